Context: an optimization exercise on an open-source flow, tuned for small area. The choices shown serve that exercise and are no tape-out recipe. Where RTL was checked, it was by simulation tests only, not by an equivalence proof against the original. Runs are listed by start time; runs that overlapped did not see each other's results, and the first one shown may already differ from the original design. The series may have gaps, and a smaller design here may also do less where the tests do not look. No functional check of the RTL was part of runs 1, 3, 17, 19, 20 and 26. In runs 12 to 28 the design's own scripts or RTL, not TritonCTS, make the clock network. The flow treats the clock pin as an ideal source. Dropping or thinning the clock tree relies on that and would not hold on a real chip. Power figures rest on the tool's default switching activity, not on a simulated workload.

**flow/config.mk**
```make
export PLATFORM = sky130hd
export DESIGN_NAME = DisplayModule
export DESIGN_NICKNAME = DisplayModule
export VERILOG_FILES = /design/flow/design.v
export SDC_FILE = /design/flow/constraint.sdc
export NUM_CORES = 4
export LEC_CHECK = 0
export CAP_MARGIN = 20
export CORE_MARGIN = 2
export CORE_UTILIZATION = 40
export SLEW_MARGIN = 20
```
**flow/constraint.sdc**
```tcl
create_clock -name core_clock -period 10.0 [get_ports {clk}]
set_input_delay 2.0000 -clock core_clock [delete_from_list [all_inputs] [get_ports {clk}]]
set_output_delay 2.0000 -clock core_clock [all_outputs]
set_load 0.01 [all_outputs]
```
**flow/design.v**
```verilog
`timescale 1ns / 1ps
module hexto7segment(
    input [3:0] x,
    output reg [6:0] r
    );
    always@(*)
        case (x)
            4'b0000 : r = 7'b0000001;
            4'b0001 : r = 7'b1001111;
            4'b0010 : r = 7'b0010010;
            4'b0011 : r = 7'b0000110;
            4'b0100 : r = 7'b1001100;
            4'b0101 : r = 7'b0100100;
            4'b0110 : r = 7'b0100000;
            4'b0111 : r = 7'b0001111;
            4'b1000 : r = 7'b0000000;
            4'b1001 : r = 7'b0001100;
            4'b1010 : r = 7'b0001000;
            4'b1011 : r = 7'b1100000;
            4'b1100 : r = 7'b0110001;
            4'b1101 : r = 7'b1000010;
            4'b1110 : r = 7'b0110000;
            4'b1111 : r = 7'b0111000;
        endcase
endmodule
`timescale 1ns / 1ps
module FourDigitOut(
    input [3:0] dig0,
    input [3:0] dig1,
    input [3:0] dig2,
    input [3:0] dig3,
    input [1:0] decimal,
    input clk,
    input en,
    input rst,
    output reg [6:0] sev_seg,
    output reg [3:0] an,
    output reg dp
    );
    wire [6:0] a,b,c,d;
    hexto7segment h0(.x(dig0), .r(a));
    hexto7segment h1(.x(dig1), .r(b));
    hexto7segment h2(.x(dig2), .r(c));
    hexto7segment h3(.x(dig3), .r(d));
    always@(posedge clk)
        if(rst) begin
            an <= 4'b0000;
            sev_seg <= 7'b0000000;
            dp <= 1'b0;
        end else if(en)
        case(an)
        4'b1110: begin 
                    an <= 4'b1101;
                    sev_seg <= b;
                    dp <= (decimal == 2'b01) ? 1'b0 : 1'b1;
                 end
        4'b1101: begin
                    an <= 4'b1011;
                    sev_seg <= c;
                    dp <= (decimal == 2'b10) ? 1'b0 : 1'b1;
                 end
        4'b1011: begin
                    an <= 4'b0111;
                    sev_seg <= d;
                    dp <= (decimal == 2'b11) ? 1'b0 : 1'b1;
                 end
        4'b0111: begin
                    an <= 4'b1110;
                    sev_seg <= a;
                    dp <= 1'b1;
                 end
        default: begin
                    an <= 4'b1110;
                    sev_seg <= a;
                    dp <= 1'b1;
                 end
        endcase
endmodule
module BCD_Adder_4 (
input [3:0] X,
input [3:0] Y,
input [3:0] Cin,
output [3:0]Z,
output[3:0] Cout);
wire [4:0] S;
assign S = X[3:0] + Y[3:0] + Cin[3:0];
assign Z = (S > 9) ? S[3:0] + 6 : S[3:0];
assign Cout = (S > 9) ? 4'b0001 : 4'b0000;
endmodule
module BCD_Adder_16(
input [15:0]X,
input [15:0]Y,
output [15:0]out,
output [3:0]Cout);
wire [3:0] C1,C2,C3;
wire [15:0] Z;
BCD_Adder_4 B1 ( X[3:0],Y[3:0],4'b0000,Z[3:0],C1);
BCD_Adder_4 B2 ( X[7:4],Y[7:4],C1,Z[7:4],C2);
BCD_Adder_4 B3 ( X[11:8],Y[11:8],C2,Z[11:8],C3);
BCD_Adder_4 B4 ( X[15:12],Y[15:12],C3,Z[15:12],Cout);
assign out = (Cout==0) ?  Z : 16'b1001100110011001;
endmodule
module Control4Adder(
input loadBCD,
input reset1,
input reset2,
input buttonU,
input buttonL,
input buttonR,
input buttonD,
input [15:0]Y,
output [15:0]adder_out,
output [3:0]Cout
);
wire [15:0]X;
wire [15:0]Z;
wire [15:0]Y2;
wire [3:0] button;
wire [1:0] reset;
reg [15:0] X1;
reg [15:0] Z1;
reg [15:0] Y1;
assign button = {buttonU,buttonL,buttonR,buttonD};
assign reset = {reset1,reset2};
always @(*)
begin
    if(loadBCD)
    Y1=Y;
    else
    Y1=0; 
end
assign Y2 = Y1;
always @(*)
begin 
		case(button)
		4'b1000: X1=16'b0000000000010000;
		4'b0100: X1=16'b0000000110000000;
		4'b0010: X1=16'b0000001000000000;
		4'b0001: X1=16'b0000010101010000;
		default: X1=0;
		endcase
end
assign X = X1;
assign adder_out = (~reset1 && ~reset2) ?  Z : Z1;
BCD_Adder_16 B5 (X, Y2, Z, Cout);
always @(*)
begin 
	case(reset)
        2'b10: Z1=16'b0000000000010000;
	    2'b01: Z1=16'b0000001000000101;
	default:Z1=0;
	endcase
end 
endmodule
`timescale 1ns / 1ps
module BCDCounter #(parameter div_bits = 26, parameter div_factor = 100000000) (
    input clk,
    input Enable,
    input Load,
    input Up,
    input Clr,
    input [3:0] D,
    output reg [3:0] Q,
    output C0
    );
    reg [div_bits:0] divider;
    wire div0 = (divider == 0) ? 1'b1 : 1'b0;
    always @ (posedge clk) begin
        if(Clr)
            divider <= 0;
        else if(divider < div_factor - 1)
            divider <= divider + 1;
        else
            divider <= 0;
    end
    always @ (posedge clk) 
    begin    
        if (Clr == 1'b1)
            Q <= 0;
        else begin
            if(Load)
                Q <= D;
            else if(!Load && Enable && Up && div0)
                Q <= (Q == 4'b1001) ? 4'b0000 : (Q + 1);
            else if(!Load && Enable && !Up && div0)
                Q <= (Q == 4'b0000) ? 4'b1001 : (Q - 1); 
            else
                Q <= Q;            
        end
    end
    assign C0 = ((Enable && Up && Q == 4'b1001) || (Enable && !Up && Q == 4'b0000)) ? 1'b1 : 1'b0;
endmodule
`timescale 1ns / 1ps
module FourDigBCD #(parameter div_bits = 26, parameter div_factor = 100000000) (
    input Clr,
    input clk,
    input Enable,
    input Load,
    input Up,
    input  [15:0] D,
    output [15:0] Q,
    output CO
    );
    wire C01, C02, C03, C04;
    BCDCounter #(div_bits, div_factor) b1(clk, Enable, Load, Up, Clr, D[3:0], Q[3:0], C01);
    BCDCounter #(div_bits, div_factor) b2(clk, C01, Load, Up, Clr, D[7:4], Q[7:4], C02);
    BCDCounter #(div_bits, div_factor) b3(clk, C02, Load, Up, Clr, D[11:8], Q[11:8], C03);
    BCDCounter #(div_bits, div_factor) b4(clk, C03, Load, Up, Clr, D[15:12], Q[15:12], C04);
    assign CO = (Enable && Up && Q == 16'h9999) || (Enable && !Up && Q == 16'h0000) ? 1'b1 : 1'b0;
endmodule
`timescale 1ns / 1ps
module SynchSinglePulse(
    input buttonIn,
    input button_en,
    input clk,
    input rst,
    output stableButton
    );
    reg synch0, synch1, synch2;
    reg synch00, synch01, synch10;
    wire debouncedButton;
    always@(posedge clk) begin
        if(rst) begin
            synch0 <= 1'b0;
            synch1 <= 1'b0;
            synch2 <= 1'b0;
        end else if(button_en) begin
            synch0 <= buttonIn;
            synch1 <= synch0;
            synch2 <= synch1;
        end
    end
    assign debouncedButton = !synch2 & synch1;
    always@(posedge clk) begin
        if(rst) begin
            synch00 <= 1'b0;
            synch01 <= 1'b0;
            synch10 <= 1'b0;
        end else begin
            synch00 <= debouncedButton;
            synch01 <= synch00;
            synch10 <= synch01;
        end
    end
    assign stableButton = !synch10 & synch01;
endmodule
`timescale 1ns / 1ps
module ClkDivider #(parameter num_bits = 31, parameter div_factor = 100000000) (
    input inclk,
    input rst,
    output reg outclk,
    output rise
    );
    wire reset;
    reg [num_bits:0] divider;
    assign reset = (divider == (div_factor >> 1)) ? 1'b1 : 1'b0;
    assign rise = reset & ~outclk;
    always@(posedge inclk) begin
        if(rst) begin
            outclk <= 1'b0;
            divider <= 0;
        end else if(reset) begin
            outclk <= outclk ^ reset;
            divider <= 0;
        end else begin
            divider <= (divider + 1);
        end
    end
endmodule
`timescale 1ns / 1ps
module DisplayModule(
    input clk,
    input rst,
    input buttonU,
    input buttonL,
    input buttonR,
    input buttonD,
    input sw0,
    input sw1,
    output [3:0] an,
    output [6:0] sev_seg,
    output dp
    );
    localparam CLK_HZ = 32768;
    reg [1:0] Sw0Reg, Sw1Reg;
    reg BCDEnable;
    reg [6:0] sevSeg2Hz, sevSeg1Hz;
    wire clk30Hz, clk2Hz, clk240Hz;
    wire en30Hz, en2Hz, en240Hz;
    wire stableButtonU, stableButtonL, stableButtonR, stableButtonD;
    wire loadBCD, CO;
    wire [6:0] sevSegOut;
    wire [15:0] newBCD, parkingTime;
    wire [3:0] Cout;
    ClkDivider #(9, CLK_HZ / 30) c0 (clk, rst, clk30Hz, en30Hz);
    ClkDivider #(13, CLK_HZ / 2) c1 (clk, rst, clk2Hz, en2Hz);
    ClkDivider #(6, CLK_HZ / 240) c2 (clk, rst, clk240Hz, en240Hz);
    SynchSinglePulse ssp0(buttonU, en30Hz, clk, rst, stableButtonU);
    SynchSinglePulse ssp1(buttonL, en30Hz, clk, rst, stableButtonL);
    SynchSinglePulse ssp2(buttonR, en30Hz, clk, rst, stableButtonR);
    SynchSinglePulse ssp3(buttonD, en30Hz, clk, rst, stableButtonD);
    always@(posedge clk) begin
        if(rst) begin
            Sw0Reg <= 2'b00;
            Sw1Reg <= 2'b00;
        end else begin
            Sw0Reg[0] <= sw0;
            Sw0Reg[1] <= Sw0Reg[0];     
            Sw1Reg[0] <= sw1;
            Sw1Reg[1] <= Sw1Reg[0];
        end
    end
    assign loadBCD = stableButtonU | stableButtonL | stableButtonR |stableButtonD | Sw1Reg[1] | Sw0Reg[1];
    FourDigBCD #(14, CLK_HZ) M1 (rst, clk, BCDEnable, loadBCD, 1'b0, newBCD, parkingTime, CO);
    Control4Adder M2 (loadBCD, sw0, sw1, stableButtonU, stableButtonL, stableButtonR, stableButtonD, parkingTime, newBCD, Cout);
    FourDigitOut M3 (parkingTime[3:0], parkingTime[7:4], parkingTime[11:8], parkingTime[15:12], 2'b00, clk, en240Hz, rst, sevSegOut, an, dp);
    always@(*) begin
        if(parkingTime > 0 && loadBCD == 0)
            BCDEnable = 1'b1;
        else
            BCDEnable = 1'b0;
    end
    always@(*) begin
        if(parkingTime <= 16'h0200 && loadBCD == 0 && parkingTime > 0)
            sevSeg2Hz = (parkingTime[0]) ? 7'h7F : 0;
        else
            sevSeg2Hz = 0;
    end
    always@(posedge clk) begin
        if(rst)
            sevSeg1Hz <= 0;
        else if(en2Hz) begin
            if(parkingTime == 0)
                sevSeg1Hz <= (sevSeg1Hz == 7'h7F) ? 0 : 7'h7F;
            else
                sevSeg1Hz <= 0;
        end
    end
    assign sev_seg = sevSeg2Hz | sevSeg1Hz | sevSegOut;
endmodule
```
**flow/run.sh**
```bash
#!/bin/bash
# synth_recipe.tcl (not shown) runs the flow's synth.tcl, then flattens the netlist and writes it again
# the make line also repeats each setting of config.mk as NAME=value (left out here)
make -C /OpenROAD-flow-scripts/flow DESIGN_CONFIG=/design/flow/config.mk WORK_HOME=/design/flow/orfs CLKGATE_MAP_FILE= SYNTH_SCRIPT=/design/flow/synth_recipe.tcl finish
```
==> flow_summary.json, run 1 <==
{
  "status": "no timing/DRC/antenna violations",
  "drc": 0,
  "synthArstFlopShare": 0,
  "grt_pass1_wl_um": 32000,
  "postRouteAntennaNets": 0,
  "max_cap_violations": 0,
  "tightest_slew_ns": 1.01,
  "final.min_clock_period_ns": 8.57,
  "crit_buf_inv": 3,
  "slew_viol_final": 0,
  "grt_use_total": 0.161,
  "synth_area_um2": 9320,
  "via_count": 7148,
  "areaGrowthSynthToFinish_pct": 10.8,
  "p_total_uw": 1870,
  "grt-ovfl-total": 0,
  "worst_slack_ns": 1.43,
  "crit_required_ns": 10.32,
  "insertion_delay_ns": 0.44,
  "floorplan.initialDensity": 0.409,
  "hold_path_class": "reg -> reg",
  "path_clk_slew_ns": 0.07,
  "viasPerCell": 5.03,
  "startpoint_type": "register",
  "max_stage_delay_ns": 0.55,
  "drt_iter0_markers": 369,
  "end_kind": "register",
  "dp_slack_ns": 1.58,
  "grt_max_degree": 59,
  "drt_first_pass_iters": 5,
  "leakage_uw": 0.00408,
  "cts_resized": 0,
  "detailed_place_hpwl_um": 13200,
  "clk_path_buf_depth": 2,
  "syn-mean-instance-area_um2": 8.51,
  "synth_cell_type_count": 80,
  "max_freq_mhz": 117,
  "grt_pass1_vias": 6521,
  "irDropWorstVdd_uv": 98.0,
  "fin_util": 0.453,
  "synth_flop_cell": "dfxtp_1",
  "io_pins": 20,
  "yosys_warnings": 9,
  "routabilityCongestion": 0.914,
  "clk_root_buffer_cell": "clkbuf_16",
  "ys_ff_latch": 179,
  "fin_crit_sh": 0.857,
  "wirelength_um": 18800,
  "rsz0062_at_grt": "no",
  "drive_gt1_frac": 0.0623,
  "fin_nets": 1159,
  "cts_tree": "done",
  "netlist_instances": 1095,
  "clock-sinks": 179,
  "whs_ns": 0.420,
  "synth_edf_count": 0,
  "numCtsBuffers": 17,
  "h-tree-depth": 4,
  "cts_setup_buffers": 0,
  "clock_skew_ns": 0.00955,
  "wl_per_cell_um": 13.2,
  "portBuffers": 19,
  "power_density_nw_per_um2": 181,
  "tns_ns": 0,
  "worstPathMaxFanout": 20,
  "finalHoldViolations": 0,
  "design.core.area_um2": 22800,
  "setup_violations": 0,
  "synth-seq-area-share": 0.385,
  "die-area_um2": 24500,
  "antenna_found_initial": 0,
  "die_w_um": 157,
  "crit_arrival_ns": 8.89,
  "worst-setup-path-type": "reg -> reg",
  "cp_slowest_cell": "o21ai_0",
  "fp-row-count": 55,
  "ctsHoldBuffers": 0,
  "diodes": 0,
  "die_y_um": 157,
  "critical-path-top-delay-family": "adder cells",
  "syn_nets": 1159,
  "slew-limit-headroom": 0.324
}
## layout by cell type (no fill, tap or decap), types with 6 or more instances in the layout
cell	instances
nor2_1	189
dfxtp_1	179
nand2_1	73
inv_1	61
nand3_1	54
ha_1	53
xor2_1	49
xnor2_1	39
a21oi_1	36
mux2i_1	25
and3_1	23
o21ai_0	23
nor2b_1	21
nor3_1	18
clkdlybuf4s50_1	18
clkbuf_16	17
nor4_1	16
nand2b_1	14
nand4_1	11
and2_1	11
a22oi_1	11
nor3b_1	9
o211ai_1	9
or3_1	8
nand3b_1	7
a211oi_1	7
or2_2	6
mux2_2	6
## routing by layer
layer | track usage | up-vias | share of wire
li1 | - | 3746 | -
met1 | 0.223 | 3277 | 0.50
met2 | 0.252 | 111 | 0.45
met3 | 0.0335 | 14 | 0.034
met4 | 0.0489 | 0 | 0.012
met5 | 0 | - | 0
## synth_stat cells, drive strengths merged (6+ instances only)
master	count	area, um2
nor4	17	121
nor3b	9	67.6
or3	8	50.1
nand2	73	274
a22oi	11	82.6
and3	23	144
and2	13	82.6
mux2	6	67.6
clkbuf	28	125
nand4	11	68.8
nor2b	21	131
xor2	49	429
nand3b	7	52.6
nor3	19	100
mux2i	25	250
a21oi	39	214
buf	15	93.8
ha	53	663
nor2	189	709
nand2b	15	101
o221ai	6	58.8
nand3	54	270
inv	62	240
or2	7	46.3
o211ai	9	67.6
dfxtp	179	3580
xnor2	39	342
o21ai	26	134
a211oi	10	90.1
## final cells by class
cell class	instances	area, um2
multi-input cells	811	5270
well taps	313	392
clock buffers	18	439
fillers	2206	12500
flip-flops and latches	179	3580
repair buffers	24	223
inverters	62	240
clock inverters	14	168
## flip-flops by register name (all words and copies together), names as in the netlist, 7 cells and up
name,cells
M1.b1.divider,15
M1.b2.divider,15
M1.b3.divider,15
M1.b4.divider,15
c1.divider,14
c0.divider,10
M3.a,7
M3.b,7
M3.c,7
M3.d,7
M3.sev_seg,7
c2.divider,7
## worst paths after layout
check / startpoint / end / slack [ns] / depth (start not counted)
min reg2reg: ssp3.synch2 / ssp3.synch00 / 0.42 / 1
max: ssp0.synch10 / M3.b[3] / 1.43 / 34
min: ssp3.synch2 / ssp3.synch00 / 0.42 / 1
max reg2reg: ssp0.synch10 / M3.b[3] / 1.43 / 34
## through the flow
step	std cells	instance area (um2)
after floorplan	1095	9320
after global placement	1388	9710
after detailed placement	1388	9710
after CTS	1420	10300
after global routing	1421	10300
final	1421	10300
## cell families (layout without fill, tap and decap cells)
group | count (synthesis) | in the layout | share of synthesized area
flip-flops | 179 | 179 | 0.385
AND/OR/NAND/NOR | 485 | 485 | 0.257
multiplexers | 31 | 31 | 0.0341
buffers and inverters | 105 | 118 | 0.0493
adder cells (fa/ha/maj) | 56 | 56 | 0.0776
XOR/XNOR | 88 | 88 | 0.0827
AO/OA/AOI/OAI | 151 | 151 | 0.115
## power breakdown
| group | total (uW) | switching [uW] | internal [uW] |
|---|---|---|---|
| sequential | 806 | 44.3 | 761 |
| clock | 676 | 312 | 364 |
| combinational | 386 | 229 | 158 |
==> inputs of run 2 (changes only) <==
==> flow/design.v (replaced) <==
`timescale 1ns / 1ps
module DisplayModule(
    input clk,
    input rst,
    input buttonU,
    input buttonL,
    input buttonR,
    input buttonD,
    input sw0,
    input sw1,
    output [3:0] an,
    output [6:0] sev_seg,
    output dp
    );
    reg p2, m3a, m3b;
    always @(posedge clk) begin
        p2  <= ~(rst | p2);
        m3a <= ~(rst | m3a | m3b);
        m3b <= ~rst & m3a;
    end
    reg [4:0] m23;
    wire m23_ph22 = ((m23 & 5'h16) == 5'h14);
    always @(posedge clk)
        if (rst | m23_ph22) m23 <= 5'h0;
        else m23 <= {~m23[3:0], m23[4] ^ m23[1]};
    reg [9:0] m547;
    wire m547_ph546 = ((m547 & 10'h37a) == 10'h368);
    wire m547_ph2 = ((m547 & 10'h26d) == 10'h228);
    always @(posedge clk)
        if (rst | m547_ph546) m547 <= 10'h2ee;
        else m547 <= {~m547[8:0], ~m547[9] ^ m547[6]};
    reg [11:0] m2731;
    wire m2731_ph2730 = ((m2731 & 12'hd9b) == 12'h513);
    always @(posedge clk)
        if (rst | m2731_ph2730) m2731 <= 12'h4b;
        else m2731 <= {~m2731[10:0], m2731[11] ^ m2731[10]};
    reg [14:0] sec;
    wire sec_low = (sec[13:0] == 14'h1555);
    wire sec_zero = sec_low & sec[14];
    always @(posedge clk)
        if (rst) sec <= 15'h5555;
        else sec <= {~sec[13:0], sec[14] ^ sec[13] ^ sec_low};
    wire k2mod6 = m3b & ~p2;
    wire e240 = k2mod6 & m23_ph22;
    wire e30  = ~p2 & m547_ph546;
    wire p30  = p2 & m547_ph2;
    wire e2   = k2mod6 & m2731_ph2730;
    wire div0 = sec_zero;
    wire [3:0] b = {buttonU, buttonL, buttonR, buttonD};
    reg [3:0] s0, s1, ed;
    always @(posedge clk) begin
        if (rst) begin
            s0 <= 4'b0; s1 <= 4'b0; ed <= 4'b0;
        end else if (e30) begin
            s0 <= b; s1 <= s0; ed <= s0 & ~s1;
        end
    end
    wire [3:0] pulse = p30 ? ed : 4'b0;
    reg [1:0] swd;
    always @(posedge clk) begin
        if (rst) swd <= 2'b0;
        else swd <= {swd[0], sw0 | sw1};
    end
    wire load = (|pulse) | swd[1];
    reg [15:0] Q;
    reg [7:0] X;    
    always @(*) begin
        case (pulse)
            4'b1000: X = 8'h01;
            4'b0100: X = 8'h18;
            4'b0010: X = 8'h20;
            4'b0001: X = 8'h55;
            default: X = 8'h00;
        endcase
    end
    wire [4:0] a1 = Q[7:4] + X[3:0];
    wire c1 = (a1 > 5'd9);
    wire [3:0] z1 = c1 ? a1[3:0] + 4'd6 : a1[3:0];
    wire [4:0] a2 = Q[11:8] + X[7:4] + c1;
    wire c2 = (a2 > 5'd9);
    wire [3:0] z2 = c2 ? a2[3:0] + 4'd6 : a2[3:0];
    wire c3 = c2 & (Q[15:12] == 4'd9);
    wire [3:0] z3 = Q[15:12] + c2;
    wire [15:0] sum = c3 ? 16'h9999 : {z3, z2, z1, Q[3:0]};
    wire [15:0] ldv = (sw0 | sw1) ? ((sw0 & sw1) ? 16'h0000 : sw0 ? 16'h0010 : 16'h0205) : sum;
    wire q0z = (Q[3:0] == 4'd0), q1z = (Q[7:4] == 4'd0), q2z = (Q[11:8] == 4'd0), q3z = (Q[15:12] == 4'd0);
    wire qz = q0z & q1z & q2z & q3z;
    wire dec = div0 & ~qz & ~load;
    wire [3:0] d0 = q0z ? 4'd9 : Q[3:0] - 1'b1;
    wire [3:0] d1 = q0z ? (q1z ? 4'd9 : Q[7:4] - 1'b1) : Q[7:4];
    wire [3:0] d2 = (q0z & q1z) ? (q2z ? 4'd9 : Q[11:8] - 1'b1) : Q[11:8];
    wire [3:0] d3 = (q0z & q1z & q2z) ? Q[15:12] - 1'b1 : Q[15:12];
    always @(posedge clk) begin
        if (rst) Q <= 16'h0000;
        else if (load) Q <= ldv;
        else if (dec) Q <= {d3, d2, d1, d0};
    end
    reg started;
    reg [1:0] g;
    reg [3:0] dig;
    reg [3:0] ndig;
    always @(*) begin
        case (g)
            2'b10: ndig = Q[3:0];
            2'b00: ndig = Q[7:4];
            2'b01: ndig = Q[11:8];
            default: ndig = Q[15:12];
        endcase
    end
    always @(posedge clk) begin
        if (rst) begin
            started <= 1'b0; g <= 2'b10; dig <= 4'd8;
        end else if (e240) begin
            started <= 1'b1; g <= {g[0], ~g[1]}; dig <= ndig;
        end
    end
    assign dp = started;
    assign an[0] = started & (g[1] | g[0]);
    assign an[1] = started & (g[1] | ~g[0]);
    assign an[2] = started & ~(g[1] & g[0]);
    assign an[3] = started & ~(g[1] & ~g[0]);
    wire [3:0] d = dig;
    wire [6:0] hx;
    assign hx[6] = (d[0] & ~d[1] & ~d[2] & ~d[3]) | (d[2] & ~d[1] & ~d[0]);
    assign hx[5] = d[2] & (d[0] ^ d[1]);
    assign hx[4] = d[1] & ~d[0] & ~d[2];
    assign hx[3] = (d[0] & ~d[1] & ~d[2]) | (d[2] & ~d[1] & ~d[0]) | (d[0] & d[1] & d[2]);
    assign hx[2] = d[0] | (d[2] & ~d[1]);
    assign hx[1] = (d[1] & ~d[2]) | (d[0] & d[1]) | (d[0] & ~d[2] & ~d[3]);
    assign hx[0] = (~d[3] & ~d[2] & ~d[1]) | (d[0] & d[1] & d[2]);
    reg blink;
    always @(posedge clk) begin
        if (rst) blink <= 1'b0;
        else if (e2) blink <= qz & ~blink;
    end
    wire flash = Q[0] & ~|Q[15:9] & ~load;
    assign sev_seg = hx | {7{flash | blink}};
endmodule
==> flow_summary.json, run 2 <==
{
  "numCtsBuffers": 9,
  "syn-mean-instance-area_um2": 8.61,
  "detailed_place_hpwl_um": 6060,
  "path_clk_slew_ns": 0.09,
  "fin_nets": 510,
  "wirelength_um": 8650,
  "yosys_warnings": 1,
  "synth_area_um2": 4050,
  "whs_ns": 0.374,
  "placed_cell_area_um2": 4330,
  "crit_required_ns": 8.00,
  "areaGrowthSynthToFinish_pct": 13.1,
  "clk_path_buf_depth": 2,
  "final_area_um2": 4570,
  "setup_violations": 0,
  "routabilityCongestion": 0.840,
  "worstPathMaxFanout": 15,
  "power_density_nw_per_um2": 202,
  "grt_pass1_vias": 3073,
  "hold_path_class": "reg -> reg",
  "design.core.area_um2": 9770,
  "tns_ns": 0,
  "drt_iter0_markers": 123,
  "top_register": "Q",
  "worst-setup-path-type": "reg -> out",
  "synth_common_cells": "dfxtp_1, nand2_1, nor2_1",
  "multi_input_area_um2": 2230,
  "ys_ff_latch": 83,
  "synth_top_area_frac": 0.411,
  "diodes": 0,
  "syn_nets": 499,
  "final_common_cell": "dfxtp_1",
  "fin_crit_sh": 0.538,
  "cts_tree": "done",
  "startpoint_type": "register",
  "crit_arrival_ns": 3.38,
  "insertion_delay_ns": 0.36,
  "die-area_um2": 10900,
  "synthArstFlopShare": 0,
  "fin_util": 0.468,
  "cpMostUsedCell": "or4_4",
  "max_freq_mhz": 186,
  "clock_skew_ns": 0.0130,
  "synth_cell_type_count": 61,
  "antenna_found_initial": 0,
  "fill_cells": 963,
  "reg.largest.list": "Q: 16 flops, sec: 15 flops, m2731: 12 flops",
  "p_total_uw": 924,
  "synth_edf_count": 0,
  "drive_gt1_frac": 0.0844,
  "synthTopCellsByArea": "dfxtp_1, ha_1, nand2_1, nor2_1, a21oi_1",
  "slew_viol_final": 0,
  "yosysMostFrequentCell": "dfxtp_1",
  "largest_reg_flops": 16,
  "final_cell_mix": "dfxtp_1, nand2_1, nor2_1, a21oi_1, inv_1",
  "leakage_uw": 0.00176,
  "portBuffers": 19,
  "grt_pass1_wl_um": 14600,
  "end_kind": "output port",
  "ctsHoldBuffers": 0,
  "synth_flop_cell": "dfxtp_1",
  "cp_slowest_cell": "clkdlybuf4s50_1",
  "die_w_um": 105,
  "slew-limit-headroom": 0.444,
  "synth-seq-area-share": 0.411,
  "rsz0062_at_grt": "no",
  "h-tree-depth": 3,
  "finalHoldViolations": 0,
  "die_y_um": 105,
  "via_count": 3347,
  "max_stage_delay_ns": 0.58,
  "cts_setup_buffers": 0,
  "fp-row-count": 36,
  "tightest_slew_ns": 0.833,
  "rrSetupSlack_ns": 4.65,
  "final.min_clock_period_ns": 5.38,
  "wl_per_cell_um": 14.0,
  "drc": 0,
  "status": "no timing/DRC/antenna violations",
  "netlist_instances": 470,
  "io_pins": 20,
  "synth_area_leader_cell": "dfxtp_1",
  "drt_first_pass_iters": 6,
  "viasPerCell": 5.41,
  "regArea_um2": 1660,
  "crit_chain": "or4_4 > a41o_1 > or4_4 > nor2_1 > a41oi_2 > o311ai_1 > clkdlybuf4s50_1",
  "max_cap_violations": 0,
  "clock-sinks": 83,
  "grt-ovfl-total": 0,
  "postRouteAntennaNets": 0,
  "irDropWorstVdd_uv": 89.6,
  "grt_max_degree": 54,
  "floorplan.initialDensity": 0.414,
  "grt_use_total": 0.163,
  "clk_root_buffer_cell": "clkbuf_8",
  "cts_resized": 0
}
[run 2: area by class of cell]
type / instances / area share
Inverter: 20 / 0.0164
Multi-Input combinational cell: 346 / 0.488
Sequential cell: 83 / 0.363
Tap cell: 133 / 0.0364
Clock inverter: 6 / 0.0224
Timing Repair Buffer: 21 / 0.0438
Clock buffer: 10 / 0.0301
[run 2: logic make-up (layout without fill, tap and decap cells)]
logic type	count (synthesis)	after routing	share of synthesized area
AND/OR/NAND/NOR	204	204	0.256
AO/OA/AOI/OAI	97	97	0.156
flip-flops	83	83	0.411
buffers and inverters	41	57	0.0399
adder cells (fa/ha/maj)	21	21	0.0687
multiplexers	14	14	0.0473
XOR/XNOR	10	10	0.0217
[run 2: worst paths after layout]
check,from,end,cells after the start
max,ed[0],sev_seg[0],7
min,m547[1],m547[2],1
min reg2reg,m547[1],m547[2],1
max reg2reg,m547[6],Q[14],22
[run 2: worst max-delay path, delay by kind of cell (launching register included)]
kind	cells	cell delay, ns
flops	1	0.39
compound gates	3	0.86
simple gates	3	1.19
buf+inv	1	0.58
[run 2: per-stage QoR]
stage	instances	setup slack (ns)
after floorplan	470	5.19
after global placement	603	4.97
after detailed placement	603	4.71
after CTS	619	4.60
after global routing	619	4.18
final	619	4.62
[run 2: where the power goes]
part           switching [uW]  internal [uW]  leakage (uW)  total, uW
registers                42.7            357      0.000681        400
clock network             133            154      0.000123        287
logic                     127            111      0.000957        237
[run 2: layer usage]
metal | vias to the layer above | GRT usage | wire (um)
met5 | - | 0 | 0
met1 | 1583 | 0.218 | 4200
met4 | 0 | 0.0598 | 139
met3 | 11 | 0.0318 | 312
met2 | 64 | 0.261 | 4000
li1 | 1689 | - | -
==> inputs of run 3 (changes only) <==
--- a/flow/design.v
+++ b/flow/design.v
@@ -64,34 +64,43 @@
     wire load = (|pulse) | swd[1];
-    reg [15:0] Q;
-    reg [7:0] X;    
-    always @(*) begin
-        case (pulse)
-            4'b1000: X = 8'h01;
-            4'b0100: X = 8'h18;
-            4'b0010: X = 8'h20;
-            4'b0001: X = 8'h55;
-            default: X = 8'h00;
-        endcase
-    end
-    wire [4:0] a1 = Q[7:4] + X[3:0];
-    wire c1 = (a1 > 5'd9);
-    wire [3:0] z1 = c1 ? a1[3:0] + 4'd6 : a1[3:0];
-    wire [4:0] a2 = Q[11:8] + X[7:4] + c1;
-    wire c2 = (a2 > 5'd9);
-    wire [3:0] z2 = c2 ? a2[3:0] + 4'd6 : a2[3:0];
-    wire c3 = c2 & (Q[15:12] == 4'd9);
-    wire [3:0] z3 = Q[15:12] + c2;
-    wire [15:0] sum = c3 ? 16'h9999 : {z3, z2, z1, Q[3:0]};
-    wire [15:0] ldv = (sw0 | sw1) ? ((sw0 & sw1) ? 16'h0000 : sw0 ? 16'h0010 : 16'h0205) : sum;
-    wire q0z = (Q[3:0] == 4'd0), q1z = (Q[7:4] == 4'd0), q2z = (Q[11:8] == 4'd0), q3z = (Q[15:12] == 4'd0);
-    wire qz = q0z & q1z & q2z & q3z;
-    wire dec = div0 & ~qz & ~load;
-    wire [3:0] d0 = q0z ? 4'd9 : Q[3:0] - 1'b1;
-    wire [3:0] d1 = q0z ? (q1z ? 4'd9 : Q[7:4] - 1'b1) : Q[7:4];
-    wire [3:0] d2 = (q0z & q1z) ? (q2z ? 4'd9 : Q[11:8] - 1'b1) : Q[11:8];
-    wire [3:0] d3 = (q0z & q1z & q2z) ? Q[15:12] - 1'b1 : Q[15:12];
+    function [4:0] fwd(input [4:0] j); fwd = {j[3:0], ~j[4]}; endfunction
+    function [4:0] bwd(input [4:0] j); bwd = {~j[0], j[4:1]}; endfunction
+    reg [4:0] j0, j1, j2, j3;    
+    wire z0 = ~j0[4] & ~j0[0], z1 = ~j1[4] & ~j1[0], z2 = ~j2[4] & ~j2[0], z3 = ~j3[4] & ~j3[0];
+    wire qz = z0 & z1 & z2 & z3;
+    wire any = |pulse;
+    wire swr = sw0 | sw1;
+    wire K = rst | (load & swr);
+    wire A = load & ~swr;
+    wire sU = pulse[3] & ~pulse[2] & ~pulse[1] & ~pulse[0];
+    wire sL = ~pulse[3] & pulse[2] & ~pulse[1] & ~pulse[0];
+    wire sR = ~pulse[3] & ~pulse[2] & pulse[1] & ~pulse[0];
+    wire sD = ~pulse[3] & ~pulse[2] & ~pulse[1] & pulse[0];
+    wire t9 = j1[4] & ~j1[3], t_ge2 = j1[1] | j1[4], t_ge5 = j1[4];
+    wire c1 = (sU & t9) | (sL & t_ge2) | (sD & t_ge5);
+    wire h9 = j2[4] & ~j2[3], h8 = j2[3] & ~j2[2], h_ge8 = j2[4] & ~j2[2], h_ge5 = j2[4], h4 = j2[3] & ~j2[4];
+    wire c2 = (sU & c1 & h9) | (sL & (h9 | (h8 & c1))) | (sR & h_ge8) | (sD & (h_ge5 | (h4 & c1)));
+    wire sat = c2 & j3[4] & ~j3[3];
+    wire As = A & ~sat;
+    wire N = A & sat;
+    wire M0 = div0 & ~qz & ~load;
+    wire M1 = M0 & z0, M2 = M1 & z1, M3 = M2 & z2;
+    wire U1 = As & sU, L1 = As & sL, D1 = As & sD;
+    wire H1 = As & ((sU & c1) | (sL & ~c1)), H2 = As & ((sL & c1) | sR);
+    wire H5 = As & sD & ~c1, H6 = As & sD & c1;
+    wire T1 = As & c2;
+    wire K5 = load & sw1 & ~sw0, K1 = load & sw0 & ~sw1;
     always @(posedge clk) begin
-        if (rst) Q <= 16'h0000;
-        else if (load) Q <= ldv;
-        else if (dec) Q <= {d3, d2, d1, d0};
+        if (rst) begin
+            j0 <= 5'b0; j1 <= 5'b0; j2 <= 5'b0; j3 <= 5'b0;
+        end else if (K) begin
+            j0 <= {5{K5}};
+            j1 <= {4'b0, K1};
+            j2 <= {3'b0, K5, K5};
+            j3 <= 5'b0;
+        end else begin
+            j0 <= N ? 5'b10000 : M0 ? bwd(j0) : j0;
+            j1 <= N ? 5'b10000 : M1 ? bwd(j1) : U1 ? fwd(j1) : L1 ? bwd(bwd(j1)) : D1 ? ~j1 : j1;
+            j2 <= N ? 5'b10000 : M2 ? bwd(j2) : H1 ? fwd(j2) : H2 ? fwd(fwd(j2)) : H5 ? ~j2 : H6 ? fwd(~j2) : j2;
+            j3 <= M3 ? bwd(j3) : T1 ? fwd(j3) : j3;
+        end
     end
@@ -99,10 +108,10 @@
     reg [1:0] g;
-    reg [3:0] dig;
-    reg [3:0] ndig;
+    reg [4:0] dig;
+    reg [4:0] ndig;
     always @(*) begin
         case (g)
-            2'b10: ndig = Q[3:0];
-            2'b00: ndig = Q[7:4];
-            2'b01: ndig = Q[11:8];
-            default: ndig = Q[15:12];
+            2'b10: ndig = j0;
+            2'b00: ndig = j1;
+            2'b01: ndig = j2;
+            default: ndig = j3;
         endcase
@@ -111,3 +120,3 @@
         if (rst) begin
-            started <= 1'b0; g <= 2'b10; dig <= 4'd8;
+            started <= 1'b0; g <= 2'b10; dig <= 5'b11000;
         end else if (e240) begin
@@ -121,11 +130,11 @@
     assign an[3] = started & ~(g[1] & ~g[0]);
-    wire [3:0] d = dig;
+    wire [4:0] j = dig;
     wire [6:0] hx;
-    assign hx[6] = (d[0] & ~d[1] & ~d[2] & ~d[3]) | (d[2] & ~d[1] & ~d[0]);
-    assign hx[5] = d[2] & (d[0] ^ d[1]);
-    assign hx[4] = d[1] & ~d[0] & ~d[2];
-    assign hx[3] = (d[0] & ~d[1] & ~d[2]) | (d[2] & ~d[1] & ~d[0]) | (d[0] & d[1] & d[2]);
-    assign hx[2] = d[0] | (d[2] & ~d[1]);
-    assign hx[1] = (d[1] & ~d[2]) | (d[0] & d[1]) | (d[0] & ~d[2] & ~d[3]);
-    assign hx[0] = (~d[3] & ~d[2] & ~d[1]) | (d[0] & d[1] & d[2]);
+    assign hx[0] = (~j[1] & j[2]) | (~j[1] & ~j[4]);
+    assign hx[1] = (~j[1] & j[2]) | (j[0] & ~j[3]);
+    assign hx[2] = (~j[3] & j[4]) | (j[0] & ~j[1]) | (~j[1] & j[2]) | (j[0] & j[2]);
+    assign hx[3] = (~j[3] & j[4]) | (j[0] & ~j[1]) | (~j[1] & j[2]) | (j[3] & ~j[4]);
+    assign hx[4] = j[1] & ~j[2];
+    assign hx[5] = j[1] & j[4];
+    assign hx[6] = (j[0] & ~j[1]) | (j[3] & ~j[4]);
     reg blink;
@@ -135,3 +144,4 @@
     end
-    wire flash = Q[0] & ~|Q[15:9] & ~load;
+    wire odd0 = (~j0[3] & j0[4]) | (j0[0] & ~j0[1]) | (~j0[1] & j0[2]) | (j0[0] & j0[4]) | (j0[2] & ~j0[3]);
+    wire flash = odd0 & ~j2[1] & ~j2[4] & z3 & ~load;
     assign sev_seg = hx | {7{flash | blink}};
--- a/flow/config.mk
+++ b/flow/config.mk
@@ -10,2 +10,4 @@
 export CORE_UTILIZATION = 40
+export CTS_CLUSTER_DIAMETER = 100
+export CTS_CLUSTER_SIZE = 40
 export SLEW_MARGIN = 20
==> flow_summary.json, run 3 <==
{
  "crit_buf_inv": 2,
  "clk_root_buffer_cell": "clkbuf_8",
  "synthArstFlopShare": 0,
  "via_count": 3302,
  "final_common_cell": "dfxtp_1",
  "hold_path_class": "reg -> reg",
  "clock_skew_ns": 0.0120,
  "critical-path-top-delay-family": "compound AO/OA/AOI/OAI gates",
  "numCtsBuffers": 9,
  "clock-sinks": 88,
  "die_w_um": 104,
  "placed_cell_area_um2": 4250,
  "die-area_um2": 10700,
  "synth_area_leader_cell": "dfxtp_1",
  "startpoint_type": "register",
  "final_cell_mix": "dfxtp_1, nor2_1, nand2_1, a21oi_1, o21ai_0",
  "p_int_uw": 598,
  "power_switching_uw": 276,
  "antenna_found_initial": 0,
  "floorplan.initialDensity": 0.409,
  "diodes": 0,
  "max_stage_delay_ns": 0.50,
  "final.min_clock_period_ns": 4.77,
  "setup_violations": 0,
  "crit_required_ns": 8.00,
  "postRouteAntennaNets": 0,
  "drt_iter0_markers": 175,
  "grt_pass1_wl_um": 14800,
  "tns_ns": 0,
  "areaGrowthSynthToFinish_pct": 12.8,
  "drive_gt1_frac": 0.0748,
  "seqPwrFrac": 0.485,
  "synth_top_area_frac": 0.444,
  "worstPathMaxFanout": 8,
  "design.core.area_um2": 9680,
  "finalHoldViolations": 0,
  "max_freq_mhz": 210,
  "detailed_place_hpwl_um": 6320,
  "yosys_warnings": 1,
  "startpoint": "m547[6]",
  "synth_edf_count": 0,
  "r2r-end": "j3[4]",
  "cp_slowest_cell": "clkdlybuf4s50_1",
  "comb_power_share": 0.222,
  "tightest_slew_ns": 0.844,
  "status": "no timing/DRC/antenna violations",
  "io_pins": 20,
  "cts_resized": 0,
  "p_sw_frac": 0.316,
  "grt_pass1_vias": 3050,
  "synthTopCellsByArea": "dfxtp_1, nor2_1, nand2_1, a21oi_1, mux2i_1",
  "synth_cell_type_count": 62,
  "ys_ff_latch": 88,
  "fill_cells": 948,
  "cp-endpoint": "sev_seg[1]",
  "yosysMostFrequentCell": "dfxtp_1",
  "rsz0062_at_grt": "no",
  "power_density_nw_per_um2": 196,
  "final_area_um2": 4470,
  "wirelength_um": 8800,
  "grt_use_total": 0.166,
  "irDropWorstVdd_uv": 115,
  "netlist_instances": 465,
  "grt_max_degree": 51,
  "cts_setup_buffers": 0,
  "drc": 0,
  "slew_viol_final": 0,
  "max_cap_violations": 0,
  "crit_chain": "inv_1 > ha_1 > nand4bb_1 > nor2_2 > a21oi_2 > a21oi_1 > nor2b_1 > o21ai_0 > clkdlybuf4s50_1",
  "syn_nets": 475,
  "p_clk_frac": 0.293,
  "synth_common_cells": "dfxtp_1, nor2_1, nand2_1",
  "synth-seq-area-share": 0.444,
  "portBuffers": 19,
  "wl_per_cell_um": 14.3,
  "reg.largest.list": "sec: 15 flops, m2731: 12 flops, m547: 10 flops",
  "r2r_cells": 11,
  "synth_area_um2": 3960,
  "drt_first_pass_iters": 4,
  "crit-reg2reg-launch": "m547[6]",
  "h-tree-depth": 3,
  "routabilityCongestion": 0.857,
  "synth_flop_cell": "dfxtp_1",
  "crit_cells": 9,
  "clk_path_buf_depth": 2,
  "fin_crit_sh": 0.477,
  "slew-limit-headroom": 0.436,
  "grt-ovfl-total": 0,
  "syn-mean-instance-area_um2": 8.52,
  "crit_arrival_ns": 2.77,
  "fp-row-count": 36,
  "path_clk_slew_ns": 0.08,
  "fin_nets": 486,
  "worst-setup-path-type": "reg -> out",
  "leakage_uw": 0.00166,
  "top_register": "sec",
  "end_kind": "output port",
  "die_y_um": 104,
  "cts_tree": "done",
  "ctsHoldBuffers": 0,
  "viasPerCell": 5.38,
  "rrSetupSlack_ns": 7.18,
  "largest_reg_flops": 15,
  "insertion_delay_ns": 0.35
}
run 3: changes by cell type in the layout (fill, tap and decap cells not counted), sizes merged, moves of 7 or more:
cell    previous run  this run
nand2b             4        11
nor2              57        74
inv               24        13
ha                19         2
nor3              18        11
run 3: worst min path at each step:
stage,end,from,cells after the start,slack (ns)
final,m2731[3],m2731[2],1,0.37
after global placement,m2731[3],m2731[2],1,0.35
after floorplan,m2731[3],m2731[2],1,0.34
after detailed placement,m2731[6],m2731[5],1,0.36
after global routing,m2731[3],m2731[2],1,0.39
after CTS,m2731[6],m2731[5],1,0.38
run 3: area by class of cell:
| type | instances | area (um2) | share of cell area |
|---|---|---|---|
| flip-flops and latches | 88 | 1760 | 0.394 |
| repair buffers | 20 | 193 | 0.0431 |
| clock buffers | 11 | 151 | 0.0339 |
| clock inverters | 5 | 61.3 | 0.0137 |
| multi-input cells | 346 | 2090 | 0.469 |
| well taps | 133 | 166 | 0.0372 |
| inverters | 11 | 41.3 | 0.00924 |
run 3: metal layers:
layer | GRT usage | up-vias | share of wire
met5 | 0 | - | 0
met4 | 0.0560 | 0 | 0.014
met3 | 0.0302 | 13 | 0.035
met2 | 0.263 | 59 | 0.46
met1 | 0.229 | 1567 | 0.49
li1 | - | 1663 | -
run 3: through the flow:
step	std cells	hold slack, ns	util	setup WS, ns	total power [uW]
after floorplan	465	0.343	-	6.34	557
after global placement	598	0.353	0.439	5.69	620
after detailed placement	598	0.359	0.439	5.59	622
after CTS	614	0.376	0.461	5.19	880
after global routing	614	0.390	0.461	5.01	924
final	614	0.374	0.461	5.23	875
run 3: kinds of logic (layout without fill, tap and decap cells):
group,count (synthesis),after routing,share of synthesized area
AND/OR/NAND/NOR,219,219,0.272
AO/OA/AOI/OAI,103,103,0.174
flip-flops,88,88,0.444
buffers and inverters,31,47,0.0309
multiplexers,20,20,0.0679
adder cells (fa/ha/maj),2,2,0.00631
XOR/XNOR,2,2,0.00442
run 3: power groups by stage:
stage,clock network (uW),logic (uW),registers [uW]
after floorplan,0,152,406
after global placement,0,190,431
after detailed placement,0,192,430
after CTS,265,193,422
after global routing,278,219,428
final,257,194,424
==> inputs of run 4 (changes only) <==
--- a/flow/design.v
+++ b/flow/design.v
@@ -51,6 +51,8 @@
     always @(posedge clk) begin
-        if (rst) begin
-            s0 <= 4'b0; s1 <= 4'b0; ed <= 4'b0;
-        end else if (e30) begin
-            s0 <= b; s1 <= s0; ed <= s0 & ~s1;
+        if (rst) s0 <= 4'b0;
+        else if (e30) s0 <= b;
+    end
+    always @(posedge clk) begin
+        if (e30) begin
+            s1 <= s0; ed <= s0 & ~s1;
         end
@@ -69,6 +71,5 @@
     wire qz = z0 & z1 & z2 & z3;
-    wire any = |pulse;
     wire swr = sw0 | sw1;
-    wire K = rst | (load & swr);
-    wire A = load & ~swr;
+    wire K = rst | (load & swr);               
+    wire A = load & ~swr & ~rst;               
     wire sU = pulse[3] & ~pulse[2] & ~pulse[1] & ~pulse[0];
@@ -83,4 +84,4 @@
     wire As = A & ~sat;
-    wire N = A & sat;
-    wire M0 = div0 & ~qz & ~load;
+    wire N = A & sat;                          
+    wire M0 = div0 & ~qz & ~load & ~rst;       
     wire M1 = M0 & z0, M2 = M1 & z1, M3 = M2 & z2;
@@ -90,17 +91,15 @@
     wire T1 = As & c2;
-    wire K5 = load & sw1 & ~sw0, K1 = load & sw0 & ~sw1;
+    wire K5 = load & sw1 & ~sw0 & ~rst, K1 = load & sw0 & ~sw1 & ~rst;
+    wire k0 = ~(K | N | M0);
+    wire k1 = ~(K | N | M1 | U1 | L1 | D1);
+    wire k2 = ~(K | N | M2 | H1 | H2 | H5 | H6);
+    wire k3 = ~(K | M3 | T1);
+    wire [4:0] nine = 5'b10000;
     always @(posedge clk) begin
-        if (rst) begin
-            j0 <= 5'b0; j1 <= 5'b0; j2 <= 5'b0; j3 <= 5'b0;
-        end else if (K) begin
-            j0 <= {5{K5}};
-            j1 <= {4'b0, K1};
-            j2 <= {3'b0, K5, K5};
-            j3 <= 5'b0;
-        end else begin
-            j0 <= N ? 5'b10000 : M0 ? bwd(j0) : j0;
-            j1 <= N ? 5'b10000 : M1 ? bwd(j1) : U1 ? fwd(j1) : L1 ? bwd(bwd(j1)) : D1 ? ~j1 : j1;
-            j2 <= N ? 5'b10000 : M2 ? bwd(j2) : H1 ? fwd(j2) : H2 ? fwd(fwd(j2)) : H5 ? ~j2 : H6 ? fwd(~j2) : j2;
-            j3 <= M3 ? bwd(j3) : T1 ? fwd(j3) : j3;
-        end
+        j0 <= ({5{k0}} & j0) | ({5{N}} & nine) | ({5{M0}} & bwd(j0)) | {5{K5}};
+        j1 <= ({5{k1}} & j1) | ({5{N}} & nine) | ({5{M1}} & bwd(j1)) | ({5{U1}} & fwd(j1))
+            | ({5{L1}} & bwd(bwd(j1))) | ({5{D1}} & ~j1) | {4'b0, K1};
+        j2 <= ({5{k2}} & j2) | ({5{N}} & nine) | ({5{M2}} & bwd(j2)) | ({5{H1}} & fwd(j2))
+            | ({5{H2}} & fwd(fwd(j2))) | ({5{H5}} & ~j2) | ({5{H6}} & fwd(~j2)) | {3'b0, K5, K5};
+        j3 <= ({5{k3}} & j3) | ({5{M3}} & bwd(j3)) | ({5{T1}} & fwd(j3));
     end
@@ -109,17 +108,13 @@
     reg [4:0] dig;
-    reg [4:0] ndig;
-    always @(*) begin
-        case (g)
-            2'b10: ndig = j0;
-            2'b00: ndig = j1;
-            2'b01: ndig = j2;
-            default: ndig = j3;
-        endcase
-    end
+    wire sel0 = e240 & g[1] & ~g[0], sel1 = e240 & ~g[1] & ~g[0];
+    wire sel2 = e240 & ~g[1] & g[0],  sel3 = e240 & g[1] & g[0];
+    wire keep = ~e240 & ~rst;
     always @(posedge clk) begin
         if (rst) begin
-            started <= 1'b0; g <= 2'b10; dig <= 5'b11000;
+            started <= 1'b0; g <= 2'b10;
         end else if (e240) begin
-            started <= 1'b1; g <= {g[0], ~g[1]}; dig <= ndig;
+            started <= 1'b1; g <= {g[0], ~g[1]};
         end
+        dig <= ({5{sel0 & ~rst}} & j0) | ({5{sel1 & ~rst}} & j1) | ({5{sel2 & ~rst}} & j2)
+             | ({5{sel3 & ~rst}} & j3) | ({5{keep}} & dig) | {rst, rst, 3'b0};
     end
==> flow_summary.json, run 4 <==
{
  "path_clk_slew_ns": 0.10,
  "crit_arrival_ns": 2.94,
  "slew-limit-headroom": 0.349,
  "syn_nets": 410,
  "fin_nets": 432,
  "synth_common_cells": "dfxtp_1, nor2_1, nand2_1",
  "die-area_um2": 10400,
  "grt_pass1_wl_um": 14200,
  "antenna_found_initial": 0,
  "netlist_instances": 400,
  "setup_violations": 0,
  "yosys_warnings": 1,
  "die_y_um": 102,
  "reg.largest.list": "sec: 15 flops, m2731: 12 flops, m547: 10 flops",
  "startpoint_type": "register",
  "tns_ns": 0,
  "syn-mean-instance-area_um2": 9.61,
  "design.core.area_um2": 9280,
  "clock-sinks": 88,
  "worst_slack_ns": 5.06,
  "synthTopCellsByArea": "dfxtp_1, edfxtp_1, nor2_1, nand2_1, nand2b_1",
  "yosysMostFrequentCell": "dfxtp_1",
  "grt_use_met3": 0.0438,
  "synth_area_um2": 3840,
  "dp_slack_ns": 5.46,
  "irDropWorstVdd_uv": 96.7,
  "synth_edf_count": 8,
  "floorplan.initialDensity": 0.414,
  "synthArstFlopShare": 0,
  "fp-row-count": 35,
  "busiest_layer": "met2",
  "largest_reg_flops": 15,
  "h-tree-depth": 3,
  "routabilityCongestion": 0.953,
  "areaGrowthSynthToFinish_pct": 13.7,
  "ys_ff_latch": 88,
  "clk_root_buffer_cell": "clkbuf_8",
  "worstPathMaxFanout": 7,
  "slew_viol_final": 0,
  "final_common_cell": "dfxtp_1",
  "tightest_slew_ns": 0.963,
  "via_count": 3047,
  "insertion_delay_ns": 0.36,
  "synth_flop_cell": "dfxtp_1",
  "grt_util_met1": 0.243,
  "synth_area_leader_cell": "dfxtp_1",
  "status": "no timing/DRC/antenna violations",
  "met2_usage": 0.269,
  "max_cap_violations": 0,
  "worst-setup-path-type": "reg -> out",
  "detailed_place_hpwl_um": 6180,
  "grt_pass1_vias": 2828,
  "synth_top_area_frac": 0.417,
  "clk_path_buf_depth": 2,
  "p_total_uw": 811,
  "drt_first_pass_iters": 4,
  "synth-seq-area-share": 0.479,
  "viasPerCell": 5.48,
  "leakage_uw": 0.00157,
  "drt_iter0_markers": 146,
  "max_freq_mhz": 203,
  "top_register": "sec",
  "io_pins": 20,
  "drc": 0,
  "fin_crit_sh": 0.494,
  "rsz0062_at_grt": "no",
  "cts_tree": "done",
  "fin_util": 0.471,
  "hold_path_class": "reg -> reg",
  "end_kind": "output port",
  "cts_setup_buffers": 0,
  "numCtsBuffers": 9,
  "drive_gt1_frac": 0.101,
  "wl_per_cell_um": 15.6,
  "grt_use_total": 0.176,
  "finalHoldViolations": 0,
  "final_area_um2": 4370,
  "portBuffers": 19,
  "grt-ovfl-total": 0,
  "placed_cell_area_um2": 4180,
  "clock_skew_ns": 0.0169,
  "diodes": 0,
  "synth_cell_type_count": 66,
  "final.min_clock_period_ns": 4.94,
  "postRouteAntennaNets": 0,
  "power_density_nw_per_um2": 186,
  "die_w_um": 102,
  "cts_resized": 0,
  "final_cell_mix": "dfxtp_1, nor2_1, nand2_1, clkdlybuf4s50_1, inv_1",
  "ctsHoldBuffers": 0,
  "grt_max_degree": 54,
  "crit_required_ns": 8.00,
  "wirelength_um": 8660
}
==> run 4: cell count changes in the layout (fill, tap and decap cells not counted), moves of 6 or more <==
cell and change:
nand2_1 -36, nor2_1 -13, a21oi_1 -13, dfxtp_1 -8, edfxtp_1 +8, inv_1 +6, o21ai_0 -14
==> run 4: kinds of logic (layout without fill, tap and decap cells) <==
logic type | count (synthesis) | count (layout) | synth area share
AOI/OAI and AO/OA | 86 | 86 | 0.172
xor gates and xnor gates | 2 | 2 | 0.00456
adders and majority gates | 2 | 2 | 0.00651
buffers and inverters | 29 | 56 | 0.0303
DFF | 88 | 88 | 0.479
muxes | 13 | 13 | 0.0511
and+or+nand+nor | 180 | 180 | 0.257
==> run 4: routing by layer <==
layer  wire length [um]  up-vias
li1                   -     1515
met1               4080     1425
met2               3900       86
met3                451       21
met4                218        0
met5                  0        -
==> run 4: area by class of cell <==
| cell class | instances | area [um2] |
|---|---|---|
| Multi-Input combinational cell | 283 | 1890 |
| Clock buffer | 9 | 124 |
| Fill cell | 906 | 4910 |
| Sequential cell | 88 | 1840 |
| Timing Repair Buffer | 23 | 220 |
| Clock inverter | 7 | 68.8 |
| Tap cell | 129 | 161 |
| Inverter | 17 | 63.8 |
==> run 4: power breakdown <==
part / leakage, uW / internal, uW / switching (uW)
registers: 0.000730 / 377 / 33.3
logic: 0.000738 / 70.8 / 89.0
clock network: 0.000102 / 98.3 / 143
total: 0.00157 / 546 / 266
==> run 4: path summary, 6_finish.rpt <==
kind	slack (ns)	to	depth (start not counted)	start
setup / recovery	5.06	sev_seg[1]	6	ed[0]
setup reg to reg	7.25	j0[1]	6	ed[2]
hold reg to reg	0.37	m2731[6]	1	m2731[5]
hold / removal	0.37	m2731[6]	1	m2731[5]
==> run 4: critical path, cell delays in order, from the launching register on <==
cell and delay (ns):
edfxtp_1 0.47, or4_1 0.59, a31oi_4 0.36, a41oi_1 0.28
nor2b_1 0.23, o21ai_0 0.08, clkdlybuf4s50_1 0.57
==> run 4: through the flow <==
stage               cells  hold slack, ns
global placement      540           0.348
CTS                   556           0.373
detailed placement    540           0.348
global route          556           0.387
finish                556           0.371
floorplan             400           0.343
==> inputs of run 5 (changes only) <==
==> flow/flow/run.sh (new file) <==
#!/bin/bash
# Own layout flow: the standard flow (standard.sh), with two changes:
#  - the combinational logic is mapped with an area-oriented ABC script
#    (flow/area.script) instead of ORFS's speed script; the flip-flops come
#    from the unchanged standard synthesis steps (dfflibmap runs before abc);
#  - the port buffers are the smallest buffer cell.
# Each tool's output goes to a log file in this folder.
set -euo pipefail
W=$(pwd)
# synthesis script: synth_recipe.tcl with abc's -script replaced
{
  head -n 1 synth_recipe.tcl
  echo "proc abc {args} { set i [lsearch \$args -script]; set args [lreplace \$args [expr {\$i+1}] [expr {\$i+1}] $W/flow/area.script]; yosys abc {*}\$args }"
  tail -n +2 synth_recipe.tcl
} > own_synth.tcl
sed -e "s#SYNTH_SCRIPT=[^ ]*#SYNTH_SCRIPT=$W/own_synth.tcl#" \
    -e "s#CLKGATE_MAP_FILE= #CLKGATE_MAP_FILE= 'BUFFER_PORTS_ARGS=-buffer_cell sky130_fd_sc_hd__buf_1' #" \
    standard.sh > own_standard.sh
bash own_standard.sh > flow_make.log 2>&1
==> flow/flow/area.script (new file) <==
strash
dch -f
amap
topo
dnsize -c
==> flow/standard.sh (new file) <==
#!/bin/bash
# synth_recipe.tcl (not shown) runs the flow's synth.tcl, then flattens the netlist and writes it again
# the make line also repeats each setting of config.mk as NAME=value (left out here)
make -C /OpenROAD-flow-scripts/flow DESIGN_CONFIG=/design/flow/config.mk WORK_HOME=/design/flow/orfs CLKGATE_MAP_FILE= SYNTH_SCRIPT=/design/flow/synth_recipe.tcl "${@:-finish}"
removed: flow/run.sh
==> flow_summary.json, run 5 <==
{
  "largest_reg_flops": 15,
  "clock_skew_ns": 0.00890,
  "grt_use_total": 0.165,
  "yosysMostFrequentCell": "dfxtp_1",
  "floorplan.initialDensity": 0.409,
  "routabilityCongestion": 0.929,
  "areaGrowthSynthToFinish_pct": 12.1,
  "cts_setup_buffers": 0,
  "finalHoldViolations": 0,
  "reg.largest.list": "sec: 15 flops, m2731: 12 flops, m547: 10 flops",
  "portBuffers": 19,
  "io_pins": 20,
  "crit_required_ns": 8.00,
  "die_w_um": 98.0,
  "final.min_clock_period_ns": 4.86,
  "fin_nets": 449,
  "wl_per_cell_um": 13.7,
  "power_density_nw_per_um2": 199,
  "final_area_um2": 3960,
  "syn_nets": 418,
  "leakage_uw": 0.00144,
  "busiest_layer": "met2",
  "ys_ff_latch": 88,
  "multi_input_area_um2": 1500,
  "via_count": 2971,
  "synthTopCellsByArea": "dfxtp_1, nor2_1, edfxtp_1, clkinv_1, o221ai_1",
  "ctsHoldBuffers": 0,
  "rrSetupSlack_ns": 5.51,
  "synth_edf_count": 8,
  "yosys_warnings": 1,
  "max_freq_mhz": 206,
  "netlist_instances": 408,
  "synth_common_cells": "dfxtp_1, nor2_1, clkinv_1",
  "r2r_cells": 19,
  "path_clk_slew_ns": 0.09,
  "rsz0062_at_grt": "no",
  "synth_top_area_frac": 0.453,
  "final_common_cell": "dfxtp_1",
  "antenna_found_initial": 0,
  "die_y_um": 98.0,
  "cts_resized": 0,
  "syn-mean-instance-area_um2": 8.66,
  "fin_crit_sh": 0.486,
  "grt-ovfl-total": 0,
  "clock-sinks": 88,
  "hold_path_class": "reg -> reg",
  "detailed_place_hpwl_um": 5520,
  "drive_gt1_frac": 0.0383,
  "grt_pass1_wl_um": 13000,
  "status": "no timing/DRC/antenna violations",
  "final_cell_mix": "dfxtp_1, nor2_1, clkinv_1, nand2_1, buf_1",
  "synth_area_um2": 3530,
  "crit_chain": "nand2_1 > nor3_1 > and4_1 > or2_0 > nor3_1 > a41oi_1 > o221ai_1 > or2_0 > buf_1",
  "placed_cell_area_um2": 3750,
  "viasPerCell": 5.38,
  "setup_violations": 0,
  "die-area_um2": 9600,
  "design.core.area_um2": 8640,
  "irDropWorstVdd_uv": 79.0,
  "worst-setup-path-type": "reg -> out",
  "grt_max_degree": 30,
  "slew_viol_final": 0,
  "h-tree-depth": 3,
  "regArea_um2": 1840,
  "synth_area_leader_cell": "dfxtp_1",
  "slew-limit-headroom": 0.303,
  "max_cap_violations": 0,
  "startpoint_type": "register",
  "fill_cells": 858,
  "end_kind": "output port",
  "drt_iter0_markers": 179,
  "met2_usage": 0.251,
  "fp-row-count": 34,
  "crit_buf_inv": 1,
  "grt_use_met3": 0.0272,
  "critical-path-top-delay-family": "simple AND/OR/NAND/NOR gates",
  "top_register": "sec",
  "crit_arrival_ns": 2.86,
  "grt_util_met1": 0.234,
  "tns_ns": 0,
  "max_stage_delay_ns": 0.54,
  "cp_slowest_cell": "a41oi_1",
  "drt_first_pass_iters": 4,
  "wirelength_um": 7550,
  "min_path_cells": 1,
  "diodes": 0,
  "drc": 0,
  "synth-seq-area-share": 0.521,
  "numCtsBuffers": 9,
  "synth_flop_cell": "dfxtp_1",
  "clk_root_buffer_cell": "clkbuf_8",
  "tightest_slew_ns": 1.04,
  "cts_tree": "done",
  "worstPathMaxFanout": 6,
  "insertion_delay_ns": 0.36,
  "grt_pass1_vias": 2756,
  "clk_path_buf_depth": 2,
  "synthArstFlopShare": 0,
  "synth_cell_type_count": 34,
  "crit_cells": 9,
  "postRouteAntennaNets": 0
}
run 5: cell count changes in the layout (fill, tap and decap cells not counted), moves of 6 or more:
cell | before | now
clkinv_1 | 0 | 50
buf_1 | 0 | 19
clkdlybuf4s50_1 | 19 | 0
o221ai_1 | 0 | 18
inv_1 | 17 | 0
o22ai_1 | 2 | 14
nor2_1 | 59 | 68
mux2i_1 | 8 | 0
a21oi_1 | 16 | 9
or3_1 | 1 | 8
nand4_1 | 4 | 10
or2_0 | 0 | 6
run 5: logic make-up (layout without fill, tap and decap cells):
kind of cell | count (synthesis) | after routing | synth area share
AO/OA/AOI/OAI | 85 | 85 | 0.170
adder cells (fa/ha/maj) | 2 | 2 | 0.00708
buffers and inverters | 50 | 86 | 0.0531
flip-flops | 88 | 88 | 0.521
AND/OR/NAND/NOR | 183 | 183 | 0.249
run 5: final cells by class:
type                            instances  area share
Clock inverter                          6      0.0190
Clock buffer                           10      0.0348
Sequential cell                        88       0.465
Timing Repair Buffer                   20      0.0199
Tap cell                              108      0.0341
Inverter                               50      0.0474
Multi-Input combinational cell        270       0.380
run 5: through the flow:
stage | total power (uW) | setup slack, ns | instances | hold slack [ns] | util
after floorplan | 490 | 5.94 | 408 | 0.361 | -
after global placement | 534 | 5.36 | 536 | 0.369 | 0.434
after detailed placement | 534 | 5.32 | 536 | 0.374 | 0.434
after CTS | 792 | 5.13 | 552 | 0.388 | 0.459
after global routing | 829 | 4.74 | 552 | 0.397 | 0.459
final | 788 | 5.14 | 552 | 0.387 | 0.459
run 5: worst register-to-register path, delay by kind of cell (launching register included):
| kind | cells | cell delay (ns) |
|---|---|---|
| AOI/OAI and AO/OA | 6 | 1.36 |
| adders and majority gates | 1 | 0.25 |
| DFF | 1 | 0.32 |
| buffers and inverters | 2 | 0.31 |
| and+or+nand+nor | 10 | 2.16 |
run 5: path summary, 6_finish.rpt:
path | from | to
setup reg to reg | m547[6] | j2[1]
setup / recovery | m547[3] | sev_seg[3]
hold / removal | m547[7] | m547[8]
hold reg to reg | m547[7] | m547[8]
run 5: routing by layer:
metal	up-vias	part of all wire
met5	-	0
met4	0	0.011
met3	6	0.051
met2	83	0.43
met1	1360	0.51
li1	1522	-
run 5: power by group:
group	total, uW	switching [uW]	internal [uW]	leakage, uW
logic	135	90.1	44.9	0.000585
registers	392	15.7	377	0.000748
clock network	261	134	126	0.000105
total	788	240	548	0.00144
==> inputs of run 6 (changes only) <==
--- a/flow/flow/run.sh
+++ b/flow/flow/run.sh
@@ -5,3 +5,4 @@
 #    from the unchanged standard synthesis steps (dfflibmap runs before abc);
-#  - the port buffers are the smallest buffer cell.
+#  - the port buffers are the smallest buffer cell;
+#  - clock tree synthesis takes the options in flow/cts_args (no dummy loads).
 # Each tool's output goes to a log file in this folder.
@@ -17,2 +18,3 @@
     -e "s#CLKGATE_MAP_FILE= #CLKGATE_MAP_FILE= 'BUFFER_PORTS_ARGS=-buffer_cell sky130_fd_sc_hd__buf_1' #" \
+    -e "s#CLKGATE_MAP_FILE= #CLKGATE_MAP_FILE= 'CTS_ARGS=$(cat flow/cts_args)' #" \
     standard.sh > own_standard.sh
==> flow/flow/cts_args (new file) <==
-sink_clustering_enable -repair_clock_nets -dont_use_dummy_load -sink_clustering_size 40 -sink_clustering_max_diameter 100
--- a/flow/config.mk
+++ b/flow/config.mk
@@ -9,5 +9,3 @@
 export CORE_MARGIN = 2
-export CORE_UTILIZATION = 40
-export CTS_CLUSTER_DIAMETER = 100
-export CTS_CLUSTER_SIZE = 40
+export CORE_UTILIZATION = 60
 export SLEW_MARGIN = 20
==> flow_summary.json, run 6 <==
{
  "cp_slowest_cell": "a41oi_1",
  "wirelength_um": 7350,
  "synthTopCellsByArea": "dfxtp_1, nor2_1, edfxtp_1, clkinv_1, o221ai_1",
  "grt_max_degree": 30,
  "crit-reg2reg-launch": "m547[6]",
  "fin_nets": 449,
  "fp-row-count": 27,
  "synth_compound_area_frac": 0.170,
  "r2r_cells": 19,
  "diodes": 0,
  "slew-limit-headroom": 0.385,
  "synth-simple-area-share": 0.249,
  "synth_edf_count": 8,
  "floorplan.initialDensity": 0.630,
  "r2r-end": "j2[1]",
  "clk_root_buffer_cell": "clkbuf_8",
  "wl_per_cell_um": 14.4,
  "netlist_instances": 408,
  "postRouteAntennaNets": 0,
  "max_freq_mhz": 207,
  "clk_path_buf_depth": 2,
  "yosysMostFrequentCell": "dfxtp_1",
  "ctsHoldBuffers": 0,
  "synth_area_leader_cell": "dfxtp_1",
  "synth-seq-area-share": 0.521,
  "crit_arrival_ns": 2.82,
  "synth_common_cells": "dfxtp_1, nor2_1, clkinv_1",
  "final.min_clock_period_ns": 4.82,
  "min_from": "sec[5]",
  "ys_ff_latch": 88,
  "clock-sinks": 88,
  "final_common_cell": "dfxtp_1",
  "cts_tree": "done",
  "setup_violations": 0,
  "hold_path_class": "reg -> reg",
  "status": "no timing/DRC/antenna violations",
  "dp_cells": 500,
  "tns_ns": 0,
  "grt_use_total": 0.245,
  "drc": 0,
  "fin_crit_sh": 0.482,
  "grt_pass1_wl_um": 12300,
  "drt_iter0_markers": 204,
  "detailed_place_hpwl_um": 5280,
  "end_kind": "output port",
  "via_count": 3080,
  "die_w_um": 80.7,
  "clock_skew_ns": 0.0240,
  "grt_pass1_vias": 2708,
  "irDropWorstVdd_uv": 121,
  "insertion_delay_ns": 0.36,
  "min_path_cells": 1,
  "critical-path-top-delay-family": "simple AND/OR/NAND/NOR gates",
  "worst-setup-path-type": "reg -> out",
  "final_cell_mix": "dfxtp_1, nor2_1, clkinv_1, nand2_1, buf_1",
  "yosys_warnings": 1,
  "finalHoldViolations": 0,
  "synth_xor_area_frac": 0,
  "tightest_slew_ns": 0.921,
  "startpoint_type": "register",
  "largest_reg_flops": 15,
  "leakage_uw": 0.00140,
  "reg.largest.list": "sec: 15 flops, m2731: 12 flops, m547: 10 flops",
  "crit_buf_inv": 1,
  "synth_top_family_by_area": "simple AND/OR/NAND/NOR gates",
  "rsz0062_at_grt": "no",
  "slew_viol_final": 0,
  "max_cap_violations": 0,
  "die_y_um": 80.7,
  "synthAdderAreaFrac": 0.00708,
  "portBuffers": 19,
  "synth_flop_cell": "dfxtp_1",
  "areaGrowthSynthToFinish_pct": 8.43,
  "worstPathMaxFanout": 6,
  "path_clk_slew_ns": 0.09,
  "io_pins": 20,
  "power_density_nw_per_um2": 186,
  "synth.area.mux_share": 0,
  "antenna_found_initial": 0,
  "synth_top_area_frac": 0.453,
  "die-area_um2": 6520,
  "routabilityCongestion": 0.982,
  "drt_first_pass_iters": 4,
  "holdPathEnd": "sec[6]",
  "rrSetupSlack_ns": 5.57,
  "crit_chain": "nand2_1 > nor3_1 > and4_1 > or2_0 > nor3_1 > a41oi_1 > o221ai_1 > or2_0 > buf_1",
  "fin_cells": 509,
  "numCtsBuffers": 9,
  "viasPerCell": 6.05,
  "design.core.area_um2": 5610,
  "syn-mean-instance-area_um2": 8.66,
  "drive_gt1_frac": 0.0252,
  "crit_required_ns": 8.00,
  "h-tree-depth": 3,
  "cts_setup_buffers": 0,
  "grt-ovfl-total": 0,
  "top_register": "sec",
  "syn_nets": 418,
  "cts_resized": 0,
  "max_stage_delay_ns": 0.52,
  "synth_area_um2": 3530,
  "synth_cell_type_count": 34,
  "synthArstFlopShare": 0
}
## run 6: how the worst max path moves through the flow
stage,from,end,slack [ns],depth (start not counted)
final,m547[3],sev_seg[3],5.18,9
after global routing,m547[3],sev_seg[3],4.93,9
after CTS,m547[3],sev_seg[3],5.20,9
after detailed placement,rst,j2[1],5.44,10
after global placement,rst,j2[1],5.49,10
after floorplan,m547[3],sev_seg[3],5.94,8
## run 6: worst reg2reg max path, delay by kind of cell (launching register included)
family / cells / cell delay, ns
AND/OR/NAND/NOR: 10 / 2.14
buffers and inverters: 2 / 0.31
flip-flops: 1 / 0.33
AO/OA/AOI/OAI: 6 / 1.27
adder cells (fa/ha/maj): 1 / 0.25
## run 6: kinds of logic after synthesis
kind of cell / Yosys count
AOI/OAI and AO/OA: 85
adders and majority gates: 2
buffers and inverters: 50
DFF: 88
and+or+nand+nor: 183
## run 6: area by class of cell
cell class | count | area, um2
Sequential cell | 88 | 1840
Fill cell | 487 | 1780
Multi-Input combinational cell | 270 | 1510
Inverter | 50 | 188
Clock buffer | 9 | 124
Tap cell | 72 | 90.1
Timing Repair Buffer | 20 | 78.8
## run 6: power by group
part | leakage [uW] | internal [uW] | switching [uW] | total, uW
clock network | 0.0000647 | 80.6 | 106 | 186
logic | 0.000586 | 44.9 | 90.4 | 135
registers | 0.000748 | 377 | 16.0 | 393
## run 6: through the flow
stage | total power (uW) | hold slack, ns | utilization | worst slack, ns | area, um2
detailed placement | 533 | 0.372 | 0.660 | 5.44 | 3700
CTS | 714 | 0.388 | 0.682 | 5.20 | 3830
global route | 747 | 0.405 | 0.683 | 4.93 | 3830
global placement | 530 | 0.370 | 0.660 | 5.49 | 3700
floorplan | 490 | 0.361 | - | 5.94 | 3530
finish | 714 | 0.383 | 0.683 | 5.18 | 3830
## run 6: metal layers
layer / part of all wire / track usage / vias up
li1: - / - / 1513
met1: 0.47 / 0.336 / 1433
met2: 0.44 / 0.373 / 110
met3: 0.057 / 0.0444 / 24
met4: 0.031 / 0.124 / 0
met5: 0 / 0 / -
==> inputs of run 7 (changes only) <==
==> flow/flow/cts_args (replaced) <==
-sink_clustering_enable -repair_clock_nets -dont_use_dummy_load -sink_clustering_size 30 -buf_list sky130_fd_sc_hd__clkbuf_8
--- a/flow/config.mk
+++ b/flow/config.mk
@@ -9,3 +9,3 @@
 export CORE_MARGIN = 2
-export CORE_UTILIZATION = 60
+export CORE_UTILIZATION = 40
 export SLEW_MARGIN = 20
==> flow_summary.json, run 7 <==
{
  "yosysMostFrequentCell": "dfxtp_1",
  "comb_power_share": 0.189,
  "reg.largest.list": "sec: 15 flops, m2731: 12 flops, m547: 10 flops",
  "synth_top_area_frac": 0.453,
  "viasPerCell": 5.39,
  "wirelength_um": 7480,
  "final_common_cell": "dfxtp_1",
  "yosys_warnings": 1,
  "grt_max_degree": 30,
  "die_w_um": 98.0,
  "clk_root_buffer_cell": "clkbuf_8",
  "numCtsBuffers": 9,
  "synth_cell_type_count": 34,
  "synth_area_leader_cell": "dfxtp_1",
  "synth_common_cells": "dfxtp_1, nor2_1, clkinv_1",
  "crit_required_ns": 8.00,
  "startpoint_type": "register",
  "wl_per_cell_um": 13.7,
  "path_clk_slew_ns": 0.08,
  "r2r-end": "j2[1]",
  "synth_area_um2": 3530,
  "drt_iter0_markers": 192,
  "synth_edf_count": 8,
  "hold_path_class": "reg -> reg",
  "floorplan.initialDensity": 0.409,
  "startpoint": "m547[3]",
  "synth-simple-area-share": 0.249,
  "design.core.area_um2": 8640,
  "fill_cells": 867,
  "syn-mean-instance-area_um2": 8.66,
  "die-area_um2": 9600,
  "max_cap_violations": 0,
  "seqPwrFrac": 0.546,
  "grt_pass1_wl_um": 12800,
  "cts_resized": 0,
  "final.min_clock_period_ns": 4.89,
  "insertion_delay_ns": 0.36,
  "p_clk_frac": 0.265,
  "synthTopCellsByArea": "dfxtp_1, nor2_1, edfxtp_1, clkinv_1, o221ai_1",
  "crit_arrival_ns": 2.89,
  "worstPathMaxFanout": 6,
  "cts_tree": "done",
  "detailed_place_hpwl_um": 5520,
  "setup_violations": 0,
  "fin_nets": 449,
  "grt_use_total": 0.164,
  "h-tree-depth": 3,
  "grt_pass1_vias": 2758,
  "dp_slack_ns": 5.32,
  "clk_path_buf_depth": 2,
  "antenna_found_initial": 0,
  "fp-row-count": 34,
  "io_pins": 20,
  "synthArstFlopShare": 0,
  "top_register": "sec",
  "slew_viol_final": 0,
  "largest_reg_flops": 15,
  "drc": 0,
  "power_switching_uw": 216,
  "netlist_instances": 408,
  "syn_nets": 418,
  "synth_xor_area_frac": 0,
  "leakage_uw": 0.00140,
  "max_freq_mhz": 204,
  "synth.area.mux_share": 0,
  "portBuffers": 19,
  "cp-endpoint": "sev_seg[3]",
  "synth_top_family_by_area": "simple AND/OR/NAND/NOR gates",
  "clock-sinks": 88,
  "synth-seq-area-share": 0.521,
  "clock_skew_ns": 0.0256,
  "cts_setup_buffers": 0,
  "fin_crit_sh": 0.489,
  "via_count": 2937,
  "ys_ff_latch": 88,
  "p_total_uw": 718,
  "irDropWorstVdd_uv": 82.5,
  "synth_compound_area_frac": 0.170,
  "ctsHoldBuffers": 0,
  "slew-limit-headroom": 0.305,
  "p_sw_frac": 0.300,
  "diodes": 0,
  "rsz0062_at_grt": "no",
  "min_path_cells": 1,
  "synth_flop_cell": "dfxtp_1",
  "drt_first_pass_iters": 4,
  "worst-setup-path-type": "reg -> out",
  "p_int_uw": 502,
  "synthAdderAreaFrac": 0.00708,
  "die_y_um": 98.0,
  "areaGrowthSynthToFinish_pct": 9.56,
  "routabilityCongestion": 0.929,
  "drive_gt1_frac": 0.0229,
  "worst_slack_ns": 5.11,
  "finalHoldViolations": 0,
  "r2r_cells": 19,
  "end_kind": "output port",
  "final_cell_mix": "dfxtp_1, nor2_1, clkinv_1, nand2_1, buf_1",
  "postRouteAntennaNets": 0,
  "tightest_slew_ns": 1.03,
  "tns_ns": 0,
  "crit-reg2reg-launch": "m547[6]",
  "rrSetupSlack_ns": 5.50,
  "grt-ovfl-total": 0,
  "status": "no timing/DRC/antenna violations",
  "power_density_nw_per_um2": 185
}
run 7: cell counts after synthesis:
No cell type changed its count.
run 7: final cells by class:
cell class              count  area, um2  share of cell area
multi-input cells         270       1500               0.388
well taps                 108        135              0.0349
repair buffers             20       78.8              0.0204
inverters                  50        188              0.0485
clock buffers               9        124              0.0320
flip-flops and latches     88       1840               0.476
run 7: worst min path at each step:
stage / from / endpoint / slack [ns]
global placement: m23[0] / m23[1] / 0.37
detailed placement: sec[1] / sec[2] / 0.37
CTS: m23[0] / m23[1] / 0.39
finish: m547[7] / m547[8] / 0.39
floorplan: sec[1] / sec[2] / 0.36
global route: m547[7] / m547[8] / 0.40
run 7: power by group through the flow:
| stage | clock [uW] | sequential (uW) | combinational, uW |
|---|---|---|---|
| 6_report | 190 | 392 | 136 |
| 2_1_floorplan | 0 | 396 | 93.7 |
| 5_1_grt | 208 | 395 | 152 |
| 3_5_place_dp | 0 | 400 | 134 |
| 4_1_cts | 193 | 392 | 135 |
| 3_3_place_gp | 0 | 400 | 134 |
run 7: worst max-delay path, stage by stage, from the launching register on:
cell and delay (ns):
dfxtp_1 0.34, nand2_1 0.07, nor3_1 0.32, and4_1 0.28, or2_0 0.17, nor3_1 0.13, a41oi_1 0.57, o221ai_1 0.27
or2_0 0.26, buf_1 0.13
run 7: routing by layer:
metal | track usage | routed length, um | part of all wire | up-vias
met5 | 0 | 0 | 0 | -
met4 | 0.0748 | 151 | 0.020 | 0
met3 | 0.0279 | 376 | 0.050 | 12
met2 | 0.247 | 3100 | 0.41 | 84
met1 | 0.231 | 3860 | 0.52 | 1325
li1 | - | - | - | 1516
run 7: kinds of logic after synthesis:
family / count (synthesis)
and+or+nand+nor: 183
DFF: 88
AOI/OAI and AO/OA: 85
buffers and inverters: 50
adders and majority gates: 2
run 7: per-stage QoR:
step	instance area, um2	cells	hold WS [ns]	util
floorplan	3530	408	0.361	-
global placement	3750	536	0.369	0.434
detailed placement	3750	536	0.374	0.434
CTS	3870	545	0.388	0.448
global route	3870	545	0.395	0.448
finish	3870	545	0.386	0.448
==> inputs of run 8 (changes only) <==
==> flow/flow/cts_args (replaced) <==
-sink_clustering_enable -repair_clock_nets -dont_use_dummy_load -sink_clustering_size 30 -buf_list sky130_fd_sc_hd__clkbuf_16
==> flow_summary.json, run 8 <==
{
  "path_clk_slew_ns": 0.06,
  "postRouteAntennaNets": 0,
  "fp-row-count": 34,
  "synth_flop_cell": "dfxtp_1",
  "crit_required_ns": 8.00,
  "largest_reg_flops": 15,
  "synth_common_cells": "dfxtp_1, nor2_1, clkinv_1",
  "status": "no timing/DRC/antenna violations",
  "startpoint_type": "register",
  "reg.largest.list": "sec: 15 flops, m2731: 12 flops, m547: 10 flops",
  "top_register": "sec",
  "slew-limit-headroom": 0.307,
  "detailed_place_hpwl_um": 5520,
  "wirelength_um": 7530,
  "syn_nets": 418,
  "ys_ff_latch": 88,
  "final.min_clock_period_ns": 4.83,
  "wl_per_cell_um": 13.8,
  "die_w_um": 98.0,
  "io_pins": 20,
  "syn-mean-instance-area_um2": 8.66,
  "fill_cells": 858,
  "synth_top_area_frac": 0.453,
  "synth_cell_type_count": 34,
  "max_stage_delay_ns": 0.54,
  "floorplan.initialDensity": 0.409,
  "synth_area_um2": 3530,
  "synthArstFlopShare": 0,
  "design.core.area_um2": 8640,
  "slew_viol_final": 0,
  "yosys_warnings": 1,
  "final_common_cell": "dfxtp_1",
  "cts_setup_buffers": 0,
  "synth_edf_count": 8,
  "viasPerCell": 5.43,
  "tightest_slew_ns": 1.03,
  "clock_skew_ns": 0.0165,
  "drt_first_pass_iters": 4,
  "drt_iter0_markers": 183,
  "h-tree-depth": 3,
  "drc": 0,
  "die-area_um2": 9600,
  "diodes": 0,
  "tns_ns": 0,
  "grt_pass1_wl_um": 13000,
  "hold_path_class": "reg -> reg",
  "grt-ovfl-total": 0,
  "crit_buf_inv": 1,
  "portBuffers": 19,
  "worst_slack_ns": 5.17,
  "synth_area_leader_cell": "dfxtp_1",
  "cts_resized": 0,
  "clk_root_buffer_cell": "clkbuf_16",
  "max_freq_mhz": 207,
  "irDropWorstVdd_uv": 106,
  "grt_max_degree": 30,
  "power_density_nw_per_um2": 202,
  "crit_arrival_ns": 2.83,
  "leakage_uw": 0.00144,
  "grt_pass1_vias": 2810,
  "cp_slowest_cell": "a41oi_1",
  "fin_util": 0.460,
  "critical-path-top-delay-family": "simple AND/OR/NAND/NOR gates",
  "grt_use_total": 0.165,
  "cts_tree": "done",
  "setup_violations": 0,
  "clk_path_buf_depth": 2,
  "crit_chain": "nand2_1 > nor3_1 > and4_1 > or2_0 > nor3_1 > a41oi_1 > o221ai_1 > or2_0 > buf_1",
  "final_cell_mix": "dfxtp_1, nor2_1, clkinv_1, nand2_1, buf_1",
  "clock-sinks": 88,
  "fin_nets": 449,
  "end_kind": "output port",
  "numCtsBuffers": 9,
  "antenna_found_initial": 0,
  "via_count": 2957,
  "dp_slack_ns": 5.32,
  "rrSetupSlack_ns": 5.44,
  "rsz0062_at_grt": "no",
  "worst-setup-path-type": "reg -> out",
  "p_total_uw": 803,
  "die_y_um": 98.0,
  "synth-seq-area-share": 0.521,
  "insertion_delay_ns": 0.33,
  "worstPathMaxFanout": 6,
  "yosysMostFrequentCell": "dfxtp_1",
  "routabilityCongestion": 0.929,
  "dp_cells": 536,
  "ctsHoldBuffers": 0,
  "fin_crit_sh": 0.483,
  "netlist_instances": 408,
  "finalHoldViolations": 0,
  "synthTopCellsByArea": "dfxtp_1, nor2_1, edfxtp_1, clkinv_1, o221ai_1",
  "areaGrowthSynthToFinish_pct": 12.4,
  "max_cap_violations": 0,
  "drive_gt1_frac": 0.0229,
  "fin_cells": 545
}
[run 8: logic make-up after synthesis]
family	count (synthesis)	share of synthesized area
compound gates	85	0.170
fa+ha+maj	2	0.00708
simple gates	183	0.249
buf+inv	50	0.0531
flops	88	0.521
[run 8: path summary, 6_finish.rpt]
kind,start,depth (start not counted),end
worst max-delay path,m547[3],9,sev_seg[3]
worst min-delay path,m547[7],1,m547[8]
worst max register to register,m547[6],19,j2[1]
worst min register to register,m547[7],1,m547[8]
[run 8: through the flow]
step	instance area (um2)	hold WS [ns]
final	3970	0.383
after global routing	3970	0.391
after CTS	3970	0.384
after detailed placement	3750	0.374
after global placement	3750	0.369
after floorplan	3530	0.361
[run 8: cell type report]
cell class,count,area (um2),area share
clock buffers,9,225,0.0567
inverters,50,188,0.0472
multi-input cells,270,1500,0.379
flip-flops and latches,88,1840,0.464
well taps,108,135,0.0340
repair buffers,20,78.8,0.0198
[run 8: power breakdown]
group	internal, uW	switching (uW)	leakage (uW)
Sequential	377	15.8	0.000748
Clock	158	116	0.000111
Combinational	44.9	90.4	0.000585
Total	580	222	0.00144
[run 8: per-layer routing]
layer	share of wire	global-route usage	vias to the layer above
li1	-	-	1516
met1	0.50	0.229	1337
met2	0.44	0.255	92
met3	0.052	0.0308	12
met4	0.015	0.0684	0
met5	0	0	-
==> inputs of run 9 (changes only) <==
==> flow/flow/cts_args (replaced) <==
-repair_clock_nets -dont_use_dummy_load -buf_list sky130_fd_sc_hd__clkbuf_16
--- a/flow/config.mk
+++ b/flow/config.mk
@@ -9,3 +9,3 @@
 export CORE_MARGIN = 2
-export CORE_UTILIZATION = 40
+export CORE_UTILIZATION = 60
 export SLEW_MARGIN = 20
==> flow_summary.json, run 9 <==
{
  "routabilityCongestion": 0.982,
  "synth_edf_count": 8,
  "top_register": "sec",
  "areaGrowthSynthToFinish_pct": 11.3,
  "max_cap_violations": 0,
  "yosysMostFrequentCell": "dfxtp_1",
  "finalHoldViolations": 0,
  "p_clk_frac": 0.340,
  "slew-limit-headroom": 0.387,
  "synth_common_cells": "dfxtp_1, nor2_1, clkinv_1",
  "final.min_clock_period_ns": 4.81,
  "tightest_slew_ns": 0.917,
  "fin_nets": 449,
  "via_count": 3055,
  "clock_skew_ns": 0.0160,
  "crit_chain": "nand2_1 > nor3_1 > and4_1 > or2_0 > nor3_1 > a41oi_1 > o221ai_1 > or2_0 > buf_1",
  "seqPwrFrac": 0.490,
  "worstPathMaxFanout": 6,
  "die_w_um": 80.7,
  "leakage_uw": 0.00144,
  "drc": 0,
  "crit_arrival_ns": 2.81,
  "status": "no timing/DRC/antenna violations",
  "cp_slowest_cell": "a41oi_1",
  "setup_violations": 0,
  "diodes": 0,
  "fill_cells": 466,
  "power_switching_uw": 223,
  "floorplan.initialDensity": 0.630,
  "max_freq_mhz": 208,
  "drive_gt1_frac": 0.0252,
  "wirelength_um": 7430,
  "grt_use_total": 0.248,
  "max_stage_delay_ns": 0.54,
  "ctsHoldBuffers": 0,
  "antenna_found_initial": 0,
  "grt_pass1_wl_um": 12400,
  "rsz0062_at_grt": "no",
  "yosys_warnings": 1,
  "crit_required_ns": 8.00,
  "final_cell_mix": "dfxtp_1, nor2_1, clkinv_1, nand2_1, buf_1",
  "syn_nets": 418,
  "comb_power_share": 0.170,
  "path_clk_slew_ns": 0.06,
  "fin_crit_sh": 0.481,
  "largest_reg_flops": 15,
  "end_kind": "output port",
  "cts_setup_buffers": 0,
  "wl_per_cell_um": 14.6,
  "die-area_um2": 6520,
  "synthTopCellsByArea": "dfxtp_1, nor2_1, edfxtp_1, clkinv_1, o221ai_1",
  "clk_path_buf_depth": 2,
  "detailed_place_hpwl_um": 5280,
  "p_sw_frac": 0.278,
  "viasPerCell": 6.00,
  "grt_pass1_vias": 2722,
  "synth-seq-area-share": 0.521,
  "reg.largest.list": "sec: 15 flops, m2731: 12 flops, m547: 10 flops",
  "synth_flop_cell": "dfxtp_1",
  "synth_area_leader_cell": "dfxtp_1",
  "hold_path_class": "reg -> reg",
  "min_path_cells": 1,
  "fin_util": 0.701,
  "grt_max_degree": 30,
  "design.core.area_um2": 5610,
  "synthArstFlopShare": 0,
  "r2r_cells": 19,
  "startpoint_type": "register",
  "cts_tree": "done",
  "ys_ff_latch": 88,
  "power_density_nw_per_um2": 204,
  "tns_ns": 0,
  "drt_first_pass_iters": 5,
  "numCtsBuffers": 9,
  "syn-mean-instance-area_um2": 8.66,
  "clk_root_buffer_cell": "clkbuf_16",
  "fp-row-count": 27,
  "netlist_instances": 408,
  "slew_viol_final": 0,
  "final_common_cell": "dfxtp_1",
  "irDropWorstVdd_uv": 176,
  "insertion_delay_ns": 0.33,
  "drt_iter0_markers": 206,
  "worst-setup-path-type": "reg -> out",
  "die_y_um": 80.7,
  "io_pins": 20,
  "synth_cell_type_count": 34,
  "synth_top_area_frac": 0.453,
  "synth_area_um2": 3530,
  "whs_ns": 0.382,
  "h-tree-depth": 3,
  "portBuffers": 19,
  "clock-sinks": 88,
  "p_int_uw": 580,
  "cts_resized": 0,
  "postRouteAntennaNets": 0,
  "grt-ovfl-total": 0
}
==> run 9: cell types whose count changed in the layout (fill, tap and decap cells not counted) <==
cell / previous run / this run
nor3_1: 17 / 16
nor3_2: 0 / 1
==> run 9: critical path, delay by kind of cell, from the launching register on <==
kind / cells / cell delay (ns)
AO/OA/AOI/OAI: 2 / 0.81
AND/OR/NAND/NOR: 6 / 1.23
buffers and inverters: 1 / 0.12
flip-flops: 1 / 0.33
==> run 9: path summary, 6_finish.rpt <==
kind | end | from | slack (ns)
worst min register to register | m2731[3] | m2731[2] | 0.38
worst max-delay path | sev_seg[3] | m547[3] | 5.19
worst min-delay path | m2731[3] | m2731[2] | 0.38
worst max register to register | j2[1] | m547[6] | 5.58
==> run 9: per-layer routing <==
layer  part of all wire  up-vias  track usage  wire length, um
met5                  0        -            0                0
met4              0.028        0        0.117              210
met3              0.049       19       0.0411              364
met2               0.45      115        0.388             3330
met1               0.47     1403        0.339             3520
li1                   -     1518            -                -
==> run 9: logic make-up after synthesis <==
kind of cell,count (synthesis),share of synthesized area
fa+ha+maj,2,0.00708
buf+inv,50,0.0531
compound gates,85,0.170
simple gates,183,0.249
flops,88,0.521
==> run 9: final cells by class <==
type	instances	area [um2]	area share
Clock buffer	9	225	0.0573
Inverter	50	188	0.0477
Multi-Input combinational cell	270	1510	0.384
Sequential cell	88	1840	0.468
Tap cell	72	90.1	0.0229
Timing Repair Buffer	20	78.8	0.0200
==> run 9: power by group through the flow <==
stage / Clock [uW] / Combinational (uW) / Sequential, uW
after CTS: 277 / 134 / 393
after global routing: 289 / 151 / 395
after global placement: 0 / 131 / 400
final: 274 / 136 / 394
after detailed placement: 0 / 133 / 400
after floorplan: 0 / 93.7 / 396
==> run 9: metrics by stage <==
step	cells	worst slack (ns)	total power (uW)	cell area, um2
3_3_place_gp	500	5.49	530	3700
3_5_place_dp	500	5.44	533	3700
6_report	509	5.19	803	3930
2_1_floorplan	408	5.94	490	3530
5_1_grt	509	4.97	836	3930
4_1_cts	509	5.23	804	3930
==> inputs of run 10 (changes only) <==
==> flow/flow/cts_args (replaced) <==
-sink_clustering_enable -repair_clock_nets -dont_use_dummy_load -sink_clustering_size 50 -sink_clustering_max_diameter 200 -distance_between_buffers 500 -buf_list sky130_fd_sc_hd__clkbuf_16
==> flow_summary.json, run 10 <==
{
  "fp-row-count": 27,
  "final.min_clock_period_ns": 4.81,
  "synth-simple-area-share": 0.249,
  "synth_area_um2": 3530,
  "synth_compound_area_frac": 0.170,
  "clk_path_buf_depth": 2,
  "synthTopCellsByArea": "dfxtp_1, nor2_1, edfxtp_1, clkinv_1, o221ai_1",
  "power_density_nw_per_um2": 204,
  "worstPathMaxFanout": 6,
  "fin_crit_sh": 0.481,
  "fin_nets": 449,
  "largest_reg_flops": 15,
  "cp_slowest_cell": "a41oi_1",
  "syn-mean-instance-area_um2": 8.66,
  "crit_buf_inv": 1,
  "synthAdderAreaFrac": 0.00708,
  "drt_first_pass_iters": 5,
  "diodes": 0,
  "clock-sinks": 88,
  "p_total_uw": 803,
  "synth_area_leader_cell": "dfxtp_1",
  "worst-setup-path-type": "reg -> out",
  "numCtsBuffers": 9,
  "areaGrowthSynthToFinish_pct": 11.3,
  "die-area_um2": 6520,
  "slew-limit-headroom": 0.387,
  "cts_resized": 0,
  "slew_viol_final": 0,
  "reg.largest.list": "sec: 15 flops, m2731: 12 flops, m547: 10 flops",
  "wl_per_cell_um": 14.6,
  "clk_root_buffer_cell": "clkbuf_16",
  "leakage_uw": 0.00144,
  "top_register": "sec",
  "rsz0062_at_grt": "no",
  "synth_common_cells": "dfxtp_1, nor2_1, clkinv_1",
  "grt-ovfl-total": 0,
  "synth_xor_area_frac": 0,
  "via_count": 3055,
  "netlist_instances": 408,
  "postRouteAntennaNets": 0,
  "cts_setup_buffers": 0,
  "ctsHoldBuffers": 0,
  "viasPerCell": 6.00,
  "yosys_warnings": 1,
  "path_clk_slew_ns": 0.06,
  "grt_max_degree": 30,
  "status": "no timing/DRC/antenna violations",
  "critical-path-top-delay-family": "simple AND/OR/NAND/NOR gates",
  "synth_top_area_frac": 0.453,
  "max_stage_delay_ns": 0.54,
  "synth_edf_count": 8,
  "synth-seq-area-share": 0.521,
  "h-tree-depth": 3,
  "insertion_delay_ns": 0.33,
  "irDropWorstVdd_uv": 176,
  "end_kind": "output port",
  "ys_ff_latch": 88,
  "synth_top_family_by_area": "simple AND/OR/NAND/NOR gates",
  "floorplan.initialDensity": 0.630,
  "grt_use_total": 0.248,
  "synth_cell_type_count": 34,
  "whs_ns": 0.382,
  "portBuffers": 19,
  "design.core.area_um2": 5610,
  "synthArstFlopShare": 0,
  "die_w_um": 80.7,
  "yosysMostFrequentCell": "dfxtp_1",
  "drt_iter0_markers": 206,
  "routabilityCongestion": 0.982,
  "clock_skew_ns": 0.0160,
  "setup_violations": 0,
  "drive_gt1_frac": 0.0252,
  "hold_path_class": "reg -> reg",
  "final_common_cell": "dfxtp_1",
  "finalHoldViolations": 0,
  "drc": 0,
  "tightest_slew_ns": 0.917,
  "crit_required_ns": 8.00,
  "cts_tree": "done",
  "synth_flop_cell": "dfxtp_1",
  "syn_nets": 418,
  "grt_pass1_wl_um": 12400,
  "max_cap_violations": 0,
  "final_cell_mix": "dfxtp_1, nor2_1, clkinv_1, nand2_1, buf_1",
  "grt_pass1_vias": 2722,
  "io_pins": 20,
  "startpoint_type": "register",
  "tns_ns": 0,
  "max_freq_mhz": 208,
  "synth.area.mux_share": 0,
  "crit_chain": "nand2_1 > nor3_1 > and4_1 > or2_0 > nor3_1 > a41oi_1 > o221ai_1 > or2_0 > buf_1",
  "detailed_place_hpwl_um": 5280,
  "die_y_um": 80.7,
  "crit_arrival_ns": 2.81,
  "antenna_found_initial": 0,
  "wirelength_um": 7430
}
[run 10: cell counts after synthesis]
Identical to the previous run, type by type.
[run 10: where the power goes]
part           switching, uW  leakage (uW)  internal (uW)  total, uW
registers               16.1      0.000748            377        394
clock network            116      0.000111            158        274
logic                   91.4      0.000586           44.9        136
total                    223       0.00144            580        803
[run 10: final timing paths]
check | endpoint | cells after the start | startpoint | slack, ns
worst max-delay path | sev_seg[3] | 9 | m547[3] | 5.19
worst min-delay path | m2731[3] | 1 | m2731[2] | 0.38
worst max register to register | j2[1] | 19 | m547[6] | 5.58
worst min register to register | m2731[3] | 1 | m2731[2] | 0.38
[run 10: cells by family after synthesis]
logic type	after synthesis
adder cells (fa/ha/maj)	2
AND/OR/NAND/NOR	183
AO/OA/AOI/OAI	85
buffers and inverters	50
flip-flops	88
[run 10: stage by stage]
stage | cells | setup WS (ns) | instance area, um2 | util
2_1_floorplan | 408 | 5.94 | 3530 | -
3_3_place_gp | 500 | 5.49 | 3700 | 0.660
3_5_place_dp | 500 | 5.44 | 3700 | 0.660
4_1_cts | 509 | 5.23 | 3930 | 0.700
5_1_grt | 509 | 4.97 | 3930 | 0.701
6_report | 509 | 5.19 | 3930 | 0.701
[run 10: area by class of cell]
type	instances	area [um2]
sequential	88	1840
timing repair buffer	20	78.8
tap	72	90.1
multi-input combinational	270	1510
clock buffer	9	225
fill	466	1680
inverter	50	188
[run 10: layer usage]
metal | share of wire | wire (um) | track usage
met1 | 0.47 | 3520 | 0.339
met2 | 0.45 | 3330 | 0.388
met3 | 0.049 | 364 | 0.0411
met4 | 0.028 | 210 | 0.117
met5 | 0 | 0 | 0
==> inputs of run 11 (changes only) <==
==> flow/flow/cts_args (replaced) <==
-sink_clustering_enable -repair_clock_nets -dont_use_dummy_load -sink_clustering_size 40 -sink_clustering_max_diameter 100
--- a/flow/config.mk
+++ b/flow/config.mk
@@ -9,3 +9,3 @@
 export CORE_MARGIN = 2
-export CORE_UTILIZATION = 60
+export CORE_UTILIZATION = 40
 export SLEW_MARGIN = 20
==> flow_summary.json, run 11 <==
{
  "clock_skew_ns": 0.0256,
  "via_count": 2937,
  "viasPerCell": 5.39,
  "rsz0062_at_grt": "no",
  "grt-ovfl-total": 0,
  "synth_flop_cell": "dfxtp_1",
  "insertion_delay_ns": 0.36,
  "grt_max_degree": 30,
  "postRouteAntennaNets": 0,
  "largest_reg_flops": 15,
  "detailed_place_hpwl_um": 5520,
  "fin_crit_sh": 0.489,
  "clk_path_buf_depth": 2,
  "drt_first_pass_iters": 4,
  "synthArstFlopShare": 0,
  "startpoint_type": "register",
  "ctsHoldBuffers": 0,
  "synth_edf_count": 8,
  "final.min_clock_period_ns": 4.89,
  "h-tree-depth": 3,
  "p_total_uw": 718,
  "cts_resized": 0,
  "fin_cells": 545,
  "synth_area_leader_cell": "dfxtp_1",
  "min_path_cells": 1,
  "clock-sinks": 88,
  "die_w_um": 98.0,
  "portBuffers": 19,
  "drive_gt1_frac": 0.0229,
  "die-area_um2": 9600,
  "tns_ns": 0,
  "grt_pass1_wl_um": 12800,
  "yosys_warnings": 1,
  "yosysMostFrequentCell": "dfxtp_1",
  "synth-seq-area-share": 0.521,
  "numCtsBuffers": 9,
  "max_cap_violations": 0,
  "synth_area_um2": 3530,
  "diodes": 0,
  "synth_top_area_frac": 0.453,
  "routabilityCongestion": 0.929,
  "drt_iter0_markers": 192,
  "netlist_instances": 408,
  "final_common_cell": "dfxtp_1",
  "syn_nets": 418,
  "design.core.area_um2": 8640,
  "cts_tree": "done",
  "areaGrowthSynthToFinish_pct": 9.56,
  "top_register": "sec",
  "floorplan.initialDensity": 0.409,
  "irDropWorstVdd_uv": 82.5,
  "drc": 0,
  "slew_viol_final": 0,
  "worst-setup-path-type": "reg -> out",
  "fin_nets": 449,
  "hold_path_class": "reg -> reg",
  "wirelength_um": 7480,
  "reg.largest.list": "sec: 15 flops, m2731: 12 flops, m547: 10 flops",
  "syn-mean-instance-area_um2": 8.66,
  "crit_required_ns": 8.00,
  "path_clk_slew_ns": 0.08,
  "crit_arrival_ns": 2.89,
  "io_pins": 20,
  "wl_per_cell_um": 13.7,
  "fp-row-count": 34,
  "slew-limit-headroom": 0.305,
  "die_y_um": 98.0,
  "end_kind": "output port",
  "fill_cells": 867,
  "max_freq_mhz": 204,
  "setup_violations": 0,
  "ys_ff_latch": 88,
  "antenna_found_initial": 0,
  "worst_slack_ns": 5.11,
  "synth_common_cells": "dfxtp_1, nor2_1, clkinv_1",
  "grt_use_total": 0.164,
  "worstPathMaxFanout": 6,
  "finalHoldViolations": 0,
  "power_density_nw_per_um2": 185,
  "tightest_slew_ns": 1.03,
  "final_cell_mix": "dfxtp_1, nor2_1, clkinv_1, nand2_1, buf_1",
  "r2r_cells": 19,
  "status": "no timing/DRC/antenna violations",
  "leakage_uw": 0.00140,
  "synth_cell_type_count": 34,
  "cts_setup_buffers": 0,
  "grt_pass1_vias": 2758,
  "dp_cells": 536,
  "synthTopCellsByArea": "dfxtp_1, nor2_1, edfxtp_1, clkinv_1, o221ai_1",
  "clk_root_buffer_cell": "clkbuf_8",
  "dp_slack_ns": 5.32
}
==> run 11: cell counts after synthesis <==
Identical to the previous run, type by type.
==> run 11: area by class of cell <==
class | instances | area (um2) | share of cell area
inverter | 50 | 188 | 0.0485
timing repair buffer | 20 | 78.8 | 0.0204
sequential | 88 | 1840 | 0.476
clock buffer | 9 | 124 | 0.0320
tap | 108 | 135 | 0.0349
multi-input combinational | 270 | 1500 | 0.388
==> run 11: final timing paths <==
path,slack [ns],start,end
min,0.39,m547[7],m547[8]
max reg2reg,5.50,m547[6],j2[1]
min reg2reg,0.39,m547[7],m547[8]
max,5.11,m547[3],sev_seg[3]
==> run 11: metal layers <==
layer / up-vias / share of wire / GRT usage
li1: 1516 / - / -
met3: 12 / 0.050 / 0.0279
met5: - / 0 / 0
met1: 1325 / 0.52 / 0.231
met4: 0 / 0.020 / 0.0748
met2: 84 / 0.41 / 0.247
==> run 11: worst max-delay path: stages, from the launching register on <==
cell      delay (ns)
dfxtp_1         0.34
nand2_1         0.07
nor3_1          0.32
and4_1          0.28
or2_0           0.17
nor3_1          0.13
a41oi_1         0.57
o221ai_1        0.27
or2_0           0.26
buf_1           0.13
==> run 11: logic make-up after synthesis <==
kind of cell	after synthesis	synth area share
fa+ha+maj	2	0.00708
simple gates	183	0.249
flops	88	0.521
buf+inv	50	0.0531
compound gates	85	0.170
==> run 11: report_power, final <==
group | leakage [uW] | switching [uW] | internal [uW] | total (uW)
clock network | 0.0000647 | 110 | 80.7 | 190
logic | 0.000585 | 90.7 | 44.9 | 136
registers | 0.000748 | 15.4 | 377 | 392
==> run 11: stage by stage <==
| stage | hold WS (ns) | util | cell area [um2] |
|---|---|---|---|
| floorplan | 0.361 | - | 3530 |
| global placement | 0.369 | 0.434 | 3750 |
| detailed placement | 0.374 | 0.434 | 3750 |
| CTS | 0.388 | 0.448 | 3870 |
| global route | 0.395 | 0.448 | 3870 |
| finish | 0.386 | 0.448 | 3870 |
==> inputs of run 12 (changes only) <==
--- a/flow/flow/run.sh
+++ b/flow/flow/run.sh
@@ -1,3 +1,3 @@
 #!/bin/bash
-# Own layout flow: the standard flow (standard.sh), with two changes:
+# Own layout flow: the standard flow (standard.sh), with these changes:
 #  - the combinational logic is mapped with an area-oriented ABC script
@@ -6,3 +6,4 @@
 #  - the port buffers are the smallest buffer cell;
-#  - clock tree synthesis takes the options in flow/cts_args (no dummy loads).
+#  - the clock is buffered by flow/pre_cts.tcl (a few clock buffers, each
+#    driving the flip-flops of one region) in place of TritonCTS.
 # Each tool's output goes to a log file in this folder.
@@ -17,4 +18,3 @@
 sed -e "s#SYNTH_SCRIPT=[^ ]*#SYNTH_SCRIPT=$W/own_synth.tcl#" \
-    -e "s#CLKGATE_MAP_FILE= #CLKGATE_MAP_FILE= 'BUFFER_PORTS_ARGS=-buffer_cell sky130_fd_sc_hd__buf_1' #" \
-    -e "s#CLKGATE_MAP_FILE= #CLKGATE_MAP_FILE= 'CTS_ARGS=$(cat flow/cts_args)' #" \
+    -e "s#CLKGATE_MAP_FILE= #CLKGATE_MAP_FILE= 'BUFFER_PORTS_ARGS=-buffer_cell sky130_fd_sc_hd__buf_1' PRE_CTS_TCL=$W/flow/pre_cts.tcl #" \
     standard.sh > own_standard.sh
==> flow/flow/pre_cts.tcl (new file) <==
# Clock buffering in place of TritonCTS: the flip-flops' clock pins are split
# by position into GROUPS regions (stripes or quadrants), each driven by one
# clock buffer (BUF) that the clock port drives.
rename clock_tree_synthesis __cts_orig
proc clock_tree_synthesis {args} {
  set GROUPS 4
  set BUF sky130_fd_sc_hd__clkbuf_16
  set block [ord::get_db_block]
  set dbu [$block getDbUnitsPerMicron]
  set sinks {}
  foreach pin [get_pins -of_objects [get_nets clk]] {
    set iterm [sta::sta_to_db_pin $pin]
    if {$iterm == "NULL" || $iterm == ""} continue
    set bbox [[$iterm getInst] getBBox]
    lappend sinks [list [expr {([$bbox xMin] + [$bbox xMax]) / 2}] [expr {([$bbox yMin] + [$bbox yMax]) / 2}] $pin]
  }
  set n [llength $sinks]
  # GROUPS = 4: quadrants (split at the median x, then each half at its
  # median y); otherwise GROUPS stripes of equal sink count along x
  set byx [lsort -integer -index 0 $sinks]
  set glist {}
  if {$GROUPS == 4} {
    set h [expr {$n / 2}]
    foreach half [list [lrange $byx 0 [expr {$h - 1}]] [lrange $byx $h end]] {
      set byy [lsort -integer -index 1 $half]
      set q [expr {[llength $byy] / 2}]
      lappend glist [lrange $byy 0 [expr {$q - 1}]] [lrange $byy $q end]
    }
  } else {
    for {set g 0} {$g < $GROUPS} {incr g} {
      lappend glist [lrange $byx [expr {$g * $n / $GROUPS}] [expr {($g + 1) * $n / $GROUPS - 1}]]
    }
  }
  set groups [llength $glist]
  puts "manual clock buffering: $n sinks in $groups groups"
  for {set g 0} {$g < $groups} {incr g} {
    set grp [lindex $glist $g]
    if {[llength $grp] == 0} continue
    set sx 0; set sy 0; set pins {}
    foreach s $grp {
      set sx [expr {$sx + [lindex $s 0]}]; set sy [expr {$sy + [lindex $s 1]}]
      lappend pins [lindex $s 2]
    }
    set cx [expr {double($sx) / [llength $grp] / $dbu}]
    set cy [expr {double($sy) / [llength $grp] / $dbu}]
    puts "  group $g: [llength $grp] sinks, buffer at $cx $cy"
    insert_buffer -buffer_cell $BUF -net clk -load_pins $pins \
      -location [list $cx $cy] -buffer_name clkbuf_m$g -net_name clknet_m$g
  }
  global_connect
  foreach nn [$block getNets] {
    if {[string match clknet_m* [$nn getName]] || [$nn getName] == "clk"} { $nn setSigType CLOCK }
  }
}
removed: flow/flow/cts_args
==> flow_summary.json, run 12 <==
{
  "die_w_um": 98.0,
  "synth_cell_type_count": 34,
  "synth_edf_count": 8,
  "slew_viol_final": 0,
  "grt_pass1_wl_um": 12700,
  "netlist_instances": 408,
  "busiest_layer": "met2",
  "dp_slack_ns": 5.32,
  "grt_pass1_vias": 2742,
  "slew-limit-headroom": 0.301,
  "synth_top_area_frac": 0.453,
  "synth-seq-area-share": 0.521,
  "worst-setup-path-type": "reg -> out",
  "drc": 0,
  "synth_area_um2": 3530,
  "viasPerCell": 5.45,
  "yosysMostFrequentCell": "dfxtp_1",
  "min_from": "m23[0]",
  "synth_compound_area_frac": 0.170,
  "yosys_warnings": 1,
  "drive_gt1_frac": 0.0116,
  "cts_resized": 0,
  "tns_ns": 0,
  "leakage_uw": 0.00138,
  "fp-row-count": 34,
  "synthArstFlopShare": 0,
  "grt_util_met1": 0.225,
  "end_kind": "output port",
  "irDropWorstVdd_uv": 118,
  "synth_area_leader_cell": "dfxtp_1",
  "antenna_found_initial": 0,
  "crit-reg2reg-launch": "m547[6]",
  "holdPathEnd": "m23[1]",
  "routabilityCongestion": 0.929,
  "final_cell_mix": "dfxtp_1, nor2_1, clkinv_1, nand2_1, buf_1",
  "path_clk_slew_ns": 0.08,
  "max_cap_violations": 0,
  "fin_crit_sh": 0.465,
  "largest_reg_flops": 15,
  "tightest_slew_ns": 1.04,
  "postRouteAntennaNets": 0,
  "grt_use_met3": 0.0115,
  "setup_violations": 0,
  "die_y_um": 98.0,
  "crit_required_ns": 8.00,
  "worstPathMaxFanout": 6,
  "synthTopCellsByArea": "dfxtp_1, nor2_1, edfxtp_1, clkinv_1, o221ai_1",
  "grt_use_total": 0.152,
  "power_density_nw_per_um2": 179,
  "clock_skew_ns": 0.0150,
  "wl_per_cell_um": 13.7,
  "detailed_place_hpwl_um": 5520,
  "portBuffers": 19,
  "drt_first_pass_iters": 4,
  "reg.largest.list": "sec: 15 flops, m2731: 12 flops, m547: 10 flops",
  "design.core.area_um2": 8640,
  "ctsHoldBuffers": 0,
  "r2r-end": "j2[1]",
  "max_freq_mhz": 215,
  "finalHoldViolations": 0,
  "final_common_cell": "dfxtp_1",
  "synth_common_cells": "dfxtp_1, nor2_1, clkinv_1",
  "die-area_um2": 9600,
  "multi_input_area_um2": 1500,
  "synth_top_family_by_area": "simple AND/OR/NAND/NOR gates",
  "synth-simple-area-share": 0.249,
  "worst_slack_ns": 5.35,
  "placed_cell_area_um2": 3750,
  "rsz0062_at_grt": "no",
  "via_count": 2943,
  "fill_cells": 861,
  "wirelength_um": 7390,
  "synth.area.mux_share": 0,
  "regArea_um2": 1840,
  "status": "no timing/DRC/antenna violations",
  "synth_xor_area_frac": 0,
  "met2_usage": 0.250,
  "syn_nets": 418,
  "areaGrowthSynthToFinish_pct": 8.89,
  "startpoint_type": "register",
  "io_pins": 20,
  "cts_setup_buffers": 0,
  "synthAdderAreaFrac": 0.00708,
  "fin_nets": 444,
  "diodes": 0,
  "insertion_delay_ns": 0.16,
  "min_path_cells": 1,
  "crit_arrival_ns": 2.65,
  "ys_ff_latch": 88,
  "drt_iter0_markers": 174,
  "grt-ovfl-total": 0,
  "syn-mean-instance-area_um2": 8.66,
  "final.min_clock_period_ns": 4.65,
  "grt_max_degree": 30,
  "r2r_cells": 19,
  "rrSetupSlack_ns": 5.50,
  "top_register": "sec",
  "synth_flop_cell": "dfxtp_1",
  "final_area_um2": 3850,
  "floorplan.initialDensity": 0.409,
  "hold_path_class": "reg -> reg"
}
==> run 12: cell types whose count changed in the layout (fill, tap and decap cells not counted) <==
cell / change
clkbuf_8: -9
clkbuf_16: +4
==> run 12: cells by family (layout without fill, tap and decap cells) <==
| logic type | count (synthesis) | after routing |
|---|---|---|
| AO/OA/AOI/OAI | 85 | 85 |
| adder cells (fa/ha/maj) | 2 | 2 |
| buffers and inverters | 50 | 74 |
| flip-flops | 88 | 88 |
| AND/OR/NAND/NOR | 183 | 183 |
==> run 12: power breakdown <==
group | switching [uW] | total (uW) | internal [uW]
logic | 90.5 | 135 | 44.9
clock network | 87.1 | 160 | 73.0
registers | 15.5 | 392 | 377
==> run 12: critical path: stages (launching register included) <==
cell and delay [ns]:
dfxtp_1 0.33, nand2_1 0.07, nor3_1 0.32, and4_1 0.28
or2_0 0.17, nor3_1 0.13, a41oi_1 0.55, o221ai_1 0.27
or2_0 0.26, buf_1 0.13
==> run 12: stage by stage <==
stage / hold WS, ns / power [uW] / cells / utilization
final: 0.388 / 688 / 540 / 0.446
after global routing: 0.396 / 724 / 540 / 0.446
after CTS: 0.374 / 660 / 540 / 0.446
after detailed placement: 0.374 / 534 / 536 / 0.434
after global placement: 0.369 / 534 / 536 / 0.434
after floorplan: 0.361 / 490 / 408 / -
==> run 12: layout make-up, clock buffers not listed <==
class	count	share of cell area
Sequential cell	88	0.479
Timing Repair Buffer	20	0.0205
Tap cell	108	0.0351
Inverter	50	0.0488
Multi-Input combinational cell	270	0.391
==> run 12: how the worst max path moves through the flow <==
stage | end | startpoint | cells after the start | slack, ns
after floorplan | sev_seg[3] | m547[3] | 8 | 5.94
after global placement | j2[1] | rst | 10 | 5.36
after detailed placement | j2[1] | rst | 10 | 5.32
after CTS | j2[1] | rst | 10 | 5.34
after global routing | sev_seg[3] | m547[3] | 9 | 4.97
final | sev_seg[3] | m547[3] | 9 | 5.35
==> run 12: layer usage <==
layer / share of wire / wire (um) / up-vias
met4: 0.014 / 106 / 0
met5: 0 / 0 / -
li1: - / - / 1508
met1: 0.51 / 3730 / 1346
met2: 0.43 / 3180 / 80
met3: 0.050 / 368 / 9
==> inputs of run 13 (changes only) <==
--- a/flow/flow/pre_cts.tcl
+++ b/flow/flow/pre_cts.tcl
@@ -5,3 +5,3 @@
 proc clock_tree_synthesis {args} {
-  set GROUPS 4
+  set GROUPS 3
   set BUF sky130_fd_sc_hd__clkbuf_16
--- a/flow/config.mk
+++ b/flow/config.mk
@@ -9,3 +9,3 @@
 export CORE_MARGIN = 2
-export CORE_UTILIZATION = 40
+export CORE_UTILIZATION = 55
 export SLEW_MARGIN = 20
==> flow_summary.json, run 13 <==
{
  "top_register": "sec",
  "final_cell_mix": "dfxtp_1, nor2_1, clkinv_1, nand2_1, buf_1",
  "synth_top_family_by_area": "simple AND/OR/NAND/NOR gates",
  "drt_iter0_markers": 216,
  "cts_resized": 0,
  "finalHoldViolations": 0,
  "final_area_um2": 3780,
  "whs_ns": 0.378,
  "routabilityCongestion": 0.897,
  "portBuffers": 19,
  "ctsHoldBuffers": 0,
  "insertion_delay_ns": 0.17,
  "holdPathEnd": "m2731[10]",
  "reg.largest.list": "sec: 15 flops, m2731: 12 flops, m547: 10 flops",
  "drt_first_pass_iters": 4,
  "worstPathMaxFanout": 6,
  "viasPerCell": 5.85,
  "cts_setup_buffers": 0,
  "startpoint": "m547[5]",
  "synthAdderAreaFrac": 0.00708,
  "slew_viol_final": 0,
  "fin_util": 0.603,
  "startpoint_type": "register",
  "fin_crit_sh": 0.455,
  "crit-reg2reg-launch": "m547[6]",
  "grt_max_degree": 31,
  "drive_gt1_frac": 0.00928,
  "setup_violations": 0,
  "crit_arrival_ns": 2.55,
  "worst-setup-path-type": "reg -> out",
  "irDropWorstVdd_uv": 240,
  "p_sw_frac": 0.285,
  "final_common_cell": "dfxtp_1",
  "fin_nets": 443,
  "synth_common_cells": "dfxtp_1, nor2_1, clkinv_1",
  "slew-limit-headroom": 0.318,
  "synth_top_area_frac": 0.453,
  "grt-ovfl-total": 0,
  "leakage_uw": 0.00137,
  "tightest_slew_ns": 1.01,
  "synth-seq-area-share": 0.521,
  "synth.area.mux_share": 0,
  "synth-simple-area-share": 0.249,
  "min_from": "m2731[9]",
  "seqPwrFrac": 0.588,
  "postRouteAntennaNets": 0,
  "synth_flop_cell": "dfxtp_1",
  "syn_nets": 418,
  "hold_path_class": "reg -> reg",
  "floorplan.initialDensity": 0.563,
  "tns_ns": 0,
  "status": "no timing/DRC/antenna violations",
  "via_count": 2971,
  "die-area_um2": 7080,
  "rrSetupSlack_ns": 5.65,
  "grt_pass1_wl_um": 12700,
  "regArea_um2": 1840,
  "detailed_place_hpwl_um": 5550,
  "areaGrowthSynthToFinish_pct": 7.08,
  "synth_area_leader_cell": "dfxtp_1",
  "grt_pass1_vias": 2692,
  "yosys_warnings": 1,
  "ys_ff_latch": 88,
  "power_switching_uw": 190,
  "crit_required_ns": 8.00,
  "final.min_clock_period_ns": 4.55,
  "fp-row-count": 29,
  "wirelength_um": 7280,
  "worst_slack_ns": 5.45,
  "synth_cell_type_count": 34,
  "synth_edf_count": 8,
  "largest_reg_flops": 15,
  "r2r-end": "j2[1]",
  "rsz0062_at_grt": "no",
  "min_path_cells": 1,
  "p_int_uw": 477,
  "synth_compound_area_frac": 0.170,
  "drc": 0,
  "die_y_um": 84.2,
  "multi_input_area_um2": 1500,
  "design.core.area_um2": 6280,
  "dp_slack_ns": 5.44,
  "max_cap_violations": 0,
  "synth_area_um2": 3530,
  "syn-mean-instance-area_um2": 8.66,
  "fill_cells": 597,
  "comb_power_share": 0.202,
  "antenna_found_initial": 0,
  "placed_cell_area_um2": 3710,
  "path_clk_slew_ns": 0.10,
  "die_w_um": 84.2,
  "p_clk_frac": 0.210,
  "yosysMostFrequentCell": "dfxtp_1",
  "io_pins": 20,
  "grt_use_total": 0.210,
  "power_density_nw_per_um2": 176,
  "max_freq_mhz": 220,
  "netlist_instances": 408,
  "r2r_cells": 18,
  "wl_per_cell_um": 14.3,
  "clock_skew_ns": 0.0199,
  "synthArstFlopShare": 0,
  "synth_xor_area_frac": 0,
  "synthTopCellsByArea": "dfxtp_1, nor2_1, edfxtp_1, clkinv_1, o221ai_1",
  "end_kind": "output port",
  "diodes": 0
}
[run 13: cells by family after synthesis]
family	Yosys count
AND/OR/NAND/NOR	183
AO/OA/AOI/OAI	85
flip-flops	88
adder cells (fa/ha/maj)	2
buffers and inverters	50
[run 13: metrics by stage]
step,power [uW],std cells
after floorplan,490,408
after global placement,533,505
after detailed placement,534,505
after CTS,643,508
after global routing,706,508
final,668,508
[run 13: area by class of cell, clock buffers not listed]
type                            instances  share of cell area
Multi-Input combinational cell        270               0.397
Timing Repair Buffer                   20              0.0208
Tap cell                               77              0.0255
Inverter                               50              0.0496
Sequential cell                        88               0.487
[run 13: worst max path at each step]
stage	end	slack [ns]	cells past startpoint
final	sev_seg[3]	5.45	9
after global routing	sev_seg[3]	5.04	9
after CTS	j2[1]	5.43	10
after detailed placement	j2[1]	5.44	10
after global placement	j2[1]	5.51	10
after floorplan	sev_seg[3]	5.94	8
[run 13: power groups by stage]
stage | clock (uW) | sequential (uW) | combinational (uW)
floorplan | 0 | 396 | 93.7
CTS | 108 | 401 | 134
finish | 140 | 393 | 135
global placement | 0 | 400 | 133
detailed placement | 0 | 400 | 134
global route | 158 | 395 | 152
[run 13: routing by layer]
metal	global-route usage	part of all wire	up-vias
met5	0	0	-
met4	0.0308	0.013	0
met3	0.00885	0.036	6
met2	0.361	0.46	69
met1	0.303	0.49	1389
li1	-	-	1507
[run 13: worst max-delay path: stages (launching register included)]
cell      delay (ns)
dfxtp_1         0.34
nand2_1         0.07
nor3_1          0.31
and4_1          0.28
or2_0           0.17
nor3_1          0.12
a41oi_1         0.49
o221ai_1        0.24
or2_0           0.25
buf_1           0.12
==> inputs of run 14 (changes only) <==
--- a/flow/config.mk
+++ b/flow/config.mk
@@ -9,3 +9,3 @@
 export CORE_MARGIN = 2
-export CORE_UTILIZATION = 55
+export CORE_UTILIZATION = 40
 export SLEW_MARGIN = 20
==> flow_summary.json, run 14 <==
{
  "fin_nets": 443,
  "worst-setup-path-type": "reg -> out",
  "irDropWorstVdd_uv": 110,
  "synth_area_um2": 3530,
  "synth_edf_count": 8,
  "synthTopCellsByArea": "dfxtp_1, nor2_1, edfxtp_1, clkinv_1, o221ai_1",
  "crit_arrival_ns": 2.72,
  "die_w_um": 98.0,
  "grt-ovfl-total": 0,
  "fin_crit_sh": 0.472,
  "max_freq_mhz": 212,
  "antenna_found_initial": 0,
  "status": "no timing/DRC/antenna violations",
  "startpoint": "m547[5]",
  "crit-reg2reg-launch": "m547[6]",
  "synth_cell_type_count": 34,
  "synth_flop_cell": "dfxtp_1",
  "wirelength_um": 7300,
  "hold_path_class": "reg -> reg",
  "clock_skew_ns": 0.0196,
  "final.min_clock_period_ns": 4.72,
  "areaGrowthSynthToFinish_pct": 8.18,
  "top_register": "sec",
  "diodes": 0,
  "grt_pass1_wl_um": 12600,
  "path_clk_slew_ns": 0.10,
  "critical-path-top-delay-family": "simple AND/OR/NAND/NOR gates",
  "regArea_um2": 1840,
  "drive_gt1_frac": 0.00928,
  "floorplan.initialDensity": 0.409,
  "setup_violations": 0,
  "tightest_slew_ns": 1.03,
  "synth_top_area_frac": 0.453,
  "synth-seq-area-share": 0.521,
  "cts_setup_buffers": 0,
  "postRouteAntennaNets": 0,
  "min_from": "m547[7]",
  "max_cap_violations": 0,
  "tns_ns": 0,
  "fp-row-count": 34,
  "crit_required_ns": 8.00,
  "slew_viol_final": 0,
  "netlist_instances": 408,
  "via_count": 2943,
  "yosysMostFrequentCell": "dfxtp_1",
  "grt_pass1_vias": 2732,
  "viasPerCell": 5.46,
  "drt_iter0_markers": 198,
  "fill_cells": 869,
  "fin_cells": 539,
  "design.core.area_um2": 8640,
  "synthArstFlopShare": 0,
  "reg.largest.list": "sec: 15 flops, m2731: 12 flops, m547: 10 flops",
  "finalHoldViolations": 0,
  "ctsHoldBuffers": 0,
  "leakage_uw": 0.00137,
  "crit_buf_inv": 1,
  "final_cell_mix": "dfxtp_1, nor2_1, clkinv_1, nand2_1, buf_1",
  "power_density_nw_per_um2": 175,
  "portBuffers": 19,
  "synth_common_cells": "dfxtp_1, nor2_1, clkinv_1",
  "whs_ns": 0.389,
  "grt_max_degree": 31,
  "p_total_uw": 669,
  "max_stage_delay_ns": 0.58,
  "detailed_place_hpwl_um": 5520,
  "syn_nets": 418,
  "die_y_um": 98.0,
  "wl_per_cell_um": 13.5,
  "cp_slowest_cell": "a41oi_1",
  "cts_resized": 0,
  "slew-limit-headroom": 0.307,
  "startpoint_type": "register",
  "rsz0062_at_grt": "no",
  "grt_use_total": 0.151,
  "synth_area_leader_cell": "dfxtp_1",
  "routabilityCongestion": 0.929,
  "drt_first_pass_iters": 5,
  "multi_input_area_um2": 1500,
  "io_pins": 20,
  "crit_chain": "nand2_1 > nor3_1 > and4_1 > or2_0 > nor3_1 > a41oi_1 > o221ai_1 > or2_0 > buf_1",
  "dp_cells": 536,
  "worstPathMaxFanout": 6,
  "syn-mean-instance-area_um2": 8.66,
  "yosys_warnings": 1,
  "largest_reg_flops": 15,
  "fin_util": 0.443,
  "drc": 0,
  "ys_ff_latch": 88,
  "final_common_cell": "dfxtp_1",
  "insertion_delay_ns": 0.18,
  "end_kind": "output port",
  "die-area_um2": 9600
}
-- run 14: cell counts in the layout (fill, tap and decap cells not counted) --
Identical to the previous run, type by type.
-- run 14: cell families (layout without fill, tap and decap cells) --
| logic type | Yosys count | after routing | synth area share |
|---|---|---|---|
| buffers and inverters | 50 | 73 | 0.0531 |
| AO/OA/AOI/OAI | 85 | 85 | 0.170 |
| flip-flops | 88 | 88 | 0.521 |
| AND/OR/NAND/NOR | 183 | 183 | 0.249 |
| adder cells (fa/ha/maj) | 2 | 2 | 0.00708 |
-- run 14: layout make-up, clock buffers not listed --
cell class                      instances  share of cell area
Multi-Input combinational cell        270               0.393
Timing Repair Buffer                   20              0.0206
Sequential cell                        88               0.482
Inverter                               50              0.0491
Tap cell                              108              0.0354
-- run 14: final timing paths --
| path | end | cells after the start | slack [ns] |
|---|---|---|---|
| worst min register to register | m547[8] | 1 | 0.39 |
| worst min-delay path | m547[8] | 1 | 0.39 |
| worst max register to register | j2[1] | 19 | 5.50 |
| worst max-delay path | sev_seg[3] | 9 | 5.28 |
-- run 14: through the flow --
stage	setup WS [ns]	area, um2
after global routing	4.94	3820
final	5.28	3820
after CTS	5.35	3820
after floorplan	5.94	3530
after detailed placement	5.32	3750
after global placement	5.36	3750
-- run 14: routing by layer --
| layer | GRT usage | part of all wire | up-vias |
|---|---|---|---|
| li1 | - | - | 1505 |
| met1 | 0.223 | 0.50 | 1332 |
| met2 | 0.250 | 0.43 | 91 |
| met3 | 0.00931 | 0.046 | 15 |
| met4 | 0.0246 | 0.016 | 0 |
| met5 | 0 | 0 | - |
-- run 14: power breakdown --
group	total (uW)	switching [uW]	internal, uW	leakage, uW
Clock	142	85.9	55.7	0.0000370
Sequential	392	15.4	377	0.000748
Combinational	135	90.2	44.9	0.000585
==> inputs of run 15 (changes only) <==
--- a/flow/design.v
+++ b/flow/design.v
@@ -26,12 +26,12 @@
     reg [9:0] m547;
-    wire m547_ph546 = ((m547 & 10'h37a) == 10'h368);
-    wire m547_ph2 = ((m547 & 10'h26d) == 10'h228);
+    wire m547_ph546 = ((m547 & 10'h26e) == 10'h46);
+    wire m547_ph2 = ((m547 & 10'h36f) == 10'h2);
     always @(posedge clk)
-        if (rst | m547_ph546) m547 <= 10'h2ee;
-        else m547 <= {~m547[8:0], ~m547[9] ^ m547[6]};
+        if (rst | m547_ph546) m547 <= 10'h0;
+        else m547 <= {~m547[8:0], m547[9] ^ m547[2]};
     reg [11:0] m2731;
-    wire m2731_ph2730 = ((m2731 & 12'hd9b) == 12'h513);
+    wire m2731_ph2730 = ((m2731 & 12'hdbf) == 12'h127);
     always @(posedge clk)
-        if (rst | m2731_ph2730) m2731 <= 12'h4b;
-        else m2731 <= {~m2731[10:0], m2731[11] ^ m2731[10]};
+        if (rst | m2731_ph2730) m2731 <= 12'h0;
+        else m2731 <= {~m2731[10:0], m2731[11] ^ m2731[0]};
     reg [14:0] sec;
==> flow/flow/area.script (replaced) <==
strash
dch -f
amap -F 5
topo
--- a/flow/config.mk
+++ b/flow/config.mk
@@ -9,3 +9,3 @@
 export CORE_MARGIN = 2
-export CORE_UTILIZATION = 40
+export CORE_UTILIZATION = 60
 export SLEW_MARGIN = 20
==> flow_summary.json, run 15 <==
{
  "status": "no timing/DRC/antenna violations",
  "synth_xor_area_frac": 0,
  "slew-limit-headroom": 0.378,
  "crit_arrival_ns": 2.76,
  "drc": 0,
  "synthTopCellsByArea": "dfxtp_1, nor2_1, edfxtp_1, clkinv_1, o21ai_0",
  "cts_setup_buffers": 0,
  "largest_reg_flops": 15,
  "synth-seq-area-share": 0.546,
  "synth-simple-area-share": 0.201,
  "yosysMostFrequentCell": "dfxtp_1",
  "synth_compound_area_frac": 0.197,
  "irDropWorstVdd_uv": 172,
  "final_cell_mix": "dfxtp_1, nor2_1, clkinv_1, o21ai_0, nand2_1",
  "areaGrowthSynthToFinish_pct": 7.24,
  "dp_cells": 470,
  "diodes": 0,
  "synth_flop_cell": "dfxtp_1",
  "io_pins": 20,
  "drive_gt1_frac": 0.00998,
  "synthArstFlopShare": 0,
  "max_stage_delay_ns": 0.42,
  "grt_max_degree": 31,
  "grt_use_total": 0.224,
  "crit-reg2reg-launch": "m547[1]",
  "final_common_cell": "dfxtp_1",
  "synth_top_area_frac": 0.475,
  "startpoint_type": "register",
  "tns_ns": 0,
  "finalHoldViolations": 0,
  "ys_ff_latch": 88,
  "seqPwrFrac": 0.615,
  "wirelength_um": 6890,
  "hold_path_class": "reg -> reg",
  "fill_cells": 463,
  "max_freq_mhz": 210,
  "leakage_uw": 0.00124,
  "worstPathMaxFanout": 6,
  "viasPerCell": 5.92,
  "p_int_uw": 472,
  "synth.area.mux_share": 0,
  "p_clk_frac": 0.215,
  "fin_cells": 473,
  "cpMostUsedCell": "clkinv_1",
  "postRouteAntennaNets": 0,
  "power_density_nw_per_um2": 180,
  "crit_chain": "clkinv_1 > nor4_1 > nand4_1 > nor2b_1 > clkinv_1 > nand2_1 > nor3_1 > clkinv_1 > nor3_1 > a31oi_1 > o221ai_1 > or2_0 > buf_1",
  "reg.largest.list": "sec: 15 flops, m2731: 12 flops, m547: 10 flops",
  "antenna_found_initial": 0,
  "synth_top_family_by_area": "simple AND/OR/NAND/NOR gates",
  "tightest_slew_ns": 0.929,
  "floorplan.initialDensity": 0.616,
  "synth_edf_count": 8,
  "syn-mean-instance-area_um2": 8.92,
  "critical-path-top-delay-family": "simple AND/OR/NAND/NOR gates",
  "fp-row-count": 27,
  "yosys_warnings": 1,
  "setup_violations": 0,
  "path_clk_slew_ns": 0.10,
  "synth_area_leader_cell": "dfxtp_1",
  "via_count": 2802,
  "portBuffers": 19,
  "insertion_delay_ns": 0.17,
  "top_register": "sec",
  "die-area_um2": 6240,
  "ctsHoldBuffers": 0,
  "worst-setup-path-type": "reg -> out",
  "fin_crit_sh": 0.476,
  "p_sw_frac": 0.275,
  "synthAdderAreaFrac": 0,
  "power_switching_uw": 179,
  "cts_resized": 0,
  "die_y_um": 79.0,
  "synth_cell_type_count": 32,
  "comb_power_share": 0.171,
  "netlist_instances": 378,
  "end_kind": "output port",
  "routabilityCongestion": 0.924,
  "wl_per_cell_um": 14.6,
  "max_cap_violations": 0,
  "synth_common_cells": "dfxtp_1, nor2_1, clkinv_1",
  "grt_pass1_vias": 2473,
  "grt-ovfl-total": 0,
  "drt_first_pass_iters": 5,
  "fin_nets": 411,
  "die_w_um": 79.0,
  "synth_area_um2": 3370,
  "slew_viol_final": 0,
  "cp_slowest_cell": "a31oi_1",
  "rsz0062_at_grt": "no",
  "design.core.area_um2": 5470,
  "grt_pass1_wl_um": 11500,
  "syn_nets": 386,
  "clock_skew_ns": 0.0115,
  "min_from": "m2731[9]",
  "final.min_clock_period_ns": 4.76,
  "crit_required_ns": 8.00,
  "detailed_place_hpwl_um": 5130,
  "crit_buf_inv": 4,
  "startpoint": "m547[1]",
  "drt_iter0_markers": 190,
  "whs_ns": 0.388
}
-- run 15: routing by layer --
| metal | up-vias | share of wire | track usage |
|---|---|---|---|
| met5 | - | 0 | 0 |
| met2 | 88 | 0.45 | 0.364 |
| met1 | 1290 | 0.47 | 0.320 |
| li1 | 1412 | - | - |
| met4 | 0 | 0.016 | 0.0483 |
| met3 | 12 | 0.065 | 0.0318 |
-- run 15: power groups by stage --
stage	Clock [uW]	Sequential [uW]	Combinational, uW
floorplan	0	401	78.7
global placement	0	408	108
detailed placement	0	408	110
CTS	108	408	110
global route	155	404	123
finish	140	400	111
-- run 15: cell families (layout without fill, tap and decap cells) --
family,count (synthesis),in the layout
buffers and inverters,50,73
DFF,88,88
AOI/OAI and AO/OA,95,95
and+or+nand+nor,145,145
-- run 15: final timing paths --
kind	to	slack, ns	depth (start not counted)
min reg2reg	m2731[10]	0.39	1
max	sev_seg[3]	5.24	13
min	m2731[10]	0.39	1
max reg2reg	j1[4]	6.17	20
-- run 15: final cells by class, clock buffers not listed --
cell class	count	area, um2	area share
Inverter	50	188	0.0519
Multi-Input combinational cell	240	1340	0.371
Timing Repair Buffer	20	78.8	0.0218
Tap cell	72	90.1	0.0249
Sequential cell	88	1840	0.509
-- run 15: stage by stage --
step / total power (uW) / setup slack [ns] / util / area (um2)
global route: 682 / 4.89 / 0.661 / 3620
global placement: 516 / 5.36 / 0.647 / 3540
detailed placement: 518 / 5.27 / 0.647 / 3540
CTS: 626 / 5.27 / 0.661 / 3620
finish: 651 / 5.24 / 0.661 / 3620
floorplan: 480 / 5.81 / - / 3370
==> inputs of run 16 (changes only) <==
--- a/flow/config.mk
+++ b/flow/config.mk
@@ -9,3 +9,3 @@
 export CORE_MARGIN = 2
-export CORE_UTILIZATION = 60
+export CORE_UTILIZATION = 40
 export SLEW_MARGIN = 20
==> flow_summary.json, run 16 <==
{
  "top_register": "sec",
  "startpoint_type": "register",
  "insertion_delay_ns": 0.17,
  "syn_nets": 386,
  "min_path_cells": 1,
  "crit_required_ns": 8.00,
  "synth-seq-area-share": 0.546,
  "worst-setup-path-type": "reg -> out",
  "areaGrowthSynthToFinish_pct": 8.46,
  "synthArstFlopShare": 0,
  "netlist_instances": 378,
  "synth_area_um2": 3370,
  "setup_violations": 0,
  "rsz0062_at_grt": "no",
  "tightest_slew_ns": 0.921,
  "viasPerCell": 5.56,
  "fin_crit_sh": 0.478,
  "ctsHoldBuffers": 0,
  "synth_flop_cell": "dfxtp_1",
  "syn-mean-instance-area_um2": 8.92,
  "reg.largest.list": "sec: 15 flops, m2731: 12 flops, m547: 10 flops",
  "portBuffers": 19,
  "path_clk_slew_ns": 0.10,
  "dp_cells": 503,
  "drt_iter0_markers": 141,
  "drc": 0,
  "grt-ovfl-total": 0,
  "detailed_place_hpwl_um": 5150,
  "final.min_clock_period_ns": 4.78,
  "synth_top_area_frac": 0.475,
  "yosys_warnings": 1,
  "grt_pass1_vias": 2499,
  "die_y_um": 95.8,
  "synth_common_cells": "dfxtp_1, nor2_1, clkinv_1",
  "drt_first_pass_iters": 5,
  "die_w_um": 95.8,
  "antenna_found_initial": 0,
  "cts_setup_buffers": 0,
  "grt_pass1_wl_um": 11700,
  "routabilityCongestion": 0.906,
  "r2r_cells": 20,
  "synthTopCellsByArea": "dfxtp_1, nor2_1, edfxtp_1, clkinv_1, o21ai_0",
  "fin_util": 0.447,
  "fin_cells": 506,
  "finalHoldViolations": 0,
  "synth_cell_type_count": 32,
  "p_total_uw": 653,
  "leakage_uw": 0.00124,
  "end_kind": "output port",
  "irDropWorstVdd_uv": 149,
  "via_count": 2812,
  "wirelength_um": 6910,
  "status": "no timing/DRC/antenna violations",
  "ys_ff_latch": 88,
  "final_cell_mix": "dfxtp_1, nor2_1, clkinv_1, o21ai_0, nand2_1",
  "synth_area_leader_cell": "dfxtp_1",
  "largest_reg_flops": 15,
  "slew_viol_final": 0,
  "final_common_cell": "dfxtp_1",
  "fp-row-count": 33,
  "clock_skew_ns": 0.0135,
  "grt_max_degree": 31,
  "tns_ns": 0,
  "power_density_nw_per_um2": 179,
  "diodes": 0,
  "cts_resized": 0,
  "wl_per_cell_um": 13.7,
  "fin_nets": 411,
  "grt_use_total": 0.153,
  "crit_arrival_ns": 2.78,
  "io_pins": 20,
  "drive_gt1_frac": 0.00998,
  "max_freq_mhz": 209,
  "postRouteAntennaNets": 0,
  "floorplan.initialDensity": 0.412,
  "synth_edf_count": 8,
  "worstPathMaxFanout": 6,
  "slew-limit-headroom": 0.384,
  "max_cap_violations": 0,
  "hold_path_class": "reg -> reg",
  "yosysMostFrequentCell": "dfxtp_1",
  "die-area_um2": 9180,
  "design.core.area_um2": 8180
}
run 16: logic make-up (layout without fill, tap and decap cells):
group	count (synthesis)	after routing	share of synthesized area
flops	88	88	0.546
simple gates	145	145	0.201
buf+inv	50	73	0.0557
compound gates	95	95	0.197
run 16: final timing paths:
check	from	slack (ns)	to
min	m547[7]	0.38	m547[8]
max reg2reg	m547[1]	6.18	j1[4]
min reg2reg	m547[7]	0.38	m547[8]
max	m547[1]	5.22	sev_seg[3]
run 16: layer usage:
metal / part of all wire / vias up / global-route usage / wire length (um)
li1: - / 1413 / - / -
met1: 0.48 / 1318 / 0.214 / 3350
met2: 0.46 / 69 / 0.266 / 3200
met3: 0.033 / 12 / 0.00705 / 227
met4: 0.020 / 0 / 0.0250 / 138
met5: 0 / - / 0 / 0
run 16: power by group:
part | leakage [uW] | total (uW) | switching, uW | internal, uW
Sequential | 0.000732 | 401 | 22.3 | 379
Combinational | 0.000475 | 112 | 74.8 | 37.2
Clock | 0.0000370 | 140 | 84.0 | 55.6
run 16: cell type report, clock buffers not listed:
class,instances,area (um2)
fill,830,4520
sequential,88,1840
multi-input combinational,240,1340
inverter,50,188
tap,105,131
timing repair buffer,20,78.8
run 16: stage by stage:
step           area [um2]  worst slack, ns  hold WS (ns)
2_1_floorplan        3370             5.81         0.361
3_3_place_gp         3580             5.34         0.370
3_5_place_dp         3580             5.24         0.372
4_1_cts              3660             5.24         0.373
5_1_grt              3660             4.74         0.392
6_report             3660             5.22         0.384
run 16: worst max-delay path: stages (launching register included):
cell,delay [ns]
dfxtp_1,0.35
clkinv_1,0.08
nor4_1,0.28
nand4_1,0.18
nor2b_1,0.21
clkinv_1,0.11
nand2_1,0.11
nor3_1,0.08
clkinv_1,0.10
nor3_1,0.05
a31oi_1,0.45
o221ai_1,0.24
or2_0,0.25
buf_1,0.13
==> inputs of run 17 (changes only) <==
--- a/flow/design.v
+++ b/flow/design.v
@@ -26,11 +26,11 @@
     reg [9:0] m547;
-    wire m547_ph546 = ((m547 & 10'h26e) == 10'h46);
-    wire m547_ph2 = ((m547 & 10'h36f) == 10'h2);
+    wire m547_ph546 = ((m547 & 10'h13f) == 10'h0);
+    wire m547_ph2 = ((m547 & 10'h2af) == 10'h82);
     always @(posedge clk)
-        if (rst | m547_ph546) m547 <= 10'h0;
-        else m547 <= {~m547[8:0], m547[9] ^ m547[2]};
+        if (rst | m547_ph546) m547 <= 10'h124;
+        else m547 <= {~m547[8:0], m547[9] ^ m547[6]};
     reg [11:0] m2731;
-    wire m2731_ph2730 = ((m2731 & 12'hdbf) == 12'h127);
+    wire m2731_ph2730 = ((m2731 & 12'hf5f) == 12'h0);
     always @(posedge clk)
-        if (rst | m2731_ph2730) m2731 <= 12'h0;
+        if (rst | m2731_ph2730) m2731 <= 12'hc9;
         else m2731 <= {~m2731[10:0], m2731[11] ^ m2731[0]};
==> flow_summary.json, run 17 <==
{
  "clock_skew_ns": 0.0185,
  "crit_arrival_ns": 2.68,
  "placed_cell_area_um2": 3590,
  "drc": 0,
  "ctsHoldBuffers": 0,
  "netlist_instances": 383,
  "synthArstFlopShare": 0,
  "die_y_um": 95.9,
  "p_clk_frac": 0.214,
  "min_from": "m2731[5]",
  "areaGrowthSynthToFinish_pct": 8.44,
  "synth_cell_type_count": 33,
  "power_switching_uw": 188,
  "wirelength_um": 6850,
  "p_sw_frac": 0.284,
  "syn_nets": 391,
  "fill_cells": 812,
  "routabilityCongestion": 0.849,
  "insertion_delay_ns": 0.18,
  "synth_area_leader_cell": "dfxtp_1",
  "regArea_um2": 1840,
  "seqPwrFrac": 0.605,
  "final.min_clock_period_ns": 4.68,
  "status": "no timing/DRC/antenna violations",
  "crit_required_ns": 8.00,
  "rsz0062_at_grt": "no",
  "finalHoldViolations": 0,
  "hold_path_class": "reg -> reg",
  "reg.largest.list": "sec: 15 flops, m2731: 12 flops, m547: 10 flops",
  "final_cell_mix": "dfxtp_1, nor2_1, clkinv_1, nand2_1, o21ai_0",
  "ys_ff_latch": 88,
  "fin_nets": 416,
  "synth_common_cells": "dfxtp_1, nor2_1, clkinv_1",
  "design.core.area_um2": 8220,
  "comb_power_share": 0.181,
  "largest_reg_flops": 15,
  "worstPathMaxFanout": 6,
  "setup_violations": 0,
  "min_path_cells": 1,
  "postRouteAntennaNets": 0,
  "portBuffers": 19,
  "max_stage_delay_ns": 0.51,
  "synth_flop_cell": "dfxtp_1",
  "drt_iter0_markers": 251,
  "via_count": 2780,
  "holdPathEnd": "m2731[6]",
  "max_cap_violations": 0,
  "grt-ovfl-total": 0,
  "dp_slack_ns": 5.46,
  "cts_setup_buffers": 0,
  "tightest_slew_ns": 0.608,
  "drive_gt1_frac": 0.00985,
  "yosysMostFrequentCell": "dfxtp_1",
  "power_density_nw_per_um2": 181,
  "synthTopCellsByArea": "dfxtp_1, edfxtp_1, nor2_1, clkinv_1, nand2_1",
  "crit_chain": "nor4b_1 > nand4_1 > nor2b_1 > nand2b_1 > nor3_1 > a41oi_1 > o221ai_1 > or2_0 > buf_1",
  "startpoint_type": "register",
  "r2r_cells": 20,
  "fin_crit_sh": 0.468,
  "slew_viol_final": 0,
  "tns_ns": 0,
  "grt_pass1_wl_um": 11500,
  "synth_area_um2": 3380,
  "cts_resized": 0,
  "worst_slack_ns": 5.32,
  "diodes": 0,
  "antenna_found_initial": 0,
  "die-area_um2": 9200,
  "critical-path-top-delay-family": "simple AND/OR/NAND/NOR gates",
  "irDropWorstVdd_uv": 144,
  "final_common_cell": "dfxtp_1",
  "p_int_uw": 475,
  "io_pins": 20,
  "wl_per_cell_um": 13.4,
  "drt_first_pass_iters": 5,
  "die_w_um": 95.9,
  "fp-row-count": 33,
  "r2r-end": "j2[3]",
  "max_freq_mhz": 214,
  "synth_top_area_frac": 0.474,
  "path_clk_slew_ns": 0.10,
  "yosys_warnings": 1,
  "final_area_um2": 3660,
  "fin_util": 0.446,
  "syn-mean-instance-area_um2": 8.82,
  "grt_pass1_vias": 2534,
  "crit_buf_inv": 1,
  "crit-reg2reg-launch": "m547[0]",
  "cp_slowest_cell": "a41oi_1",
  "slew-limit-headroom": 0.592,
  "grt_max_degree": 31,
  "detailed_place_hpwl_um": 5080,
  "grt_use_total": 0.151,
  "synth_edf_count": 8,
  "fin_cells": 511,
  "leakage_uw": 0.00126,
  "end_kind": "output port",
  "multi_input_area_um2": 1340,
  "rrSetupSlack_ns": 6.18,
  "top_register": "sec",
  "viasPerCell": 5.44,
  "floorplan.initialDensity": 0.411,
  "worst-setup-path-type": "reg -> out",
  "dp_cells": 508,
  "synth-seq-area-share": 0.545
}
## run 17: changes by cell type in the layout (fill, tap and decap cells not counted), moves of 2 or more
cell / previous run / this run
nor4_1: 2 / 4
nor2_1: 65 / 59
a21oi_1: 5 / 8
o21ai_0: 27 / 24
nand2_1: 24 / 35
or4_1: 3 / 0
or3_1: 5 / 1
clkinv_1: 50 / 54
o22ai_1: 13 / 10
## run 17: area by class of cell, clock buffers not listed
class / count / share of cell area
repair buffers: 20 / 0.0215
flip-flops and latches: 88 / 0.503
well taps: 105 / 0.0358
multi-input cells: 241 / 0.364
inverters: 54 / 0.0553
## run 17: per-layer routing
metal,part of all wire,vias up,GRT usage
met1,0.48,1278,0.214
met5,0,-,0
met2,0.47,85,0.267
li1,-,1415,-
met4,0.0045,0,0.0119
met3,0.048,2,0.00705
## run 17: cells by family (layout without fill, tap and decap cells)
kind of cell	count (synthesis)	count (layout)	share of synthesized area
buf+inv	54	77	0.0600
simple gates	145	145	0.194
flops	88	88	0.545
compound gates	96	96	0.201
## run 17: power groups by stage
stage                     sequential, uW  clock, uW  combinational, uW
after floorplan                      401          0               85.5
after global placement               409          0                120
after detailed placement             409          0                119
after CTS                            409        108                120
after global routing                 404        158                136
final                                401        142                120
## run 17: worst reg2reg max path: cells and delay by family (launching register included)
family,cells,cell delay [ns]
buffers and inverters,3,0.57
AND/OR/NAND/NOR,10,1.91
AO/OA/AOI/OAI,7,0.95
flip-flops,1,0.34
## run 17: stage by stage
| step | total power [uW] | hold WS [ns] |
|---|---|---|
| floorplan | 487 | 0.343 |
| global placement | 530 | 0.353 |
| detailed placement | 528 | 0.355 |
| CTS | 636 | 0.355 |
| global route | 698 | 0.393 |
| finish | 663 | 0.375 |
## run 17: worst max path at each step
stage | start | to | slack [ns] | cells after the start
2_1_floorplan | m547[0] | sev_seg[3] | 5.95 | 8
3_3_place_gp | rst | j3[3] | 5.59 | 9
3_5_place_dp | rst | j3[3] | 5.46 | 9
4_1_cts | rst | j3[3] | 5.45 | 9
5_1_grt | m547[0] | sev_seg[3] | 5.10 | 9
6_report | m547[0] | sev_seg[3] | 5.32 | 9
==> inputs of run 18 (changes only) <==
--- a/flow/design.v
+++ b/flow/design.v
@@ -26,11 +26,11 @@
     reg [9:0] m547;
-    wire m547_ph546 = ((m547 & 10'h13f) == 10'h0);
-    wire m547_ph2 = ((m547 & 10'h2af) == 10'h82);
+    wire m547_ph546 = ((m547 & 10'h26e) == 10'h46);
+    wire m547_ph2 = ((m547 & 10'h36f) == 10'h2);
     always @(posedge clk)
-        if (rst | m547_ph546) m547 <= 10'h124;
-        else m547 <= {~m547[8:0], m547[9] ^ m547[6]};
+        if (rst | m547_ph546) m547 <= 10'h0;
+        else m547 <= {~m547[8:0], m547[9] ^ m547[2]};
     reg [11:0] m2731;
-    wire m2731_ph2730 = ((m2731 & 12'hf5f) == 12'h0);
+    wire m2731_ph2730 = ((m2731 & 12'hdbf) == 12'h127);
     always @(posedge clk)
-        if (rst | m2731_ph2730) m2731 <= 12'hc9;
+        if (rst | m2731_ph2730) m2731 <= 12'h0;
         else m2731 <= {~m2731[10:0], m2731[11] ^ m2731[0]};
==> flow/flow/area.script (replaced) <==
strash
dch
amap -F 5
topo
==> flow_summary.json, run 18 <==
{
  "finalHoldViolations": 0,
  "cts_resized": 0,
  "top_register": "sec",
  "status": "no timing/DRC/antenna violations",
  "yosys_warnings": 1,
  "syn-mean-instance-area_um2": 8.88,
  "synth_flop_cell": "dfxtp_1",
  "die-area_um2": 9190,
  "final_common_cell": "dfxtp_1",
  "die_y_um": 95.9,
  "synthTopCellsByArea": "dfxtp_1, nor2_1, edfxtp_1, clkinv_1, o21ai_0",
  "leakage_uw": 0.00125,
  "end_kind": "output port",
  "worst_slack_ns": 5.19,
  "setup_violations": 0,
  "slew_viol_final": 0,
  "design.core.area_um2": 8220,
  "netlist_instances": 380,
  "cts_setup_buffers": 0,
  "final_cell_mix": "dfxtp_1, nor2_1, clkinv_1, nand2_1, o21ai_0",
  "rsz0062_at_grt": "no",
  "startpoint_type": "register",
  "irDropWorstVdd_uv": 130,
  "synth-seq-area-share": 0.546,
  "ys_ff_latch": 88,
  "synth_common_cells": "dfxtp_1, nor2_1, clkinv_1",
  "top_layer": "met4",
  "areaGrowthSynthToFinish_pct": 8.45,
  "power_density_nw_per_um2": 180,
  "clock_skew_ns": 0.0151,
  "dr_wl_met3_um": 330,
  "syn_nets": 388,
  "viasPerCell": 5.54,
  "final.min_clock_period_ns": 4.81,
  "synth_cell_type_count": 31,
  "insertion_delay_ns": 0.17,
  "max_cap_violations": 0,
  "drc": 0,
  "tightest_slew_ns": 0.899,
  "hold_path_class": "reg -> reg",
  "max_freq_mhz": 208,
  "antenna_found_initial": 0,
  "synthArstFlopShare": 0,
  "reg.largest.list": "sec: 15 flops, m2731: 12 flops, m547: 10 flops",
  "slew-limit-headroom": 0.399,
  "wl_met2_um": 3130,
  "synth_area_leader_cell": "dfxtp_1",
  "fin_util": 0.445,
  "synth_area_um2": 3370,
  "grt_pass1_vias": 2517,
  "tns_ns": 0,
  "io_pins": 20,
  "detailed_place_hpwl_um": 5160,
  "drt_first_pass_iters": 6,
  "worstPathMaxFanout": 4,
  "fin_crit_sh": 0.481,
  "dp_slack_ns": 5.41,
  "worst-setup-path-type": "reg -> out",
  "diodes": 0,
  "floorplan.initialDensity": 0.411,
  "wirelength_um": 6870,
  "path_clk_slew_ns": 0.11,
  "wl_per_cell_um": 13.5,
  "synth_top_area_frac": 0.475,
  "portBuffers": 19,
  "crit_arrival_ns": 2.81,
  "grt-ovfl-total": 0,
  "grt_pass1_wl_um": 11500,
  "via_count": 2814,
  "drive_gt1_frac": 0.00993,
  "fp-row-count": 33,
  "grt_use_total": 0.151,
  "synth_edf_count": 8,
  "postRouteAntennaNets": 0,
  "crit_required_ns": 8.00,
  "wl_met1_um": 3240,
  "die_w_um": 95.9,
  "fin_nets": 413,
  "grt_max_degree": 32,
  "drt_iter0_markers": 161,
  "yosysMostFrequentCell": "dfxtp_1",
  "largest_reg_flops": 15,
  "ctsHoldBuffers": 0,
  "routabilityCongestion": 0.846
}
run 18: cell types whose count changed after synthesis, sizes merged, moves of 2 or more:
| cell | previous run | this run |
|---|---|---|
| nand2 | 35 | 25 |
| nor2 | 59 | 66 |
| o211ai | 7 | 0 |
| clkinv | 54 | 50 |
| nand2b | 5 | 1 |
| or3 | 1 | 5 |
| nand3 | 2 | 5 |
| o22ai | 10 | 13 |
| a211oi | 4 | 6 |
| a221oi | 5 | 3 |
| nand4bb | 1 | 3 |
| nor3 | 19 | 21 |
| or2 | 3 | 5 |
run 18: layout make-up, clock buffers not listed:
cell class | count | area (um2)
fillers | 804 | 4560
inverters | 50 | 188
multi-input cells | 242 | 1350
flip-flops and latches | 88 | 1840
well taps | 105 | 131
repair buffers | 20 | 78.8
run 18: cell families after synthesis:
group	after synthesis	synth area share
AO/OA/AOI/OAI	89	0.185
AND/OR/NAND/NOR	153	0.213
flip-flops	88	0.546
buffers and inverters	50	0.0556
run 18: layer usage:
layer | vias up | track usage
met5 | - | 0
met4 | 0 | 0.0417
met3 | 10 | 0.0102
met2 | 92 | 0.255
met1 | 1298 | 0.208
li1 | 1414 | -
run 18: path summary, 6_finish.rpt:
check / from / end / slack, ns / depth (start not counted)
worst max-delay path: m547[1] / sev_seg[3] / 5.19 / 13
worst min-delay path: m23[3] / m23[4] / 0.38 / 1
worst max register to register: m547[1] / j2[4] / 5.66 / 20
worst min register to register: m23[3] / m23[4] / 0.38 / 1
run 18: worst max-delay path, stage by stage, from the launching register on:
cell and delay, ns:
dfxtp_1 0.35, clkinv_1 0.08, nor4_1 0.57, nand4_1 0.20
nand2_1 0.16, nor3_1 0.10, clkinv_1 0.09, nor3_1 0.06
a31oi_1 0.29, clkinv_1 0.13, a21oi_1 0.18, o21ai_0 0.13
or2_0 0.20, buf_1 0.12
run 18: power breakdown:
part,total [uW],switching [uW],internal (uW)
Combinational,116,76.3,40.2
Sequential,402,23.7,378
Clock,142,86.0,55.7
Total,660,186,474
run 18: through the flow:
step	hold slack, ns	instances	instance area, um2	total power (uW)
finish	0.384	508	3660	660
global placement	0.366	505	3580	524
detailed placement	0.371	505	3580	525
CTS	0.372	508	3660	633
global route	0.398	508	3660	698
floorplan	0.361	380	3370	485
==> inputs of run 19 (changes only) <==
--- a/flow/design.v
+++ b/flow/design.v
@@ -26,11 +26,11 @@
     reg [9:0] m547;
-    wire m547_ph546 = ((m547 & 10'h26e) == 10'h46);
-    wire m547_ph2 = ((m547 & 10'h36f) == 10'h2);
+    wire m547_ph546 = ((m547 & 10'h13f) == 10'h0);
+    wire m547_ph2 = ((m547 & 10'h2af) == 10'h82);
     always @(posedge clk)
-        if (rst | m547_ph546) m547 <= 10'h0;
-        else m547 <= {~m547[8:0], m547[9] ^ m547[2]};
+        if (rst | m547_ph546) m547 <= 10'h124;
+        else m547 <= {~m547[8:0], m547[9] ^ m547[6]};
     reg [11:0] m2731;
-    wire m2731_ph2730 = ((m2731 & 12'hdbf) == 12'h127);
+    wire m2731_ph2730 = ((m2731 & 12'hf5f) == 12'h0);
     always @(posedge clk)
-        if (rst | m2731_ph2730) m2731 <= 12'h0;
+        if (rst | m2731_ph2730) m2731 <= 12'hc9;
         else m2731 <= {~m2731[10:0], m2731[11] ^ m2731[0]};
==> flow_summary.json, run 19 <==
{
  "antenna_found_initial": 0,
  "portBuffers": 19,
  "ys_ff_latch": 88,
  "synth_area_um2": 3370,
  "top_register": "sec",
  "synthArstFlopShare": 0,
  "crit_chain": "nor4b_1 > nand4_1 > nand2b_1 > nand2b_1 > nor3_1 > a41oi_1 > clkinv_1 > a21oi_1 > o21ai_0 > or2_0 > buf_1",
  "path_clk_slew_ns": 0.10,
  "worstPathMaxFanout": 5,
  "netlist_instances": 377,
  "synth-seq-area-share": 0.547,
  "fin_crit_sh": 0.464,
  "rsz0062_at_grt": "no",
  "power_density_nw_per_um2": 182,
  "slew_viol_final": 0,
  "syn-mean-instance-area_um2": 8.93,
  "die_w_um": 95.7,
  "cp-endpoint": "sev_seg[3]",
  "critical-path-top-delay-family": "simple AND/OR/NAND/NOR gates",
  "crit-reg2reg-launch": "m547[0]",
  "irDropWorstVdd_uv": 124,
  "drt_first_pass_iters": 5,
  "insertion_delay_ns": 0.18,
  "end_kind": "output port",
  "die-area_um2": 9170,
  "r2r_cells": 18,
  "synth_cell_type_count": 37,
  "via_count": 2779,
  "viasPerCell": 5.50,
  "crit_arrival_ns": 2.64,
  "routabilityCongestion": 0.876,
  "grt_max_degree": 33,
  "io_pins": 20,
  "synth_edf_count": 8,
  "synth_common_cells": "dfxtp_1, nor2_1, clkinv_1",
  "setup_violations": 0,
  "status": "no timing/DRC/antenna violations",
  "crit_cells": 11,
  "placed_cell_area_um2": 3580,
  "design.core.area_um2": 8180,
  "final.min_clock_period_ns": 4.64,
  "postRouteAntennaNets": 0,
  "synth_flop_cell": "dfxtp_1",
  "max_cap_violations": 0,
  "tightest_slew_ns": 0.690,
  "yosys_warnings": 1,
  "diodes": 0,
  "crit_buf_inv": 2,
  "floorplan.initialDensity": 0.412,
  "grt-ovfl-total": 0,
  "rrSetupSlack_ns": 6.06,
  "max_freq_mhz": 215,
  "grt_pass1_vias": 2557,
  "cpMostUsedCell": "nand2b_1",
  "startpoint_type": "register",
  "drt_iter0_markers": 194,
  "min_path_cells": 1,
  "max_stage_delay_ns": 0.34,
  "r2r-end": "j2[3]",
  "final_area_um2": 3650,
  "worst-setup-path-type": "reg -> out",
  "clock_skew_ns": 0.0212,
  "syn_nets": 385,
  "tns_ns": 0,
  "die_y_um": 95.7,
  "drc": 0,
  "final_cell_mix": "dfxtp_1, nor2_1, clkinv_1, nand2_1, o21ai_0",
  "cts_resized": 0,
  "wl_per_cell_um": 13.8,
  "wirelength_um": 6960,
  "largest_reg_flops": 15,
  "cts_setup_buffers": 0,
  "startpoint": "m547[0]",
  "synth_area_leader_cell": "dfxtp_1",
  "cp_slowest_cell": "dfxtp_1",
  "crit_required_ns": 8.00,
  "grt_use_total": 0.154,
  "synth_top_area_frac": 0.476,
  "finalHoldViolations": 0,
  "fp-row-count": 33,
  "ctsHoldBuffers": 0,
  "final_common_cell": "dfxtp_1",
  "yosysMostFrequentCell": "dfxtp_1",
  "leakage_uw": 0.00124,
  "whs_ns": 0.379,
  "synthTopCellsByArea": "dfxtp_1, edfxtp_1, nor2_1, clkinv_1, a222oi_1",
  "grt_pass1_wl_um": 11700,
  "fin_util": 0.447,
  "reg.largest.list": "sec: 15 flops, m2731: 12 flops, m547: 10 flops",
  "hold_path_class": "reg -> reg",
  "detailed_place_hpwl_um": 5380,
  "fin_nets": 410,
  "drive_gt1_frac": 0.0100,
  "areaGrowthSynthToFinish_pct": 8.47,
  "slew-limit-headroom": 0.535
}
[run 19: cell count changes after synthesis, sizes merged, moves of 3 or more]
cell,delta
or3,-3
nand2,+4
nor3,-4
a211oi,-3
nand2b,+5
[run 19: stage by stage]
step	worst slack [ns]	cells	power, uW
2_1_floorplan	6.01	377	485
3_3_place_gp	5.55	502	525
3_5_place_dp	5.40	502	527
4_1_cts	5.41	505	635
5_1_grt	5.06	505	699
6_report	5.36	505	665
[run 19: worst min path at each step]
stage	from	endpoint
4_1_cts	m2731[5]	m2731[6]
3_3_place_gp	m2731[5]	m2731[6]
2_1_floorplan	m2731[5]	m2731[6]
3_5_place_dp	m2731[5]	m2731[6]
6_report	m2731[5]	m2731[6]
5_1_grt	m2731[5]	m2731[6]
[run 19: power breakdown]
part	internal (uW)	switching, uW	total [uW]
sequential	377	23.2	400
combinational	40.4	80.5	121
clock	55.8	87.8	144
[run 19: routing by layer]
layer	wire length [um]	global-route usage	vias up
li1	-	-	1404
met1	3160	0.204	1277
met2	3340	0.274	86
met3	333	0.0133	12
met4	125	0.0345	0
met5	0	0	-
[run 19: worst reg2reg max path, cell delays in order, from the launching register on]
cell	delay, ns
dfxtp_1	0.34
nor4b_1	0.29
nand4_1	0.19
nand2b_1	0.21
nand2_1	0.09
nor3_1	0.08
o21ai_0	0.12
o21ai_0	0.12
nor2_1	0.17
clkinv_1	0.15
a21oi_1	0.22
o221a_1	0.27
nor3_1	0.11
nor3b_1	0.27
clkinv_1	0.23
nor2_1	0.36
clkinv_1	0.26
nand4_1	0.24
o21ai_0	0.12
[run 19: layout make-up, clock buffers not listed]
class	instances	area, um2
fill	806	4520
sequential	88	1840
multi-input combinational	238	1330
tap	105	131
inverter	51	191
timing repair buffer	20	78.8
[run 19: cells by family (layout without fill, tap and decap cells)]
group                  Yosys count  in the layout  synth area share
and+or+nand+nor                147            147             0.200
DFF                             88             88             0.547
buffers and inverters           51             74            0.0569
AOI/OAI and AO/OA               91             91             0.196
==> inputs of run 20 (changes only) <==
==> flow/flow/run.sh (replaced) <==
#!/bin/bash
# Own layout flow: the standard flow (standard.sh), with these changes:
#  - the combinational logic is mapped with several area-oriented ABC scripts
#    (flow/abc_*.script, by flow/abc_pick.tcl) and the smallest mapping is
#    kept, in place of ORFS's speed script; the flip-flops come from the
#    unchanged standard synthesis steps (dfflibmap runs before abc);
#  - the port buffers are the smallest buffer cell;
#  - the clock is buffered by flow/pre_cts.tcl (a few clock buffers, each
#    driving the flip-flops of one region) in place of TritonCTS.
# Each tool's output goes to a log file in this folder.
set -euo pipefail
W=$(pwd)
# synthesis script: synth_recipe.tcl with abc wrapped by abc_pick.tcl
{
  head -n 1 synth_recipe.tcl
  echo "set ::ABC_PICK_SCRIPTS [lsort [glob $W/flow/abc_*.script]]"
  echo "source $W/flow/abc_pick.tcl"
  tail -n +2 synth_recipe.tcl
} > own_synth.tcl
sed -e "s#SYNTH_SCRIPT=[^ ]*#SYNTH_SCRIPT=$W/own_synth.tcl#" \
    -e "s#CLKGATE_MAP_FILE= #CLKGATE_MAP_FILE= 'BUFFER_PORTS_ARGS=-buffer_cell sky130_fd_sc_hd__buf_1' PRE_CTS_TCL=$W/flow/pre_cts.tcl #" \
    standard.sh > own_standard.sh
bash own_standard.sh > flow_make.log 2>&1
==> flow/flow/abc_a5.script (new file) <==
strash
dch -f
amap
topo
dnsize -c
==> flow/flow/abc_c7.script (new file) <==
strash
ifraig
scorr
dc2
dch -f
amap -F 5
topo
==> flow/flow/abc_d6.script (new file) <==
strash
dch -f
amap -F 5
topo
==> flow/flow/abc_e1.script (new file) <==
strash
dch -f
amap -F 10 -A 10
topo
==> flow/flow/abc_e3.script (new file) <==
strash
dch
amap -F 5
topo
==> flow/flow/abc_f4.script (new file) <==
strash
&get -n
&dc2
&dc2
&put
dch -f
amap -F 5
topo
==> flow/flow/abc_pick.tcl (new file) <==
# Wraps yosys's abc: maps the combinational logic with each ABC script in
# ABC_PICK_SCRIPTS and keeps the mapping with the smallest cell area. The
# flip-flops are already mapped when abc runs and abc leaves them alone.
proc abc {args} {
  set i [lsearch $args -script]
  set lib [lindex $args [expr {[lsearch $args -liberty] + 1}]]
  yosys design -save abc_pick_before
  set best_area -1
  set best_script ""
  foreach script $::ABC_PICK_SCRIPTS {
    yosys design -load abc_pick_before
    yosys abc {*}[lreplace $args [expr {$i + 1}] [expr {$i + 1}] $script]
    set stat [yosys tee -q -s result.string stat -liberty $lib]
    if {![regexp {Chip area for module '[^']*': ([0-9.]+)} $stat -> area]} { continue }
    puts "abc_pick: $script area $area"
    if {$best_area < 0 || $area < $best_area} { set best_area $area; set best_script $script }
  }
  puts "abc_pick: using $best_script (area $best_area)"
  yosys design -load abc_pick_before
  yosys abc {*}[lreplace $args [expr {$i + 1}] [expr {$i + 1}] $best_script]
}
removed: flow/flow/area.script
==> flow_summary.json, run 20 <==
{
  "netlist_instances": 369,
  "fin_crit_sh": 0.507,
  "tightest_slew_ns": 0.792,
  "wirelength_um": 6870,
  "synth-seq-area-share": 0.548,
  "max_stage_delay_ns": 0.53,
  "slew-limit-headroom": 0.467,
  "power_switching_uw": 187,
  "p_clk_frac": 0.218,
  "areaGrowthSynthToFinish_pct": 8.71,
  "irDropWorstVdd_uv": 124,
  "power_density_nw_per_um2": 181,
  "reg.largest.list": "sec: 15 flops, m2731: 12 flops, m547: 10 flops",
  "postRouteAntennaNets": 0,
  "dr_wl_met3_um": 261,
  "wl_per_cell_um": 13.8,
  "fp-row-count": 33,
  "grt_pass1_vias": 2512,
  "final_cell_mix": "dfxtp_1, nor2_1, clkinv_1, nand2_1, o21ai_0",
  "p_sw_frac": 0.283,
  "synth_edf_count": 8,
  "p_int_uw": 473,
  "grt_pass1_wl_um": 11500,
  "crit_required_ns": 10.07,
  "yosysMostFrequentCell": "dfxtp_1",
  "cp_slowest_cell": "nor3_1",
  "slew_viol_final": 0,
  "design.core.area_um2": 8180,
  "final_common_cell": "dfxtp_1",
  "max_freq_mhz": 197,
  "antenna_found_initial": 0,
  "syn-mean-instance-area_um2": 9.11,
  "synthArstFlopShare": 0,
  "die_y_um": 95.7,
  "detailed_place_hpwl_um": 5120,
  "drc": 0,
  "critical-path-top-delay-family": "simple AND/OR/NAND/NOR gates",
  "tns_ns": 0,
  "ctsHoldBuffers": 0,
  "dp_cells": 495,
  "drt_iter0_markers": 225,
  "crit_chain": "buf_1 > buf_4 > clkinv_1 > nand4b_1 > nor2_1 > nand2_1 > nor2_1 > clkinv_1 > nor3_1 > clkinv_1 > nor3_1 > nor3_1 > a222oi_1 > clkinv_1",
  "status": "no timing/DRC/antenna violations",
  "drive_gt1_frac": 0.0127,
  "via_count": 2768,
  "fin_cells": 498,
  "max_cap_violations": 0,
  "routabilityCongestion": 0.949,
  "crit_arrival_ns": 5.14,
  "wl_met1_um": 3400,
  "synth_common_cells": "dfxtp_1, clkinv_1, nor2_1",
  "grt-ovfl-total": 0,
  "path_clk_slew_ns": 0.12,
  "hold_path_class": "reg -> reg",
  "synth_cell_type_count": 34,
  "setup_violations": 0,
  "synth_area_um2": 3360,
  "comb_power_share": 0.171,
  "synth_flop_cell": "dfxtp_1",
  "diodes": 0,
  "end_kind": "register",
  "top_layer": "met4",
  "drt_first_pass_iters": 6,
  "insertion_delay_ns": 0.18,
  "fin_nets": 403,
  "crit_buf_inv": 6,
  "portBuffers": 19,
  "worst-setup-path-type": "in -> reg",
  "io_pins": 20,
  "viasPerCell": 5.56,
  "startpoint_type": "primary input",
  "largest_reg_flops": 15,
  "rsz0062_at_grt": "no",
  "synth_top_area_frac": 0.476,
  "yosys_warnings": 1,
  "die_w_um": 95.7,
  "cts_setup_buffers": 0,
  "synth_area_leader_cell": "dfxtp_1",
  "wl_met2_um": 3090,
  "ys_ff_latch": 88,
  "finalHoldViolations": 0,
  "floorplan.initialDensity": 0.411,
  "die-area_um2": 9160,
  "fin_util": 0.447,
  "top_register": "sec",
  "worstPathMaxFanout": 27,
  "grt_use_total": 0.151,
  "seqPwrFrac": 0.611,
  "syn_nets": 377,
  "leakage_uw": 0.00121,
  "cts_resized": 0,
  "grt_max_degree": 31,
  "clock_skew_ns": 0.0172,
  "cpMostUsedCell": "clkinv_1",
  "final.min_clock_period_ns": 5.07,
  "synthTopCellsByArea": "dfxtp_1, edfxtp_1, clkinv_1, nor2_1, a222oi_1"
}
[run 20: cell families after synthesis]
logic type,Yosys count,share of synthesized area
flip-flops,88,0.548
buffers and inverters,53,0.0592
AO/OA/AOI/OAI,93,0.199
XOR/XNOR,1,0.00260
AND/OR/NAND/NOR,134,0.192
[run 20: metrics by stage]
stage / hold slack (ns) / worst slack [ns] / total power [uW] / area (um2)
finish: 0.392 / 4.93 / 660 / 3660
global route: 0.405 / 4.44 / 695 / 3660
CTS: 0.369 / 4.79 / 632 / 3660
detailed placement: 0.369 / 4.78 / 524 / 3580
global placement: 0.370 / 4.90 / 523 / 3580
floorplan: 0.354 / 5.62 / 483 / 3360
[run 20: power groups by stage]
stage | clock network (uW) | registers (uW) | logic, uW
final | 144 | 403 | 113
after floorplan | 0 | 402 | 81.5
after detailed placement | 0 | 410 | 114
after global routing | 159 | 407 | 129
after global placement | 0 | 410 | 113
after CTS | 108 | 411 | 114
[run 20: routing by layer]
layer  up-vias  track usage
li1       1399            -
met1      1299        0.214
met2        58        0.256
met3        12      0.00783
met4         0       0.0286
met5         -            0
[run 20: area by class of cell, clock buffers not listed]
class | instances | area [um2]
multi-input cells | 228 | 1320
inverters | 53 | 199
flip-flops and latches | 88 | 1840
repair buffers | 21 | 86.3
fillers | 800 | 4520
well taps | 105 | 131
[run 20: path summary, 6_finish.rpt]
path / startpoint / slack, ns / end / depth (start not counted)
worst min register to register: m547[4] / 0.39 / m547[5] / 1
worst max register to register: m547[0] / 5.73 / j2[4] / 15
worst min-delay path: m547[4] / 0.39 / m547[5] / 1
worst max-delay path: rst / 4.93 / j3[0] / 14
[run 20: worst register-to-register path: stages, from the launching register on]
cell and delay, ns:
dfxtp_1 0.34, nor4b_1 0.31, nand4_1 0.22, or4_1 0.58, or3_1 0.37, o211ai_1 0.18
clkinv_1 0.17, nor2_1 0.19, a22oi_1 0.09, o221ai_1 0.29, a21oi_1 0.14, clkinv_1 0.13
nor2_1 0.14, or3_1 0.35, or4_1 0.50, o211ai_1 0.21
==> inputs of run 21 (changes only) <==
--- a/flow/design.v
+++ b/flow/design.v
@@ -105,17 +105,19 @@
     end
-    reg started;
     reg [1:0] g;
-    reg [4:0] dig;
-    wire sel0 = e240 & g[1] & ~g[0], sel1 = e240 & ~g[1] & ~g[0];
-    wire sel2 = e240 & ~g[1] & g[0],  sel3 = e240 & g[1] & g[0];
+    reg [3:0] dig;
+    wire gs0 = g[1] & ~g[0], gs1 = ~g[1] & ~g[0], gs2 = ~g[1] & g[0], gs3 = g[1] & g[0];
+    wire [4:0] nj = ({5{gs0}} & j0) | ({5{gs1}} & j1) | ({5{gs2}} & j2) | ({5{gs3}} & j3);
+    wire [3:0] nc;       
+    assign nc[0] = ~nj[1] | (nj[3] & ~nj[4]);
+    assign nc[1] = (nj[1] & nj[3]) | (~nj[2] & nj[4]);
+    assign nc[2] = ~nj[0] | (nj[1] & ~nj[2]);
+    assign nc[3] = (~nj[0] & ~nj[4]) | (~nj[2] & nj[3]);
+    wire load_dig = e240 & ~rst;
     wire keep = ~e240 & ~rst;
     always @(posedge clk) begin
-        if (rst) begin
-            started <= 1'b0; g <= 2'b10;
-        end else if (e240) begin
-            started <= 1'b1; g <= {g[0], ~g[1]};
-        end
-        dig <= ({5{sel0 & ~rst}} & j0) | ({5{sel1 & ~rst}} & j1) | ({5{sel2 & ~rst}} & j2)
-             | ({5{sel3 & ~rst}} & j3) | ({5{keep}} & dig) | {rst, rst, 3'b0};
+        if (rst) g <= 2'b10;
+        else if (e240) g <= {g[0], ~g[1]};
+        dig <= ({4{load_dig}} & nc) | ({4{keep}} & dig) | {rst, rst, 2'b0};
     end
+    wire started = ~dig[3] | dig[0];
     assign dp = started;
@@ -125,11 +127,11 @@
     assign an[3] = started & ~(g[1] & ~g[0]);
-    wire [4:0] j = dig;
+    wire [3:0] q = dig;
     wire [6:0] hx;
-    assign hx[0] = (~j[1] & j[2]) | (~j[1] & ~j[4]);
-    assign hx[1] = (~j[1] & j[2]) | (j[0] & ~j[3]);
-    assign hx[2] = (~j[3] & j[4]) | (j[0] & ~j[1]) | (~j[1] & j[2]) | (j[0] & j[2]);
-    assign hx[3] = (~j[3] & j[4]) | (j[0] & ~j[1]) | (~j[1] & j[2]) | (j[3] & ~j[4]);
-    assign hx[4] = j[1] & ~j[2];
-    assign hx[5] = j[1] & j[4];
-    assign hx[6] = (j[0] & ~j[1]) | (j[3] & ~j[4]);
+    assign hx[0] = q[0] & ~q[1];
+    assign hx[1] = ~q[1] & ~q[3];
+    assign hx[2] = ~q[2] | (q[0] & ~q[3]);
+    assign hx[3] = q[0] & ~q[3];
+    assign hx[4] = ~q[0] & ~q[1] & q[2] & ~q[3];
+    assign hx[5] = ~q[0] & q[1];
+    assign hx[6] = q[0] & ~q[2];
     reg blink;
==> flow_summary.json, run 21 <==
{
  "portBuffers": 19,
  "synth-seq-area-share": 0.542,
  "insertion_delay_ns": 0.18,
  "yosysMostFrequentCell": "dfxtp_1",
  "rsz0062_at_grt": "no",
  "rrSetupSlack_ns": 5.94,
  "path_clk_slew_ns": 0.12,
  "tns_ns": 0,
  "top_register": "sec",
  "crit_chain": "nor4b_1 > nand4_1 > nor2b_1 > o21bai_1 > nor3_1 > a31oi_1 > o21ai_0 > or2_0 > buf_1",
  "ys_ff_latch": 86,
  "drt_iter0_markers": 198,
  "ctsHoldBuffers": 0,
  "drt_first_pass_iters": 6,
  "synth_area_um2": 3330,
  "max_cap_violations": 0,
  "grt_pass1_vias": 2543,
  "design.core.area_um2": 8130,
  "wl_per_cell_um": 13.5,
  "synth_area_leader_cell": "dfxtp_1",
  "top_layer": "met4",
  "yosys_warnings": 1,
  "fin_nets": 411,
  "viasPerCell": 5.52,
  "r2r_cells": 19,
  "areaGrowthSynthToFinish_pct": 8.58,
  "postRouteAntennaNets": 0,
  "final_cell_mix": "dfxtp_1, nor2_1, clkinv_1, nand2_1, o21ai_0",
  "fp-row-count": 33,
  "drc": 0,
  "synthAdderAreaFrac": 0,
  "end_kind": "output port",
  "crit-reg2reg-launch": "m547[0]",
  "synth_edf_count": 8,
  "wl_met2_um": 3000,
  "setup_violations": 0,
  "grt-ovfl-total": 0,
  "grt_max_degree": 30,
  "die_y_um": 95.2,
  "synth_top_family_by_area": "simple AND/OR/NAND/NOR gates",
  "io_pins": 20,
  "power_density_nw_per_um2": 183,
  "startpoint": "m547[0]",
  "slew-limit-headroom": 0.358,
  "grt_use_total": 0.156,
  "antenna_found_initial": 0,
  "cts_resized": 0,
  "tightest_slew_ns": 0.960,
  "largest_reg_flops": 15,
  "final_common_cell": "dfxtp_1",
  "synth_flop_cell": "dfxtp_1",
  "synth_top_area_frac": 0.470,
  "clock_skew_ns": 0.0201,
  "diodes": 0,
  "cp-endpoint": "sev_seg[2]",
  "wirelength_um": 6840,
  "syn-mean-instance-area_um2": 8.80,
  "synth.area.mux_share": 0,
  "synth_cell_type_count": 34,
  "drive_gt1_frac": 0.00998,
  "wl_met1_um": 3410,
  "fin_crit_sh": 0.446,
  "cts_setup_buffers": 0,
  "slew_viol_final": 0,
  "synthTopCellsByArea": "dfxtp_1, nor2_1, edfxtp_1, clkinv_1, o21ai_0",
  "startpoint_type": "register",
  "reg.largest.list": "sec: 15 flops, m2731: 12 flops, m547: 10 flops",
  "netlist_instances": 378,
  "max_stage_delay_ns": 0.39,
  "fill_cells": 810,
  "die_w_um": 95.2,
  "via_count": 2792,
  "syn_nets": 386,
  "final.min_clock_period_ns": 4.46,
  "min_from": "m23[0]",
  "cp_slowest_cell": "a31oi_1",
  "synth_xor_area_frac": 0,
  "max_freq_mhz": 224,
  "grt_pass1_wl_um": 11800,
  "r2r-end": "j3[3]",
  "synth_compound_area_frac": 0.197,
  "p_total_uw": 662,
  "hold_path_class": "reg -> reg",
  "crit_arrival_ns": 2.46,
  "worstPathMaxFanout": 6,
  "fin_util": 0.444,
  "synth_common_cells": "dfxtp_1, nor2_1, clkinv_1",
  "crit_required_ns": 8.00,
  "floorplan.initialDensity": 0.409,
  "synthArstFlopShare": 0,
  "irDropWorstVdd_uv": 131,
  "dr_wl_met3_um": 321,
  "synth-simple-area-share": 0.201,
  "worst-setup-path-type": "reg -> out",
  "routabilityCongestion": 0.920,
  "die-area_um2": 9060,
  "detailed_place_hpwl_um": 5060,
  "status": "no timing/DRC/antenna violations",
  "leakage_uw": 0.00125,
  "finalHoldViolations": 0
}
-- run 21: changes by cell type in the layout (fill, tap and decap cells not counted), sizes merged, moves of 3 or more --
cell	previous run	this run
nor4	7	4
or4	5	2
a222oi	11	8
o221ai	12	7
o22ai	8	14
nor2	53	68
o21a	7	4
-- run 21: per-stage QoR --
step	hold WS, ns	worst slack (ns)	instances	area [um2]
after floorplan	0.358	6.07	378	3330
after global placement	0.373	5.78	503	3540
after detailed placement	0.372	5.75	503	3540
after CTS	0.375	5.74	506	3610
after global routing	0.402	5.11	506	3610
final	0.390	5.54	506	3610
-- run 21: area by class of cell, clock buffers not listed --
cell class | count | area [um2] | area share
inverters | 54 | 203 | 0.0561
well taps | 105 | 131 | 0.0364
repair buffers | 20 | 78.8 | 0.0218
flip-flops and latches | 86 | 1800 | 0.499
multi-input cells | 238 | 1320 | 0.366
-- run 21: power breakdown --
part	switching, uW	internal [uW]
sequential	23.7	370
combinational	82.7	43.5
clock	86.2	55.7
-- run 21: per-layer routing --
layer	GRT usage	vias up
met5	0	-
met4	0.0278	0
met3	0.0142	10
met2	0.252	74
met1	0.229	1300
li1	-	1408
-- run 21: critical path: cells and delay by family (launching register included) --
| family | cells | cell delay [ns] |
|---|---|---|
| and+or+nand+nor | 5 | 1.04 |
| AOI/OAI and AO/OA | 3 | 0.78 |
| DFF | 1 | 0.35 |
| buffers and inverters | 1 | 0.12 |
-- run 21: worst min path at each step --
| stage | endpoint | slack [ns] | cells after the start |
|---|---|---|---|
| after global routing | m2731[8] | 0.40 | 1 |
| after detailed placement | sec[2] | 0.37 | 1 |
| after global placement | m2731[6] | 0.37 | 1 |
| after CTS | sec[10] | 0.38 | 1 |
| final | m23[1] | 0.39 | 1 |
| after floorplan | m547[5] | 0.36 | 1 |
-- run 21: kinds of logic (layout without fill, tap and decap cells) --
logic type / Yosys count / after routing
AOI/OAI and AO/OA: 93 / 93
buffers and inverters: 54 / 77
DFF: 86 / 86
and+or+nand+nor: 145 / 145
==> inputs of run 22 (changes only) <==
==> flow/flow/abc_b3.script (new file) <==
strash
ifraig
scorr
dc2
dch -f
amap
topo
==> flow/flow/abc_b8.script (new file) <==
strash
dch -f
map -a
amap
topo
==> flow/flow/abc_c1.script (new file) <==
strash
ifraig
scorr
dc2
dch -f
amap
strash
dch -f
amap
topo
==> flow/flow/abc_e2.script (new file) <==
strash
dch -f
amap -F 3
topo
==> flow/flow/abc_e4.script (new file) <==
strash
dch -f
amap -F 5
strash
dch -f
amap -F 5
topo
==> flow/flow/abc_f1.script (new file) <==
strash
&get -n
&deepsyn -T 30
&put
dch -f
amap -F 5
topo
==> flow_summary.json, run 22 <==
{
  "synth-simple-area-share": 0.201,
  "wirelength_um": 6860,
  "drive_gt1_frac": 0.00990,
  "seqPwrFrac": 0.590,
  "syn_nets": 389,
  "largest_reg_flops": 15,
  "grt_util_met1": 0.214,
  "synth_edf_count": 8,
  "postRouteAntennaNets": 0,
  "crit-reg2reg-launch": "p2",
  "synth.area.mux_share": 0,
  "hold_path_class": "reg -> reg",
  "die_w_um": 95.1,
  "grt-ovfl-total": 0,
  "fin_cells": 509,
  "grt_pass1_vias": 2568,
  "top_register": "sec",
  "setup_violations": 0,
  "synthTopCellsByArea": "dfxtp_1, nor2_1, edfxtp_1, clkinv_1, o21ai_0",
  "via_count": 2745,
  "grt_pass1_wl_um": 11600,
  "fill_cells": 805,
  "grt_use_total": 0.153,
  "portBuffers": 19,
  "synthArstFlopShare": 0,
  "r2r_cells": 14,
  "worstPathMaxFanout": 22,
  "rsz0062_at_grt": "no",
  "tightest_slew_ns": 0.684,
  "cp-endpoint": "j3[0]",
  "met2_usage": 0.265,
  "final_cell_mix": "dfxtp_1, nor2_1, clkinv_1, o21ai_0, nand2_1",
  "startpoint": "rst",
  "synthAdderAreaFrac": 0,
  "drt_first_pass_iters": 9,
  "synth_area_leader_cell": "dfxtp_1",
  "synth_cell_type_count": 32,
  "crit_required_ns": 10.07,
  "clock_skew_ns": 0.0175,
  "cts_resized": 0,
  "p_clk_frac": 0.215,
  "p_sw_frac": 0.288,
  "r2r-end": "j3[0]",
  "max_freq_mhz": 220,
  "end_kind": "register",
  "startpoint_type": "primary input",
  "cts_setup_buffers": 0,
  "ys_ff_latch": 86,
  "detailed_place_hpwl_um": 5160,
  "crit_arrival_ns": 4.60,
  "grt_use_met3": 0.00870,
  "finalHoldViolations": 0,
  "busiest_layer": "met2",
  "synth_top_family_by_area": "simple AND/OR/NAND/NOR gates",
  "viasPerCell": 5.39,
  "antenna_found_initial": 0,
  "routabilityCongestion": 0.929,
  "irDropWorstVdd_uv": 133,
  "drc": 0,
  "areaGrowthSynthToFinish_pct": 8.60,
  "reg.largest.list": "sec: 15 flops, m2731: 12 flops, m547: 10 flops",
  "power_switching_uw": 189,
  "synth_area_um2": 3320,
  "synth_top_area_frac": 0.471,
  "die_y_um": 95.1,
  "fin_crit_sh": 0.454,
  "insertion_delay_ns": 0.17,
  "io_pins": 20,
  "synth_compound_area_frac": 0.193,
  "rrSetupSlack_ns": 6.29,
  "slew_viol_final": 0,
  "grt_max_degree": 30,
  "slew-limit-headroom": 0.540,
  "comb_power_share": 0.195,
  "max_cap_violations": 0,
  "fin_nets": 414,
  "path_clk_slew_ns": 0.11,
  "floorplan.initialDensity": 0.408,
  "yosys_warnings": 1,
  "p_int_uw": 468,
  "synth-seq-area-share": 0.543,
  "die-area_um2": 9040,
  "power_density_nw_per_um2": 183,
  "tns_ns": 0,
  "final_common_cell": "dfxtp_1",
  "diodes": 0,
  "syn-mean-instance-area_um2": 8.71,
  "dp_cells": 506,
  "status": "no timing/DRC/antenna violations",
  "design.core.area_um2": 8130,
  "final.min_clock_period_ns": 4.54,
  "drt_iter0_markers": 224,
  "synth_common_cells": "dfxtp_1, nor2_1, clkinv_1",
  "fp-row-count": 33,
  "synth_flop_cell": "dfxtp_1",
  "worst-setup-path-type": "in -> reg",
  "netlist_instances": 381,
  "yosysMostFrequentCell": "dfxtp_1",
  "ctsHoldBuffers": 0,
  "synth_xor_area_frac": 0,
  "leakage_uw": 0.00124,
  "wl_per_cell_um": 13.5
}
run 22: cell types whose count changed in the layout (fill, tap and decap cells not counted), sizes merged, moves of 3 or more:
cell	change
o21ai	+3
nand4bb	-3
nor2	-3
nor3	+4
o21a	-3
o211ai	-3
run 22: logic make-up after synthesis:
group | Yosys count
buf+inv | 55
simple gates | 147
compound gates | 93
flops | 86
run 22: power groups by stage:
stage | registers, uW | clock network, uW | logic (uW)
floorplan | 390 | 0 | 91.1
detailed placement | 396 | 0 | 127
finish | 388 | 141 | 128
global placement | 396 | 0 | 125
CTS | 396 | 106 | 128
global route | 391 | 156 | 147
run 22: metrics by stage:
stage | utilization | worst slack [ns] | hold WS (ns) | instance area [um2] | total power (uW)
after global routing | 0.443 | 5.18 | 0.402 | 3600 | 694
after CTS | 0.443 | 5.32 | 0.358 | 3600 | 630
final | 0.443 | 5.46 | 0.378 | 3600 | 658
after detailed placement | 0.434 | 5.33 | 0.358 | 3530 | 523
after floorplan | - | 6.05 | 0.343 | 3320 | 481
after global placement | 0.434 | 5.44 | 0.351 | 3530 | 521
run 22: worst min path at each step:
stage	from	to	slack [ns]	cells past startpoint
global placement	m2731[5]	m2731[6]	0.35	1
finish	m2731[5]	m2731[6]	0.38	1
detailed placement	m2731[5]	m2731[6]	0.36	1
CTS	m2731[5]	m2731[6]	0.36	1
global route	m2731[5]	m2731[6]	0.40	1
floorplan	m2731[5]	m2731[6]	0.34	1
run 22: final cells by class, clock buffers not listed:
type                            instances  area, um2  area share
Sequential cell                        86       1800       0.500
Multi-Input combinational cell        240       1310       0.364
Inverter                               55        206      0.0573
Tap cell                              105        131      0.0365
Timing Repair Buffer                   20       78.8      0.0219
run 22: worst max-delay path, stage by stage:
cell	delay, ns
buf_1	0.07
buf_4	0.20
clkinv_1	0.23
nand2_1	0.10
or3_1	0.41
nor2_1	0.17
clkinv_1	0.19
nor3_1	0.56
nor3_1	0.22
a222oi_1	0.34
clkinv_1	0.10
run 22: metal layers:
metal / part of all wire / routed length, um / vias up
li1: - / - / 1408
met5: 0 / 0 / -
met3: 0.032 / 219 / 9
met2: 0.46 / 3190 / 64
met4: 0.0093 / 64 / 0
met1: 0.49 / 3390 / 1264
==> inputs of run 23 (changes only) <==
--- a/flow/flow/pre_cts.tcl
+++ b/flow/flow/pre_cts.tcl
@@ -1,3 +1,3 @@
 # Clock buffering in place of TritonCTS: the flip-flops' clock pins are split
-# by position into GROUPS regions (stripes or quadrants), each driven by one
+# by position into GROUPS balanced clusters (k-means), each driven by one
 # clock buffer (BUF) that the clock port drives.
@@ -17,17 +17,42 @@
   set n [llength $sinks]
-  # GROUPS = 4: quadrants (split at the median x, then each half at its
-  # median y); otherwise GROUPS stripes of equal sink count along x
+  # balanced k-means: GROUPS clusters of (nearly) equal size, seeded by
+  # stripes along x, refined by assigning sinks to the nearest center with
+  # spare room
   set byx [lsort -integer -index 0 $sinks]
+  set cap [expr {($n + $GROUPS - 1) / $GROUPS}]
   set glist {}
-  if {$GROUPS == 4} {
-    set h [expr {$n / 2}]
-    foreach half [list [lrange $byx 0 [expr {$h - 1}]] [lrange $byx $h end]] {
-      set byy [lsort -integer -index 1 $half]
-      set q [expr {[llength $byy] / 2}]
-      lappend glist [lrange $byy 0 [expr {$q - 1}]] [lrange $byy $q end]
+  for {set g 0} {$g < $GROUPS} {incr g} {
+    lappend glist [lrange $byx [expr {$g * $n / $GROUPS}] [expr {($g + 1) * $n / $GROUPS - 1}]]
+  }
+  for {set it 0} {$it < 20} {incr it} {
+    set cs {}
+    foreach grp $glist {
+      set sx 0; set sy 0
+      foreach s $grp { set sx [expr {$sx + [lindex $s 0]}]; set sy [expr {$sy + [lindex $s 1]}] }
+      lappend cs [list [expr {double($sx) / [llength $grp]}] [expr {double($sy) / [llength $grp]}]]
     }
-  } else {
-    for {set g 0} {$g < $GROUPS} {incr g} {
-      lappend glist [lrange $byx [expr {$g * $n / $GROUPS}] [expr {($g + 1) * $n / $GROUPS - 1}]]
+    # all (distance, sink, group) pairs, nearest first
+    set pairs {}
+    set si 0
+    foreach s $sinks {
+      for {set g 0} {$g < $GROUPS} {incr g} {
+        set c [lindex $cs $g]
+        lappend pairs [list [expr {abs([lindex $s 0] - [lindex $c 0]) + abs([lindex $s 1] - [lindex $c 1])}] $si $g]
+      }
+      incr si
     }
+    set pairs [lsort -real -index 0 $pairs]
+    set done {}
+    set cnt {}
+    for {set g 0} {$g < $GROUPS} {incr g} { lappend cnt 0 }
+    set new {}
+    for {set g 0} {$g < $GROUPS} {incr g} { lappend new {} }
+    foreach p $pairs {
+      set si [lindex $p 1]; set g [lindex $p 2]
+      if {[dict exists $done $si] || [lindex $cnt $g] >= $cap} continue
+      dict set done $si 1
+      lset cnt $g [expr {[lindex $cnt $g] + 1}]
+      lset new $g [concat [lindex $new $g] [list [lindex $sinks $si]]]
+    }
+    set glist $new
   }
==> flow_summary.json, run 23 <==
{
  "synth_area_leader_cell": "dfxtp_1",
  "crit_required_ns": 10.06,
  "grt_pass1_vias": 2561,
  "fin_crit_sh": 0.453,
  "syn-mean-instance-area_um2": 8.71,
  "crit_arrival_ns": 4.59,
  "synthTopCellsByArea": "dfxtp_1, nor2_1, edfxtp_1, clkinv_1, o21ai_0",
  "fp-row-count": 33,
  "synth_area_um2": 3320,
  "worstPathMaxFanout": 22,
  "clock_skew_ns": 0.0114,
  "fill_cells": 804,
  "routabilityCongestion": 0.929,
  "startpoint_type": "primary input",
  "cts_setup_buffers": 0,
  "tightest_slew_ns": 0.651,
  "fin_nets": 414,
  "rsz0062_at_grt": "no",
  "slew-limit-headroom": 0.562,
  "die_y_um": 95.1,
  "portBuffers": 19,
  "drt_iter0_markers": 215,
  "worst-setup-path-type": "in -> reg",
  "crit_chain": "buf_1 > buf_4 > clkinv_1 > nand2_1 > or3_1 > nor2_1 > clkinv_1 > nor3_1 > nor3_1 > a222oi_1 > clkinv_1",
  "grt_pass1_wl_um": 11600,
  "drt_first_pass_iters": 7,
  "setup_violations": 0,
  "die-area_um2": 9040,
  "cts_resized": 0,
  "hold_path_class": "reg -> reg",
  "regArea_um2": 1800,
  "yosysMostFrequentCell": "dfxtp_1",
  "viasPerCell": 5.34,
  "via_count": 2718,
  "postRouteAntennaNets": 0,
  "final_area_um2": 3600,
  "status": "no timing/DRC/antenna violations",
  "p_total_uw": 656,
  "max_freq_mhz": 221,
  "diodes": 0,
  "areaGrowthSynthToFinish_pct": 8.60,
  "leakage_uw": 0.00124,
  "synthArstFlopShare": 0,
  "yosys_warnings": 1,
  "end_kind": "register",
  "netlist_instances": 381,
  "synth-seq-area-share": 0.543,
  "die_w_um": 95.1,
  "insertion_delay_ns": 0.17,
  "design.core.area_um2": 8130,
  "final_cell_mix": "dfxtp_1, nor2_1, clkinv_1, o21ai_0, nand2_1",
  "wl_per_cell_um": 13.4,
  "tns_ns": 0,
  "max_stage_delay_ns": 0.55,
  "io_pins": 20,
  "cp_slowest_cell": "nor3_1",
  "synth_top_area_frac": 0.471,
  "multi_input_area_um2": 1310,
  "reg.largest.list": "sec: 15 flops, m2731: 12 flops, m547: 10 flops",
  "detailed_place_hpwl_um": 5160,
  "power_density_nw_per_um2": 182,
  "antenna_found_initial": 0,
  "drive_gt1_frac": 0.00990,
  "finalHoldViolations": 0,
  "synth_edf_count": 8,
  "top_register": "sec",
  "ys_ff_latch": 86,
  "slew_viol_final": 0,
  "drc": 0,
  "cpMostUsedCell": "clkinv_1",
  "grt_max_degree": 30,
  "synth_flop_cell": "dfxtp_1",
  "grt-ovfl-total": 0,
  "synth_common_cells": "dfxtp_1, nor2_1, clkinv_1",
  "largest_reg_flops": 15,
  "irDropWorstVdd_uv": 134,
  "placed_cell_area_um2": 3530,
  "grt_use_total": 0.153,
  "floorplan.initialDensity": 0.408,
  "final_common_cell": "dfxtp_1",
  "wirelength_um": 6830,
  "final.min_clock_period_ns": 4.53,
  "max_cap_violations": 0,
  "path_clk_slew_ns": 0.11,
  "ctsHoldBuffers": 0,
  "syn_nets": 389,
  "synth_cell_type_count": 32
}
==> run 23: stage by stage <==
stage                     setup slack (ns)   util  instances  hold WS, ns
after CTS                             5.32  0.443        509        0.358
after detailed placement              5.33  0.434        506        0.358
after global routing                  5.17  0.443        509        0.403
final                                 5.47  0.443        509        0.379
after global placement                5.44  0.434        506        0.351
after floorplan                       6.05      -        381        0.343
==> run 23: critical path, delay by kind of cell <==
| kind | cells | cell delay (ns) |
|---|---|---|
| buffers and inverters | 5 | 0.79 |
| and+or+nand+nor | 5 | 1.46 |
| AOI/OAI and AO/OA | 1 | 0.34 |
==> run 23: final cells by class, clock buffers not listed <==
| class | instances | area share |
|---|---|---|
| sequential | 86 | 0.500 |
| multi-input combinational | 240 | 0.364 |
| inverter | 55 | 0.0573 |
| tap | 105 | 0.0365 |
| timing repair buffer | 20 | 0.0219 |
==> run 23: logic make-up after synthesis <==
kind of cell,count (synthesis),share of synthesized area
AND/OR/NAND/NOR,147,0.201
AO/OA/AOI/OAI,93,0.193
flip-flops,86,0.543
buffers and inverters,55,0.0622
==> run 23: final timing paths <==
kind            start  endpoint  slack (ns)  cells after the start
max               rst     j3[0]        5.47                     11
min          m2731[5]  m2731[6]        0.38                      1
max reg2reg        p2     j3[0]        6.28                     14
min reg2reg  m2731[5]  m2731[6]        0.38                      1
==> run 23: report_power, final <==
group	total (uW)	leakage, uW	switching [uW]	internal [uW]
clock	139	0.0000370	83.7	55.6
combinational	128	0.000486	84.5	44.0
sequential	388	0.000714	19.4	369
==> run 23: routing by layer <==
layer,share of wire,wire length [um],vias up,track usage
met3,0.025,173,6,0.00791
li1,-,-,1413,-
met5,0,0,-,0
met4,0.012,80,0,0.0217
met2,0.46,3170,39,0.267
met1,0.50,3410,1260,0.214
==> inputs of run 24 (changes only) <==
--- a/flow/flow/pre_cts.tcl
+++ b/flow/flow/pre_cts.tcl
@@ -5,4 +5,4 @@
 proc clock_tree_synthesis {args} {
-  set GROUPS 3
-  set BUF sky130_fd_sc_hd__clkbuf_16
+  set GROUPS 4
+  set BUF sky130_fd_sc_hd__clkbuf_8
   set block [ord::get_db_block]
--- a/flow/config.mk
+++ b/flow/config.mk
@@ -9,3 +9,4 @@
 export CORE_MARGIN = 2
-export CORE_UTILIZATION = 40
+export CORE_UTILIZATION = 65
+export PLACE_DENSITY = 0.8
 export SLEW_MARGIN = 20
==> flow_summary.json, run 24 <==
{
  "rsz0062_at_grt": "no",
  "io_pins": 20,
  "diodes": 0,
  "grt_pass1_wl_um": 10800,
  "synthTopCellsByArea": "dfxtp_1, nor2_1, edfxtp_1, clkinv_1, o21ai_0",
  "max_cap_violations": 0,
  "design.core.area_um2": 5010,
  "tns_ns": 0,
  "setup_violations": 0,
  "largest_reg_flops": 15,
  "floorplan.initialDensity": 0.662,
  "fp-row-count": 26,
  "worst_slack_ns": 5.57,
  "status": "no timing/DRC/antenna violations",
  "fin_nets": 415,
  "viasPerCell": 5.83,
  "synth_cell_type_count": 32,
  "die_w_um": 75.5,
  "postRouteAntennaNets": 0,
  "grt_use_total": 0.235,
  "wl_per_cell_um": 13.9,
  "die-area_um2": 5690,
  "crit_arrival_ns": 4.51,
  "grt-ovfl-total": 0,
  "yosysMostFrequentCell": "dfxtp_1",
  "leakage_uw": 0.00123,
  "cts_setup_buffers": 0,
  "die_y_um": 75.5,
  "drive_gt1_frac": 0.0123,
  "fill_cells": 423,
  "reg.largest.list": "sec: 15 flops, m2731: 12 flops, m547: 10 flops",
  "synth_top_area_frac": 0.471,
  "via_count": 2768,
  "syn_nets": 389,
  "fin_crit_sh": 0.443,
  "finalHoldViolations": 0,
  "worstPathMaxFanout": 22,
  "antenna_found_initial": 0,
  "irDropWorstVdd_uv": 174,
  "power_density_nw_per_um2": 180,
  "clock_skew_ns": 0.0112,
  "netlist_instances": 381,
  "startpoint_type": "primary input",
  "slew-limit-headroom": 0.603,
  "syn-mean-instance-area_um2": 8.71,
  "final_common_cell": "dfxtp_1",
  "ys_ff_latch": 86,
  "multi_input_area_um2": 1310,
  "drc": 0,
  "tightest_slew_ns": 0.592,
  "drt_first_pass_iters": 5,
  "end_kind": "register",
  "crit_required_ns": 10.07,
  "cts_resized": 0,
  "yosys_warnings": 1,
  "final_cell_mix": "dfxtp_1, nor2_1, clkinv_1, o21ai_0, nand2_1",
  "synth_area_leader_cell": "dfxtp_1",
  "wirelength_um": 6580,
  "synth-seq-area-share": 0.543,
  "synth_edf_count": 8,
  "synthArstFlopShare": 0,
  "areaGrowthSynthToFinish_pct": 6.67,
  "synth_area_um2": 3320,
  "routabilityCongestion": 0.947,
  "top_register": "sec",
  "path_clk_slew_ns": 0.12,
  "max_freq_mhz": 225,
  "insertion_delay_ns": 0.18,
  "detailed_place_hpwl_um": 5000,
  "regArea_um2": 1800,
  "portBuffers": 19,
  "worst-setup-path-type": "in -> reg",
  "synth_flop_cell": "dfxtp_1",
  "synth_common_cells": "dfxtp_1, nor2_1, clkinv_1",
  "grt_max_degree": 23,
  "hold_path_class": "reg -> reg",
  "grt_pass1_vias": 2417,
  "slew_viol_final": 0,
  "final.min_clock_period_ns": 4.43,
  "drt_iter0_markers": 191,
  "fin_util": 0.707,
  "p_total_uw": 637,
  "ctsHoldBuffers": 0,
  "dp_slack_ns": 5.39
}
## run 24: cell counts after synthesis
No cell type changed its count.
## run 24: cell type report, clock buffers not listed
class | instances | area share
tap | 70 | 0.0247
multi-input combinational | 240 | 0.370
timing repair buffer | 20 | 0.0223
inverter | 55 | 0.0583
sequential | 86 | 0.509
## run 24: path summary, 6_finish.rpt
kind	from	depth (start not counted)	to	slack, ns
min reg2reg	m2731[5]	1	m2731[6]	0.38
min	m2731[5]	1	m2731[6]	0.38
max	rst	11	j3[0]	5.57
max reg2reg	p2	17	j2[1]	6.34
## run 24: metal layers
layer,GRT usage,part of all wire,vias up
li1,-,-,1412
met1,0.346,0.47,1263
met2,0.385,0.47,75
met3,0.0146,0.040,18
met4,0.0546,0.020,0
met5,0,0,-
## run 24: where the power goes
part	internal [uW]	switching, uW
clock network	37.6	81.5
registers	369	20.6
logic	43.9	85.0
## run 24: worst max-delay path, cell delays in order
cell and delay [ns]:
buf_1 0.07, buf_4 0.20, clkinv_1 0.23, nand2_1 0.10, or3_1 0.42, nor2_1 0.15
clkinv_1 0.18, nor3_1 0.52, nor3_1 0.21, a222oi_1 0.33, clkinv_1 0.10
## run 24: per-stage QoR
step                      hold WS (ns)  cells  area (um2)
after detailed placement         0.353    471        3480
after global routing             0.406    475        3540
final                            0.379    475        3540
after CTS                        0.353    475        3540
after global placement           0.346    471        3480
after floorplan                  0.343    381        3320
## run 24: cell families (layout without fill, tap and decap cells)
kind of cell           count (synthesis)  after routing  synth area share
AOI/OAI and AO/OA                     93             93             0.193
buffers and inverters                 55             79            0.0622
DFF                                   86             86             0.543
and+or+nand+nor                      147            147             0.201
==> inputs of run 25 (changes only) <==
--- a/flow/flow/run.sh
+++ b/flow/flow/run.sh
@@ -7,3 +7,3 @@
 #  - the port buffers are the smallest buffer cell;
-#  - the clock is buffered by flow/pre_cts.tcl (a few clock buffers, each
+#  - the clock is buffered by flow/pre_cts.tcl (three clock buffers, each
 #    driving the flip-flops of one region) in place of TritonCTS.
--- a/flow/flow/pre_cts.tcl
+++ b/flow/flow/pre_cts.tcl
@@ -5,4 +5,4 @@
 proc clock_tree_synthesis {args} {
-  set GROUPS 4
-  set BUF sky130_fd_sc_hd__clkbuf_8
+  set GROUPS 3
+  set BUF sky130_fd_sc_hd__clkbuf_16
   set block [ord::get_db_block]
--- a/flow/config.mk
+++ b/flow/config.mk
@@ -9,4 +9,3 @@
 export CORE_MARGIN = 2
-export CORE_UTILIZATION = 65
-export PLACE_DENSITY = 0.8
+export CORE_UTILIZATION = 40
 export SLEW_MARGIN = 20
==> flow_summary.json, run 25 <==
{
  "end_kind": "register",
  "final_area_um2": 3600,
  "max_freq_mhz": 221,
  "via_count": 2718,
  "power_switching_uw": 188,
  "finalHoldViolations": 0,
  "fin_crit_sh": 0.453,
  "holdPathEnd": "m2731[6]",
  "drt_first_pass_iters": 7,
  "fp-row-count": 33,
  "crit_required_ns": 10.06,
  "fin_nets": 414,
  "crit_arrival_ns": 4.59,
  "min_path_cells": 1,
  "rsz0062_at_grt": "no",
  "hold_path_class": "reg -> reg",
  "synth_top_area_frac": 0.471,
  "clock_skew_ns": 0.0114,
  "slew-limit-headroom": 0.562,
  "rrSetupSlack_ns": 6.28,
  "synthArstFlopShare": 0,
  "syn_nets": 389,
  "yosys_warnings": 1,
  "setup_violations": 0,
  "synth_edf_count": 8,
  "reg.largest.list": "sec: 15 flops, m2731: 12 flops, m547: 10 flops",
  "p_sw_frac": 0.286,
  "die_y_um": 95.1,
  "placed_cell_area_um2": 3530,
  "cts_resized": 0,
  "critical-path-top-delay-family": "simple AND/OR/NAND/NOR gates",
  "ctsHoldBuffers": 0,
  "grt-ovfl-total": 0,
  "synth_common_cells": "dfxtp_1, nor2_1, clkinv_1",
  "drt_iter0_markers": 215,
  "diodes": 0,
  "final_common_cell": "dfxtp_1",
  "fill_cells": 804,
  "grt_pass1_vias": 2561,
  "p_clk_frac": 0.212,
  "r2r_cells": 14,
  "wirelength_um": 6830,
  "startpoint_type": "primary input",
  "antenna_found_initial": 0,
  "status": "no timing/DRC/antenna violations",
  "max_cap_violations": 0,
  "areaGrowthSynthToFinish_pct": 8.60,
  "insertion_delay_ns": 0.17,
  "seqPwrFrac": 0.592,
  "grt_pass1_wl_um": 11600,
  "tightest_slew_ns": 0.651,
  "floorplan.initialDensity": 0.408,
  "syn-mean-instance-area_um2": 8.71,
  "synth_flop_cell": "dfxtp_1",
  "fin_cells": 509,
  "synth_area_um2": 3320,
  "synth-seq-area-share": 0.543,
  "synth_cell_type_count": 32,
  "detailed_place_hpwl_um": 5160,
  "grt_max_degree": 30,
  "p_int_uw": 468,
  "synthTopCellsByArea": "dfxtp_1, nor2_1, edfxtp_1, clkinv_1, o21ai_0",
  "largest_reg_flops": 15,
  "wl_per_cell_um": 13.4,
  "postRouteAntennaNets": 0,
  "crit_buf_inv": 5,
  "drive_gt1_frac": 0.00990,
  "crit_chain": "buf_1 > buf_4 > clkinv_1 > nand2_1 > or3_1 > nor2_1 > clkinv_1 > nor3_1 > nor3_1 > a222oi_1 > clkinv_1",
  "crit-reg2reg-launch": "p2",
  "tns_ns": 0,
  "min_from": "m2731[5]",
  "ys_ff_latch": 86,
  "max_stage_delay_ns": 0.55,
  "drc": 0,
  "synth_area_leader_cell": "dfxtp_1",
  "leakage_uw": 0.00124,
  "grt_use_total": 0.153,
  "r2r-end": "j3[0]",
  "cpMostUsedCell": "clkinv_1",
  "final_cell_mix": "dfxtp_1, nor2_1, clkinv_1, o21ai_0, nand2_1",
  "routabilityCongestion": 0.929,
  "worstPathMaxFanout": 22,
  "slew_viol_final": 0,
  "path_clk_slew_ns": 0.11,
  "power_density_nw_per_um2": 182,
  "comb_power_share": 0.196,
  "die-area_um2": 9040,
  "design.core.area_um2": 8130,
  "die_w_um": 95.1,
  "cp_slowest_cell": "nor3_1",
  "yosysMostFrequentCell": "dfxtp_1",
  "irDropWorstVdd_uv": 134,
  "whs_ns": 0.379,
  "dp_cells": 506,
  "cts_setup_buffers": 0,
  "io_pins": 20,
  "viasPerCell": 5.34,
  "top_register": "sec",
  "worst-setup-path-type": "in -> reg",
  "netlist_instances": 381,
  "portBuffers": 19,
  "final.min_clock_period_ns": 4.53
}
[run 25: cell counts after synthesis]
Identical to the previous run, type by type.
[run 25: layout make-up, clock buffers not listed]
class                           instances  area, um2  share of cell area
Sequential cell                        86       1800               0.500
Multi-Input combinational cell        240       1310               0.364
Inverter                               55        206              0.0573
Tap cell                              105        131              0.0365
Timing Repair Buffer                   20       78.8              0.0219
[run 25: logic make-up (layout without fill, tap and decap cells)]
| logic type | after synthesis | in the layout | synth area share |
|---|---|---|---|
| AOI/OAI and AO/OA | 93 | 93 | 0.193 |
| buffers and inverters | 55 | 78 | 0.0622 |
| and+or+nand+nor | 147 | 147 | 0.201 |
| DFF | 86 | 86 | 0.543 |
[run 25: how the worst max path moves through the flow]
stage	startpoint	to	slack, ns	depth (start not counted)
floorplan	rst	j3[1]	6.05	9
CTS	rst	j3[0]	5.32	11
detailed placement	rst	j3[0]	5.33	11
global route	p2	sev_seg[2]	5.17	11
global placement	rst	j3[3]	5.44	11
finish	rst	j3[0]	5.47	11
[run 25: power by group through the flow]
stage               logic [uW]  clock network [uW]  registers (uW)
floorplan                 91.1                   0             390
global placement           125                   0             396
detailed placement         127                   0             396
CTS                        128                 106             396
global route               147                 156             391
finish                     128                 139             388
[run 25: worst register-to-register path: stages (launching register included)]
cell	delay (ns)
dfxtp_1	0.35
nand2_1	0.08
nor3_1	0.04
nand3_1	0.15
nor2b_1	0.08
o21bai_1	0.18
nor3_1	0.51
clkinv_1	0.26
or3_1	0.39
nor2_1	0.18
clkinv_1	0.19
nor3_1	0.55
nor3_1	0.22
a222oi_1	0.34
clkinv_1	0.10
[run 25: stage by stage]
stage	utilization	total power (uW)	setup slack [ns]
after global routing	0.443	694	5.17
final	0.443	656	5.47
after floorplan	-	481	6.05
after CTS	0.443	630	5.32
after global placement	0.434	521	5.44
after detailed placement	0.434	523	5.33
[run 25: layer usage]
layer	share of wire	wire [um]	GRT usage	up-vias
met1	0.50	3410	0.214	1260
met5	0	0	0	-
met4	0.012	80	0.0217	0
met2	0.46	3170	0.267	39
li1	-	-	-	1413
met3	0.025	173	0.00791	6
==> inputs of run 26 (changes only) <==
--- a/flow/design.v
+++ b/flow/design.v
@@ -49,3 +49,3 @@
     wire [3:0] b = {buttonU, buttonL, buttonR, buttonD};
-    reg [3:0] s0, s1, ed;
+    reg [3:0] s0, s1, s2;
     always @(posedge clk) begin
@@ -56,5 +56,6 @@
         if (e30) begin
-            s1 <= s0; ed <= s0 & ~s1;
+            s1 <= s0; s2 <= s1;
         end
     end
+    wire [3:0] ed = s1 & ~s2;            
     wire [3:0] pulse = p30 ? ed : 4'b0;
==> flow/flow/abc_g2.script (new file) <==
strash
dch -f
amap -F 10 -A 10
strash
dch -f
amap -F 10 -A 10
topo
==> flow/flow/abc_g5.script (new file) <==
strash
&get -n
&dc2
&put
dch -f
amap -F 5
strash
dch -f
amap -F 5
topo
==> flow/flow/abc_g6.script (new file) <==
strash
dch -f
amap -F 5
strash
dch
amap -F 5
topo
==> flow_summary.json, run 26 <==
{
  "status": "no timing/DRC/antenna violations",
  "synthTopCellsByArea": "dfxtp_1, edfxtp_1, nor2_1, clkinv_1, a222oi_1",
  "die_w_um": 94.8,
  "setup_violations": 0,
  "synth_flop_cell": "dfxtp_1",
  "grt_use_met3": 0.00798,
  "grt_use_total": 0.147,
  "grt_max_degree": 34,
  "final_cell_mix": "dfxtp_1, nor2_1, clkinv_1, buf_1, o21ai_0",
  "comb_power_share": 0.127,
  "synth_cell_type_count": 33,
  "postRouteAntennaNets": 0,
  "seqPwrFrac": 0.635,
  "antenna_found_initial": 0,
  "startpoint_type": "primary input",
  "p_clk_frac": 0.238,
  "rsz0062_at_grt": "no",
  "wl_per_cell_um": 13.3,
  "crit_arrival_ns": 5.76,
  "final_area_um2": 3590,
  "drt_iter0_markers": 184,
  "fp-row-count": 33,
  "worst-setup-path-type": "in -> reg",
  "largest_reg_flops": 15,
  "die-area_um2": 8990,
  "routabilityCongestion": 0.922,
  "ys_ff_latch": 86,
  "grt_pass1_wl_um": 11000,
  "drc": 0,
  "top_register": "sec",
  "via_count": 2665,
  "drt_first_pass_iters": 6,
  "path_clk_slew_ns": 0.12,
  "design.core.area_um2": 8090,
  "slew_viol_final": 0,
  "final_common_cell": "dfxtp_1",
  "clock_skew_ns": 0.0211,
  "portBuffers": 19,
  "slew-limit-headroom": 0.517,
  "crit_required_ns": 10.07,
  "tightest_slew_ns": 0.721,
  "io_pins": 20,
  "drive_gt1_frac": 0.0104,
  "max_cap_violations": 0,
  "p_int_uw": 448,
  "synth_edf_count": 8,
  "detailed_place_hpwl_um": 4900,
  "busiest_layer": "met2",
  "ctsHoldBuffers": 0,
  "placed_cell_area_um2": 3510,
  "power_switching_uw": 151,
  "grt_pass1_vias": 2397,
  "floorplan.initialDensity": 0.408,
  "syn_nets": 369,
  "synth-seq-area-share": 0.546,
  "end_kind": "register",
  "insertion_delay_ns": 0.18,
  "synth_top_area_frac": 0.473,
  "die_y_um": 94.8,
  "reg.largest.list": "sec: 15 flops, m2731: 12 flops, m547: 10 flops",
  "leakage_uw": 0.00125,
  "synth_common_cells": "dfxtp_1, nor2_1, clkinv_1",
  "yosys_warnings": 1,
  "grt-ovfl-total": 0,
  "netlist_instances": 361,
  "cts_setup_buffers": 0,
  "yosysMostFrequentCell": "dfxtp_1",
  "syn-mean-instance-area_um2": 9.14,
  "hold_path_class": "reg -> reg",
  "synth_area_leader_cell": "dfxtp_1",
  "wirelength_um": 6490,
  "worstPathMaxFanout": 33,
  "areaGrowthSynthToFinish_pct": 8.64,
  "p_sw_frac": 0.252,
  "final.min_clock_period_ns": 5.69,
  "cts_resized": 0,
  "irDropWorstVdd_uv": 112,
  "fin_nets": 394,
  "met2_usage": 0.254,
  "tns_ns": 0,
  "finalHoldViolations": 0,
  "fin_crit_sh": 0.569,
  "diodes": 0,
  "grt_util_met1": 0.206,
  "max_freq_mhz": 176,
  "viasPerCell": 5.45,
  "power_density_nw_per_um2": 167,
  "synthArstFlopShare": 0,
  "synth_area_um2": 3300
}
==> run 26: cell count changes in the layout (fill, tap and decap cells not counted), sizes merged, moves of 4 or more <==
cell,previous run,this run
nand2,25,7
nor3,18,7
or2,4,15
o21ai,26,18
clkinv,55,61
a222oi,8,13
a22oi,5,0
nor2b,8,3
a32o,0,4
nand2b,1,5
nand3,8,4
o21a,1,5
==> run 26: metal layers <==
metal  up-vias  share of wire  wire (um)
met5         -              0          0
met4         0          0.018        116
met3        11          0.032        205
met2        54           0.47       3040
met1      1246           0.48       3130
li1       1354              -          -
==> run 26: power by group through the flow <==
| stage | combinational (uW) | sequential [uW] | clock (uW) |
|---|---|---|---|
| 2_1_floorplan | 54.2 | 383 | 0 |
| 3_3_place_gp | 74.3 | 388 | 0 |
| 3_5_place_dp | 75.4 | 388 | 0 |
| 4_1_cts | 75.9 | 388 | 106 |
| 5_1_grt | 86.9 | 383 | 157 |
| 6_report | 75.9 | 380 | 142 |
==> run 26: kinds of logic (layout without fill, tap and decap cells) <==
group,Yosys count,in the layout,synth area share
and+or+nand+nor,124,124,0.182
AOI/OAI and AO/OA,90,90,0.203
DFF,86,86,0.546
buffers and inverters,61,84,0.0694
==> run 26: final timing paths <==
| check | start | to | slack, ns | cells past startpoint |
|---|---|---|---|---|
| max | rst | j3[3] | 4.31 | 13 |
| min | m23[2] | m23[3] | 0.38 | 1 |
| max reg2reg | sec[13] | j3[3] | 5.37 | 14 |
| min reg2reg | m23[2] | m23[3] | 0.38 | 1 |
==> run 26: area by class of cell, clock buffers not listed <==
| class | instances | area (um2) |
|---|---|---|
| tap | 105 | 131 |
| timing repair buffer | 20 | 78.8 |
| fill | 822 | 4510 |
| inverter | 61 | 229 |
| multi-input combinational | 214 | 1270 |
| sequential | 86 | 1800 |
==> run 26: through the flow <==
stage / total power [uW] / hold slack (ns) / utilization / cells / setup WS, ns
final: 598 / 0.382 / 0.443 / 489 / 4.31
after global routing: 628 / 0.401 / 0.443 / 489 / 3.79
after global placement: 463 / 0.360 / 0.434 / 486 / 4.34
after CTS: 570 / 0.366 / 0.443 / 489 / 4.21
after detailed placement: 463 / 0.364 / 0.434 / 486 / 4.21
after floorplan: 437 / 0.353 / - / 361 / 5.03
==> run 26: critical path, cell delays in order <==
cell and delay [ns]:
buf_1 0.07, buf_4 0.21, a311o_1 0.35, nor4_1 0.33, clkinv_1 0.27, nor3_1 0.42, clkinv_1 0.23, nor3_1 0.43
clkinv_1 0.22, nor3_1 0.52, nor3_1 0.20, a222oi_1 0.41, clkinv_1 0.10
==> inputs of run 27 (changes only) <==
--- a/flow/design.v
+++ b/flow/design.v
@@ -49,3 +49,3 @@
     wire [3:0] b = {buttonU, buttonL, buttonR, buttonD};
-    reg [3:0] s0, s1, s2;
+    reg [3:0] s0, s1, ed;
     always @(posedge clk) begin
@@ -56,6 +56,5 @@
         if (e30) begin
-            s1 <= s0; s2 <= s1;
+            s1 <= s0; ed <= s0 & ~s1;
         end
     end
-    wire [3:0] ed = s1 & ~s2;            
     wire [3:0] pulse = p30 ? ed : 4'b0;
==> flow_summary.json, run 27 <==
{
  "grt_use_total": 0.149,
  "max_cap_violations": 0,
  "floorplan.initialDensity": 0.408,
  "largest_reg_flops": 15,
  "wirelength_um": 6590,
  "cts_resized": 0,
  "syn_nets": 382,
  "postRouteAntennaNets": 0,
  "ctsHoldBuffers": 0,
  "crit_required_ns": 10.06,
  "synth_area_um2": 3300,
  "end_kind": "register",
  "drc": 0,
  "viasPerCell": 5.37,
  "path_clk_slew_ns": 0.11,
  "drt_first_pass_iters": 5,
  "power_density_nw_per_um2": 183,
  "tns_ns": 0,
  "finalHoldViolations": 0,
  "regArea_um2": 1800,
  "cp_slowest_cell": "a222oi_1",
  "crit_chain": "buf_1 > buf_4 > nor2_1 > nand3_1 > clkinv_1 > nand2_1 > nor2_1 > clkinv_1 > nor3_1 > nand2_1 > nor2_1 > nor3_1 > a222oi_1 > clkinv_1",
  "min_from": "m547[4]",
  "worst-setup-path-type": "in -> reg",
  "hold_path_class": "reg -> reg",
  "leakage_uw": 0.00123,
  "worstPathMaxFanout": 25,
  "synth_flop_cell": "dfxtp_1",
  "io_pins": 20,
  "wl_per_cell_um": 13.1,
  "rsz0062_at_grt": "no",
  "max_stage_delay_ns": 0.30,
  "rrSetupSlack_ns": 6.24,
  "die-area_um2": 8990,
  "areaGrowthSynthToFinish_pct": 8.65,
  "routabilityCongestion": 0.868,
  "holdPathEnd": "m547[5]",
  "reg.largest.list": "sec: 15 flops, m2731: 12 flops, m547: 10 flops",
  "fp-row-count": 33,
  "synth_top_area_frac": 0.473,
  "dp_slack_ns": 5.41,
  "fill_cells": 848,
  "crit_arrival_ns": 4.52,
  "syn-mean-instance-area_um2": 8.82,
  "grt_pass1_wl_um": 11200,
  "min_path_cells": 1,
  "setup_violations": 0,
  "startpoint_type": "primary input",
  "synth_area_leader_cell": "dfxtp_1",
  "final.min_clock_period_ns": 4.46,
  "synth_edf_count": 8,
  "synth-seq-area-share": 0.546,
  "via_count": 2694,
  "irDropWorstVdd_uv": 105,
  "insertion_delay_ns": 0.17,
  "antenna_found_initial": 0,
  "synthTopCellsByArea": "dfxtp_1, edfxtp_1, nor2_1, clkinv_1, o21ai_0",
  "max_freq_mhz": 224,
  "clock_skew_ns": 0.0129,
  "cts_setup_buffers": 0,
  "yosysMostFrequentCell": "dfxtp_1",
  "r2r_cells": 19,
  "fin_crit_sh": 0.446,
  "synth_cell_type_count": 32,
  "portBuffers": 19,
  "top_register": "sec",
  "slew_viol_final": 0,
  "netlist_instances": 374,
  "grt_pass1_vias": 2460,
  "status": "no timing/DRC/antenna violations",
  "slew-limit-headroom": 0.363,
  "synth_common_cells": "dfxtp_1, nor2_1, clkinv_1",
  "worst_slack_ns": 5.54,
  "final_cell_mix": "dfxtp_1, nor2_1, clkinv_1, o21ai_0, nand2_1",
  "multi_input_area_um2": 1310,
  "detailed_place_hpwl_um": 4960,
  "crit-reg2reg-launch": "p2",
  "final_common_cell": "dfxtp_1",
  "whs_ns": 0.383,
  "die_y_um": 94.8,
  "drt_iter0_markers": 221,
  "grt_max_degree": 30,
  "fin_nets": 407,
  "drive_gt1_frac": 0.0101,
  "ys_ff_latch": 86,
  "r2r-end": "j3[1]",
  "yosys_warnings": 1,
  "synthArstFlopShare": 0,
  "die_w_um": 94.8,
  "tightest_slew_ns": 0.954,
  "diodes": 0,
  "grt-ovfl-total": 0,
  "design.core.area_um2": 8090
}
## run 27: changes by cell type after synthesis, moves of 6 or more
cell | before | now
nand2_1 | 7 | 23
clkinv_1 | 61 | 49
nor3_1 | 7 | 19
or2_0 | 15 | 4
a222oi_1 | 13 | 5
o21ai_0 | 18 | 26
a22oi_1 | 0 | 6
## run 27: worst max-delay path: cells and delay by family
kind	cells	cell delay, ns
buffers and inverters	5	0.64
AOI/OAI and AO/OA	1	0.30
and+or+nand+nor	8	1.55
## run 27: per-stage QoR
| stage | cell area, um2 | instances | util | total power [uW] |
|---|---|---|---|---|
| finish | 3580 | 502 | 0.443 | 656 |
| global route | 3580 | 502 | 0.443 | 693 |
| CTS | 3580 | 502 | 0.443 | 632 |
| detailed placement | 3510 | 499 | 0.434 | 525 |
| global placement | 3510 | 499 | 0.434 | 525 |
| floorplan | 3300 | 374 | - | 484 |
## run 27: per-layer routing
| layer | wire length (um) | up-vias | track usage |
|---|---|---|---|
| li1 | - | 1389 | - |
| met1 | 3370 | 1245 | 0.214 |
| met2 | 2890 | 51 | 0.248 |
| met3 | 226 | 9 | 0.0104 |
| met4 | 101 | 0 | 0.0290 |
| met5 | 0 | - | 0 |
## run 27: area by class of cell, clock buffers not listed
class                           instances  area share
Inverter                               49      0.0513
Timing Repair Buffer                   20      0.0220
Multi-Input combinational cell        239       0.366
Sequential cell                        86       0.503
Tap cell                              105      0.0366
## run 27: cells by family (layout without fill, tap and decap cells)
family          Yosys count  after routing  synth area share
compound gates           94             94             0.196
buf+inv                  49             72            0.0557
flops                    86             86             0.546
simple gates            145            145             0.202
## run 27: worst max-delay path by stage
stage / startpoint / endpoint / slack [ns] / cells past startpoint
6_report: rst / j3[1] / 5.54 / 14
5_1_grt: rst / j3[1] / 5.28 / 14
4_1_cts: rst / j3[1] / 5.38 / 14
3_5_place_dp: rst / j3[1] / 5.41 / 14
3_3_place_gp: rst / j3[2] / 5.55 / 14
2_1_floorplan: rst / j3[0] / 6.11 / 12
## run 27: power by group
group	switching [uW]	leakage (uW)	total, uW	internal (uW)
clock network	81.8	0.0000370	137	55.5
logic	80.7	0.000475	125	44.1
registers	23.4	0.000714	394	370
total	186	0.00123	656	470
==> inputs of run 28 (changes only) <==
--- a/flow/design.v
+++ b/flow/design.v
@@ -49,3 +49,6 @@
     wire [3:0] b = {buttonU, buttonL, buttonR, buttonD};
-    reg [3:0] s0, s1, ed;
+    reg [3:0] s0, s1;
+    reg ev; reg [1:0] ei;
+    wire [3:0] E = s0 & ~s1;
+    wire one = (E == 4'b1000) | (E == 4'b0100) | (E == 4'b0010) | (E == 4'b0001);
     always @(posedge clk) begin
@@ -56,6 +59,9 @@
         if (e30) begin
-            s1 <= s0; ed <= s0 & ~s1;
+            s1 <= s0;
+            ev <= one;
+            ei <= {one & (E[1] | E[0]), (one & (E[2] | E[0])) | (~one & (|E))};
         end
     end
-    wire [3:0] pulse = p30 ? ed : 4'b0;
+    wire pv = p30 & ev;
+    wire pany = p30 & (ev | ei[0]);
     reg [1:0] swd;
@@ -65,3 +71,3 @@
     end
-    wire load = (|pulse) | swd[1];
+    wire load = pany | swd[1];
     function [4:0] fwd(input [4:0] j); fwd = {j[3:0], ~j[4]}; endfunction
@@ -74,6 +80,6 @@
     wire A = load & ~swr & ~rst;               
-    wire sU = pulse[3] & ~pulse[2] & ~pulse[1] & ~pulse[0];
-    wire sL = ~pulse[3] & pulse[2] & ~pulse[1] & ~pulse[0];
-    wire sR = ~pulse[3] & ~pulse[2] & pulse[1] & ~pulse[0];
-    wire sD = ~pulse[3] & ~pulse[2] & ~pulse[1] & pulse[0];
+    wire sU = pv & ~ei[1] & ~ei[0];
+    wire sL = pv & ~ei[1] & ei[0];
+    wire sR = pv & ei[1] & ~ei[0];
+    wire sD = pv & ei[1] & ei[0];
     wire t9 = j1[4] & ~j1[3], t_ge2 = j1[1] | j1[4], t_ge5 = j1[4];
==> flow_summary.json, run 28 <==
{
  "status": "no timing/DRC/antenna violations",
  "cts_setup_buffers": 0,
  "r2r_cells": 20,
  "slew-limit-headroom": 0.553,
  "antenna_found_initial": 0,
  "end_kind": "register",
  "crit_arrival_ns": 4.44,
  "design.core.area_um2": 8090,
  "rrSetupSlack_ns": 5.74,
  "worstPathMaxFanout": 23,
  "slew_viol_final": 0,
  "yosys_warnings": 1,
  "ys_ff_latch": 85,
  "areaGrowthSynthToFinish_pct": 8.67,
  "reg.largest.list": "sec: 15 flops, m2731: 12 flops, m547: 10 flops",
  "fin_nets": 412,
  "fp-row-count": 33,
  "wl_per_cell_um": 13.4,
  "syn-mean-instance-area_um2": 8.69,
  "power_density_nw_per_um2": 178,
  "grt_pass1_vias": 2635,
  "die_y_um": 94.7,
  "crit_required_ns": 10.05,
  "synth-seq-area-share": 0.538,
  "viasPerCell": 5.42,
  "grt_use_total": 0.157,
  "drive_gt1_frac": 0.00995,
  "crit-reg2reg-launch": "m547[1]",
  "setup_violations": 0,
  "clock_skew_ns": 0.0101,
  "top_register": "sec",
  "final.min_clock_period_ns": 4.39,
  "synth_flop_cell": "dfxtp_1",
  "die-area_um2": 8970,
  "floorplan.initialDensity": 0.407,
  "irDropWorstVdd_uv": 109,
  "rsz0062_at_grt": "no",
  "startpoint_type": "primary input",
  "grt_pass1_wl_um": 11900,
  "synthTopCellsByArea": "dfxtp_1, nor2_1, edfxtp_1, clkinv_1, o21ai_0",
  "grt-ovfl-total": 0,
  "holdPathEnd": "m2731[6]",
  "fin_crit_sh": 0.439,
  "yosysMostFrequentCell": "dfxtp_1",
  "leakage_uw": 0.00122,
  "max_freq_mhz": 228,
  "drt_iter0_markers": 144,
  "max_cap_violations": 0,
  "tightest_slew_ns": 0.653,
  "cts_resized": 0,
  "largest_reg_flops": 15,
  "synthArstFlopShare": 0,
  "r2r-end": "j1[4]",
  "min_from": "m2731[5]",
  "syn_nets": 387,
  "p_total_uw": 638,
  "final_cell_mix": "dfxtp_1, nor2_1, clkinv_1, o21ai_0, nand2_1",
  "diodes": 0,
  "netlist_instances": 379,
  "routabilityCongestion": 0.907,
  "detailed_place_hpwl_um": 5150,
  "path_clk_slew_ns": 0.10,
  "drt_first_pass_iters": 6,
  "min_path_cells": 1,
  "portBuffers": 19,
  "insertion_delay_ns": 0.17,
  "grt_max_degree": 30,
  "final_common_cell": "dfxtp_1",
  "tns_ns": 0,
  "synth_top_area_frac": 0.474,
  "io_pins": 20,
  "synth_edf_count": 7,
  "via_count": 2750,
  "synth_common_cells": "dfxtp_1, nor2_1, clkinv_1",
  "synth_area_um2": 3290,
  "postRouteAntennaNets": 0,
  "synth_area_leader_cell": "dfxtp_1",
  "wirelength_um": 6780,
  "die_w_um": 94.7,
  "finalHoldViolations": 0,
  "worst-setup-path-type": "in -> reg",
  "synth_cell_type_count": 35,
  "drc": 0,
  "hold_path_class": "reg -> reg",
  "ctsHoldBuffers": 0
}
## run 28: changes by cell type in the layout (fill, tap and decap cells not counted), sizes merged, moves of 4 or more
cell / change
a222oi: +4
clkinv: +5
nand3: -4
nor2: +9
nor3: -9
o22a: -4
or3: -4
## run 28: how the worst max path moves through the flow
stage	start	endpoint	slack (ns)
detailed placement	rst	j3[4]	5.50
global placement	rst	j3[1]	5.62
finish	rst	j3[2]	5.61
global route	m547[1]	j1[4]	5.13
floorplan	rst	j3[0]	6.25
CTS	rst	j3[4]	5.50
## run 28: cell type report, clock buffers not listed
| cell class | instances | area (um2) |
|---|---|---|
| tap | 105 | 131 |
| multi-input combinational | 240 | 1320 |
| inverter | 54 | 203 |
| fill | 845 | 4520 |
| sequential | 85 | 1770 |
| timing repair buffer | 20 | 78.8 |
## run 28: critical path: stages
cell,delay [ns]
buf_1,0.07
buf_4,0.20
clkinv_1,0.23
nand4_1,0.28
or2_0,0.40
nor3_1,0.60
nor3_1,0.23
a222oi_1,0.32
clkinv_1,0.10
## run 28: layer usage
layer,vias to the layer above,routed length (um),track usage
li1,1401,-,-
met1,1271,3390,0.224
met2,62,3040,0.268
met3,16,253,0.0104
met4,0,99,0.0205
met5,-,0,0
## run 28: kinds of logic after synthesis
logic type,Yosys count,share of synthesized area
flip-flops,85,0.538
AND/OR/NAND/NOR,142,0.196
buffers and inverters,54,0.0616
AO/OA/AOI/OAI,98,0.204
## run 28: power by group
group	internal [uW]	switching, uW	leakage, uW
Combinational	38.7	75.5	0.000487
Sequential	364	20.1	0.000697
Clock	55.6	83.6	0.0000370
## run 28: stage by stage
stage	util	area [um2]	std cells	hold slack, ns	worst slack [ns]
3_5_place_dp	0.433	3500	504	0.356	5.50
3_3_place_gp	0.433	3500	504	0.345	5.62
4_1_cts	0.442	3580	507	0.356	5.50
6_report	0.442	3580	507	0.376	5.61
5_1_grt	0.442	3580	507	0.390	5.13
2_1_floorplan	-	3290	379	0.343	6.25

==> what the ideal ports hide <==
The results above use ideal ports. As a check the final layouts listed here were re-extracted and re-timed, cells and wires unchanged.
Step 1 sets driving cells, clkbuf_16 on the clock port and buf_2 on the other inputs (assumed; they add their load-dependent delay and slew).
Step 2 times the ports against the registers' clock, not the clock port: input delays grow and output delays shrink by t, the midpoint of the rising clock arrivals with the driver on.
Three values: no drivers, after step 1, after step 2; two values: the first two.
run	t, ns	slack for setup (ns)	worst hold slack (ns)	clock arrival spread, ns	worst data-port slew with drivers (ns)
run 1	0.477	1.434 / 1.434 / 1.434	0.420 / 0.420 / 0.420	0.010 / 0.009	0.03
run 2	0.389	4.618 / 4.584 / 4.654	0.374 / 0.374 / 0.374	0.013 / 0.013	0.03
run 3	0.376	5.228 / 5.198 / 5.574	0.374 / 0.374 / 0.374	0.012 / 0.012	0.04
run 4	0.389	5.063 / 5.030 / 5.419	0.371 / 0.371 / 0.371	0.018 / 0.017	0.04
run 5	0.381	5.141 / 5.112 / 5.292	0.387 / 0.387 / 0.387	0.009 / 0.009	0.04
run 6	0.371	5.177 / 5.150 / 5.395	0.383 / 0.383 / 0.383	0.025 / 0.025	0.03
run 7	0.376	5.110 / 5.081 / 5.291	0.386 / 0.386 / 0.386	0.025 / 0.026	0.04
run 8	0.356	5.172 / 5.139 / 5.276	0.383 / 0.383 / 0.383	0.017 / 0.017	0.04
run 9	0.360	5.190 / 5.155 / 5.402	0.382 / 0.382 / 0.382	0.017 / 0.017	0.03
run 10	0.360	5.190 / 5.155 / 5.402	0.382 / 0.382 / 0.382	0.017 / 0.017	0.03
run 11	0.376	5.110 / 5.081 / 5.291	0.386 / 0.386 / 0.386	0.025 / 0.026	0.04
run 12	0.224	5.347 / 5.272 / 5.324	0.388 / 0.388 / 0.388	0.015 / 0.016	0.04
run 13	0.221	5.447 / 5.390 / 5.368	0.378 / 0.378 / 0.378	0.020 / 0.020	0.03
run 14	0.228	5.279 / 5.216 / 5.303	0.389 / 0.389 / 0.389	0.020 / 0.020	0.04
run 15	0.223	5.244 / 5.185 / 5.254	0.388 / 0.388 / 0.388	0.011 / 0.011	0.03
run 16	0.221	5.216 / 5.159 / 5.175	0.384 / 0.384 / 0.384	0.014 / 0.014	0.03
run 17	0.227	5.316 / 5.257 / 5.414	0.375 / 0.375 / 0.375	0.019 / 0.019	0.03
run 18	0.227	5.187 / 5.126 / 5.354	0.384 / 0.384 / 0.384	0.015 / 0.015	0.03
run 19	0.226	5.357 / 5.298 / 5.402	0.379 / 0.379 / 0.379	0.021 / 0.021	0.03
run 20	0.226	4.930 / 4.967 / 4.741	0.392 / 0.392 / 0.392	0.017 / 0.017	0.03
run 21	0.227	5.535 / 5.474 / 5.701	0.390 / 0.390 / 0.390	0.020 / 0.020	0.03
run 22	0.224	5.465 / 5.452 / 5.282	0.378 / 0.378 / 0.378	0.018 / 0.017	0.03
run 23	0.224	5.474 / 5.430 / 5.292	0.379 / 0.379 / 0.379	0.013 / 0.013	0.03
run 24	0.225	5.565 / 5.516 / 5.375	0.379 / 0.379 / 0.379	0.011 / 0.012	0.04
run 25	0.224	5.474 / 5.430 / 5.292	0.379 / 0.379 / 0.379	0.013 / 0.013	0.03
run 26	0.224	4.308 / 4.347 / 4.123	0.382 / 0.382 / 0.382	0.022 / 0.021	0.05
run 27	0.223	5.539 / 5.574 / 5.359	0.383 / 0.383 / 0.383	0.013 / 0.013	0.03
run 28	0.224	5.609 / 5.649 / 5.426	0.376 / 0.376 / 0.376	0.012 / 0.011	0.03
After both steps every run listed still meets setup and hold. For run 24, which loses most, drivers alone change the setup slack by -0.049 ns; drivers and shift together by -0.190 ns.
